Source: an optimization exercise on an open RTL-to-GDS flow (aim: small area). Production flows keep margins and buffers that such runs may drop. Where RTL was checked, it was by simulation tests only, not by an equivalence proof against the original. Runs are listed by start time; runs that overlapped did not see each other's results, and the first one shown may already differ from the original design. The series may have gaps, and a smaller design here may also do less where the tests do not look. Only the layout flow was run in runs 3 to 5 and 21; the RTL was not checked for function there.

==> flow/design.v <==
module fir_pipeline #(
    parameter DATA_WIDTH  = 24,
    parameter TAP_NUM     = 64,
    parameter COEFF_WIDTH = 26
)(
    input  logic                          clk,
    input  logic                          rst_n,
    input  logic                          in_valid,
    input  logic signed [DATA_WIDTH-1:0]  in_data,
    output logic                          out_valid,
    output logic signed [DATA_WIDTH+15:0] out_data
);
    localparam int NR = TAP_NUM - 2;    
    localparam int AW = 27;             
    function automatic logic signed [COEFF_WIDTH-1:0] coeff(input integer k);
        case (k)
            0: coeff = 26'sd0;
            1: coeff = 26'sd137;
            2: coeff = -26'sd531;
            3: coeff = 26'sd51;
            4: coeff = 26'sd2256;
            5: coeff = -26'sd4368;
            6: coeff = 26'sd1756;
            7: coeff = 26'sd6984;
            8: coeff = -26'sd14653;
            9: coeff = 26'sd9000;
            10: coeff = 26'sd13355;
            11: coeff = -26'sd35455;
            12: coeff = 26'sd28671;
            13: coeff = 26'sd17439;
            14: coeff = -26'sd70614;
            15: coeff = 26'sd71227;
            16: coeff = 26'sd10121;
            17: coeff = -26'sd121666;
            18: coeff = 26'sd150813;
            19: coeff = -26'sd25292;
            20: coeff = -26'sd185871;
            21: coeff = 26'sd286953;
            22: coeff = -26'sd117772;
            23: coeff = -26'sd255456;
            24: coeff = 26'sd515868;
            25: coeff = -26'sd327817;
            26: coeff = -26'sd318777;
            27: coeff = 26'sd953354;
            28: coeff = -26'sd866001;
            29: coeff = -26'sd363288;
            30: coeff = 26'sd2439282;
            31: coeff = -26'sd4406275;
            32: coeff = 26'sd21990352;
            33: coeff = -26'sd4406275;
            34: coeff = 26'sd2439282;
            35: coeff = -26'sd363288;
            36: coeff = -26'sd866001;
            37: coeff = 26'sd953354;
            38: coeff = -26'sd318777;
            39: coeff = -26'sd327817;
            40: coeff = 26'sd515868;
            41: coeff = -26'sd255456;
            42: coeff = -26'sd117772;
            43: coeff = 26'sd286953;
            44: coeff = -26'sd185871;
            45: coeff = -26'sd25292;
            46: coeff = 26'sd150813;
            47: coeff = -26'sd121666;
            48: coeff = 26'sd10121;
            49: coeff = 26'sd71227;
            50: coeff = -26'sd70614;
            51: coeff = 26'sd17439;
            52: coeff = 26'sd28671;
            53: coeff = -26'sd35455;
            54: coeff = 26'sd13355;
            55: coeff = 26'sd9000;
            56: coeff = -26'sd14653;
            57: coeff = 26'sd6984;
            58: coeff = 26'sd1756;
            59: coeff = -26'sd4368;
            60: coeff = 26'sd2256;
            61: coeff = 26'sd51;
            62: coeff = -26'sd531;
            63: coeff = 26'sd137;
            default: coeff = '0;
        endcase
    endfunction
    function automatic logic signed [COEFF_WIDTH-1:0] step_coeff(input logic [5:0] v);
        integer k;
        if (v == 6'd0)       k = 63;
        else if (v == 6'd62) k = 1;
        else                 k = v + 1;
        step_coeff = coeff(k);
    endfunction
    logic [DATA_WIDTH-1:0] ring [0:NR-1];    
    logic [DATA_WIDTH-1:0] buf_q;            
    logic [5:0]  v;       
    logic [4:0]  j;       
    logic        busy;
    logic        pend;
    logic        clr;
    logic        ov;
    logic signed [AW-1:0] acc;
    always_ff @(posedge clk) begin
        ring[0] <= busy ? buf_q : (clr ? '0 : ring[NR-1]);
        for (int i = 1; i < NR; i++) ring[i] <= ring[i-1];
        if (busy)          buf_q <= ring[NR-1];
        else if (in_valid) buf_q <= in_data;
    end
    wire last_pass = (j == 5'd23);
    wire bit_in    = last_pass ? ~ring[NR-1][DATA_WIDTH-1] : ring[NR-1][j];
    wire signed [AW-1:0] coef = AW'(step_coeff(v));
    wire signed [AW-1:0] term = bit_in ? coef : AW'(0);
    wire signed [AW-1:0] half = {acc[AW-1], acc[AW-1:1]};
    wire signed [AW-1:0] base = (v == 6'd0) ? ((j == 5'd0) ? AW'(0) : half) : acc;
    wire cin = last_pass && (v == 6'd0 || v == 6'd1);
    always_ff @(posedge clk or negedge rst_n) begin
        if (!rst_n) begin
            v    <= '0;
            j    <= '0;
            busy <= 1'b0;
            pend <= 1'b0;
            clr  <= 1'b1;
            ov   <= 1'b0;
            acc  <= AW'(1) <<< 24;    
        end else begin
            ov <= in_valid;
            if (in_valid) pend <= 1'b1;
            if (!busy) begin
                v <= (v == 6'd61) ? 6'd0 : v + 6'd1;
                if (v == 6'd61) begin
                    clr <= 1'b0;
                    if (pend && !clr) begin
                        busy <= 1'b1;
                        pend <= 1'b0;
                    end
                end
            end else if (j == 5'd24) begin
                busy <= 1'b0;
                j    <= '0;
                v    <= 6'd2;
            end else begin
                v   <= (v == 6'd62) ? 6'd0 : v + 6'd1;
                acc <= base + term + AW'(cin);
                if (v == 6'd62) j <= j + 5'd1;
            end
        end
    end
    wire signed [AW-2:0] res = acc[AW-1:1] - (AW-1)'(1 << 23);
    assign out_valid = ov;
    assign out_data  = {{(DATA_WIDTH+16-(AW-1)){res[AW-2]}}, res};
endmodule
==> flow/run.sh <==
#!/bin/bash
# synth_recipe.tcl (not shown) runs the flow's synth.tcl, then flattens the netlist and writes it again
# the make line also repeats each setting of config.mk as NAME=value (left out here)
make -C /OpenROAD-flow-scripts/flow DESIGN_CONFIG=/design/flow/config.mk WORK_HOME=/design/flow/orfs CLKGATE_MAP_FILE= SYNTH_SCRIPT=/design/flow/synth_recipe.tcl finish
==> flow/config.mk <==
export PLATFORM = sky130hd
export DESIGN_NAME = fir_pipeline
export DESIGN_NICKNAME = fir_pipeline
export VERILOG_FILES = /design/flow/design.v
export SDC_FILE = /design/flow/constraint.sdc
export NUM_CORES = 8
export LEC_CHECK = 0
export CAP_MARGIN = 20
export CORE_MARGIN = 2
export CORE_UTILIZATION = 40
export SLEW_MARGIN = 20
==> flow/constraint.sdc <==
create_clock -name core_clock -period 10.0 [get_ports {clk}]
set_input_delay 2.0000 -clock core_clock [delete_from_list [all_inputs] [get_ports {clk}]]
set_output_delay 2.0000 -clock core_clock [all_outputs]
set_load 0.01 [all_outputs]
==> results.txt, run 1 <==
- Across the run, the number of max-cap violations was 0.
- The first global-routing pass estimated 98.94 mm of wire.
- Among all stages on the critical path, the largest delay is contributed by sky130_fd_sc_hd__ha_1.
- For this run, the post-layout net count is 2681.
- No sink is reached through more buffers than the 3 on the longest clock path.
- The number of hold-slack violations in the final timing report is 0.
- The cell depth of the worst flop-to-flop path is 21.
- The post-CTS resize count is 0.
- Counting distinct cell types in the post-synthesis netlist gives 81.
- During synthesis, Yosys emitted a total of 2 warnings.
- The total die area is 95560 µm².
- Dividing the final minimum period by the clock period gives 0.6632.
- The dominant cell type by area after synthesis is sky130_fd_sc_hd__dfxtp_1.
- Of the synthesized area, sequential elements account for 0.8475.
- Counting the fill cells in the layout gives 7927.
- The worst hold path passes through 0 cells.
- The combined buffer and inverter count along the critical path is 1.
- The finished cells cover 43740 µm².
- The initial utilization of the core area, before any placement, comes to 0.4051.
- The family of cells with the greatest summed delay on the critical path is compound AO/OA/AOI/OAI gates.
- The clock transition time at the flip-flop clock pins of the worst setup and hold paths is 60 ps.
- Setup repair after global routing left no endpoint under its margin.
- The achievable clock frequency is 0.1508 GHz.
- The run finished with no timing, DRC or antenna violations.
- The HPWL after detailed placement is 36.56 mm.
- The largest fanout on the critical path is 16.
- The most common cell in the synthesized netlist is sky130_fd_sc_hd__dfxtp_1.
- The area overhead of the layout relative to synthesis is 17.45%.
- The routed via count is 17330.
- The total negative slack for setup checks is 0 ps.
- The number of instances in the synthesized netlist is 2494.
- The path length in cells of the critical path is 21.
- The proportion of register bits with asynchronous set or reset after synthesis is 0.02703.
- The post-synthesis sequential element count is 1554.
- The die is 309.1 µm wide.
- Data on the critical path is required at its endpoint by 10620 ps.
- At the end of routability-driven placement, the weighted congestion stood at 0.8383.
- In this run the number of H-tree levels came out at 4.
- Row generation in the floorplan step produced 111 rows.
- The stage delay of the slowest cell on the critical path is 690 ps.
- After clock tree synthesis, the setup repair step added 0 buffers.
- The number of hold buffers added after CTS was 0.
- The pre-antenna-repair detailed-routing pass consisted of 5 iterations.
- The routed wire length is 62.45 mm.
- The routed design could run at a clock period as short as 6632 ps.
- The kind of path behind the tightest hold check is reg -> reg.
- The final cell count without fillers is 3962.
- In this run the tool buffered the top-level ports with 67 buffer cells.
- The core region is 91940 µm².
- At the later pin of the worst-skew pair, clock insertion delay measures 750 ps.
- Entering global routing, the biggest net connects 66 pins.
- The mapped netlist covers 37240 µm².
- The share of the synthesized area in the top cell type is 0.7999.
- Across every metal layer, demand over resource in global routing totals 0.1337.
- At the end of the flow the core is filled with cells to 0.4757.
- Counting every net in the synthesized netlist gives 2566.
- The element type at the critical path end is a flop.
- The average via count per standard cell is 4.374.
- The final setup skew is 33.41 ps.
- The worst pin sits at a relative slew slack of 0.2346.
- Ranked by instance count, the synthesized netlist is headed by sky130_fd_sc_hd__dfxtp_1, sky130_fd_sc_hd__nand2_1, sky130_fd_sc_hd__o21ai_0.
- The via count of the first global-routing pass is 17590.
- At the worst endpoint, the arrival time is 7250 ps.
- The signal on the critical path passes through inv_1 > ha_1 > nand3_2 > o21ai_0 > nand2_1 > ha_1 > nand2_1 > nand2_1 > a21oi_1 > o311a_1 > nor3_1 > a311oi_1 > ha_1 > o21ai_0 > nor4_1 > nor2_1 > o211ai_1 > a211oi_1 > nor2_1 > a311oi_1 > o32a_1.
- The actual transition at the worst max-transition pin is 1145 ps.
- The max-slew violation count is 0.
- The setup path with the least slack is of type reg -> reg.
- After the first detailed-routing iteration, the DRC count stood at 1144.
- The overall die height is 309.1 µm.
- The number of sinks driven by the clock tree is 1554.
- The global-route congestion overflow total is 0.
- The library cell used as clock root buffer is sky130_fd_sc_hd__clkbuf_16.
- In this run, synthesis inferred 24 flip-flops with an integrated enable.
- After synthesis, the cell types taking the most area are sky130_fd_sc_hd__dfxtp_1, sky130_fd_sc_hd__dfrtp_1, sky130_fd_sc_hd__edfxtp_1.
- The number of CTS-inserted buffers is 141.
- The most frequently used flop master after synthesis is sky130_fd_sc_hd__dfxtp_1.
- The top-level I/O count is 68.
- TritonCTS built the clock tree.
- After detailed placement, the design holds a cell count of 3708.
- A synthesized cell averages 14.93 µm².
- The placed instances occupy a cell area of 39040 µm².
- The worst setup path is launched from a flop.
- In the routed design, unresolved DRC markers number 0.
- The count of nets left with antenna violations once routing finished came out at 0.
- Of the cells placed in the final design, the portion with a size suffix greater than 1 is 0.1075.
- Setup violations remaining at the end of the flow were counted as 0.
- The post-detailed-route wirelength per cell is 15.76 µm.
- The initial antenna violation count is 1.
## flip-flops by register name, indices dropped and copies added, names as in the netlist
signal / flops
v: 6
j: 5
busy: 1
clr: 1
pend: 1
buf_q: 24
ov: 1
acc: 27
ring: 1488
## layout by cell type, fill, tap and decap left out, drive strengths merged, types with 27 or more instances in the layout
cell	synthesis	layout
nand2	175	175
ha	43	43
clkbuf	62	197
nor2	68	68
clkdlybuf4s50	0	66
nand3	52	52
o21ai	120	120
mux2	27	27
a21oi	72	72
clkinv	0	36
nand2b	30	30
dfrtp	40	40
dfxtp	1488	1488
## final cells by class
class	count	area [µm²]	share of cell area
Sequential cell	1554	31560	0.7217
Multi-Input combinational cell	813	5084	0.1162
Clock buffer	197	4001	0.09148
Tap cell	1243	1555	0.03556
Timing Repair Buffer	83	793.3	0.01814
Clock inverter	54	675.6	0.01545
Inverter	16	60.06	0.001373
Antenna cell	2	5.005	0.0001144
## metal layers
layer / up-vias / track usage / wire length (µm)
li1: 8452 / - / -
met1: 8299 / 0.1861 / 30740
met2: 428 / 0.1945 / 26610
met3: 149 / 0.03426 / 3131
met4: 0 / 0.06299 / 1969
met5: - / 0 / 0
## logic make-up after synthesis
group | Yosys count | share of synthesized area
compound gates | 321 | 0.05403
xor+xnor | 22 | 0.005174
fa+ha+maj | 45 | 0.01552
buf+inv | 127 | 0.01713
mux | 35 | 0.01243
flops | 1554 | 0.8475
simple gates | 390 | 0.04818
## per-stage QoR
stage	setup WS (ps)	hold WS, ps
after global placement	3390	310.9
final	3368	308.5
after global routing	2871	310.3
after detailed placement	3455	312.1
after CTS	3443	302.8
after floorplan	4895	309.6
## worst reg2reg max path: cells and delay by family, from the launching register on
family	cells	cell delay [ps]
flops	1	520
compound gates	9	3000
fa+ha+maj	3	1290
buf+inv	1	210
simple gates	8	1510
## worst paths after layout
kind | from | endpoint | slack, ps
setup / recovery | v[0] | acc[25] | 3370
min in group asynchronous | rst_n | acc[23] | 1330
setup reg to reg | v[0] | acc[25] | 3370
max in group asynchronous | rst_n | busy | 8110
hold reg to reg | ring[7][1] | ring[8][1] | 310
hold / removal | ring[7][1] | ring[8][1] | 310
Power of run 1 is not shown: the default activity estimate is doubtful for this run.
==> inputs of run 2 (changes only) <==
--- a/flow/config.mk
+++ b/flow/config.mk
@@ -8,4 +8,7 @@
 export CAP_MARGIN = 20
 export CORE_MARGIN = 2
 export CORE_UTILIZATION = 40
+export CTS_BUF_LIST = sky130_fd_sc_hd__clkbuf_8
+export CTS_CLUSTER_DIAMETER = 50
+export CTS_CLUSTER_SIZE = 20
 export SLEW_MARGIN = 20
==> run 2 against run 1 <==
Compared with the run above:
- clock-buffer cell count fell by 90
- largest cell class unchanged
- utilization shrank 2.9 points
- wire length fell by 2.7%
- setup slack got worse by 15 ps
- final cell count decreased by 2.4%
- non-clock buffer count stayed put
- via count fell by 2.3%
- still clean on timing, DRC and antenna
- critical endpoint unchanged
==> results.txt, run 2 <==
- The total negative slack for setup checks is 0 ps (unchanged).
- The worst-case setup slack after placement came to 3455 ps (unchanged).
- The post-detailed-route wirelength per cell is 15.72 µm (was 15.76 µm).
- The via count of the first global-routing pass was 16860 (was 17590).
- The quantity of hold-fixing buffers added after cts came to 0 (unchanged).
- The most frequently used flop master after synthesis is sky130_fd_sc_hd__dfxtp_1 (unchanged).
- The final net count is 2642 (was 2681).
- The routed wire length is 60.77 mm (was 62.45 mm).
- The actual transition at the worst max-transition pin is 1099 ps (was 1145 ps).
- The family of cells with the greatest summed delay on the critical path is compound AO/OA/AOI/OAI gates (unchanged).
- The top register by number of flip-flops is ring (unchanged).
- The register-to-register path setup slack is 3350 ps (was 3370 ps).
- The top-level I/O count is 68 (unchanged).
- The fraction of the yosys area taken by sequential cells came to 0.8475 (unchanged).
- The total die area came to 95560 µm² (unchanged).
- The number of fill cells is 8222 (was 7927).
- The clock latency on the worst-skew pair is 780 ps (was 750 ps).
- The overall die height is 309.1 µm (unchanged).
- The yosys synthesis warning count is 2 (unchanged).
- Cell types with the largest area share after synthesis: sky130_fd_sc_hd__dfxtp_1, sky130_fd_sc_hd__dfrtp_1, sky130_fd_sc_hd__edfxtp_1 (unchanged).
- Largest regs: ring x1488, acc x27, buf_q x24 (unchanged).
- The achievable clock frequency is 0.1505 GHz (was 0.1508 GHz).
- The max-slew violation count came to 0 (unchanged).
- The share of cells above drive strength 1 is 0.08362 (was 0.1075).
- The clock transition time at the flip-flop clock pins of the worst setup and hold paths is 110 ps (was 60 ps).
- The final cycle utilization of the critical path came to 0.6646 (was 0.6632).
- The remaining max-slew budget at the tightest pin is 0.2656 (was 0.2346).
- The flip-flop count of the largest register, all copies and words added is 1488 (unchanged).
- The global-route wire length before repair is 95.92 mm (was 98.94 mm).
- The number of hold-slack violations in the final timing report came to 0 (unchanged).
- The minimum clock period is 6646 ps (was 6632 ps).
- The smallest setup slack after layout is 3354 ps (was 3368 ps).
- Most frequent cells after synthesis: sky130_fd_sc_hd__dfxtp_1, sky130_fd_sc_hd__nand2_1, sky130_fd_sc_hd__o21ai_0 (unchanged).
- The most common cell after layout, fill and taps aside is sky130_fd_sc_hd__dfxtp_1 (unchanged).
- The number of sinks driven by the clock tree is 1554 (unchanged).
- The worst-case clock buffer depth is 3 (unchanged).
- The data required time at the worst endpoint came to 10650 ps (was 10620 ps).
- The total iterations of the first detailed-routing run is 5 (unchanged).
- The worst hold slack was 302.4 ps (was 308.5 ps).
- The start-to-end type of the worst setup path is reg -> reg (unchanged).
- Cell-by-cell trace of the critical path: inv_1 > ha_1 > nand3_2 > o21ai_0 > nand2_1 > ha_1 > nand2_1 > nand2_1 > a21oi_1 > o311a_1 > nor3_1 > a311oi_1 > ha_1 > o21ai_0 > nor4_1 > nor2_1 > o211ai_1 > a211oi_1 > nor2_1 > a311oi_1 > o32a_1 (unchanged).
- The number of nets produced by synthesis is 2566 (unchanged).
- The average cell area after synthesis was 14.93 µm² (unchanged).
- The dominant cell type by area after synthesis is sky130_fd_sc_hd__dfxtp_1 (unchanged).
- Commonest cells after routing, fill and taps aside: sky130_fd_sc_hd__dfxtp_1, sky130_fd_sc_hd__nand2_1, sky130_fd_sc_hd__o21ai_0 (was sky130_fd_sc_hd__dfxtp_1, sky130_fd_sc_hd__nand2_1, sky130_fd_sc_hd__clkbuf_16).
- The reported max-cap violation count is 0 (unchanged).
- The initial core utilization was 0.4051 (unchanged).
- The largest fanout on the critical path is 16 (unchanged).
- The number of core rows came to 111 (unchanged).
- Result of the run: finished clean (unchanged).
- The library cell used as clock root buffer is sky130_fd_sc_hd__clkbuf_8 (was sky130_fd_sc_hd__clkbuf_16).
- The number of CTS-inserted buffers is 102 (was 141).
- The maximum number of pins on one net before global-route repair is 66 (unchanged).
- The number of distinct library cell variants in the gate-level netlist after synthesis is 81 (unchanged).
- The number of nets still failing antenna checks after routing came to 0 (unchanged).
- The area overhead of the layout relative to synthesis is 10.19% (was 17.45%).
- The post-detailed-placement half-perimeter wirelength was 36.56 mm (unchanged).
- The placer's final routability congestion estimate is 0.8383 (unchanged).
- The routed via count is 16940 (was 17330).
- The stage delay of the slowest cell on the critical path is 690 ps (about the same).
- The proportion of register bits with asynchronous set or reset after synthesis came to 0.02703 (unchanged).
- The violation count after the first detailed-route iteration is 1141 (was 1144).
- The clock tree from TritonCTS is built (unchanged).
- The post-CTS resize count was 0 (unchanged).
- The number of setup buffers added after CTS is 0 (unchanged).
- The DRC violation count after routing is 0 (unchanged).
- The combined buffer and inverter count along the critical path was 1 (unchanged).
- The startpoint class of the critical path is a flop (unchanged).
- The element type at the critical path end is a flop (unchanged).
- The cell at the slowest stage of the critical path is sky130_fd_sc_hd__ha_1 (unchanged).
- The kind of path behind the tightest hold check was reg -> reg (unchanged).
- The H-tree depth is 3 (was 4).
- The share of the synthesized area in the top cell type is 0.7999 (unchanged).
- The number of synthesized flops with an enable pin is 24 (unchanged).
- The average via count per standard cell came to 4.381 (was 4.374).
- The global-route congestion overflow total was 0 (unchanged).
- The number of endpoints failing setup at the final stage came to 0 (unchanged).
- The final core utilization came to 0.4463 (was 0.4757).
- The area of the placeable core is 91940 µm² (unchanged).
- The number of buffer cells added on primary ports was 67 (unchanged).
- The post-synthesis cell area is 37240 µm² (unchanged).
- The final setup skew came to 37.63 ps (was 33.41 ps).
- The initial antenna violation count is 3 (was 1).
- The x dimension of the die is 309.1 µm (unchanged).
- The most numerous cell in the Yosys netlist is sky130_fd_sc_hd__dfxtp_1 (unchanged).
- The data arrival time of the critical path came to 7300 ps (was 7250 ps).
- The number of instances in the synthesized netlist is 2494 (unchanged).
- Setup repair after global routing missed its margin: false (unchanged).
- The total track usage is 0.1285 (was 0.1337).
- The post-synthesis sequential element count is 1554 (unchanged).
run 2: cell types whose count changed in the layout (fill, tap and decap cells not counted), moves of 3 or more:
cell	previous run	this run
sky130_fd_sc_hd__bufinv_16	7	1
sky130_fd_sc_hd__clkbuf_1	32	0
sky130_fd_sc_hd__clkbuf_8	22	107
sky130_fd_sc_hd__inv_12	0	8
sky130_fd_sc_hd__inv_6	2	6
sky130_fd_sc_hd__clkbuf_16	143	0
sky130_fd_sc_hd__clkinv_1	3	0
sky130_fd_sc_hd__inv_1	15	25
sky130_fd_sc_hd__clkinv_2	22	4
sky130_fd_sc_hd__inv_8	2	5
run 2: kinds of logic after synthesis:
kind of cell / synth area share
flip-flops: 0.8475
AND/OR/NAND/NOR: 0.04818
AO/OA/AOI/OAI: 0.05403
buffers and inverters: 0.01713
adder cells (fa/ha/maj): 0.01552
multiplexers: 0.01243
XOR/XNOR: 0.005174
run 2: path summary, 6_finish.rpt:
| check | to | cells past startpoint | start |
|---|---|---|---|
| worst max-delay path | acc[25] | 21 | v[0] |
| worst min-delay path | ring[9][6] | 0 | ring[8][6] |
| worst max register to register | acc[25] | 21 | v[0] |
| worst min register to register | ring[9][6] | 0 | ring[8][6] |
| max in group asynchronous | busy | 2 | rst_n |
| min in group asynchronous | acc[19] | 2 | rst_n |
run 2: metal layers:
layer  track usage  share of wire
met3       0.02864          0.044
met2        0.1881           0.42
met1        0.1848           0.50
met4       0.05046          0.030
met5             0              0
run 2: cell type report:
| class | count | area [µm²] | share of cell area |
|---|---|---|---|
| clock inverters | 46 | 498.0 | 0.01213 |
| diodes | 4 | 10.01 | 0.0002439 |
| clock buffers | 107 | 1473 | 0.03589 |
| multi-input cells | 813 | 5084 | 0.1239 |
| inverters | 16 | 60.06 | 0.001464 |
| well taps | 1243 | 1555 | 0.03790 |
| repair buffers | 83 | 793.3 | 0.01933 |
| flip-flops and latches | 1554 | 31560 | 0.7692 |
run 2: per-stage QoR:
stage | instances | area, µm²
detailed placement | 3708 | 39040
finish | 3866 | 41040
floorplan | 2494 | 37240
CTS | 3861 | 41010
global placement | 3708 | 39030
global route | 3864 | 41030
Power of run 2 is not shown: the default activity estimate is doubtful for this run.
==> inputs of run 3 (changes only) <==
--- a/flow/design.v
+++ b/flow/design.v
@@ -81,35 +81,44 @@
             default: coeff = '0;
         endcase
     endfunction
-    function automatic logic signed [COEFF_WIDTH-1:0] step_coeff(input logic [5:0] v);
-        integer k;
-        if (v == 6'd0)       k = 63;
-        else if (v == 6'd62) k = 1;
-        else                 k = v + 1;
-        step_coeff = coeff(k);
+    function automatic logic signed [COEFF_WIDTH-1:0] fold_coeff(input logic [4:0] i);
+        fold_coeff = coeff(i + 1);
+    endfunction
+    function automatic logic [AW-1:0] add3(input logic [AW-1:0] a, input logic [AW-1:0] b,
+                                           input logic ci);
+        logic c;
+        c = ci;
+        for (int i = 0; i < AW; i++) begin
+            add3[i] = a[i] ^ b[i] ^ c;
+            c = (a[i] & b[i]) | (c & (a[i] ^ b[i]));
+        end
     endfunction
     logic [DATA_WIDTH-1:0] ring [0:NR-1];    
     logic [DATA_WIDTH-1:0] buf_q;            
-    logic [5:0]  v;       
+    logic [5:0]  v;
     logic [4:0]  j;       
     logic        busy;
     logic        pend;
     logic        clr;
     logic        ov;
-    logic signed [AW-1:0] acc;
+    logic [AW-1:0] acc;
+    wire [DATA_WIDTH-1:0] head = ring[NR-1];
+    wire [DATA_WIDTH-1:0] head_rot = {head[0], head[DATA_WIDTH-1:1]};
     always_ff @(posedge clk) begin
-        ring[0] <= busy ? buf_q : (clr ? '0 : ring[NR-1]);
+        ring[0] <= busy ? buf_q : (clr ? '0 : head);
         for (int i = 1; i < NR; i++) ring[i] <= ring[i-1];
-        if (busy)          buf_q <= ring[NR-1];
+        if (busy)          buf_q <= head_rot;
         else if (in_valid) buf_q <= in_data;
     end
     wire last_pass = (j == 5'd23);
-    wire bit_in    = last_pass ? ~ring[NR-1][DATA_WIDTH-1] : ring[NR-1][j];
-    wire signed [AW-1:0] coef = AW'(step_coeff(v));
-    wire signed [AW-1:0] term = bit_in ? coef : AW'(0);
-    wire signed [AW-1:0] half = {acc[AW-1], acc[AW-1:1]};
-    wire signed [AW-1:0] base = (v == 6'd0) ? ((j == 5'd0) ? AW'(0) : half) : acc;
-    wire cin = last_pass && (v == 6'd0 || v == 6'd1);
+    wire bit_in    = head[0] ^ last_pass;
+    wire [4:0] fi  = v[4:0] ^ {5{v[5]}};
+    wire [AW-1:0] coef = AW'(fold_coeff(fi));
+    wire [AW-1:0] term = coef & {AW{bit_in}};
+    wire first = (v == 6'd0);
+    wire shift = first & (j != 5'd0);
+    wire [AW-1:0] base = ({acc[AW-1], acc[AW-1:1]} & {AW{shift}}) | (acc & {AW{~first}});
+    wire cin = last_pass & (v[5:1] == 5'd0);
     always_ff @(posedge clk or negedge rst_n) begin
         if (!rst_n) begin
             v    <= '0;
@@ -118,13 +127,13 @@
             pend <= 1'b0;
             clr  <= 1'b1;
             ov   <= 1'b0;
-            acc  <= AW'(1) <<< 24;    
+            acc  <= AW'(1) << 24;    
         end else begin
             ov <= in_valid;
             if (in_valid) pend <= 1'b1;
             if (!busy) begin
-                v <= (v == 6'd61) ? 6'd0 : v + 6'd1;
-                if (v == 6'd61) begin
+                v <= (v == 6'd62) ? 6'd0 : (v == 6'd31) ? 6'd33 : v + 6'd1;
+                if (v == 6'd62) begin
                     clr <= 1'b0;
                     if (pend && !clr) begin
                         busy <= 1'b1;
@@ -136,13 +145,13 @@
                 j    <= '0;
                 v    <= 6'd2;
             end else begin
-                v   <= (v == 6'd62) ? 6'd0 : v + 6'd1;
-                acc <= base + term + AW'(cin);
-                if (v == 6'd62) j <= j + 5'd1;
+                v   <= (v == 6'd31) ? 6'd33 : v + 6'd1;
+                acc <= add3(base, term, cin);
+                if (v == 6'd63) j <= j + 5'd1;
             end
         end
     end
-    wire signed [AW-2:0] res = acc[AW-1:1] - (AW-1)'(1 << 23);
+    wire [AW-2:0] res = acc[AW-1:1] - (AW-1)'(1 << 23);
     assign out_valid = ov;
     assign out_data  = {{(DATA_WIDTH+16-(AW-1)){res[AW-2]}}, res};
 endmodule
--- a/flow/config.mk
+++ b/flow/config.mk
@@ -5,6 +5,7 @@
 export SDC_FILE = /design/flow/constraint.sdc
 export NUM_CORES = 8
 export LEC_CHECK = 0
+export ABC_AREA = 1
 export CAP_MARGIN = 20
 export CORE_MARGIN = 2
 export CORE_UTILIZATION = 40
==> run 3 against run 2 <==
Compared with the run above:
- the layout now fails its checks (negative setup slack)
- final cell count fell by 2.9%
- worst hold slack better by 18 ps
- critical path depth up 23
- first-iteration DRC count down 34%
- wire length decreased by 15%
- design area shrank 0.33%
- global-route usage fell by 1.3 points
- sequential cell count unchanged
- sequential share of layout area grew 0.26 points
- maximum frequency decreased by 41%
==> results.txt, run 3 <==
- The fraction of the yosys area taken by sequential cells is 0.8820 (was 0.8475).
- Commonest cells after routing, fill and taps aside: sky130_fd_sc_hd__dfxtp_1, sky130_fd_sc_hd__nand2_1, sky130_fd_sc_hd__buf_4 (was sky130_fd_sc_hd__dfxtp_1, sky130_fd_sc_hd__nand2_1, sky130_fd_sc_hd__o21ai_0).
- The proportion of register bits with asynchronous set or reset after synthesis is 0.02703 (unchanged).
- The average cell area after synthesis was 15.59 µm² (was 14.93 µm²).
- The post-synthesis cell area is 35790 µm² (was 37240 µm²).
- The final net count was 2602 (was 2642).
- The number of synthesized flops with an enable pin is 24 (unchanged).
- The area overhead of the layout relative to synthesis is 14.30% (was 10.19%).
- Cell types with the largest area share after synthesis: sky130_fd_sc_hd__dfxtp_1, sky130_fd_sc_hd__dfrtp_1, sky130_fd_sc_hd__nand2_1 (was sky130_fd_sc_hd__dfxtp_1, sky130_fd_sc_hd__dfrtp_1, sky130_fd_sc_hd__edfxtp_1).
- The dominant cell type by area after synthesis is sky130_fd_sc_hd__dfxtp_1 (unchanged).
- The achievable clock frequency was 0.08866 GHz (was 0.1505 GHz).
- The maximum number of pins on one net before global-route repair is 55 (was 66).
- The number of nets still failing antenna checks after routing is 0 (unchanged).
- The reported max-cap violation count is 0 (unchanged).
- The number of endpoints failing setup at the final stage is 5 (was 0).
- The placer's final routability congestion estimate is 0.8150 (was 0.8383).
- The top register by number of flip-flops was ring (unchanged).
- The total negative slack for setup checks is -3312 ps (was 0 ps).
- The number of nets produced by synthesis is 2369 (was 2566).
- The register-to-register path setup slack was -1280 ps (was 3350 ps).
- The total iterations of the first detailed-routing run is 5 (unchanged).
- The share of cells above drive strength 1 was 0.1515 (was 0.08362).
- By instance count, the cell type seen most on the critical path is sky130_fd_sc_hd__fa_2.
- The clock latency on the worst-skew pair came to 740 ps (was 780 ps).
- The average via count per standard cell came to 4.035 (was 4.381).
- The run did not pass the layout checks because of negative setup slack.
- The number of instances in the synthesized netlist is 2295 (was 2494).
- The launching element of the worst setup path is v[5] (was v[0]).
- The data arrival time of the critical path was 11890 ps (was 7300 ps).
- The post-synthesis sequential element count is 1554 (unchanged).
- The via count of the first global-routing pass was 15580 (was 16860).
- The area of the placeable core came to 88510 µm² (was 91940 µm²).
- The cell at the slowest stage of the critical path is sky130_fd_sc_hd__dfrtp_2 (was sky130_fd_sc_hd__ha_1).
- The routed wire length is 51.93 mm (was 60.77 mm).
- The number of buffer cells added on primary ports was 67 (unchanged).
- The kind of path behind the tightest hold check was reg -> reg (unchanged).
- The most common cell after layout, fill and taps aside is sky130_fd_sc_hd__dfxtp_1 (unchanged).
- The data required time at the worst endpoint is 10610 ps (was 10650 ps).
- The initial antenna violation count is 3 (unchanged).
- The total track usage is 0.1156 (was 0.1285).
- The clock transition time at the flip-flop clock pins of the worst setup and hold paths is 110 ps (about the same).
- The total die area is 91870 µm² (was 95560 µm²).
- The final setup skew is 24.45 ps (was 37.63 ps).
- The smallest setup slack after layout is -1279 ps (was 3354 ps).
- The cell depth of the worst flop-to-flop path is 44 (was 21).
- Largest regs: ring x1488, acc x27, buf_q x24 (unchanged).
- The library cell used as clock root buffer is sky130_fd_sc_hd__clkbuf_8 (unchanged).
- The number of hold-slack violations in the final timing report came to 0 (unchanged).
- The actual transition at the worst max-transition pin was 844.0 ps (was 1099 ps).
- The DRC violation count after routing is 0 (unchanged).
- The flip-flop count of the largest register, all copies and words added is 1488 (unchanged).
- The routed via count was 15150 (was 16940).
- The minimum clock period is 11280 ps (was 6646 ps).
- The family of cells with the greatest summed delay on the critical path is adder cells (was compound AO/OA/AOI/OAI gates).
- The number of distinct library cell variants in the gate-level netlist after synthesis is 45 (was 81).
- The share of the synthesized area in the top cell type came to 0.8324 (was 0.7999).
- The start-to-end type of the worst setup path is reg -> reg (unchanged).
- The startpoint class of the critical path was a flop (unchanged).
- The H-tree depth is 3 (unchanged).
- The final cycle utilization of the critical path is 1.128 (was 0.6646).
- The post-detailed-placement half-perimeter wirelength came to 31.55 mm (was 36.56 mm).
- The number of sinks driven by the clock tree is 1554 (unchanged).
- The worst setup path endpoint is acc[26] (was acc[25]).
- The combined buffer and inverter count along the critical path is 5 (was 1).
- The max-slew violation count is 0 (unchanged).
- The path length in cells of the critical path came to 44 (was 21).
- Setup repair after global routing missed its margin: true (was false).
- Most frequent cells after synthesis: sky130_fd_sc_hd__dfxtp_1, sky130_fd_sc_hd__nand2_1, sky130_fd_sc_hd__inv_1 (was sky130_fd_sc_hd__dfxtp_1, sky130_fd_sc_hd__nand2_1, sky130_fd_sc_hd__o21ai_0).
- The top-level I/O count was 68 (unchanged).
- The number of CTS-inserted buffers is 102 (unchanged).
- The global-route wire length before repair came to 84.24 mm (was 95.92 mm).
- The most numerous cell in the Yosys netlist is sky130_fd_sc_hd__dfxtp_1 (unchanged).
- The global-route congestion overflow total is 0 (unchanged).
- The violation count after the first detailed-route iteration is 753 (was 1141).
- The reg-to-reg startpoint is v[5] (was v[0]).
- The post-detailed-route wirelength per cell is 13.83 µm (was 15.72 µm).
- The largest fanout on the critical path came to 8 (was 16).
- The number of core rows is 109 (was 111).
- The yosys synthesis warning count is 2 (unchanged).
- The worst-case clock buffer depth is 3 (unchanged).
- The overall die height is 303.1 µm (was 309.1 µm).
- The endpoint of the worst-slack reg-to-reg timing path is acc[26] (was acc[25]).
- The stage delay of the slowest cell on the critical path is 510 ps (was 690 ps).
- The most frequently used flop master after synthesis is sky130_fd_sc_hd__dfxtp_1 (unchanged).
- The x dimension of the die came to 303.1 µm (was 309.1 µm).
- The remaining max-slew budget at the tightest pin is 0.4374 (was 0.2656).
- The initial core utilization is 0.4043 (was 0.4051).
- The element type at the critical path end was a flop (unchanged).
- The clock tree from TritonCTS is built (unchanged).
- Result of the run: finished with violations (was finished clean).
[run 3: cell types whose count changed after synthesis, sizes merged, moves of 30 or more]
cell	delta
a21oi	-46
clkbuf	-41
inv	+79
nand2	+97
nand2b	-30
nor2	-41
o21ai	-51
[run 3: final cells by class]
type	count	area (µm²)
fillers	7604	47610
flip-flops and latches	1554	31570
multi-input cells	571	3649
repair buffers	202	1702
clock buffers	108	1486
well taps	1165	1458
clock inverters	56	646.9
inverters	97	389.1
diodes	2	5.005
[run 3: worst min path at each step]
stage | start | to | slack [ps] | depth (start not counted)
detailed placement | ring[0][1] | ring[1][1] | 310 | 0
CTS | ring[3][18] | ring[4][18] | 320 | 0
global route | ring[0][3] | ring[1][3] | 310 | 0
finish | ring[3][18] | ring[4][18] | 320 | 0
floorplan | ring[9][0] | ring[10][0] | 310 | 0
global placement | ring[59][1] | ring[60][1] | 310 | 0
[run 3: timing repair]
action	CTS	global route
gates resized for setup	18	12
gates cloned	1	0
pin swaps	10	5
setup endpoints to repair	5	5
buffers inserted	13	3
hold buffers	0	0
[run 3: worst register-to-register path: cells and delay by family, from the launching register on]
kind	cells	cell delay [ps]
flops	1	510
simple gates	11	910
buf+inv	5	450
xor+xnor	1	180
compound gates	1	80
fa+ha+maj	26	9110
[run 3: cell families after synthesis]
family                   synth area share
XOR/XNOR                        0.0007344
AND/OR/NAND/NOR                   0.04958
adder cells (fa/ha/maj)           0.02189
buffers and inverters             0.02413
AO/OA/AOI/OAI                     0.02168
flip-flops                         0.8820
[run 3: layer usage]
layer	share of wire	vias to the layer above	track usage	wire (µm)
li1	-	7597	-	-
met1	0.53	7180	0.1736	27450
met2	0.39	264	0.1611	20510
met3	0.047	108	0.02763	2425
met4	0.030	2	0.04293	1540
met5	0.00015	-	0	8
[run 3: through the flow]
step	util	area (µm²)	setup slack (ps)	instances	hold WS (ps)
finish	0.4621	40900	-1279	3755	320.3
global route	0.4621	40900	-1634	3755	314.6
CTS	0.4610	40800	-1289	3750	320.5
detailed placement	0.4349	38490	-1398	3572	312.1
global placement	0.4349	38490	-1427	3572	310.2
floorplan	-	35950	-965.9	2295	309.6
Power of run 3 is not shown: the default activity estimate is doubtful for this run.
==> inputs of run 4 (changes only) <==
--- a/flow/design.v
+++ b/flow/design.v
@@ -12,6 +12,8 @@
 );
     localparam int NR = TAP_NUM - 2;    
     localparam int AW = 27;             
+    localparam int LW = 13;             
+    localparam int HW = AW - LW;        
     function automatic logic signed [COEFF_WIDTH-1:0] coeff(input integer k);
         case (k)
             0: coeff = 26'sd0;
@@ -84,12 +86,22 @@
     function automatic logic signed [COEFF_WIDTH-1:0] fold_coeff(input logic [4:0] i);
         fold_coeff = coeff(i + 1);
     endfunction
-    function automatic logic [AW-1:0] add3(input logic [AW-1:0] a, input logic [AW-1:0] b,
-                                           input logic ci);
+    function automatic logic [LW:0] add_lo(input logic [LW-1:0] a, input logic [LW-1:0] b,
+                                          input logic ci);
         logic c;
         c = ci;
-        for (int i = 0; i < AW; i++) begin
-            add3[i] = a[i] ^ b[i] ^ c;
+        for (int i = 0; i < LW; i++) begin
+            add_lo[i] = a[i] ^ b[i] ^ c;
+            c = (a[i] & b[i]) | (c & (a[i] ^ b[i]));
+        end
+        add_lo[LW] = c;
+    endfunction
+    function automatic logic [HW-1:0] add_hi(input logic [HW-1:0] a, input logic [HW-1:0] b,
+                                            input logic ci);
+        logic c;
+        c = ci;
+        for (int i = 0; i < HW; i++) begin
+            add_hi[i] = a[i] ^ b[i] ^ c;
             c = (a[i] & b[i]) | (c & (a[i] ^ b[i]));
         end
     endfunction
@@ -102,23 +114,32 @@
     logic        clr;
     logic        ov;
     logic [AW-1:0] acc;
+    logic        cs;
     wire [DATA_WIDTH-1:0] head = ring[NR-1];
     wire [DATA_WIDTH-1:0] head_rot = {head[0], head[DATA_WIDTH-1:1]};
     always_ff @(posedge clk) begin
         ring[0] <= busy ? buf_q : (clr ? '0 : head);
         for (int i = 1; i < NR; i++) ring[i] <= ring[i-1];
-        if (busy)          buf_q <= head_rot;
-        else if (in_valid) buf_q <= in_data;
+        buf_q <= (head_rot & {DATA_WIDTH{busy}}) | (in_data & {DATA_WIDTH{~busy & in_valid}})
+               | (buf_q & {DATA_WIDTH{~busy & ~in_valid}});
     end
     wire last_pass = (j == 5'd23);
-    wire bit_in    = head[0] ^ last_pass;
+    wire tail      = (j == 5'd24);
+    wire bit_in    = (head[0] ^ last_pass) & ~tail;
     wire [4:0] fi  = v[4:0] ^ {5{v[5]}};
     wire [AW-1:0] coef = AW'(fold_coeff(fi));
     wire [AW-1:0] term = coef & {AW{bit_in}};
-    wire first = (v == 6'd0);
+    wire first = (v == 6'd0) & ~tail;
     wire shift = first & (j != 5'd0);
-    wire [AW-1:0] base = ({acc[AW-1], acc[AW-1:1]} & {AW{shift}}) | (acc & {AW{~first}});
+    wire keep  = ~first;
+    wire [LW-1:0] lo = acc[LW-1:0];
+    wire [HW-1:0] hi = acc[AW-1:LW];
+    wire [LW-1:0] lo_base = ({hi[0] ^ cs, lo[LW-1:1]} & {LW{shift}}) | (lo & {LW{keep}});
+    wire [HW-1:0] hi_base = ({hi[HW-1], hi[HW-1:1]} & {HW{shift}}) | (hi & {HW{keep}});
+    wire hc  = cs & (keep | (shift & hi[0]));
     wire cin = last_pass & (v[5:1] == 5'd0);
+    wire [LW:0]   lo_sum = add_lo(lo_base, term[LW-1:0], cin);
+    wire [HW-1:0] hi_sum = add_hi(hi_base, term[AW-1:LW], hc);
     always_ff @(posedge clk or negedge rst_n) begin
         if (!rst_n) begin
             v    <= '0;
@@ -128,6 +149,7 @@
             clr  <= 1'b1;
             ov   <= 1'b0;
             acc  <= AW'(1) << 24;    
+            cs   <= 1'b0;
         end else begin
             ov <= in_valid;
             if (in_valid) pend <= 1'b1;
@@ -140,14 +162,17 @@
                         pend <= 1'b0;
                     end
                 end
-            end else if (j == 5'd24) begin
-                busy <= 1'b0;
-                j    <= '0;
-                v    <= 6'd2;
             end else begin
-                v   <= (v == 6'd31) ? 6'd33 : v + 6'd1;
-                acc <= add3(base, term, cin);
-                if (v == 6'd63) j <= j + 5'd1;
+                acc <= {hi_sum, lo_sum[LW-1:0]};
+                cs  <= lo_sum[LW];
+                if (tail) begin
+                    busy <= 1'b0;
+                    j    <= '0;
+                    v    <= 6'd2;
+                end else begin
+                    v <= (v == 6'd31) ? 6'd33 : v + 6'd1;
+                    if (v == 6'd63) j <= j + 5'd1;
+                end
             end
         end
     end
==> run 4 against run 3 <==
Compared with the run above:
- clock-buffer cell count shrank 2
- synthesized cell count up 2.8%
- sequential share of layout area increased by 1.9 points
- clock skew is 13 ps higher
- worst hold slack worse by 19 ps
- setup slack better by 2200 ps
- first-iteration DRC count shrank 5.8%
- the run now finishes clean
- register-to-register slack improved by 2200 ps
- critical path depth is 13 lower
- maximum frequency is 24% higher
==> results.txt, run 4 <==
- Result of the run: finished clean (was finished with violations).
- The reg-to-reg startpoint is v[5] (unchanged).
- The family of cells with the greatest summed delay on the critical path is adder cells (unchanged).
- The library cell used as clock root buffer is sky130_fd_sc_hd__clkbuf_8 (unchanged).
- The post-synthesis cell area is 35860 µm² (was 35790 µm²).
- The worst-case clock buffer depth came to 3 (unchanged).
- The number of nets produced by synthesis came to 2432 (was 2369).
- The data required time at the worst endpoint was 10600 ps (was 10610 ps).
- The via count of the first global-routing pass came to 15750 (was 15580).
- The remaining max-slew budget at the tightest pin is 0.4494 (was 0.4374).
- Most frequent cells after synthesis: sky130_fd_sc_hd__dfxtp_1, sky130_fd_sc_hd__nand2_1, sky130_fd_sc_hd__o21ai_0 (was sky130_fd_sc_hd__dfxtp_1, sky130_fd_sc_hd__nand2_1, sky130_fd_sc_hd__inv_1).
- The number of buffer cells added on primary ports was 67 (unchanged).
- The post-detailed-placement half-perimeter wirelength is 33.06 mm (was 31.55 mm).
- The start point of the worst hold path is ring[40][23] (was ring[3][18]).
- The start-to-end type of the worst setup path is reg -> reg (unchanged).
- The total negative slack for setup checks is 0 ps (was -3312 ps).
- The cell at the slowest stage of the critical path is sky130_fd_sc_hd__dfrtp_1 (was sky130_fd_sc_hd__dfrtp_2).
- The H-tree depth is 3 (unchanged).
- The post-detailed-route wirelength per cell came to 14.84 µm (was 13.83 µm).
- The number of synthesized flops with an enable pin is 0 (was 24).
- The most numerous cell in the Yosys netlist is sky130_fd_sc_hd__dfxtp_1 (unchanged).
- The yosys synthesis warning count is 2 (unchanged).
- Commonest cells after routing, fill and taps aside: sky130_fd_sc_hd__dfxtp_1, sky130_fd_sc_hd__nand2_1, sky130_fd_sc_hd__clkbuf_8 (was sky130_fd_sc_hd__dfxtp_1, sky130_fd_sc_hd__nand2_1, sky130_fd_sc_hd__buf_4).
- The violation count after the first detailed-route iteration came to 709 (was 753).
- The stage delay of the slowest cell on the critical path is 600 ps (was 510 ps).
- The top-level I/O count is 68 (unchanged).
- The number of distinct library cell variants in the gate-level netlist after synthesis came to 46 (was 45).
- The launching element of the worst setup path was v[5] (unchanged).
- The dominant cell type by area after synthesis is sky130_fd_sc_hd__dfxtp_1 (unchanged).
- The routed wire length was 54.58 mm (was 51.93 mm).
- The post-synthesis sequential element count is 1555 (was 1554).
- The clock latency on the worst-skew pair was 760 ps (was 740 ps).
- The total iterations of the first detailed-routing run was 5 (unchanged).
- The fraction of the yosys area taken by sequential cells is 0.8741 (was 0.8820).
- The cell count of the worst hold path is 0 (unchanged).
- The number of setup buffers added after CTS came to 0 (was 13).
- The minimum clock period is 9110 ps (was 11280 ps).
- The clock transition time at the flip-flop clock pins of the worst setup and hold paths is 100 ps (was 110 ps).
- The placer's final routability congestion estimate came to 0.7842 (was 0.8150).
- The path length in cells of the critical path is 31 (was 44).
- The cell depth of the worst flop-to-flop path is 31 (was 44).
- The combined buffer and inverter count along the critical path is 5 (unchanged).
- The initial antenna violation count is 2 (was 3).
- The max-slew violation count is 0 (unchanged).
- The number of sinks driven by the clock tree came to 1555 (was 1554).
- The number of endpoints failing setup at the final stage is 0 (was 5).
- Cell types with the largest area share after synthesis: sky130_fd_sc_hd__dfxtp_1, sky130_fd_sc_hd__dfrtp_1, sky130_fd_sc_hd__nand2_1 (unchanged).
- The area of the placeable core came to 88650 µm² (was 88510 µm²).
- Largest regs: ring x1488, acc x27, buf_q x24 (unchanged).
- The final cycle utilization of the critical path was 0.9110 (was 1.128).
- The proportion of register bits with asynchronous set or reset after synthesis came to 0.02765 (was 0.02703).
- The total die area was 92060 µm² (was 91870 µm²).
- The quantity of hold-fixing buffers added after cts came to 0 (unchanged).
- The reported max-cap violation count is 0 (unchanged).
- The initial core utilization is 0.4045 (was 0.4043).
- The overall die height came to 303.4 µm (was 303.1 µm).
- The average via count per standard cell was 4.151 (was 4.035).
- The routed via count is 15270 (was 15150).
- The cell seen most often among critical-path stages is sky130_fd_sc_hd__fa_1 (was sky130_fd_sc_hd__fa_2).
- The average cell area after synthesis was 15.20 µm² (was 15.59 µm²).
- The DRC violation count after routing is 0 (unchanged).
- The achievable clock frequency is 0.1098 GHz (was 0.08866 GHz).
- The flip-flop count of the largest register, all copies and words added is 1488 (unchanged).
- The actual transition at the worst max-transition pin is 824.0 ps (was 844.0 ps).
- The top register by number of flip-flops was ring (unchanged).
- The x dimension of the die was 303.4 µm (was 303.1 µm).
- The register-to-register path setup slack is 890 ps (was -1280 ps).
- The number of core rows is 109 (unchanged).
- The smallest setup slack after layout is 890.0 ps (was -1279 ps).
- Setup repair after global routing missed its margin: false (was true).
- The share of cells above drive strength 1 is 0.07732 (was 0.1515).
- The worst min-delay path endpoint is ring[41][23] (was ring[4][18]).
- The startpoint class of the critical path is a flop (unchanged).
- The global-route congestion overflow total was 0 (unchanged).
- The maximum number of pins on one net before global-route repair is 67 (was 55).
- The final setup skew came to 37.66 ps (was 24.45 ps).
- The element type at the critical path end was a flop (unchanged).
- The total track usage is 0.1226 (was 0.1156).
- The number of CTS-inserted buffers is 100 (was 102).
- The final net count is 2531 (was 2602).
- The data arrival time of the critical path was 9710 ps (was 11890 ps).
- The global-route wire length before repair was 87.84 mm (was 84.24 mm).
- The area overhead of the layout relative to synthesis is 10.52% (was 14.30%).
- The number of nets still failing antenna checks after routing came to 0 (unchanged).
- The post-CTS resize count is 0 (was 18).
- The share of the synthesized area in the top cell type was 0.8441 (was 0.8324).
- The number of instances in the synthesized netlist is 2360 (was 2295).
- The worst-case setup slack after placement is 882.2 ps (was -1398 ps).
- The clock tree from TritonCTS is built (unchanged).
- The endpoint of the worst-slack reg-to-reg timing path is acc[12] (was acc[26]).
- The most common cell after layout, fill and taps aside is sky130_fd_sc_hd__dfxtp_1 (unchanged).
- The kind of path behind the tightest hold check is reg -> reg (unchanged).
- The largest fanout on the critical path is 13 (was 8).
- The number of hold-slack violations in the final timing report is 0 (unchanged).
- The most frequently used flop master after synthesis is sky130_fd_sc_hd__dfxtp_1 (unchanged).
run 4: cell count changes in the layout (fill, tap and decap cells not counted), moves of 24 or more:
cell / change
sky130_fd_sc_hd__buf_4: -121
sky130_fd_sc_hd__dfxtp_1: +24
sky130_fd_sc_hd__edfxtp_1: -24
sky130_fd_sc_hd__fa_1: +25
sky130_fd_sc_hd__fa_2: -25
sky130_fd_sc_hd__o211ai_1: +25
sky130_fd_sc_hd__o21ai_0: +36
run 4: how the worst max path moves through the flow:
stage                    to  slack (ps)
floorplan           acc[12]        1880
CTS                 acc[12]         850
global route        acc[12]         260
detailed placement  acc[12]         880
global placement    acc[12]         960
finish              acc[12]         890
run 4: final cells by class:
type | instances | area, µm²
Multi-Input combinational cell | 632 | 3659
Inverter | 92 | 347.8
Clock inverter | 46 | 599.3
Clock buffer | 106 | 1459
Timing Repair Buffer | 78 | 750.7
Fill cell | 7781 | 49020
Tap cell | 1165 | 1458
Sequential cell | 1555 | 31350
Antenna cell | 4 | 10.01
run 4: cells by family (layout without fill, tap and decap cells):
logic type                 Yosys count  count (layout)  synth area share
xor gates and xnor gates             3               3         0.0009423
DFF                               1555            1555            0.8741
buffers and inverters              173             322           0.02421
and+or+nand+nor                    381             381           0.04637
adders and majority gates           45              45           0.02114
AOI/OAI and AO/OA                  203             203           0.03318
other                                0               4                 0
run 4: routing by layer:
| layer | GRT usage | part of all wire | wire (µm) |
|---|---|---|---|
| met4 | 0.05124 | 0.032 | 1771 |
| met2 | 0.1714 | 0.40 | 21740 |
| met5 | 0 | 0 | 0 |
| met1 | 0.1800 | 0.52 | 28440 |
| met3 | 0.03091 | 0.048 | 2628 |
run 4: per-stage QoR:
step,hold slack (ps),instances,area (µm²),utilization
2_1_floorplan,309.6,2360,35860,-
3_3_place_gp,309.8,3522,37550,0.4236
3_5_place_dp,312.1,3522,37560,0.4237
4_1_cts,299.4,3674,39620,0.4469
5_1_grt,303.0,3676,39630,0.4470
6_report,301.2,3678,39630,0.4471
Power of run 4 is not shown: the default activity estimate is doubtful for this run.
==> inputs of run 5 (changes only) <==
==> flow/flow/run.sh (new file) <==
#!/bin/bash
# Standard ORFS layout (standard.sh) with two changes:
#  - clock tree synthesis without dummy loads, clkbuf_8 leaf clusters
#  - port buffers use buf_1
set -euo pipefail
export CTS_ARGS="-sink_clustering_enable -repair_clock_nets -dont_use_dummy_load -buf_list sky130_fd_sc_hd__clkbuf_8 -sink_clustering_size 20 -sink_clustering_max_diameter 50"
export BUFFER_PORTS_ARGS="-buffer_cell sky130_fd_sc_hd__buf_1"
bash standard.sh > standard.log 2>&1
==> flow/standard.sh (new file) <==
#!/bin/bash
# synth_recipe.tcl (not shown) runs the flow's synth.tcl, then flattens the netlist and writes it again
# the make line also repeats each setting of config.mk as NAME=value (left out here)
make -C /OpenROAD-flow-scripts/flow DESIGN_CONFIG=/design/flow/config.mk WORK_HOME=/design/flow/orfs CLKGATE_MAP_FILE= SYNTH_SCRIPT=/design/flow/synth_recipe.tcl "${@:-finish}"
removed: flow/run.sh
==> run 5 against run 4 <==
Compared with the run above:
- still clean
- largest cell class unchanged
- non-clock buffer count stayed put
- maximum frequency is 1.5% lower
- setup slack worse by 140 ps
- register-to-register slack worse by 140 ps
==> results.txt, run 5 <==
- The post-synthesis sequential element count is 1555 (unchanged).
- The number of nets still failing antenna checks after routing is 0 (unchanged).
- The start-to-end type of the worst setup path is reg -> reg (unchanged).
- The dominant cell type by area after synthesis is sky130_fd_sc_hd__dfxtp_1 (unchanged).
- The average cell area after synthesis was 15.20 µm² (unchanged).
- The global-route wire length before repair is 84.88 mm (was 87.84 mm).
- The final setup skew is 106.9 ps (was 37.66 ps).
- The number of CTS-inserted buffers is 102 (was 100).
- The maximum number of pins on one net before global-route repair came to 67 (unchanged).
- The number of hold-slack violations in the final timing report is 0 (unchanged).
- The stage delay of the slowest cell on the critical path is 590 ps (was 600 ps).
- The number of fill cells is 7946 (was 7781).
- The cell seen most often among critical-path stages is sky130_fd_sc_hd__fa_1 (unchanged).
- The yosys synthesis warning count is 2 (unchanged).
- The area fraction in compound gates after synthesis is 0.03318 (unchanged).
- The actual transition at the worst max-transition pin is 896.8 ps (was 824.0 ps).
- The via count of the first global-routing pass is 14960 (was 15750).
- The library cell used as clock root buffer was sky130_fd_sc_hd__clkbuf_8 (unchanged).
- The average via count per standard cell is 4.161 (was 4.151).
- The most frequently used flop master after synthesis was sky130_fd_sc_hd__dfxtp_1 (unchanged).
- Commonest cells after routing, fill and taps aside: sky130_fd_sc_hd__dfxtp_1, sky130_fd_sc_hd__nand2_1, sky130_fd_sc_hd__clkbuf_8 (unchanged).
- The post-CTS resize count came to 0 (unchanged).
- The number of placed cells counting well taps is 3522 (unchanged).
- The number of distinct library cell variants in the gate-level netlist after synthesis came to 46 (unchanged).
- The worst-case clock buffer depth is 3 (unchanged).
- The placer's final routability congestion estimate is 0.7857 (was 0.7842).
- The number of nets produced by synthesis is 2432 (unchanged).
- The routed wire length is 54.07 mm (was 54.58 mm).
- The met1 routing resource usage after global routing is 0.1797 (was 0.1800).
- Cell types with the largest area share after synthesis: sky130_fd_sc_hd__dfxtp_1, sky130_fd_sc_hd__dfrtp_1, sky130_fd_sc_hd__nand2_1 (unchanged).
- The most common cell after layout, fill and taps aside is sky130_fd_sc_hd__dfxtp_1 (unchanged).
- The multiplexer area fraction after synthesis came to 0 (unchanged).
- The max-slew violation count came to 0 (unchanged).
- The global routing usage on met2 is 0.1646 (was 0.1714).
- The startpoint class of the critical path is a flop (unchanged).
- The number of synthesized flops with an enable pin is 0 (unchanged).
- The post-synthesis cell area is 35860 µm² (unchanged).
- The combinational family with the most area after synthesis is simple AND/OR/NAND/NOR gates (unchanged).
- The H-tree depth is 3 (unchanged).
- The quantity of hold-fixing buffers added after cts is 0 (unchanged).
- The top-level I/O count is 68 (unchanged).
- Largest regs: ring x1488, acc x27, buf_q x24 (unchanged).
- Setup repair after global routing missed its margin: false (unchanged).
- The share of the synthesized area in the top cell type is 0.8441 (unchanged).
- The flip-flop count of the largest register, all copies and words added was 1488 (unchanged).
- The remaining max-slew budget at the tightest pin is 0.4007 (was 0.4494).
- The total iterations of the first detailed-routing run is 5 (unchanged).
- The area overhead of the layout relative to synthesis was 7.540% (was 10.52%).
- The total track usage is 0.1196 (was 0.1226).
- The most numerous cell in the Yosys netlist is sky130_fd_sc_hd__dfxtp_1 (unchanged).
- The number of buffer cells added on primary ports is 67 (unchanged).
- The final cycle utilization of the critical path was 0.9249 (was 0.9110).
- The fraction of the yosys area taken by sequential cells was 0.8741 (unchanged).
- The share of cells above drive strength 1 came to 0.06181 (was 0.07732).
- The global routing met3 resource utilization is 0.02727 (was 0.03091).
- The number of sinks driven by the clock tree is 1555 (unchanged).
- The total negative slack for setup checks was 0 ps (unchanged).
- The global-route congestion overflow total is 0 (unchanged).
- The initial core utilization is 0.4045 (unchanged).
- The routed via count is 15090 (was 15270).
- The proportion of register bits with asynchronous set or reset after synthesis is 0.02765 (unchanged).
- The post-detailed-route wirelength per cell is 14.91 µm (was 14.84 µm).
- The clock transition time at the flip-flop clock pins of the worst setup and hold paths is 110 ps (was 100 ps).
- The number of instances in the synthesized netlist came to 2360 (unchanged).
- The post-detailed-placement half-perimeter wirelength was 33.00 mm (was 33.06 mm).
- The clock latency on the worst-skew pair is 730 ps (was 760 ps).
- The simple logic cell fraction of the synthesized area was 0.04637 (unchanged).
- The x dimension of the die was 303.4 µm (unchanged).
- The DRC violation count after routing was 0 (unchanged).
- The area of the placeable core is 88650 µm² (unchanged).
- The top register by number of flip-flops was ring (unchanged).
- The most crowded layer after global routing is met1 (unchanged).
- The reported max-cap violation count came to 0 (unchanged).
- The final net count came to 2533 (was 2531).
- The data required time at the worst endpoint was 10510 ps (was 10600 ps).
- The largest fanout on the critical path is 19 (was 13).
- The element type at the critical path end is a flop (unchanged).
- The cell at the slowest stage of the critical path is sky130_fd_sc_hd__dfrtp_1 (unchanged).
- The minimum clock period is 9249 ps (was 9110 ps).
- The achievable clock frequency came to 0.1081 GHz (was 0.1098 GHz).
- The data arrival time of the critical path came to 9760 ps (was 9710 ps).
- Result of the run: finished clean (unchanged).
- The total die area came to 92060 µm² (unchanged).
- The xor-xnor portion of the synthesized cell area is 0.0009420 (unchanged).
- Most frequent cells after synthesis: sky130_fd_sc_hd__dfxtp_1, sky130_fd_sc_hd__nand2_1, sky130_fd_sc_hd__o21ai_0 (unchanged).
- The initial antenna violation count came to 2 (unchanged).
- The adder-cell share of the synthesized area is 0.02114 (unchanged).
- The final cell count without fillers is 3626 (was 3678).
- The clock tree from TritonCTS is built (unchanged).
- The number of setup buffers added after CTS is 0 (unchanged).
- The number of endpoints failing setup at the final stage was 0 (unchanged).
- The overall die height was 303.4 µm (unchanged).
- The violation count after the first detailed-route iteration is 730 (was 709).
- The kind of path behind the tightest hold check was reg -> reg (unchanged).
- The number of core rows is 109 (unchanged).
==> run 5: cell counts after synthesis <==
Identical to the previous run, type by type.
==> run 5: worst paths after layout <==
| path | startpoint | endpoint | cells past startpoint | slack [ps] |
|---|---|---|---|---|
| worst max-delay path | v[5] | acc[12] | 32 | 750 |
| max in group asynchronous | rst_n | ov | 2 | 8110 |
| worst min register to register | ring[12][0] | ring[13][0] | 0 | 230 |
| min in group asynchronous | rst_n | acc[26] | 2 | 1370 |
| worst max register to register | v[5] | acc[12] | 32 | 750 |
| worst min-delay path | ring[12][0] | ring[13][0] | 0 | 230 |
==> run 5: cell families after synthesis <==
logic type	count (synthesis)
adders and majority gates	45
buffers and inverters	173
and+or+nand+nor	381
DFF	1555
xor gates and xnor gates	3
AOI/OAI and AO/OA	203
==> run 5: layer usage <==
layer	routed length, µm	share of wire
met5	0	0
met4	1717	0.032
met3	2676	0.049
met2	21470	0.40
met1	28200	0.52
==> run 5: layout make-up <==
type | count | area (µm²) | area share
sequential | 1555 | 31350 | 0.8129
multi-input combinational | 632 | 3666 | 0.09506
tap | 1165 | 1458 | 0.03780
clock buffer | 102 | 1404 | 0.03640
inverter | 92 | 347.8 | 0.009020
timing repair buffer | 78 | 335.3 | 0.008695
antenna | 2 | 5.005 | 0.0001298
==> run 5: worst max-delay path, delay by kind of cell, from the launching register on <==
family                   cells  cell delay [ps]
AND/OR/NAND/NOR             10             1240
buffers and inverters        6             1010
adder cells (fa/ha/maj)     14             6080
flip-flops                   1              590
AO/OA/AOI/OAI                2              160
==> run 5: metrics by stage <==
stage | area (µm²) | hold WS (ps) | worst slack [ps] | util
detailed placement | 37150 | 312.1 | 782.8 | 0.4191
finish | 38560 | 231.1 | 750.8 | 0.4350
global placement | 37140 | 309.7 | 968.7 | 0.4190
floorplan | 35860 | 309.6 | 1880 | -
global route | 38560 | 228.9 | 226.5 | 0.4350
CTS | 38550 | 224.4 | 752.9 | 0.4349
Power of run 5 is not shown: the default activity estimate is doubtful for this run.
==> inputs of run 6 (changes only) <==
--- a/flow/design.v
+++ b/flow/design.v
@@ -123,23 +123,28 @@
         buf_q <= (head_rot & {DATA_WIDTH{busy}}) | (in_data & {DATA_WIDTH{~busy & in_valid}})
                | (buf_q & {DATA_WIDTH{~busy & ~in_valid}});
     end
+    localparam logic [AW-1:0] FIX = AW'(2) - (AW'(1) << 24);
     wire last_pass = (j == 5'd23);
     wire tail      = (j == 5'd24);
-    wire bit_in    = (head[0] ^ last_pass) & ~tail;
+    wire act       = busy & ~tail;
+    wire bit_in    = (head[0] ^ last_pass) & act;
     wire [4:0] fi  = v[4:0] ^ {5{v[5]}};
     wire [AW-1:0] coef = AW'(fold_coeff(fi));
-    wire [AW-1:0] term = coef & {AW{bit_in}};
-    wire first = (v == 6'd0) & ~tail;
+    wire [AW-1:0] term = (coef & {AW{bit_in}}) | (FIX & {AW{tail}});
+    wire first = (v == 6'd0) & act;
     wire shift = first & (j != 5'd0);
-    wire keep  = ~first;
+    wire keep  = ~first & ~clr;
     wire [LW-1:0] lo = acc[LW-1:0];
     wire [HW-1:0] hi = acc[AW-1:LW];
     wire [LW-1:0] lo_base = ({hi[0] ^ cs, lo[LW-1:1]} & {LW{shift}}) | (lo & {LW{keep}});
     wire [HW-1:0] hi_base = ({hi[HW-1], hi[HW-1:1]} & {HW{shift}}) | (hi & {HW{keep}});
     wire hc  = cs & (keep | (shift & hi[0]));
-    wire cin = last_pass & (v[5:1] == 5'd0);
-    wire [LW:0]   lo_sum = add_lo(lo_base, term[LW-1:0], cin);
+    wire [LW:0]   lo_sum = add_lo(lo_base, term[LW-1:0], 1'b0);
     wire [HW-1:0] hi_sum = add_hi(hi_base, term[AW-1:LW], hc);
+    always_ff @(posedge clk) begin
+        acc <= {hi_sum, lo_sum[LW-1:0]};
+        cs  <= lo_sum[LW];
+    end
     always_ff @(posedge clk or negedge rst_n) begin
         if (!rst_n) begin
             v    <= '0;
@@ -148,8 +153,6 @@
             pend <= 1'b0;
             clr  <= 1'b1;
             ov   <= 1'b0;
-            acc  <= AW'(1) << 24;    
-            cs   <= 1'b0;
         end else begin
             ov <= in_valid;
             if (in_valid) pend <= 1'b1;
@@ -162,21 +165,16 @@
                         pend <= 1'b0;
                     end
                 end
+            end else if (tail) begin
+                busy <= 1'b0;
+                j    <= '0;
+                v    <= 6'd2;
             end else begin
-                acc <= {hi_sum, lo_sum[LW-1:0]};
-                cs  <= lo_sum[LW];
-                if (tail) begin
-                    busy <= 1'b0;
-                    j    <= '0;
-                    v    <= 6'd2;
-                end else begin
-                    v <= (v == 6'd31) ? 6'd33 : v + 6'd1;
-                    if (v == 6'd63) j <= j + 5'd1;
-                end
+                v <= (v == 6'd31) ? 6'd33 : v + 6'd1;
+                if (v == 6'd63) j <= j + 5'd1;
             end
         end
     end
-    wire [AW-2:0] res = acc[AW-1:1] - (AW-1)'(1 << 23);
     assign out_valid = ov;
-    assign out_data  = {{(DATA_WIDTH+16-(AW-1)){res[AW-2]}}, res};
+    assign out_data  = {{(DATA_WIDTH+16-(AW-1)){acc[AW-1]}}, acc[AW-1:1]};
 endmodule
==> flow/flow/run.sh (replaced) <==
#!/bin/bash
# Standard ORFS layout (standard.sh) with these changes:
#  - synthesis maps with our own ABC script (flow/abc_area.script, used as
#    ORFS's area script; ABC_AREA is set in config.mk)
#  - clock tree synthesis without dummy loads, with our buffer and clustering
#  - port buffers use buf_1
set -euo pipefail
rm -rf scripts_local
cp -r "$FLOW_HOME/scripts" scripts_local
cp flow/abc_area.script scripts_local/abc_area.script
export SCRIPTS_DIR="$PWD/scripts_local"
export CTS_ARGS="-sink_clustering_enable -repair_clock_nets -dont_use_dummy_load -buf_list sky130_fd_sc_hd__clkbuf_16 -sink_clustering_size 35 -sink_clustering_max_diameter 60"
export BUFFER_PORTS_ARGS="-buffer_cell sky130_fd_sc_hd__buf_1"
bash standard.sh > standard.log 2>&1
==> flow/flow/abc_area.script (new file) <==
strash
&get -n
&deepsyn -J 300 -S 1
&put
&get -n
&dch
&nf -R 1000
&put
topo
stime -c
--- a/flow/config.mk
+++ b/flow/config.mk
@@ -9,7 +9,4 @@
 export CAP_MARGIN = 20
 export CORE_MARGIN = 2
 export CORE_UTILIZATION = 40
-export CTS_BUF_LIST = sky130_fd_sc_hd__clkbuf_8
-export CTS_CLUSTER_DIAMETER = 50
-export CTS_CLUSTER_SIZE = 20
 export SLEW_MARGIN = 20
==> run 6 against run 5 <==
Compared with the run above:
- sequential cell count unchanged
- clock-buffer cell count decreased by 31
- synthesized cell count fell by 15%
- worst hold slack better by 18 ps
- first-iteration DRC count grew 38%
- critical path type unchanged
- critical endpoint is now acc[12]
==> results.txt, run 6 <==
- The remaining max-slew budget at the tightest pin is 0.4073 (was 0.4007).
- The placer's final routability congestion estimate came to 0.8023 (was 0.7857).
- The total die area is 88350 µm² (was 92060 µm²).
- The number of nets still failing antenna checks after routing is 0 (unchanged).
- The share of cells above drive strength 1 is 0.03968 (was 0.06181).
- The overall die height is 297.2 µm (was 303.4 µm).
- The number of distinct library cell variants in the gate-level netlist after synthesis is 40 (was 46).
- The H-tree depth was 3 (unchanged).
- The cell seen most often among critical-path stages is sky130_fd_sc_hd__fa_1 (unchanged).
- The diode insertion count for antenna repair is 0 (was 2).
- The top register by number of flip-flops is ring (unchanged).
- The most frequently used flop master after synthesis is sky130_fd_sc_hd__dfxtp_1 (unchanged).
- The DRC violation count after routing came to 0 (unchanged).
- The number of CTS-inserted buffers is 71 (was 102).
- The post-detailed-route wirelength per cell was 13.68 µm (was 14.91 µm).
- The post-synthesis cell area is 34400 µm² (was 35860 µm²).
- The global-route congestion overflow total is 0 (unchanged).
- The library cell used as clock root buffer was sky130_fd_sc_hd__clkbuf_16 (was sky130_fd_sc_hd__clkbuf_8).
- Largest regs: ring x1488, acc x27, buf_q x24 (unchanged).
- The post-detailed-placement half-perimeter wirelength came to 25.40 mm (was 33.00 mm).
- The most numerous cell in the Yosys netlist was sky130_fd_sc_hd__dfxtp_1 (unchanged).
- The share of the synthesized area in the top cell type is 0.8963 (was 0.8441).
- The area overhead of the layout relative to synthesis is 9.359% (was 7.540%).
- The minimum clock period came to 9260 ps (was 9249 ps).
- The fraction of the yosys area taken by sequential cells is 0.9072 (was 0.8741).
- The clock transition time at the flip-flop clock pins of the worst setup and hold paths is 110 ps (about the same).
- The maximum number of pins on one net before global-route repair is 56 (was 67).
- The top-level I/O count came to 68 (unchanged).
- The average cell area after synthesis is 17.09 µm² (was 15.20 µm²).
- The cell at the slowest stage of the critical path was sky130_fd_sc_hd__xor2_1 (was sky130_fd_sc_hd__dfrtp_1).
- The total iterations of the first detailed-routing run is 5 (unchanged).
- Result of the run: finished clean (unchanged).
- The number of setup buffers added after CTS was 0 (unchanged).
- The number of instances in the synthesized netlist was 2013 (was 2360).
- The max-slew violation count is 0 (unchanged).
- The final setup skew is 92.76 ps (was 106.9 ps).
- The element type at the critical path end was a flop (unchanged).
- The reg-to-reg startpoint is v[0] (was v[5]).
- The initial antenna violation count is 2 (unchanged).
- The number of core rows is 107 (was 109).
- The largest fanout on the critical path is 12 (was 19).
- The routed wire length is 44.60 mm (was 54.07 mm).
- Commonest cells after routing, fill and taps aside: sky130_fd_sc_hd__dfxtp_1, sky130_fd_sc_hd__clkbuf_16, sky130_fd_sc_hd__buf_1 (was sky130_fd_sc_hd__dfxtp_1, sky130_fd_sc_hd__nand2_1, sky130_fd_sc_hd__clkbuf_8).
- The flip-flop count of the largest register, all copies and words added came to 1488 (unchanged).
- The clock tree from TritonCTS is built (unchanged).
- The post-synthesis sequential element count is 1555 (unchanged).
- The most common cell after layout, fill and taps aside is sky130_fd_sc_hd__dfxtp_1 (unchanged).
- The number of sinks driven by the clock tree is 1555 (unchanged).
- The average via count per standard cell is 4.047 (was 4.161).
- The final cycle utilization of the critical path is 0.9260 (was 0.9249).
- Most frequent cells after synthesis: sky130_fd_sc_hd__dfxtp_1, sky130_fd_sc_hd__nand2_1, sky130_fd_sc_hd__nor2_1 (was sky130_fd_sc_hd__dfxtp_1, sky130_fd_sc_hd__nand2_1, sky130_fd_sc_hd__o21ai_0).
- The data arrival time of the critical path was 9690 ps (was 9760 ps).
- The x dimension of the die is 297.2 µm (was 303.4 µm).
- The post-CTS resize count is 0 (unchanged).
- The initial core utilization came to 0.4040 (was 0.4045).
- The area of the placeable core is 85150 µm² (was 88650 µm²).
- The data required time at the worst endpoint is 10430 ps (was 10510 ps).
- The achievable clock frequency is 0.1080 GHz (was 0.1081 GHz).
- The total negative slack for setup checks is 0 ps (unchanged).
- The dominant cell type by area after synthesis is sky130_fd_sc_hd__dfxtp_1 (unchanged).
- Cell types with the largest area share after synthesis: sky130_fd_sc_hd__dfxtp_1, sky130_fd_sc_hd__fa_1, sky130_fd_sc_hd__dfrtp_1 (was sky130_fd_sc_hd__dfxtp_1, sky130_fd_sc_hd__dfrtp_1, sky130_fd_sc_hd__nand2_1).
- Setup repair after global routing missed its margin: false (unchanged).
- The worst-case clock buffer depth is 3 (unchanged).
- The number of hold-slack violations in the final timing report was 0 (unchanged).
- The launching element of the worst setup path is v[0] (was v[5]).
- The proportion of register bits with asynchronous set or reset after synthesis is 0.009646 (was 0.02765).
- The routed via count came to 13200 (was 15090).
- The total track usage is 0.1015 (was 0.1196).
- The stage delay of the slowest cell on the critical path came to 600 ps (was 590 ps).
- The startpoint class of the critical path is a flop (unchanged).
- The number of buffer cells added on primary ports is 67 (unchanged).
- The reported max-cap violation count is 0 (unchanged).
- The via count of the first global-routing pass is 13460 (was 14960).
- The quantity of hold-fixing buffers added after cts is 0 (unchanged).
- The actual transition at the worst max-transition pin is 866.7 ps (was 896.8 ps).
- The yosys synthesis warning count is 2 (unchanged).
- The violation count after the first detailed-route iteration came to 1004 (was 730).
- The final net count is 2193 (was 2533).
- The kind of path behind the tightest hold check is reg -> reg (unchanged).
- The clock latency on the worst-skew pair came to 650 ps (was 730 ps).
- The number of synthesized flops with an enable pin was 0 (unchanged).
- The global-route wire length before repair is 72.77 mm (was 84.88 mm).
- The number of endpoints failing setup at the final stage is 0 (unchanged).
- The start point of the worst hold path was ring[9][2] (was ring[12][0]).
- The number of nets produced by synthesis is 2087 (was 2432).
- The start-to-end type of the worst setup path is reg -> reg (unchanged).
run 6: changes by cell type in the layout (fill, tap and decap cells not counted), sizes merged, moves of 28 or more:
cell,change
a22o,+38
clkbuf,-32
clkinv,+43
dfxtp,+28
inv,-91
nand2,-200
nand3,-60
o21ai,-79
run 6: worst paths after layout:
path | slack [ps] | to | cells past startpoint
setup reg to reg | 740 | acc[12] | 28
hold / removal | 250 | ring[10][2] | 0
hold reg to reg | 250 | ring[10][2] | 0
setup / recovery | 740 | acc[12] | 28
max in group asynchronous | 7890 | busy | 1
min in group asynchronous | 1450 | v[4] | 1
run 6: through the flow:
| step | setup slack, ps | std cells | area (µm²) | utilization | hold slack, ps |
|---|---|---|---|---|---|
| 4_1_cts | 765.2 | 3261 | 37620 | 0.4418 | 247.1 |
| 3_5_place_dp | 895.0 | 3190 | 35840 | 0.4209 | 312.1 |
| 2_1_floorplan | 1966 | 2013 | 34400 | - | 309.6 |
| 6_report | 740.0 | 3261 | 37620 | 0.4418 | 249.1 |
| 3_3_place_gp | 990.2 | 3190 | 35840 | 0.4209 | 310.1 |
| 5_1_grt | 59.23 | 3261 | 37620 | 0.4418 | 237.0 |
run 6: worst max-delay path, delay by kind of cell, from the launching register on:
family                     cells  cell delay (ps)
adders and majority gates     12             4960
and+or+nand+nor                8             1880
buffers and inverters          5              780
xor gates and xnor gates       1              600
DFF                            1              460
AOI/OAI and AO/OA              2              380
run 6: cell families after synthesis:
kind of cell    after synthesis  synth area share
simple gates                155           0.01972
buf+inv                      84           0.01353
compound gates              158           0.03339
flops                      1555            0.9072
fa+ha+maj                    47           0.02255
xor+xnor                     14          0.003565
run 6: layout make-up:
| cell class | instances | area [µm²] |
|---|---|---|
| Clock buffer | 71 | 1777 |
| Fill cell | 7410 | 47530 |
| Inverter | 44 | 165.2 |
| Multi-Input combinational cell | 374 | 2739 |
| Sequential cell | 1555 | 31210 |
| Tap cell | 1144 | 1431 |
| Timing Repair Buffer | 73 | 296.5 |
run 6: metal layers:
| layer | track usage | part of all wire | vias up |
|---|---|---|---|
| met3 | 0.02286 | 0.048 | 105 |
| li1 | - | - | 6560 |
| met1 | 0.1500 | 0.52 | 6276 |
| met2 | 0.1421 | 0.40 | 252 |
| met5 | 0 | 0.00040 | - |
| met4 | 0.04377 | 0.030 | 4 |
Power of run 6 is not shown: the default activity estimate is doubtful for this run.
==> inputs of run 7 (changes only) <==
--- a/flow/flow/run.sh
+++ b/flow/flow/run.sh
@@ -9,6 +9,6 @@
 cp -r "$FLOW_HOME/scripts" scripts_local
 cp flow/abc_area.script scripts_local/abc_area.script
 export SCRIPTS_DIR="$PWD/scripts_local"
-export CTS_ARGS="-sink_clustering_enable -repair_clock_nets -dont_use_dummy_load -buf_list sky130_fd_sc_hd__clkbuf_16 -sink_clustering_size 35 -sink_clustering_max_diameter 60"
+export CTS_ARGS="-sink_clustering_enable -repair_clock_nets -dont_use_dummy_load -buf_list sky130_fd_sc_hd__clkbuf_8 -sink_clustering_size 20 -sink_clustering_max_diameter 50"
 export BUFFER_PORTS_ARGS="-buffer_cell sky130_fd_sc_hd__buf_1"
 bash standard.sh > standard.log 2>&1
--- a/flow/config.mk
+++ b/flow/config.mk
@@ -8,5 +8,5 @@
 export ABC_AREA = 1
 export CAP_MARGIN = 20
 export CORE_MARGIN = 2
-export CORE_UTILIZATION = 40
+export CORE_UTILIZATION = 60
 export SLEW_MARGIN = 20
==> run 7 against run 6 <==
Compared with the run above:
- register-to-register slack gained 60 ps
- sequential cell count unchanged
- wire length shrank 7.5%
- setup slack better by 64 ps
- design area fell by 2.5%
- maximum frequency increased by 0.69%
==> results.txt, run 7 <==
- The clock tree from TritonCTS was built (unchanged).
- The cell at the slowest stage of the critical path is sky130_fd_sc_hd__xor2_1 (unchanged).
- The flip-flop count of the largest register, all copies and words added is 1488 (unchanged).
- The number of nets still failing antenna checks after routing was 0 (unchanged).
- The number of nets produced by synthesis came to 2087 (unchanged).
- The quantity of hold-fixing buffers added after cts is 0 (unchanged).
- The post-CTS resize count is 0 (unchanged).
- The cell seen most often among critical-path stages is sky130_fd_sc_hd__fa_1 (unchanged).
- The combined buffer and inverter count along the critical path is 5 (unchanged).
- The data required time at the worst endpoint is 10470 ps (was 10430 ps).
- The multiplexer area fraction after synthesis is 0 (unchanged).
- The combinational family with the most area after synthesis was compound AO/OA/AOI/OAI gates (unchanged).
- Cell types with the largest area share after synthesis: sky130_fd_sc_hd__dfxtp_1, sky130_fd_sc_hd__fa_1, sky130_fd_sc_hd__dfrtp_1 (unchanged).
- The family of cells with the greatest summed delay on the critical path is adder cells (unchanged).
- The total iterations of the first detailed-routing run is 17 (was 5).
- The reported max-cap violation count is 0 (unchanged).
- The xor-xnor portion of the synthesized cell area is 0.003565 (unchanged).
- The final net count is 2217 (was 2193).
- The detailed-routing wirelength on met1 is 21.28 mm (was 23.25 mm).
- The largest fanout on the critical path came to 12 (unchanged).
- The minimum clock period came to 9196 ps (was 9260 ps).
- The highest routing layer actually used is met4 (was met5).
- The worst-case clock buffer depth is 3 (unchanged).
- The post-detailed-route wirelength per cell was 14.23 µm (was 13.68 µm).
- The total area of multi-input combinational cells is 2744 µm² (was 2739 µm²).
- The actual transition at the worst max-transition pin is 923.2 ps (was 866.7 ps).
- The worst hold slack is 262.8 ps (was 249.1 ps).
- The number of core rows was 87 (was 107).
- Largest regs: ring x1488, acc x27, buf_q x24 (unchanged).
- The startpoint class of the critical path is a flop (unchanged).
- The number of fill cells is 4008 (was 7410).
- The top-level I/O count came to 68 (unchanged).
- The library cell used as clock root buffer is sky130_fd_sc_hd__clkbuf_8 (was sky130_fd_sc_hd__clkbuf_16).
- The achievable clock frequency is 0.1087 GHz (was 0.1080 GHz).
- The number of buffer cells added on primary ports is 67 (unchanged).
- The post-synthesis cell area is 34400 µm² (unchanged).
- The simple logic cell fraction of the synthesized area is 0.01972 (unchanged).
- The data arrival time of the critical path is 9660 ps (was 9690 ps).
- The overall die height was 243.4 µm (was 297.2 µm).
- The H-tree depth is 3 (unchanged).
- The post-synthesis sequential element count was 1555 (unchanged).
- The average via count per standard cell is 4.586 (was 4.047).
- The number of sinks driven by the clock tree is 1555 (unchanged).
- The wire length on met3 is 2.137 mm (was 2.151 mm).
- The post-detailed-placement half-perimeter wirelength was 22.10 mm (was 25.40 mm).
- The maximum number of pins on one net before global-route repair is 56 (unchanged).
- The global-route congestion overflow total is 0 (unchanged).
- The violation count after the first detailed-route iteration is 1242 (was 1004).
- The DRC violation count after routing is 0 (unchanged).
- The number of endpoints failing setup at the final stage came to 0 (unchanged).
- The area of the placeable core was 56500 µm² (was 85150 µm²).
- Commonest cells after routing, fill and taps aside: sky130_fd_sc_hd__dfxtp_1, sky130_fd_sc_hd__clkbuf_8, sky130_fd_sc_hd__buf_1 (was sky130_fd_sc_hd__dfxtp_1, sky130_fd_sc_hd__clkbuf_16, sky130_fd_sc_hd__buf_1).
- The number of distinct library cell variants in the gate-level netlist after synthesis is 40 (unchanged).
- The dominant cell type by area after synthesis is sky130_fd_sc_hd__dfxtp_1 (unchanged).
- The routed wire length is 41.24 mm (was 44.60 mm).
- The number of hold-slack violations in the final timing report came to 0 (unchanged).
- The share of cells above drive strength 1 came to 0.05044 (was 0.03968).
- The element type at the critical path end is a flop (unchanged).
- The number of setup buffers added after CTS is 0 (unchanged).
- The initial core utilization was 0.6088 (was 0.4040).
- The clock transition time at the flip-flop clock pins of the worst setup and hold paths came to 100 ps (was 110 ps).
- The area overhead of the layout relative to synthesis is 6.624% (was 9.359%).
- The final cycle utilization of the critical path is 0.9196 (was 0.9260).
- The top register by number of flip-flops is ring (unchanged).
- The final setup skew was 81.20 ps (was 92.76 ps).
- The global-route wire length before repair is 68.57 mm (was 72.77 mm).
- The yosys synthesis warning count is 2 (unchanged).
- The kind of path behind the tightest hold check is reg -> reg (unchanged).
- The stage delay of the slowest cell on the critical path is 580 ps (was 600 ps).
- The area fraction in compound gates after synthesis is 0.03339 (unchanged).
- The max-slew violation count is 0 (unchanged).
- Setup repair after global routing missed its margin: false (unchanged).
- The remaining max-slew budget at the tightest pin is 0.3831 (was 0.4073).
- The initial antenna violation count was 1 (was 2).
- The proportion of register bits with asynchronous set or reset after synthesis was 0.009646 (unchanged).
- The total track usage came to 0.1435 (was 0.1015).
- The fraction of the yosys area taken by sequential cells came to 0.9072 (unchanged).
- The number of synthesized flops with an enable pin is 0 (unchanged).
- The routed via count is 13290 (was 13200).
- The total negative slack for setup checks is 0 ps (unchanged).
- The adder-cell share of the synthesized area came to 0.02255 (unchanged).
- Result of the run: finished clean (unchanged).
- The share of the synthesized area in the top cell type was 0.8963 (unchanged).
- Most frequent cells after synthesis: sky130_fd_sc_hd__dfxtp_1, sky130_fd_sc_hd__nand2_1, sky130_fd_sc_hd__nor2_1 (unchanged).
- The start-to-end type of the worst setup path is reg -> reg (unchanged).
- The number of CTS-inserted buffers is 96 (was 71).
- The most common cell after layout, fill and taps aside is sky130_fd_sc_hd__dfxtp_1 (unchanged).
- The total die area is 59260 µm² (was 88350 µm²).
- The placer's final routability congestion estimate is 1.047 (was 0.8023).
- The routed length on met2 is 15.99 mm (was 17.84 mm).
- The via count of the first global-routing pass is 13300 (was 13460).
- The number of instances in the synthesized netlist is 2013 (unchanged).
- The x dimension of the die is 243.4 µm (was 297.2 µm).
- The most numerous cell in the Yosys netlist was sky130_fd_sc_hd__dfxtp_1 (unchanged).
- The storage element area came to 31210 µm² (unchanged).
- The average cell area after synthesis is 17.09 µm² (unchanged).
- The clock latency on the worst-skew pair was 660 ps (was 650 ps).
- The most frequently used flop master after synthesis is sky130_fd_sc_hd__dfxtp_1 (unchanged).
## run 7: cell counts after synthesis
Identical to the previous run, type by type.
## run 7: area by class of cell
type	count	share of cell area
repair buffers	72	0.007881
diodes	1	0.00006823
flip-flops and latches	1555	0.8509
well taps	756	0.02579
clock buffers	96	0.03603
multi-input cells	374	0.07482
inverters	44	0.004503
## run 7: stage by stage
stage          worst slack, ps  utilization  instance area (µm²)  std cells
6_report                 803.6       0.6492                36680       2898
3_5_place_dp             980.5       0.6257                35350       2801
4_1_cts                  882.1       0.6491                36670       2897
2_1_floorplan             1966            -                34400       2013
3_3_place_gp              1348       0.6257                35350       2801
5_1_grt                  257.3       0.6492                36680       2898
## run 7: routing by layer
metal	GRT usage	vias up
li1	-	6592
met3	0.03723	173
met2	0.1953	380
met5	0	-
met4	0.06333	0
met1	0.2163	6146
## run 7: worst paths after layout
path / startpoint / end / slack (ps) / cells after the start
min reg2reg: ring[30][4] / ring[31][4] / 260 / 0
max: v[0] / acc[12] / 800 / 28
min in group asynchronous: rst_n / v[4] / 1400 / 1
max reg2reg: v[0] / acc[12] / 800 / 28
min: ring[30][4] / ring[31][4] / 260 / 0
max in group asynchronous: rst_n / busy / 8040 / 1
## run 7: logic make-up after synthesis
group / Yosys count
buffers and inverters: 84
adder cells (fa/ha/maj): 47
flip-flops: 1555
AO/OA/AOI/OAI: 158
XOR/XNOR: 14
AND/OR/NAND/NOR: 155
Power of run 7 is not shown: the default activity estimate is doubtful for this run.
==> inputs of run 8 (changes only) <==
--- a/flow/flow/run.sh
+++ b/flow/flow/run.sh
@@ -9,6 +9,6 @@
 cp -r "$FLOW_HOME/scripts" scripts_local
 cp flow/abc_area.script scripts_local/abc_area.script
 export SCRIPTS_DIR="$PWD/scripts_local"
-export CTS_ARGS="-sink_clustering_enable -repair_clock_nets -dont_use_dummy_load -buf_list sky130_fd_sc_hd__clkbuf_8 -sink_clustering_size 20 -sink_clustering_max_diameter 50"
+export CTS_ARGS="-sink_clustering_enable -repair_clock_nets -dont_use_dummy_load -buf_list sky130_fd_sc_hd__clkbuf_8 -sink_clustering_size 26 -sink_clustering_max_diameter 35"
 export BUFFER_PORTS_ARGS="-buffer_cell sky130_fd_sc_hd__buf_1"
 bash standard.sh > standard.log 2>&1
==> run 8 against run 7 <==
Compared with the run above:
- critical path type unchanged
- clock skew decreased by 14 ps
- wire length up 1.2%
- utilization is 1.1 points higher
- first-iteration DRC count fell by 7.4%
- via count up 1.9%
- global-route usage rose by 0.49 points
- final cell count up 1.5%
- die area did not move
- critical path depth did not move
- design area increased by 1.6%
- sequential share of layout area down 1.4 points
- highest routed layer unchanged
- register-to-register slack better by 110 ps
==> results.txt, run 8 <==
- Result of the run: finished clean (unchanged).
- The actual transition at the worst max-transition pin was 896.2 ps (was 923.2 ps).
- The number of core rows came to 87 (unchanged).
- The data arrival time of the critical path was 9660 ps (about the same).
- The data required time at the worst endpoint is 10570 ps (was 10470 ps).
- The xor-xnor portion of the synthesized cell area is 0.003565 (unchanged).
- The post-detailed-placement half-perimeter wirelength is 22.10 mm (unchanged).
- The combinational family with the most area after synthesis is compound AO/OA/AOI/OAI gates (unchanged).
- The number of nets still failing antenna checks after routing is 0 (unchanged).
- The startpoint class of the critical path is a flop (unchanged).
- The detailed-routing wirelength on met1 is 21.06 mm (was 21.28 mm).
- The element type at the critical path end is a flop (unchanged).
- The via count of the first global-routing pass is 13680 (was 13300).
- The largest fanout on the critical path is 12 (unchanged).
- The number of endpoints failing setup at the final stage is 0 (unchanged).
- The reported max-cap violation count is 0 (unchanged).
- The minimum clock period is 9091 ps (was 9196 ps).
- The area fraction in compound gates after synthesis was 0.03339 (unchanged).
- The multiplexer area fraction after synthesis came to 0 (unchanged).
- Commonest cells after routing, fill and taps aside: sky130_fd_sc_hd__dfxtp_1, sky130_fd_sc_hd__clkbuf_8, sky130_fd_sc_hd__buf_1 (unchanged).
- The final cycle utilization of the critical path is 0.9091 (was 0.9196).
- The diode insertion count for antenna repair was 0 (was 1).
- The cell count of the worst hold path is 0 (unchanged).
- The top register by number of flip-flops is ring (unchanged).
- The most common cell after layout, fill and taps aside is sky130_fd_sc_hd__dfxtp_1 (unchanged).
- The share of cells above drive strength 1 came to 0.06957 (was 0.05044).
- The most frequently used flop master after synthesis is sky130_fd_sc_hd__dfxtp_1 (unchanged).
- The number of sinks driven by the clock tree came to 1555 (unchanged).
- The adder-cell share of the synthesized area is 0.02255 (unchanged).
- The number of distinct library cell variants in the gate-level netlist after synthesis came to 40 (unchanged).
- Largest regs: ring x1488, acc x27, buf_q x24 (unchanged).
- The initial antenna violation count was 0 (was 1).
- The total track usage was 0.1484 (was 0.1435).
- The violation count after the first detailed-route iteration is 1150 (was 1242).
- The clock transition time at the flip-flop clock pins of the worst setup and hold paths was 90 ps (was 100 ps).
- The flip-flop count of the largest register, all copies and words added came to 1488 (unchanged).
- The post-synthesis sequential element count is 1555 (unchanged).
- The number of synthesized flops with an enable pin is 0 (unchanged).
- The launching element of the worst setup path is v[0] (unchanged).
- The post-detailed-route wirelength per cell came to 14.19 µm (was 14.23 µm).
- Most frequent cells after synthesis: sky130_fd_sc_hd__dfxtp_1, sky130_fd_sc_hd__nand2_1, sky130_fd_sc_hd__nor2_1 (unchanged).
- The clock latency on the worst-skew pair is 760 ps (was 660 ps).
- The number of fill cells came to 3941 (was 4008).
- The number of setup buffers added after CTS is 0 (unchanged).
- The global-route congestion overflow total is 0 (unchanged).
- The stage delay of the slowest cell on the critical path is 570 ps (was 580 ps).
- The overall die height is 243.4 µm (unchanged).
- The top-level I/O count is 68 (unchanged).
- The simple logic cell fraction of the synthesized area is 0.01972 (unchanged).
- The most numerous cell in the Yosys netlist is sky130_fd_sc_hd__dfxtp_1 (unchanged).
- The start point of the worst hold path is ring[25][6] (was ring[30][4]).
- The H-tree depth is 4 (was 3).
- The total iterations of the first detailed-routing run came to 22 (was 17).
- The library cell used as clock root buffer is sky130_fd_sc_hd__clkbuf_8 (unchanged).
- The remaining max-slew budget at the tightest pin is 0.4011 (was 0.3831).
- The highest routing layer actually used is met4 (unchanged).
- The routed wire length is 41.72 mm (was 41.24 mm).
- The routed length on met2 is 16.45 mm (was 15.99 mm).
- The number of hold-slack violations in the final timing report is 0 (unchanged).
- The total die area was 59260 µm² (unchanged).
- The proportion of register bits with asynchronous set or reset after synthesis came to 0.009646 (unchanged).
- The cell depth of the worst flop-to-flop path is 28 (unchanged).
- The fraction of the yosys area taken by sequential cells is 0.9072 (unchanged).
- The total negative slack for setup checks came to 0 ps (unchanged).
- The initial core utilization is 0.6088 (unchanged).
- The worst min-delay path endpoint is ring[26][6] (was ring[31][4]).
- The average cell area after synthesis was 17.09 µm² (unchanged).
- The register-to-register path setup slack is 910 ps (was 800 ps).
- The max-slew violation count is 0 (unchanged).
- The maximum number of pins on one net before global-route repair is 56 (unchanged).
- The final setup skew came to 67.47 ps (was 81.20 ps).
- The quantity of hold-fixing buffers added after cts is 0 (unchanged).
- The kind of path behind the tightest hold check is reg -> reg (unchanged).
- The final net count is 2261 (was 2217).
- The post-synthesis cell area came to 34400 µm² (unchanged).
- The wire length on met3 is 2.579 mm (was 2.137 mm).
- The routed via count is 13550 (was 13290).
- The placer's final routability congestion estimate is 1.047 (unchanged).
- The DRC violation count after routing is 0 (unchanged).
- The dominant cell type by area after synthesis was sky130_fd_sc_hd__dfxtp_1 (unchanged).
- The x dimension of the die was 243.4 µm (unchanged).
- The post-CTS resize count is 0 (unchanged).
- The achievable clock frequency came to 0.1100 GHz (was 0.1087 GHz).
- The start-to-end type of the worst setup path is reg -> reg (unchanged).
- Setup repair after global routing missed its margin: false (unchanged).
- The endpoint of the worst-slack reg-to-reg timing path is acc[12] (unchanged).
- The number of buffer cells added on primary ports is 67 (unchanged).
- The cell at the slowest stage of the critical path is sky130_fd_sc_hd__xor2_1 (unchanged).
- The reg-to-reg startpoint was v[0] (unchanged).
- The number of instances in the synthesized netlist was 2013 (unchanged).
- The area overhead of the layout relative to synthesis was 8.377% (was 6.624%).
- The number of CTS-inserted buffers is 140 (was 96).
- The area of the placeable core is 56500 µm² (unchanged).
- The worst-case clock buffer depth is 3 (unchanged).
- The cell seen most often among critical-path stages is sky130_fd_sc_hd__fa_1 (unchanged).
- The share of the synthesized area in the top cell type came to 0.8963 (unchanged).
- The clock tree from TritonCTS is built (unchanged).
- Cell types with the largest area share after synthesis: sky130_fd_sc_hd__dfxtp_1, sky130_fd_sc_hd__fa_1, sky130_fd_sc_hd__dfrtp_1 (unchanged).
- The number of nets produced by synthesis is 2087 (unchanged).
- The global-route wire length before repair is 69.81 mm (was 68.57 mm).
- The average via count per standard cell is 4.607 (was 4.586).
- The yosys synthesis warning count was 2 (unchanged).
-- run 8: logic make-up (layout without fill, tap and decap cells) --
kind of cell | Yosys count | in the layout
fa+ha+maj | 47 | 47
xor+xnor | 14 | 14
buf+inv | 84 | 256
flops | 1555 | 1555
simple gates | 155 | 155
compound gates | 158 | 158
-- run 8: layout make-up --
type / count / area (µm²) / share of cell area
timing repair buffer: 72 / 289.0 / 0.007753
inverter: 44 / 165.2 / 0.004430
sequential: 1555 / 31210 / 0.8371
clock buffer: 140 / 1927 / 0.05169
tap: 756 / 945.9 / 0.02537
multi-input combinational: 374 / 2744 / 0.07361
-- run 8: metrics by stage --
step           utilization  worst slack [ps]  cells  area [µm²]  hold slack, ps
2_1_floorplan            -              1966   2013       34400           309.6
3_3_place_gp        0.6257              1348   2801       35350           309.6
3_5_place_dp        0.6257             980.5   2801       35350           312.1
4_1_cts             0.6598             959.8   2941       37280           252.5
5_1_grt             0.6598             323.2   2941       37280           263.3
6_report            0.6598             908.9   2941       37280           260.8
-- run 8: worst max-delay path by stage --
stage,to,slack [ps],depth (start not counted)
6_report,acc[12],910,28
2_1_floorplan,acc[12],1970,28
3_3_place_gp,acc[12],1350,28
4_1_cts,acc[12],960,28
5_1_grt,acc[12],320,28
3_5_place_dp,acc[12],980,28
-- run 8: per-layer routing --
layer | GRT usage | up-vias
met5 | 0 | -
met4 | 0.08499 | 0
met3 | 0.04494 | 166
met2 | 0.1971 | 398
met1 | 0.2155 | 6298
li1 | - | 6688
-- run 8: critical path, delay by kind of cell (launching register included) --
kind / cells / cell delay [ps]
adders and majority gates: 12 / 4990
and+or+nand+nor: 8 / 1870
buffers and inverters: 5 / 740
xor gates and xnor gates: 1 / 570
DFF: 1 / 410
AOI/OAI and AO/OA: 2 / 350
Power of run 8 is not shown: the default activity estimate is doubtful for this run.
==> inputs of run 9 (changes only) <==
--- a/flow/flow/run.sh
+++ b/flow/flow/run.sh
@@ -9,6 +9,6 @@
 cp -r "$FLOW_HOME/scripts" scripts_local
 cp flow/abc_area.script scripts_local/abc_area.script
 export SCRIPTS_DIR="$PWD/scripts_local"
-export CTS_ARGS="-sink_clustering_enable -repair_clock_nets -dont_use_dummy_load -buf_list sky130_fd_sc_hd__clkbuf_8 -sink_clustering_size 26 -sink_clustering_max_diameter 35"
+export CTS_ARGS="-sink_clustering_enable -repair_clock_nets -dont_use_dummy_load -buf_list sky130_fd_sc_hd__clkbuf_4 -sink_clustering_size 12 -sink_clustering_max_diameter 30"
 export BUFFER_PORTS_ARGS="-buffer_cell sky130_fd_sc_hd__buf_1"
 bash standard.sh > standard.log 2>&1
--- a/flow/config.mk
+++ b/flow/config.mk
@@ -8,5 +8,5 @@
 export ABC_AREA = 1
 export CAP_MARGIN = 20
 export CORE_MARGIN = 2
-export CORE_UTILIZATION = 60
+export CORE_UTILIZATION = 40
 export SLEW_MARGIN = 20
==> run 9 against run 8 <==
Compared with the run above:
- non-clock buffer count increased by 1
- critical path type unchanged
- die area rose by 49%
- still clean
- first-iteration DRC count fell by 17%
- setup slack worse by 96 ps
- utilization shrank 22 points
- worst hold slack improved by 4.9 ps
- sequential cell count is the same
- final cell count increased by 15%
- maximum frequency is 1.0% lower
- critical endpoint unchanged
- via count up 2.6%
- clock-buffer cell count increased by 53
- clock skew increased by 51 ps
==> results.txt, run 9 <==
- The H-tree depth is 4 (unchanged).
- The initial antenna violation count is 3 (was 0).
- Result of the run: finished clean (unchanged).
- The actual transition at the worst max-transition pin is 865.5 ps (was 896.2 ps).
- The data arrival time of the critical path is 9980 ps (was 9660 ps).
- The number of setup buffers added after CTS is 0 (unchanged).
- The post-detailed-route wirelength per cell is 13.53 µm (was 14.19 µm).
- The overall die height was 297.2 µm (was 243.4 µm).
- The number of nets still failing antenna checks after routing is 0 (unchanged).
- The largest fanout on the critical path is 12 (unchanged).
- The average via count per standard cell is 4.108 (was 4.607).
- The number of buffer cells added on primary ports is 67 (unchanged).
- The post-synthesis cell area was 34400 µm² (unchanged).
- The top register by number of flip-flops is ring (unchanged).
- The proportion of register bits with asynchronous set or reset after synthesis is 0.009646 (unchanged).
- The number of nets produced by synthesis is 2087 (unchanged).
- The top-level I/O count was 68 (unchanged).
- The violation count after the first detailed-route iteration is 950 (was 1150).
- The area overhead of the layout relative to synthesis is 8.428% (was 8.377%).
- The maximum number of pins on one net before global-route repair was 56 (unchanged).
- The number of core rows is 107 (was 87).
- The minimum clock period is 9187 ps (was 9091 ps).
- The number of hold-slack violations in the final timing report is 0 (unchanged).
- The number of sinks driven by the clock tree came to 1555 (unchanged).
- The most common cell after layout, fill and taps aside was sky130_fd_sc_hd__dfxtp_1 (unchanged).
- The stage delay of the slowest cell on the critical path is 600 ps (was 570 ps).
- The number of instances in the synthesized netlist came to 2013 (unchanged).
- The clock tree from TritonCTS is built (unchanged).
- The post-CTS resize count came to 0 (unchanged).
- The number of distinct library cell variants in the gate-level netlist after synthesis is 40 (unchanged).
- The share of cells above drive strength 1 came to 0.09201 (was 0.06957).
- The clock latency on the worst-skew pair is 1010 ps (was 760 ps).
- The max-slew violation count came to 0 (unchanged).
- The via count of the first global-routing pass came to 14670 (was 13680).
- The routed wire length is 45.82 mm (was 41.72 mm).
- The most frequently used flop master after synthesis is sky130_fd_sc_hd__dfxtp_1 (unchanged).
- The data required time at the worst endpoint was 10800 ps (was 10570 ps).
- The quantity of hold-fixing buffers added after cts was 0 (unchanged).
- The dominant cell type by area after synthesis is sky130_fd_sc_hd__dfxtp_1 (unchanged).
- The final setup skew is 118.2 ps (was 67.47 ps).
- The number of CTS-inserted buffers is 193 (was 140).
- Setup repair after global routing missed its margin: false (unchanged).
- The achievable clock frequency came to 0.1088 GHz (was 0.1100 GHz).
- The reported max-cap violation count is 0 (unchanged).
- The cell at the slowest stage of the critical path is sky130_fd_sc_hd__xor2_1 (unchanged).
- The kind of path behind the tightest hold check is reg -> reg (unchanged).
- The DRC violation count after routing is 0 (unchanged).
- The global-route congestion overflow total was 0 (unchanged).
- The total track usage is 0.1070 (was 0.1484).
- The x dimension of the die was 297.2 µm (was 243.4 µm).
- The cell seen most often among critical-path stages is sky130_fd_sc_hd__fa_1 (unchanged).
- The post-detailed-placement half-perimeter wirelength is 25.40 mm (was 22.10 mm).
- The flip-flop count of the largest register, all copies and words added is 1488 (unchanged).
- The number of endpoints failing setup at the final stage is 0 (unchanged).
- The start-to-end type of the worst setup path is reg -> reg (unchanged).
- The global-route wire length before repair is 75.96 mm (was 69.81 mm).
- The final cycle utilization of the critical path is 0.9187 (was 0.9091).
- The startpoint class of the critical path was a flop (unchanged).
- The library cell used as clock root buffer is sky130_fd_sc_hd__clkbuf_4 (was sky130_fd_sc_hd__clkbuf_8).
- The worst-case clock buffer depth was 3 (unchanged).
- The yosys synthesis warning count is 2 (unchanged).
- The average cell area after synthesis is 17.09 µm² (unchanged).
- Most frequent cells after synthesis: sky130_fd_sc_hd__dfxtp_1, sky130_fd_sc_hd__nand2_1, sky130_fd_sc_hd__nor2_1 (unchanged).
- The total negative slack for setup checks is 0 ps (unchanged).
- Cell types with the largest area share after synthesis: sky130_fd_sc_hd__dfxtp_1, sky130_fd_sc_hd__fa_1, sky130_fd_sc_hd__dfrtp_1 (unchanged).
- The total iterations of the first detailed-routing run was 5 (was 22).
- Commonest cells after routing, fill and taps aside: sky130_fd_sc_hd__dfxtp_1, sky130_fd_sc_hd__clkbuf_4, sky130_fd_sc_hd__buf_1 (was sky130_fd_sc_hd__dfxtp_1, sky130_fd_sc_hd__clkbuf_8, sky130_fd_sc_hd__buf_1).
- The placer's final routability congestion estimate is 0.8023 (was 1.047).
- The clock transition time at the flip-flop clock pins of the worst setup and hold paths is 100 ps (was 90 ps).
- The post-synthesis sequential element count came to 1555 (unchanged).
- The most numerous cell in the Yosys netlist was sky130_fd_sc_hd__dfxtp_1 (unchanged).
- The initial core utilization is 0.4040 (was 0.6088).
- The fraction of the yosys area taken by sequential cells is 0.9072 (unchanged).
- The final net count came to 2315 (was 2261).
- The remaining max-slew budget at the tightest pin came to 0.4081 (was 0.4011).
- The total die area is 88350 µm² (was 59260 µm²).
- The share of the synthesized area in the top cell type is 0.8963 (unchanged).
- The area of the placeable core is 85150 µm² (was 56500 µm²).
- The routed via count is 13910 (was 13550).
- Largest regs: ring x1488, acc x27, buf_q x24 (unchanged).
- The number of synthesized flops with an enable pin is 0 (unchanged).
- The element type at the critical path end is a flop (unchanged).
-- run 9: cell counts after synthesis --
No cell type changed its count.
-- run 9: worst max-delay path: cells and delay by family (launching register included) --
| family | cells | cell delay, ps |
|---|---|---|
| xor gates and xnor gates | 1 | 600 |
| and+or+nand+nor | 8 | 1840 |
| AOI/OAI and AO/OA | 2 | 390 |
| buffers and inverters | 5 | 750 |
| adders and majority gates | 12 | 4980 |
| DFF | 1 | 440 |
-- run 9: per-stage QoR --
stage               cell area, µm²  hold WS, ps  instances    util  worst slack [ps]
finish                       37300        265.8       3386  0.4380             812.6
global route                 37290        267.3       3384  0.4380             81.49
CTS                          37290        256.2       3383  0.4379             808.2
detailed placement           35840        312.1       3190  0.4209             895.0
global placement             35840        310.1       3190  0.4209             990.2
floorplan                    34400        309.6       2013       -              1966
-- run 9: cells by family after synthesis --
group	count (synthesis)	share of synthesized area
xor gates and xnor gates	14	0.003565
adders and majority gates	47	0.02255
and+or+nand+nor	155	0.01972
buffers and inverters	84	0.01353
AOI/OAI and AO/OA	158	0.03339
DFF	1555	0.9072
-- run 9: final cells by class --
type / instances / area, µm²
Multi-Input combinational cell: 374 / 2739
Timing Repair Buffer: 73 / 296.5
Clock buffer: 193 / 1449
Inverter: 44 / 165.2
Antenna cell: 3 / 7.507
Tap cell: 1144 / 1431
Sequential cell: 1555 / 31210
Fill cell: 7508 / 47850
-- run 9: worst paths after layout --
path,start,endpoint,slack (ps),cells past startpoint
hold / removal,ring[22][0],ring[23][0],270,0
setup / recovery,v[1],acc[12],810,28
max in group asynchronous,rst_n,busy,8270,1
setup reg to reg,v[1],acc[12],810,28
hold reg to reg,ring[22][0],ring[23][0],270,0
min in group asynchronous,rst_n,v[5],1090,1
-- run 9: routing by layer --
layer  global-route usage  share of wire  up-vias
met3              0.03710          0.057      154
li1                     -              -     6854
met5                    0        0.00039        -
met1               0.1483           0.50     6533
met2               0.1448           0.40      363
met4              0.06025          0.037        4
Power of run 9 is not shown: the default activity estimate is doubtful for this run.
==> inputs of run 10 (changes only) <==
--- a/flow/flow/run.sh
+++ b/flow/flow/run.sh
@@ -9,6 +9,6 @@
 cp -r "$FLOW_HOME/scripts" scripts_local
 cp flow/abc_area.script scripts_local/abc_area.script
 export SCRIPTS_DIR="$PWD/scripts_local"
-export CTS_ARGS="-sink_clustering_enable -repair_clock_nets -dont_use_dummy_load -buf_list sky130_fd_sc_hd__clkbuf_4 -sink_clustering_size 12 -sink_clustering_max_diameter 30"
+export CTS_ARGS="-sink_clustering_enable -repair_clock_nets -dont_use_dummy_load -buf_list sky130_fd_sc_hd__clkbuf_8 -sink_clustering_size 20 -sink_clustering_max_diameter 50"
 export BUFFER_PORTS_ARGS="-buffer_cell sky130_fd_sc_hd__buf_1"
 bash standard.sh > standard.log 2>&1
==> run 10 against run 9 <==
Compared with the run above:
- first-iteration DRC count is 6.7% higher
- setup slack worse by 81 ps
- via count fell by 4.3%
- synthesized cell count stayed put
- final cell count shrank 2.7%
- wire length is 2.1% lower
- still clean
- sequential share of layout area rose by 0.11 points
- critical path depth is the same
- die area is the same
- critical path type unchanged
- global-route usage shrank 0.47 points
- utilization fell by 0.059 points
==> results.txt, run 10 <==
- Result of the run: finished clean (unchanged).
- The share of the synthesized area in the top cell type is 0.8963 (unchanged).
- The yosys synthesis warning count is 2 (unchanged).
- The initial antenna violation count is 3 (unchanged).
- The number of nets still failing antenna checks after routing was 0 (unchanged).
- The proportion of register bits with asynchronous set or reset after synthesis is 0.009646 (unchanged).
- The average via count per standard cell is 4.040 (was 4.108).
- The number of hold-slack violations in the final timing report is 0 (unchanged).
- The stage delay of the slowest cell on the critical path is 600 ps (about the same).
- The instance area at placement is 35840 µm² (unchanged).
- The routed via count is 13310 (was 13910).
- The cell at the slowest stage of the critical path was sky130_fd_sc_hd__xor2_1 (unchanged).
- The number of synthesized flops with an enable pin came to 0 (unchanged).
- The element type at the critical path end is a flop (unchanged).
- The post-detailed-route wirelength per cell is 13.62 µm (was 13.53 µm).
- The total negative slack for setup checks was 0 ps (unchanged).
- The violation count after the first detailed-route iteration is 1014 (was 950).
- The final cell count without fillers is 3293 (was 3386).
- The number of nets produced by synthesis came to 2087 (unchanged).
- The quantity of hold-fixing buffers added after cts is 0 (unchanged).
- The total track usage is 0.1023 (was 0.1070).
- The total die area is 88350 µm² (unchanged).
- The number of distinct library cell variants in the gate-level netlist after synthesis is 40 (unchanged).
- The cell seen most often among critical-path stages was sky130_fd_sc_hd__fa_1 (unchanged).
- The data required time at the worst endpoint is 10500 ps (was 10800 ps).
- The start-to-end type of the worst setup path is reg -> reg (unchanged).
- The kind of path behind the tightest hold check is reg -> reg (unchanged).
- The fraction of the yosys area taken by sequential cells was 0.9072 (unchanged).
- The post-detailed-placement half-perimeter wirelength was 25.40 mm (unchanged).
- The reported max-cap violation count came to 0 (unchanged).
- The most frequently used flop master after synthesis is sky130_fd_sc_hd__dfxtp_1 (unchanged).
- The final instance area was 37250 µm² (was 37300 µm²).
- The total iterations of the first detailed-routing run was 5 (unchanged).
- The achievable clock frequency is 0.1079 GHz (was 0.1088 GHz).
- The top-level I/O count came to 68 (unchanged).
- The share of cells above drive strength 1 is 0.05354 (was 0.09201).
- The worst hold slack is 271.5 ps (was 265.8 ps).
- Most frequent cells after synthesis: sky130_fd_sc_hd__dfxtp_1, sky130_fd_sc_hd__nand2_1, sky130_fd_sc_hd__nor2_1 (unchanged).
- The placer's final routability congestion estimate is 0.8023 (unchanged).
- The post-CTS resize count was 0 (unchanged).
- The most numerous cell in the Yosys netlist is sky130_fd_sc_hd__dfxtp_1 (unchanged).
- The final setup skew is 83.84 ps (was 118.2 ps).
- The number of buffer cells added on primary ports came to 67 (unchanged).
- The routed wire length came to 44.85 mm (was 45.82 mm).
- Commonest cells after routing, fill and taps aside: sky130_fd_sc_hd__dfxtp_1, sky130_fd_sc_hd__clkbuf_8, sky130_fd_sc_hd__buf_1 (was sky130_fd_sc_hd__dfxtp_1, sky130_fd_sc_hd__clkbuf_4, sky130_fd_sc_hd__buf_1).
- Largest regs: ring x1488, acc x27, buf_q x24 (unchanged).
- The DRC violation count after routing is 0 (unchanged).
- The library cell used as clock root buffer is sky130_fd_sc_hd__clkbuf_8 (was sky130_fd_sc_hd__clkbuf_4).
- The number of endpoints failing setup at the final stage is 0 (unchanged).
- The number of instances in the synthesized netlist was 2013 (unchanged).
- The global-route wire length before repair came to 73.44 mm (was 75.96 mm).
- The clock latency on the worst-skew pair is 700 ps (was 1010 ps).
- The via count of the first global-routing pass is 13730 (was 14670).
- The post-synthesis sequential element count was 1555 (unchanged).
- The final net count is 2224 (was 2315).
- The data arrival time of the critical path is 9770 ps (was 9980 ps).
- The max-slew violation count is 0 (unchanged).
- The clock transition time at the flip-flop clock pins of the worst setup and hold paths is 100 ps (about the same).
- The final cycle utilization of the critical path is 0.9268 (was 0.9187).
- The number of CTS-inserted buffers is 102 (was 193).
- The minimum clock period is 9268 ps (was 9187 ps).
- The maximum number of pins on one net before global-route repair was 56 (unchanged).
- The actual transition at the worst max-transition pin is 866.6 ps (was 865.5 ps).
- The remaining max-slew budget at the tightest pin came to 0.4073 (was 0.4081).
- The dominant cell type by area after synthesis is sky130_fd_sc_hd__dfxtp_1 (unchanged).
- The flip-flop count of the largest register, all copies and words added is 1488 (unchanged).
- The largest fanout on the critical path is 12 (unchanged).
- The area overhead of the layout relative to synthesis is 8.283% (was 8.428%).
- The clock tree from TritonCTS is built (unchanged).
- The number of placed cells counting well taps is 3190 (unchanged).
- The overall die height is 297.2 µm (unchanged).
- The most common cell after layout, fill and taps aside is sky130_fd_sc_hd__dfxtp_1 (unchanged).
- The average cell area after synthesis was 17.09 µm² (unchanged).
- The number of setup buffers added after CTS was 0 (unchanged).
- The global-route congestion overflow total was 0 (unchanged).
- The top register by number of flip-flops is ring (unchanged).
- The post-synthesis cell area is 34400 µm² (unchanged).
- The startpoint class of the critical path is a flop (unchanged).
- The x dimension of the die is 297.2 µm (unchanged).
- The number of sinks driven by the clock tree is 1555 (unchanged).
- The worst-case clock buffer depth came to 3 (unchanged).
- The initial core utilization was 0.4040 (unchanged).
- Cell types with the largest area share after synthesis: sky130_fd_sc_hd__dfxtp_1, sky130_fd_sc_hd__fa_1, sky130_fd_sc_hd__dfrtp_1 (unchanged).
- The area of the placeable core is 85150 µm² (unchanged).
- The H-tree depth is 3 (was 4).
- Setup repair after global routing missed its margin: false (unchanged).
- The number of core rows is 107 (unchanged).
## run 10: changes by cell type in the layout (fill, tap and decap cells not counted), sizes merged
cell / change
clkbuf: -91
diode: -2
## run 10: layout make-up
type / instances / area [µm²]
fillers: 7457 / 47900
flip-flops and latches: 1555 / 31210
multi-input cells: 374 / 2739
well taps: 1144 / 1431
clock buffers: 102 / 1404
repair buffers: 73 / 296.5
inverters: 44 / 165.2
diodes: 1 / 2.502
## run 10: kinds of logic after synthesis
logic type,share of synthesized area
simple gates,0.01972
buf+inv,0.01353
xor+xnor,0.003565
fa+ha+maj,0.02255
compound gates,0.03339
flops,0.9072
## run 10: layer usage
metal	routed length, µm	up-vias	GRT usage	share of wire
li1	-	6607	-	-
met1	23240	6306	0.1495	0.52
met2	18030	272	0.1417	0.40
met3	2187	116	0.02534	0.049
met4	1379	4	0.04810	0.031
met5	18	-	0	0.00040
## run 10: worst max-delay path, delay by kind of cell (launching register included)
| family | cells | cell delay, ps |
|---|---|---|
| adders and majority gates | 12 | 4980 |
| AOI/OAI and AO/OA | 2 | 380 |
| DFF | 1 | 450 |
| xor gates and xnor gates | 1 | 600 |
| buffers and inverters | 5 | 780 |
| and+or+nand+nor | 8 | 1880 |
## run 10: worst paths after layout
kind | end | slack, ps | cells after the start | from
setup reg to reg | acc[12] | 730 | 28 | v[0]
hold reg to reg | ring[36][4] | 270 | 0 | ring[35][4]
setup / recovery | acc[12] | 730 | 28 | v[0]
min in group asynchronous | v[4] | 1380 | 1 | rst_n
max in group asynchronous | v[3] | 7990 | 1 | rst_n
hold / removal | ring[36][4] | 270 | 0 | ring[35][4]
## run 10: metrics by stage
| step | worst slack (ps) | util |
|---|---|---|
| finish | 731.7 | 0.4374 |
| detailed placement | 895.0 | 0.4209 |
| global placement | 990.2 | 0.4209 |
| global route | 95.04 | 0.4374 |
| CTS | 763.5 | 0.4374 |
| floorplan | 1966 | - |
Power of run 10 is not shown: the default activity estimate is doubtful for this run.
==> inputs of run 11 (changes only) <==
--- a/flow/flow/run.sh
+++ b/flow/flow/run.sh
@@ -9,6 +9,6 @@
 cp -r "$FLOW_HOME/scripts" scripts_local
 cp flow/abc_area.script scripts_local/abc_area.script
 export SCRIPTS_DIR="$PWD/scripts_local"
-export CTS_ARGS="-sink_clustering_enable -repair_clock_nets -dont_use_dummy_load -buf_list sky130_fd_sc_hd__clkbuf_8 -sink_clustering_size 20 -sink_clustering_max_diameter 50"
+export CTS_ARGS="-sink_clustering_enable -repair_clock_nets -dont_use_dummy_load -buf_list sky130_fd_sc_hd__clkbuf_8 -sink_clustering_size 20 -sink_clustering_max_diameter 80"
 export BUFFER_PORTS_ARGS="-buffer_cell sky130_fd_sc_hd__buf_1"
 bash standard.sh > standard.log 2>&1
--- a/flow/config.mk
+++ b/flow/config.mk
@@ -8,5 +8,5 @@
 export ABC_AREA = 1
 export CAP_MARGIN = 20
 export CORE_MARGIN = 2
-export CORE_UTILIZATION = 40
+export CORE_UTILIZATION = 50
 export SLEW_MARGIN = 20
==> run 11 against run 10 <==
Compared with the run above:
- still clean on timing, DRC and antenna
- synthesized cell count unchanged
- global-route usage increased by 2.4 points
- clock-buffer cell count decreased by 13
- via count decreased by 1.4%
- sequential cell count unchanged
- critical path depth unchanged
- worst hold slack got worse by 13 ps
- critical endpoint unchanged
- highest routed layer is now met4
==> results.txt, run 11 <==
- The post-detailed-route wirelength per cell is 14.23 µm (was 13.62 µm).
- The number of distinct library cell variants in the gate-level netlist after synthesis is 40 (unchanged).
- The kind of path behind the tightest hold check is reg -> reg (unchanged).
- The clock latency on the worst-skew pair is 690 ps (was 700 ps).
- The number of sinks driven by the clock tree came to 1555 (unchanged).
- The remaining max-slew budget at the tightest pin is 0.4679 (was 0.4073).
- Result of the run: finished clean (unchanged).
- The global-route wire length before repair was 71.58 mm (was 73.44 mm).
- The total negative slack for setup checks was 0 ps (unchanged).
- The global-route congestion overflow total is 0 (unchanged).
- The minimum clock period was 9142 ps (was 9268 ps).
- The initial core utilization is 0.5033 (was 0.4040).
- The final cycle utilization of the critical path is 0.9142 (was 0.9268).
- Cell types with the largest area share after synthesis: sky130_fd_sc_hd__dfxtp_1, sky130_fd_sc_hd__fa_1, sky130_fd_sc_hd__dfrtp_1 (unchanged).
- The routed length on met2 came to 17.56 mm (was 18.03 mm).
- The highest routing layer actually used is met4 (was met5).
- The most common cell after layout, fill and taps aside is sky130_fd_sc_hd__dfxtp_1 (unchanged).
- The post-synthesis cell area came to 34400 µm² (unchanged).
- The post-detailed-placement half-perimeter wirelength is 24.17 mm (was 25.40 mm).
- Largest regs: ring x1488, acc x27, buf_q x24 (unchanged).
- The area of the placeable core is 68350 µm² (was 85150 µm²).
- The number of setup buffers added after CTS came to 0 (unchanged).
- The violation count after the first detailed-route iteration is 546 (was 1014).
- The average via count per standard cell is 4.349 (was 4.040).
- The detailed-routing wirelength on met1 is 21.90 mm (was 23.24 mm).
- The data required time at the worst endpoint came to 10510 ps (was 10500 ps).
- The number of endpoints failing setup at the final stage is 0 (unchanged).
- The element type at the critical path end was a flop (unchanged).
- The worst-case clock buffer depth was 3 (unchanged).
- The number of synthesized flops with an enable pin is 0 (unchanged).
- The dominant cell type by area after synthesis is sky130_fd_sc_hd__dfxtp_1 (unchanged).
- The clock tree from TritonCTS was built (unchanged).
- The most numerous cell in the Yosys netlist is sky130_fd_sc_hd__dfxtp_1 (unchanged).
- The flip-flop count of the largest register, all copies and words added was 1488 (unchanged).
- The cell at the slowest stage of the critical path is sky130_fd_sc_hd__xor2_1 (unchanged).
- The number of buffer cells added on primary ports is 67 (unchanged).
- The start-to-end type of the worst setup path is reg -> reg (unchanged).
- Most frequent cells after synthesis: sky130_fd_sc_hd__dfxtp_1, sky130_fd_sc_hd__nand2_1, sky130_fd_sc_hd__nor2_1 (unchanged).
- The proportion of register bits with asynchronous set or reset after synthesis came to 0.009646 (unchanged).
- The DRC violation count after routing came to 0 (unchanged).
- The maximum number of pins on one net before global-route repair was 55 (was 56).
- The number of core rows is 96 (was 107).
- The library cell used as clock root buffer is sky130_fd_sc_hd__clkbuf_8 (unchanged).
- The number of instances in the synthesized netlist is 2013 (unchanged).
- The share of cells above drive strength 1 is 0.04778 (was 0.05354).
- The achievable clock frequency is 0.1094 GHz (was 0.1079 GHz).
- The x dimension of the die is 266.3 µm (was 297.2 µm).
- The top-level I/O count is 68 (unchanged).
- The total track usage came to 0.1264 (was 0.1023).
- The most frequently used flop master after synthesis is sky130_fd_sc_hd__dfxtp_1 (unchanged).
- The number of placed cells counting well taps came to 2928 (was 3190).
- The overall die height came to 266.3 µm (was 297.2 µm).
- The wire length on met3 is 1.983 mm (was 2.187 mm).
- The initial antenna violation count was 1 (was 3).
- The post-synthesis sequential element count is 1555 (unchanged).
- The share of the synthesized area in the top cell type is 0.8963 (unchanged).
- The top register by number of flip-flops was ring (unchanged).
- The startpoint class of the critical path was a flop (unchanged).
- The routed via count is 13130 (was 13310).
- The H-tree depth is 3 (unchanged).
- The actual transition at the worst max-transition pin came to 778.0 ps (was 866.6 ps).
- The routed wire length is 42.94 mm (was 44.85 mm).
- The placer's final routability congestion estimate came to 0.7829 (was 0.8023).
- The via count of the first global-routing pass was 13510 (was 13730).
- The total iterations of the first detailed-routing run is 5 (unchanged).
- The quantity of hold-fixing buffers added after cts came to 0 (unchanged).
- The number of hold-slack violations in the final timing report came to 0 (unchanged).
- The number of nets produced by synthesis is 2087 (unchanged).
- The reported max-cap violation count came to 0 (unchanged).
- The average cell area after synthesis is 17.09 µm² (unchanged).
- The clock transition time at the flip-flop clock pins of the worst setup and hold paths was 110 ps (was 100 ps).
- The final core utilization is 0.5375 (was 0.4374).
- The max-slew violation count is 0 (unchanged).
- The stage delay of the slowest cell on the critical path is 650 ps (was 600 ps).
- The yosys synthesis warning count is 2 (unchanged).
- Commonest cells after routing, fill and taps aside: sky130_fd_sc_hd__dfxtp_1, sky130_fd_sc_hd__clkbuf_8, sky130_fd_sc_hd__buf_1 (unchanged).
- The largest fanout on the critical path is 12 (unchanged).
- The number of CTS-inserted buffers is 89 (was 102).
- The data arrival time of the critical path is 9650 ps (was 9770 ps).
- Setup repair after global routing missed its margin: false (unchanged).
- The fraction of the yosys area taken by sequential cells came to 0.9072 (unchanged).
- The final net count is 2211 (was 2224).
- The final setup skew is 81.31 ps (was 83.84 ps).
- The final cell count without fillers came to 3018 (was 3293).
- The post-CTS resize count is 0 (unchanged).
- The worst hold slack was 258.5 ps (was 271.5 ps).
- The area overhead of the layout relative to synthesis is 6.810% (was 8.283%).
- The number of nets still failing antenna checks after routing came to 0 (unchanged).
- The total die area is 70910 µm² (was 88350 µm²).
- The cell seen most often among critical-path stages is sky130_fd_sc_hd__fa_1 (unchanged).
-- run 11: layout make-up --
class                           instances  area (µm²)
Multi-Input combinational cell        374        2739
Timing Repair Buffer                   73       296.5
Antenna cell                            1       2.502
Clock buffer                           89        1225
Tap cell                              882        1104
Inverter                               44       165.2
Sequential cell                      1555       31210
Fill cell                            5377       31610
-- run 11: per-layer routing --
layer  global-route usage  vias to the layer above
li1                     -                     6587
met1               0.1834                     6187
met2               0.1819                      246
met3              0.02939                      105
met4              0.05390                        0
met5                    0                        -
-- run 11: logic make-up after synthesis --
family	synth area share
AO/OA/AOI/OAI	0.03339
buffers and inverters	0.01353
adder cells (fa/ha/maj)	0.02255
flip-flops	0.9072
AND/OR/NAND/NOR	0.01972
XOR/XNOR	0.003565
-- run 11: final timing paths --
kind	slack (ps)	cells after the start	to	from
max in group asynchronous	7990	1	busy	rst_n
max reg2reg	860	28	acc[12]	v[0]
min reg2reg	260	0	ring[48][18]	ring[47][18]
min in group asynchronous	1410	1	ov	rst_n
max	860	28	acc[12]	v[0]
min	260	0	ring[48][18]	ring[47][18]
-- run 11: stage by stage --
| step | cell area, µm² | setup slack (ps) |
|---|---|---|
| after floorplan | 34400 | 1966 |
| after global placement | 35510 | 942.2 |
| after detailed placement | 35510 | 827.6 |
| final | 36740 | 858.1 |
| after global routing | 36740 | 212.3 |
| after CTS | 36740 | 784.1 |
-- run 11: worst max-delay path: cells and delay by family (launching register included) --
kind,cells,cell delay [ps]
buf+inv,5,770
flops,1,450
xor+xnor,1,650
compound gates,2,350
fa+ha+maj,12,4990
simple gates,8,1780
Power of run 11 is not shown: the default activity estimate is doubtful for this run.
==> inputs of run 12 (changes only) <==
--- a/flow/flow/run.sh
+++ b/flow/flow/run.sh
@@ -9,6 +9,6 @@
 cp -r "$FLOW_HOME/scripts" scripts_local
 cp flow/abc_area.script scripts_local/abc_area.script
 export SCRIPTS_DIR="$PWD/scripts_local"
-export CTS_ARGS="-sink_clustering_enable -repair_clock_nets -dont_use_dummy_load -buf_list sky130_fd_sc_hd__clkbuf_8 -sink_clustering_size 20 -sink_clustering_max_diameter 80"
+export CTS_ARGS="-sink_clustering_enable -repair_clock_nets -dont_use_dummy_load -buf_list sky130_fd_sc_hd__clkbuf_8 -sink_clustering_size 22 -sink_clustering_max_diameter 80"
 export BUFFER_PORTS_ARGS="-buffer_cell sky130_fd_sc_hd__buf_1"
 bash standard.sh > standard.log 2>&1
==> run 12 against run 11 <==
Compared with the run above:
- first-iteration DRC count increased by 1.5%
- sequential share of layout area increased by 0.22 points
- utilization decreased by 0.14 points
- largest cell class unchanged
- synthesized cell count unchanged
- via count about the same
- register-to-register slack got worse by 50 ps
- final cell count decreased by 0.20%
- worst hold slack improved by 13 ps
- critical endpoint unchanged
==> results.txt, run 12 <==
- The reported max-cap violation count is 0 (unchanged).
- The dominant cell type by area after synthesis is sky130_fd_sc_hd__dfxtp_1 (unchanged).
- The endpoint of the worst-slack reg-to-reg timing path is acc[12] (unchanged).
- The cell at the slowest stage of the critical path is sky130_fd_sc_hd__xor2_1 (unchanged).
- The number of buffer cells added on primary ports came to 67 (unchanged).
- The smallest setup slack after layout is 813.0 ps (was 858.1 ps).
- The number of nets still failing antenna checks after routing is 0 (unchanged).
- The DRC violation count after routing is 0 (unchanged).
- The most common cell after layout, fill and taps aside is sky130_fd_sc_hd__dfxtp_1 (unchanged).
- The fraction of the yosys area taken by sequential cells is 0.9072 (unchanged).
- The area overhead of the layout relative to synthesis is 6.537% (was 6.810%).
- The post-detailed-placement half-perimeter wirelength is 24.17 mm (unchanged).
- The start-to-end type of the worst setup path was reg -> reg (unchanged).
- Result of the run: finished clean (unchanged).
- The total iterations of the first detailed-routing run is 5 (unchanged).
- Setup repair after global routing missed its margin: false (unchanged).
- The total track usage was 0.1258 (was 0.1264).
- The post-detailed-route wirelength per cell came to 14.35 µm (was 14.23 µm).
- The routed wire length is 43.21 mm (was 42.94 mm).
- The reg-to-reg startpoint is v[0] (unchanged).
- The achievable clock frequency was 0.1089 GHz (was 0.1094 GHz).
- The number of distinct library cell variants in the gate-level netlist after synthesis was 40 (unchanged).
- Largest regs: ring x1488, acc x27, buf_q x24 (unchanged).
- The number of nets produced by synthesis came to 2087 (unchanged).
- The actual transition at the worst max-transition pin is 780.6 ps (was 778.0 ps).
- The average via count per standard cell is 4.356 (was 4.349).
- The final net count is 2204 (was 2211).
- The clock transition time at the flip-flop clock pins of the worst setup and hold paths is 120 ps (was 110 ps).
- The remaining max-slew budget at the tightest pin is 0.4662 (was 0.4679).
- The top register by number of flip-flops is ring (unchanged).
- The global-route congestion overflow total is 0 (unchanged).
- The average cell area after synthesis is 17.09 µm² (unchanged).
- The global-route wire length before repair is 71.26 mm (was 71.58 mm).
- The stage delay of the slowest cell on the critical path is 650 ps (about the same).
- The largest fanout on the critical path is 12 (unchanged).
- The placer's final routability congestion estimate is 0.7829 (unchanged).
- The cell count of the worst hold path is 0 (unchanged).
- The kind of path behind the tightest hold check is reg -> reg (unchanged).
- The max-slew violation count is 0 (unchanged).
- The H-tree depth was 3 (unchanged).
- The overall die height is 266.3 µm (unchanged).
- The instance area at placement was 35510 µm² (unchanged).
- The worst min-delay path endpoint is ring[25][17] (was ring[48][18]).
- The number of CTS-inserted buffers is 82 (was 89).
- The data required time at the worst endpoint came to 10510 ps (about the same).
- The top-level I/O count was 68 (unchanged).
- The share of cells above drive strength 1 is 0.04464 (was 0.04778).
- The initial core utilization came to 0.5033 (unchanged).
- The register-to-register path setup slack is 810 ps (was 860 ps).
- Commonest cells after routing, fill and taps aside: sky130_fd_sc_hd__dfxtp_1, sky130_fd_sc_hd__clkbuf_8, sky130_fd_sc_hd__buf_1 (unchanged).
- The post-synthesis sequential element count is 1555 (unchanged).
- The element type at the critical path end was a flop (unchanged).
- The number of sinks driven by the clock tree came to 1555 (unchanged).
- The clock tree from TritonCTS was built (unchanged).
- The final cell count without fillers is 3012 (was 3018).
- The data arrival time of the critical path is 9690 ps (was 9650 ps).
- The number of hold-slack violations in the final timing report is 0 (unchanged).
- The final setup skew was 61.60 ps (was 81.31 ps).
- The total negative slack for setup checks came to 0 ps (unchanged).
- The cell depth of the worst flop-to-flop path is 28 (unchanged).
- The number of setup buffers added after CTS is 0 (unchanged).
- The number of instances in the synthesized netlist was 2013 (unchanged).
- The flip-flop count of the largest register, all copies and words added is 1488 (unchanged).
- The post-synthesis cell area is 34400 µm² (unchanged).
- The start point of the worst hold path is ring[24][17] (was ring[47][18]).
- The minimum clock period was 9187 ps (was 9142 ps).
- The x dimension of the die came to 266.3 µm (unchanged).
- The routed via count is 13120 (was 13130).
- The most frequently used flop master after synthesis is sky130_fd_sc_hd__dfxtp_1 (unchanged).
- The number of placed cells counting well taps is 2928 (unchanged).
- The final instance area came to 36650 µm² (was 36740 µm²).
- The most numerous cell in the Yosys netlist was sky130_fd_sc_hd__dfxtp_1 (unchanged).
- The violation count after the first detailed-route iteration was 554 (was 546).
- The number of synthesized flops with an enable pin is 0 (unchanged).
- The worst-case clock buffer depth was 3 (unchanged).
- The quantity of hold-fixing buffers added after cts was 0 (unchanged).
- The maximum number of pins on one net before global-route repair is 55 (unchanged).
- The worst-case setup slack after placement came to 827.6 ps (unchanged).
- The initial antenna violation count is 1 (unchanged).
- The number of core rows is 96 (unchanged).
- The startpoint class of the critical path is a flop (unchanged).
- The yosys synthesis warning count is 2 (unchanged).
- The post-CTS resize count is 0 (unchanged).
- The area of the placeable core is 68350 µm² (unchanged).
- The proportion of register bits with asynchronous set or reset after synthesis is 0.009646 (unchanged).
- The final cycle utilization of the critical path was 0.9187 (was 0.9142).
- The number of endpoints failing setup at the final stage is 0 (unchanged).
- Cell types with the largest area share after synthesis: sky130_fd_sc_hd__dfxtp_1, sky130_fd_sc_hd__fa_1, sky130_fd_sc_hd__dfrtp_1 (unchanged).
- The library cell used as clock root buffer is sky130_fd_sc_hd__clkbuf_8 (unchanged).
- The clock latency on the worst-skew pair is 700 ps (was 690 ps).
- Most frequent cells after synthesis: sky130_fd_sc_hd__dfxtp_1, sky130_fd_sc_hd__nand2_1, sky130_fd_sc_hd__nor2_1 (unchanged).
- The share of the synthesized area in the top cell type is 0.8963 (unchanged).
- The total die area was 70910 µm² (unchanged).
- The via count of the first global-routing pass came to 13350 (was 13510).
- The cell seen most often among critical-path stages is sky130_fd_sc_hd__fa_1 (unchanged).
## run 12: changes by cell type in the layout (fill, tap and decap cells not counted), sizes merged
cell / change
diode: +1
clkbuf: -7
## run 12: metal layers
metal / GRT usage / vias to the layer above / wire, µm
li1: - / 6566 / -
met5: 0 / - / 0
met2: 0.1788 / 221 / 17350
met3: 0.02837 / 115 / 1848
met1: 0.1848 / 6219 / 22350
met4: 0.05466 / 0 / 1659
## run 12: metrics by stage
step,hold WS (ps),util
6_report,271.3,0.5362
5_1_grt,268.5,0.5362
4_1_cts,264.6,0.5361
3_5_place_dp,312.1,0.5196
3_3_place_gp,311.2,0.5196
2_1_floorplan,309.6,-
## run 12: cell type report
class	count	area, µm²
fillers	5401	31700
clock buffers	82	1129
inverters	44	165.2
diodes	2	5.005
flip-flops and latches	1555	31210
well taps	882	1104
multi-input cells	374	2739
repair buffers	73	296.5
## run 12: worst max-delay path, delay by kind of cell, from the launching register on
kind / cells / cell delay (ps)
AOI/OAI and AO/OA: 2 / 370
xor gates and xnor gates: 1 / 650
adders and majority gates: 12 / 5000
buffers and inverters: 5 / 770
DFF: 1 / 450
and+or+nand+nor: 8 / 1770
## run 12: how the worst max path moves through the flow
| stage | cells past startpoint | startpoint | slack, ps | end |
|---|---|---|---|---|
| 6_report | 28 | v[0] | 810 | acc[12] |
| 3_3_place_gp | 28 | v[0] | 940 | acc[12] |
| 5_1_grt | 28 | v[0] | 190 | acc[12] |
| 2_1_floorplan | 28 | v[0] | 1970 | acc[12] |
| 3_5_place_dp | 28 | v[0] | 830 | acc[12] |
| 4_1_cts | 28 | v[0] | 770 | acc[12] |
## run 12: cells by family after synthesis
group           after synthesis  share of synthesized area
xor+xnor                     14                   0.003565
buf+inv                      84                    0.01353
simple gates                155                    0.01972
compound gates              158                    0.03339
flops                      1555                     0.9072
fa+ha+maj                    47                    0.02255
Power of run 12 is not shown: the default activity estimate is doubtful for this run.
==> inputs of run 13 (changes only) <==
--- a/flow/flow/run.sh
+++ b/flow/flow/run.sh
@@ -9,6 +9,6 @@
 cp -r "$FLOW_HOME/scripts" scripts_local
 cp flow/abc_area.script scripts_local/abc_area.script
 export SCRIPTS_DIR="$PWD/scripts_local"
-export CTS_ARGS="-sink_clustering_enable -repair_clock_nets -dont_use_dummy_load -buf_list sky130_fd_sc_hd__clkbuf_8 -sink_clustering_size 22 -sink_clustering_max_diameter 80"
+export CTS_ARGS="-sink_clustering_enable -repair_clock_nets -dont_use_dummy_load -buf_list sky130_fd_sc_hd__clkbuf_8 -sink_clustering_size 22 -sink_clustering_max_diameter 60"
 export BUFFER_PORTS_ARGS="-buffer_cell sky130_fd_sc_hd__buf_1"
 bash standard.sh > standard.log 2>&1
--- a/flow/config.mk
+++ b/flow/config.mk
@@ -8,5 +8,5 @@
 export ABC_AREA = 1
 export CAP_MARGIN = 20
 export CORE_MARGIN = 2
-export CORE_UTILIZATION = 50
+export CORE_UTILIZATION = 55
 export SLEW_MARGIN = 20
==> run 13 against run 12 <==
Compared with the run above:
- die area down 9.0%
- global-route usage grew 2.2 points
- maximum frequency up 1.6%
- utilization grew 5.7 points
- via count grew 0.43%
- still clean
- synthesized cell count is the same
- non-clock buffer count increased by 8
- design area hardly changed
==> results.txt, run 13 <==
- The via count of the first global-routing pass came to 13280 (was 13350).
- The most numerous cell in the Yosys netlist is sky130_fd_sc_hd__dfxtp_1 (unchanged).
- The data arrival time of the critical path is 9540 ps (was 9690 ps).
- The initial antenna violation count is 2 (was 1).
- The number of nets produced by synthesis is 2087 (unchanged).
- The average via count per standard cell is 4.427 (was 4.356).
- The most frequently used flop master after synthesis was sky130_fd_sc_hd__dfxtp_1 (unchanged).
- The x dimension of the die is 254.1 µm (was 266.3 µm).
- The final setup skew came to 85.82 ps (was 61.60 ps).
- The dominant cell type by area after synthesis is sky130_fd_sc_hd__dfxtp_1 (unchanged).
- The achievable clock frequency is 0.1106 GHz (was 0.1089 GHz).
- The final net count came to 2213 (was 2204).
- Cell types with the largest area share after synthesis: sky130_fd_sc_hd__dfxtp_1, sky130_fd_sc_hd__fa_1, sky130_fd_sc_hd__dfrtp_1 (unchanged).
- The overall die height was 254.1 µm (was 266.3 µm).
- The clock tree from TritonCTS is built (unchanged).
- The flip-flop count of the largest register, all copies and words added was 1488 (unchanged).
- The element type at the critical path end is a flop (unchanged).
- The number of buffer cells added on primary ports is 67 (unchanged).
- The area of the placeable core is 61830 µm² (was 68350 µm²).
- The cell seen most often among critical-path stages is sky130_fd_sc_hd__fa_1 (unchanged).
- The routed wire length is 46.16 mm (was 43.21 mm).
- The library cell used as clock root buffer is sky130_fd_sc_hd__clkbuf_8 (unchanged).
- The max-slew violation count is 0 (unchanged).
- The largest fanout on the critical path is 10 (was 12).
- The remaining max-slew budget at the tightest pin is 0.4266 (was 0.4662).
- The stage delay of the slowest cell on the critical path is 650 ps (about the same).
- The data required time at the worst endpoint was 10500 ps (was 10510 ps).
- The number of CTS-inserted buffers is 83 (was 82).
- The post-synthesis cell area is 34400 µm² (unchanged).
- The total area of multi-input combinational cells was 2739 µm² (unchanged).
- The number of fill cells is 4650 (was 5401).
- The global-route wire length before repair was 73.26 mm (was 71.26 mm).
- The reported max-cap violation count is 0 (unchanged).
- Setup repair after global routing missed its margin: false (unchanged).
- The number of synthesized flops with an enable pin is 0 (unchanged).
- The share of the synthesized area in the top cell type came to 0.8963 (unchanged).
- The clock latency on the worst-skew pair came to 700 ps (about the same).
- The number of endpoints failing setup at the final stage is 0 (unchanged).
- The post-detailed-placement half-perimeter wirelength is 27.05 mm (was 24.17 mm).
- The post-detailed-route wirelength per cell is 15.51 µm (was 14.35 µm).
- The actual transition at the worst max-transition pin is 838.4 ps (was 780.6 ps).
- The top register by number of flip-flops is ring (unchanged).
- The maximum number of pins on one net before global-route repair is 55 (unchanged).
- The violation count after the first detailed-route iteration is 573 (was 554).
- The initial core utilization is 0.5564 (was 0.5033).
- The total track usage was 0.1475 (was 0.1258).
- The number of hold-slack violations in the final timing report is 0 (unchanged).
- The kind of path behind the tightest hold check is reg -> reg (unchanged).
- The post-synthesis sequential element count is 1555 (unchanged).
- The routed via count is 13180 (was 13120).
- The number of distinct library cell variants in the gate-level netlist after synthesis is 40 (unchanged).
- The number of placed cells counting well taps is 2891 (was 2928).
- The worst-case clock buffer depth is 3 (unchanged).
- The quantity of hold-fixing buffers added after cts is 0 (unchanged).
- The number of nets still failing antenna checks after routing is 0 (unchanged).
- The DRC violation count after routing was 0 (unchanged).
- The clock transition time at the flip-flop clock pins of the worst setup and hold paths is 110 ps (was 120 ps).
- The top-level I/O count came to 68 (unchanged).
- The global-route congestion overflow total is 0 (unchanged).
- The most common cell after layout, fill and taps aside is sky130_fd_sc_hd__dfxtp_1 (unchanged).
- Commonest cells after routing, fill and taps aside: sky130_fd_sc_hd__dfxtp_1, sky130_fd_sc_hd__clkbuf_8, sky130_fd_sc_hd__buf_1 (unchanged).
- The cell depth of the worst flop-to-flop path came to 29 (was 28).
- The total die area came to 64560 µm² (was 70910 µm²).
- The proportion of register bits with asynchronous set or reset after synthesis is 0.009646 (unchanged).
- The H-tree depth is 3 (unchanged).
- The placer's final routability congestion estimate came to 0.7950 (was 0.7829).
- The cell at the slowest stage of the critical path is sky130_fd_sc_hd__xor2_1 (unchanged).
- The total iterations of the first detailed-routing run came to 7 (was 5).
- The cell count of the worst hold path is 0 (unchanged).
- The average cell area after synthesis is 17.09 µm² (unchanged).
- Result of the run: finished clean (unchanged).
- The storage element area is 31210 µm² (unchanged).
- Largest regs: ring x1488, acc x27, buf_q x24 (unchanged).
- The share of cells above drive strength 1 is 0.04867 (was 0.04464).
- The number of setup buffers added after CTS came to 0 (unchanged).
- The fraction of the yosys area taken by sequential cells is 0.9072 (unchanged).
- The start-to-end type of the worst setup path was reg -> reg (unchanged).
- The startpoint class of the critical path is a flop (unchanged).
- The number of instances in the synthesized netlist is 2013 (unchanged).
- The final cell count without fillers is 2977 (was 3012).
- The number of sinks driven by the clock tree came to 1555 (unchanged).
- The post-CTS resize count is 0 (unchanged).
- The number of core rows is 91 (was 96).
- The area overhead of the layout relative to synthesis came to 6.595% (was 6.537%).
- The minimum clock period is 9039 ps (was 9187 ps).
- The final cycle utilization of the critical path is 0.9039 (was 0.9187).
- The yosys synthesis warning count is 2 (unchanged).
- The total negative slack for setup checks is 0 ps (unchanged).
- Most frequent cells after synthesis: sky130_fd_sc_hd__dfxtp_1, sky130_fd_sc_hd__nand2_1, sky130_fd_sc_hd__nor2_1 (unchanged).
## run 13: routing by layer
| metal | track usage | up-vias | wire length [µm] |
|---|---|---|---|
| met4 | 0.06050 | 0 | 1538 |
| li1 | - | 6601 | - |
| met3 | 0.02940 | 98 | 1545 |
| met1 | 0.2146 | 6310 | 23850 |
| met2 | 0.2167 | 169 | 19230 |
| met5 | 0 | - | 0 |
## run 13: critical path: cells and delay by family, from the launching register on
family | cells | cell delay (ps)
AO/OA/AOI/OAI | 2 | 370
XOR/XNOR | 1 | 650
adder cells (fa/ha/maj) | 12 | 5020
buffers and inverters | 6 | 1010
flip-flops | 1 | 460
AND/OR/NAND/NOR | 8 | 1340
## run 13: kinds of logic after synthesis
group                    count (synthesis)  share of synthesized area
buffers and inverters                   84                    0.01353
AND/OR/NAND/NOR                        155                    0.01972
AO/OA/AOI/OAI                          158                    0.03339
adder cells (fa/ha/maj)                 47                    0.02255
flip-flops                            1555                     0.9072
XOR/XNOR                                14                   0.003565
## run 13: per-stage QoR
stage            util  setup WS [ps]  instance area (µm²)  hold slack, ps
2_1_floorplan       -           1966                34400           309.6
3_3_place_gp   0.5744           1237                35520           309.6
3_5_place_dp   0.5744          963.0                35520           312.1
4_1_cts        0.5929          847.9                36660           254.4
5_1_grt        0.5930          291.5                36660           242.7
6_report       0.5930          961.0                36670           255.7
## run 13: final cells by class
class                      instances  area share
sequential                      1555      0.8511
multi-input combinational        374     0.07470
clock buffer                      83     0.03116
tap                              837     0.02856
timing repair buffer              81    0.009726
inverter                          44    0.004504
antenna                            3   0.0002048
## run 13: path summary, 6_finish.rpt
path | from | end | slack [ps]
setup / recovery | v[0] | acc[12] | 960
hold reg to reg | ring[25][19] | ring[26][19] | 260
setup reg to reg | v[0] | acc[12] | 960
min in group asynchronous | rst_n | ov | 1350
max in group asynchronous | rst_n | busy | 8030
hold / removal | ring[25][19] | ring[26][19] | 260
Power of run 13 is not shown: the default activity estimate is doubtful for this run.
==> inputs of run 14 (changes only) <==
--- a/flow/flow/run.sh
+++ b/flow/flow/run.sh
@@ -9,6 +9,7 @@
 cp -r "$FLOW_HOME/scripts" scripts_local
 cp flow/abc_area.script scripts_local/abc_area.script
 export SCRIPTS_DIR="$PWD/scripts_local"
-export CTS_ARGS="-sink_clustering_enable -repair_clock_nets -dont_use_dummy_load -buf_list sky130_fd_sc_hd__clkbuf_8 -sink_clustering_size 22 -sink_clustering_max_diameter 60"
+export CTS_ARGS="-sink_clustering_enable -repair_clock_nets -dont_use_dummy_load -buf_list sky130_fd_sc_hd__clkbuf_8 -sink_clustering_size 22 -sink_clustering_max_diameter 80"
 export BUFFER_PORTS_ARGS="-buffer_cell sky130_fd_sc_hd__buf_1"
+export DONT_USE_CELLS="sky130_fd_sc_hd__ha_1 sky130_fd_sc_hd__ha_2 sky130_fd_sc_hd__ha_4"
 bash standard.sh > standard.log 2>&1
--- a/flow/config.mk
+++ b/flow/config.mk
@@ -8,5 +8,5 @@
 export ABC_AREA = 1
 export CAP_MARGIN = 20
 export CORE_MARGIN = 2
-export CORE_UTILIZATION = 55
+export CORE_UTILIZATION = 50
 export SLEW_MARGIN = 20
==> run 14 against run 13 <==
Compared with the run above:
- die area up 9.8%
- sequential share of layout area hardly changed
- wire length down 6.4%
- global-route usage shrank 2.2 points
- area after synthesis did not move
==> results.txt, run 14 <==
- Result of the run: finished clean (unchanged).
- The initial antenna violation count is 1 (was 2).
- The startpoint class of the critical path is a flop (unchanged).
- The final net count came to 2204 (was 2213).
- The post-CTS resize count came to 0 (unchanged).
- The overall die height is 266.3 µm (was 254.1 µm).
- Most frequent cells after synthesis: sky130_fd_sc_hd__dfxtp_1, sky130_fd_sc_hd__nand2_1, sky130_fd_sc_hd__nor2_1 (unchanged).
- Largest regs: ring x1488, acc x27, buf_q x24 (unchanged).
- The number of setup buffers added after CTS came to 0 (unchanged).
- The number of endpoints failing setup at the final stage is 0 (unchanged).
- The share of cells above drive strength 1 came to 0.04464 (was 0.04867).
- The cell at the slowest stage of the critical path is sky130_fd_sc_hd__xor2_1 (unchanged).
- The violation count after the first detailed-route iteration is 554 (was 573).
- The quantity of hold-fixing buffers added after cts came to 0 (unchanged).
- The number of sinks driven by the clock tree was 1555 (unchanged).
- The dominant cell type by area after synthesis is sky130_fd_sc_hd__dfxtp_1 (unchanged).
- The post-synthesis sequential element count is 1555 (unchanged).
- The total die area was 70910 µm² (was 64560 µm²).
- The actual transition at the worst max-transition pin was 780.6 ps (was 838.4 ps).
- The combined buffer and inverter count along the critical path is 5 (was 6).
- The minimum clock period is 9187 ps (was 9039 ps).
- The number of core rows was 96 (was 91).
- Cell types with the largest area share after synthesis: sky130_fd_sc_hd__dfxtp_1, sky130_fd_sc_hd__fa_1, sky130_fd_sc_hd__dfrtp_1 (unchanged).
- The post-synthesis cell area is 34400 µm² (unchanged).
- The clock transition time at the flip-flop clock pins of the worst setup and hold paths came to 120 ps (was 110 ps).
- Setup repair after global routing missed its margin: false (unchanged).
- The stage delay of the slowest cell on the critical path is 650 ps (about the same).
- The top-level I/O count came to 68 (unchanged).
- The worst-case clock buffer depth is 3 (unchanged).
- The max-slew violation count came to 0 (unchanged).
- The initial core utilization is 0.5033 (was 0.5564).
- The average cell area after synthesis is 17.09 µm² (unchanged).
- The clock tree from TritonCTS is built (unchanged).
- The number of synthesized flops with an enable pin is 0 (unchanged).
- The library cell used as clock root buffer is sky130_fd_sc_hd__clkbuf_8 (unchanged).
- The number of CTS-inserted buffers is 82 (was 83).
- The post-detailed-route wirelength per cell is 14.35 µm (was 15.51 µm).
- The flip-flop count of the largest register, all copies and words added is 1488 (unchanged).
- The most common cell after layout, fill and taps aside is sky130_fd_sc_hd__dfxtp_1 (unchanged).
- The kind of path behind the tightest hold check was reg -> reg (unchanged).
- The smallest setup slack after layout is 813.0 ps (was 961.0 ps).
- The number of nets produced by synthesis is 2087 (unchanged).
- The proportion of register bits with asynchronous set or reset after synthesis is 0.009646 (unchanged).
- The cell seen most often among critical-path stages was sky130_fd_sc_hd__fa_1 (unchanged).
- The worst hold slack came to 271.3 ps (was 255.7 ps).
- The yosys synthesis warning count is 2 (unchanged).
- The H-tree depth is 3 (unchanged).
- The number of fill cells is 5401 (was 4650).
- The largest fanout on the critical path is 12 (was 10).
- The fraction of the yosys area taken by sequential cells is 0.9072 (unchanged).
- The family of cells with the greatest summed delay on the critical path is adder cells (unchanged).
- The worst-case setup slack after placement is 827.6 ps (was 963.0 ps).
- The area of the placeable core is 68350 µm² (was 61830 µm²).
- The clock latency on the worst-skew pair is 700 ps (about the same).
- The data required time at the worst endpoint is 10510 ps (was 10500 ps).
- The achievable clock frequency came to 0.1089 GHz (was 0.1106 GHz).
- The data arrival time of the critical path is 9690 ps (was 9540 ps).
- The final core utilization came to 0.5362 (was 0.5930).
- The final cycle utilization of the critical path is 0.9187 (was 0.9039).
- The DRC violation count after routing is 0 (unchanged).
- The global-route congestion overflow total is 0 (unchanged).
- The most numerous cell in the Yosys netlist was sky130_fd_sc_hd__dfxtp_1 (unchanged).
- The number of nets still failing antenna checks after routing was 0 (unchanged).
- The number of buffer cells added on primary ports is 67 (unchanged).
- The most frequently used flop master after synthesis is sky130_fd_sc_hd__dfxtp_1 (unchanged).
- The final setup skew is 61.60 ps (was 85.82 ps).
- The element type at the critical path end is a flop (unchanged).
- The reported max-cap violation count was 0 (unchanged).
- The start-to-end type of the worst setup path is reg -> reg (unchanged).
- The share of the synthesized area in the top cell type is 0.8963 (unchanged).
- The global-route wire length before repair is 71.26 mm (was 73.26 mm).
- The remaining max-slew budget at the tightest pin is 0.4662 (was 0.4266).
- The number of distinct library cell variants in the gate-level netlist after synthesis is 40 (unchanged).
- The total track usage came to 0.1258 (was 0.1475).
- The routed wire length is 43.21 mm (was 46.16 mm).
- The post-detailed-placement half-perimeter wirelength is 24.17 mm (was 27.05 mm).
- The x dimension of the die is 266.3 µm (was 254.1 µm).
- The number of hold-slack violations in the final timing report is 0 (unchanged).
- The via count of the first global-routing pass is 13350 (was 13280).
- The total negative slack for setup checks is 0 ps (unchanged).
- The routed via count is 13120 (was 13180).
- The area overhead of the layout relative to synthesis is 6.537% (was 6.595%).
- The number of instances in the synthesized netlist is 2013 (unchanged).
- Commonest cells after routing, fill and taps aside: sky130_fd_sc_hd__dfxtp_1, sky130_fd_sc_hd__clkbuf_8, sky130_fd_sc_hd__buf_1 (unchanged).
- The maximum number of pins on one net before global-route repair is 55 (unchanged).
- The placer's final routability congestion estimate came to 0.7829 (was 0.7950).
- The average via count per standard cell is 4.356 (was 4.427).
- The total iterations of the first detailed-routing run was 5 (was 7).
- The top register by number of flip-flops is ring (unchanged).
## run 14: cell counts after synthesis
No cell type changed its count.
## run 14: path summary, 6_finish.rpt
| check | from | endpoint | slack, ps | cells after the start |
|---|---|---|---|---|
| setup / recovery | v[0] | acc[12] | 810 | 28 |
| hold / removal | ring[24][17] | ring[25][17] | 270 | 0 |
| setup reg to reg | v[0] | acc[12] | 810 | 28 |
| hold reg to reg | ring[24][17] | ring[25][17] | 270 | 0 |
| max in group asynchronous | rst_n | busy | 8060 | 1 |
| min in group asynchronous | rst_n | ov | 1390 | 1 |
## run 14: cells by family after synthesis
logic type	synth area share
adder cells (fa/ha/maj)	0.02255
AND/OR/NAND/NOR	0.01972
AO/OA/AOI/OAI	0.03339
buffers and inverters	0.01353
flip-flops	0.9072
XOR/XNOR	0.003565
## run 14: metal layers
| metal | up-vias | GRT usage | routed length [µm] |
|---|---|---|---|
| li1 | 6566 | - | - |
| met1 | 6219 | 0.1848 | 22350 |
| met2 | 221 | 0.1788 | 17350 |
| met3 | 115 | 0.02837 | 1848 |
| met4 | 0 | 0.05466 | 1659 |
| met5 | - | 0 | 0 |
## run 14: area by class of cell
| type | instances | area [µm²] | share of cell area |
|---|---|---|---|
| inverter | 44 | 165.2 | 0.004507 |
| antenna | 2 | 5.005 | 0.0001366 |
| clock buffer | 82 | 1129 | 0.03080 |
| timing repair buffer | 73 | 296.5 | 0.008092 |
| tap | 882 | 1104 | 0.03011 |
| sequential | 1555 | 31210 | 0.8516 |
| multi-input combinational | 374 | 2739 | 0.07474 |
## run 14: metrics by stage
step	std cells	area [µm²]
after floorplan	2013	34400
after global placement	2928	35510
after detailed placement	2928	35510
after CTS	3010	36640
after global routing	3012	36650
final	3012	36650
Power of run 14 is not shown: the default activity estimate is doubtful for this run.
==> inputs of run 15 (changes only) <==
==> flow/run.sh (new file) <==
#!/bin/bash
# synth_recipe.tcl (not shown) runs the flow's synth.tcl, then flattens the netlist and writes it again
# the make line also repeats each setting of config.mk as NAME=value (left out here)
make -C /OpenROAD-flow-scripts/flow DESIGN_CONFIG=/design/flow/config.mk WORK_HOME=/design/flow/orfs CLKGATE_MAP_FILE= SYNTH_SCRIPT=/design/flow/synth_recipe.tcl finish
--- a/flow/config.mk
+++ b/flow/config.mk
@@ -9,4 +9,7 @@
 export CAP_MARGIN = 20
 export CORE_MARGIN = 2
 export CORE_UTILIZATION = 50
+export CTS_BUF_LIST = sky130_fd_sc_hd__clkbuf_8
+export CTS_CLUSTER_DIAMETER = 80
+export CTS_CLUSTER_SIZE = 20
 export SLEW_MARGIN = 20
removed: flow/flow/run.sh
removed: flow/flow/abc_area.script
removed: flow/standard.sh
==> run 15 against run 14 <==
Compared with the run above:
- still clean
- wire length grew 20%
- global-route usage grew 2.0 points
- synthesized cell count grew 12%
- maximum frequency grew 13%
- critical path depth grew 1
- worst hold slack gained 45 ps
- utilization grew 0.94 points
- area after synthesis grew 2.3%
- die area grew 2.2%
- sequential share of layout area shrank 3.2 points
- via count grew 8.7%
- final cell count grew 9.7%
- critical endpoint unchanged
==> results.txt, run 15 <==
- The cell at the slowest stage of the critical path is sky130_fd_sc_hd__fa_1 (was sky130_fd_sc_hd__xor2_1).
- The H-tree depth is 3 (unchanged).
- The routed via count is 14260 (was 13120).
- The final net count is 2419 (was 2204).
- The via count of the first global-routing pass came to 14480 (was 13350).
- The average cell area after synthesis came to 15.63 µm² (was 17.09 µm²).
- The routed wire length is 52.00 mm (was 43.21 mm).
- The post-detailed-placement half-perimeter wirelength is 31.94 mm (was 24.17 mm).
- The reported max-cap violation count is 0 (unchanged).
- The dominant cell type by area after synthesis is sky130_fd_sc_hd__dfxtp_1 (unchanged).
- The most common cell after layout, fill and taps aside was sky130_fd_sc_hd__dfxtp_1 (unchanged).
- The element type at the critical path end is a flop (unchanged).
- The remaining max-slew budget at the tightest pin came to 0.3747 (was 0.4662).
- The final cell count without fillers came to 3303 (was 3012).
- The share of cells above drive strength 1 is 0.05678 (was 0.04464).
- The yosys synthesis warning count is 2 (unchanged).
- The library cell used as clock root buffer is sky130_fd_sc_hd__clkbuf_8 (unchanged).
- The number of distinct library cell variants in the gate-level netlist after synthesis is 44 (was 40).
- The minimum clock period came to 8129 ps (was 9187 ps).
- The violation count after the first detailed-route iteration was 594 (was 554).
- The number of nets still failing antenna checks after routing is 0 (unchanged).
- The number of instances in the synthesized netlist is 2251 (was 2013).
- The flip-flop count of the largest register, all copies and words added is 1488 (unchanged).
- The global-route congestion overflow total is 0 (unchanged).
- The quantity of hold-fixing buffers added after cts is 0 (unchanged).
- The max-slew violation count is 0 (unchanged).
- The kind of path behind the tightest hold check is reg -> reg (unchanged).
- The number of setup buffers added after CTS was 0 (unchanged).
- The final cycle utilization of the critical path came to 0.8129 (was 0.9187).
- The area overhead of the layout relative to synthesis was 8.242% (was 6.537%).
- The average via count per standard cell is 4.318 (was 4.356).
- The overall die height is 269.2 µm (was 266.3 µm).
- The share of the synthesized area in the top cell type came to 0.8764 (was 0.8963).
- The most numerous cell in the Yosys netlist is sky130_fd_sc_hd__dfxtp_1 (unchanged).
- The global-route wire length before repair is 82.53 mm (was 71.26 mm).
- The total iterations of the first detailed-routing run is 6 (was 5).
- The cell seen most often among critical-path stages is sky130_fd_sc_hd__fa_1 (unchanged).
- The DRC violation count after routing is 0 (unchanged).
- The total track usage is 0.1459 (was 0.1258).
- The placer's final routability congestion estimate was 0.7772 (was 0.7829).
- The post-detailed-route wirelength per cell was 15.74 µm (was 14.35 µm).
- Setup repair after global routing missed its margin: false (unchanged).
- The clock tree from TritonCTS is built (unchanged).
- The combined buffer and inverter count along the critical path is 7 (was 5).
- The number of fill cells is 5695 (was 5401).
- The post-synthesis sequential element count is 1555 (unchanged).
- The worst-case clock buffer depth is 3 (unchanged).
- The fraction of the yosys area taken by sequential cells was 0.8871 (was 0.9072).
- The initial core utilization is 0.5041 (was 0.5033).
- The total die area was 72490 µm² (was 70910 µm²).
- The number of sinks driven by the clock tree is 1555 (unchanged).
- The data required time at the worst endpoint is 10650 ps (was 10510 ps).
- The actual transition at the worst max-transition pin is 935.0 ps (was 780.6 ps).
- The top register by number of flip-flops is ring (unchanged).
- The clock latency on the worst-skew pair was 710 ps (was 700 ps).
- The total negative slack for setup checks is 0 ps (unchanged).
- The number of placed cells counting well taps is 3192 (was 2928).
- Commonest cells after routing, fill and taps aside: sky130_fd_sc_hd__dfxtp_1, sky130_fd_sc_hd__nand2_1, sky130_fd_sc_hd__inv_1 (was sky130_fd_sc_hd__dfxtp_1, sky130_fd_sc_hd__clkbuf_8, sky130_fd_sc_hd__buf_1).
- The achievable clock frequency is 0.1230 GHz (was 0.1089 GHz).
- The data arrival time of the critical path is 8770 ps (was 9690 ps).
- The stage delay of the slowest cell on the critical path is 530 ps (was 650 ps).
- The post-CTS resize count is 0 (unchanged).
- Result of the run: finished clean (unchanged).
- The clock transition time at the flip-flop clock pins of the worst setup and hold paths is 120 ps (about the same).
- The number of core rows was 97 (was 96).
- The number of synthesized flops with an enable pin is 0 (unchanged).
- The most frequently used flop master after synthesis is sky130_fd_sc_hd__dfxtp_1 (unchanged).
- The x dimension of the die is 269.2 µm (was 266.3 µm).
- The area of the placeable core came to 69790 µm² (was 68350 µm²).
- The proportion of register bits with asynchronous set or reset after synthesis came to 0.009646 (unchanged).
- The number of CTS-inserted buffers was 90 (was 82).
- The final setup skew is 20.35 ps (was 61.60 ps).
- The top-level I/O count is 68 (unchanged).
- The initial antenna violation count is 3 (was 1).
- The startpoint class of the critical path is a flop (unchanged).
- The final core utilization was 0.5456 (was 0.5362).
- The worst hold slack is 316.1 ps (was 271.3 ps).
- The number of nets produced by synthesis is 2325 (was 2087).
- The start-to-end type of the worst setup path is reg -> reg (unchanged).
- The number of buffer cells added on primary ports is 67 (unchanged).
- Largest regs: ring x1488, acc x27, buf_q x24 (unchanged).
- The post-synthesis cell area came to 35180 µm² (was 34400 µm²).
- The family of cells with the greatest summed delay on the critical path is adder cells (unchanged).
- The maximum number of pins on one net before global-route repair came to 40 (was 55).
- Most frequent cells after synthesis: sky130_fd_sc_hd__dfxtp_1, sky130_fd_sc_hd__nand2_1, sky130_fd_sc_hd__inv_1 (was sky130_fd_sc_hd__dfxtp_1, sky130_fd_sc_hd__nand2_1, sky130_fd_sc_hd__nor2_1).
- The number of endpoints failing setup at the final stage was 0 (unchanged).
- The largest fanout on the critical path came to 37 (was 12).
- Cell types with the largest area share after synthesis: sky130_fd_sc_hd__dfxtp_1, sky130_fd_sc_hd__nand2_1, sky130_fd_sc_hd__fa_1 (was sky130_fd_sc_hd__dfxtp_1, sky130_fd_sc_hd__fa_1, sky130_fd_sc_hd__dfrtp_1).
- The number of hold-slack violations in the final timing report came to 0 (unchanged).
==> run 15: cell types whose count changed in the layout (fill, tap and decap cells not counted), moves of 13 or more <==
cell                              change
sky130_fd_sc_hd__nand2_1            +136
sky130_fd_sc_hd__inv_1              +118
sky130_fd_sc_hd__buf_1               -67
sky130_fd_sc_hd__clkdlybuf4s50_1     +67
sky130_fd_sc_hd__nand3_1             +51
sky130_fd_sc_hd__clkinv_1            -43
sky130_fd_sc_hd__a22o_1              -38
sky130_fd_sc_hd__nor2_1              -29
sky130_fd_sc_hd__o21ai_0             +26
sky130_fd_sc_hd__o22ai_1             +23
sky130_fd_sc_hd__a222oi_1            -15
sky130_fd_sc_hd__o211ai_1            +13
==> run 15: area by class of cell <==
class	count	area, µm²	share of cell area
multi-input cells	504	3054	0.08021
inverters	122	460.4	0.01209
well taps	940	1176	0.03089
flip-flops and latches	1555	31210	0.8196
diodes	3	7.507	0.0001972
clock buffers	93	1280	0.03362
clock inverters	14	162.7	0.004272
repair buffers	72	728.2	0.01913
==> run 15: final timing paths <==
| path | startpoint | endpoint | slack (ps) | cells after the start |
|---|---|---|---|---|
| setup / recovery | v[5] | acc[12] | 1870 | 29 |
| hold / removal | ring[41][20] | ring[42][20] | 320 | 0 |
| setup reg to reg | v[5] | acc[12] | 1870 | 29 |
| hold reg to reg | ring[41][20] | ring[42][20] | 320 | 0 |
| max in group asynchronous | rst_n | j[0] | 7620 | 1 |
| min in group asynchronous | rst_n | ov | 1780 | 1 |
==> run 15: worst reg2reg max path, delay by kind of cell (launching register included) <==
family	cells	cell delay [ps]
simple gates	8	1410
fa+ha+maj	13	5170
buf+inv	7	880
flops	1	490
compound gates	1	140
==> run 15: through the flow <==
stage               setup WS [ps]  cell area (µm²)
floorplan                    2781            35180
global placement             1836            36600
detailed placement           1846            36600
CTS                          1837            38040
global route                 1422            38070
finish                       1871            38080
==> run 15: cell families (layout without fill, tap and decap cells) <==
family / Yosys count / count (layout) / synth area share
flip-flops: 1555 / 1555 / 0.8871
adder cells (fa/ha/maj): 47 / 47 / 0.02205
AND/OR/NAND/NOR: 305 / 305 / 0.03827
AO/OA/AOI/OAI: 150 / 150 / 0.02593
other: 0 / 3 / 0
buffers and inverters: 192 / 301 / 0.02611
XOR/XNOR: 2 / 2 / 0.0004981
==> run 15: routing by layer <==
layer / global-route usage / vias to the layer above / wire [µm]
met5: 0 / - / 14
met4: 0.05440 / 4 / 1422
met3: 0.02805 / 100 / 1909
met2: 0.2131 / 204 / 21760
met1: 0.2159 / 6832 / 26890
li1: - / 7123 / -
Power of run 15 is not shown: the default activity estimate is doubtful for this run.
==> inputs of run 16 (changes only) <==
==> flow/flow/run.sh (new file) <==
#!/bin/bash
# Standard ORFS layout (standard.sh) with these changes:
#  - synthesis maps with our own ABC script (flow/abc_area.script, used as
#    ORFS's area script; ABC_AREA is set in config.mk)
#  - extra don't-use cells: sky130_fd_sc_hd__ha_1 sky130_fd_sc_hd__ha_2 sky130_fd_sc_hd__ha_4 sky130_fd_sc_hd__o21ai_0 sky130_fd_sc_hd__a21boi_0 sky130_fd_sc_hd__and2_0 sky130_fd_sc_hd__o311ai_0 sky130_fd_sc_hd__or2_0
#  - clock tree synthesis without dummy loads, with our buffer and clustering
#  - port buffers use buf_1
# Each tool's output is in orfs/logs; make's output is in standard.log.
set -euo pipefail
rm -rf scripts_local
cp -r "$FLOW_HOME/scripts" scripts_local
cp flow/abc_area.script scripts_local/abc_area.script
cat > config_local.mk <<EOC
include $PWD/config.mk
export SCRIPTS_DIR = $PWD/scripts_local
export CTS_ARGS = -sink_clustering_enable -repair_clock_nets -dont_use_dummy_load -buf_list sky130_fd_sc_hd__clkbuf_8 -sink_clustering_size 22 -sink_clustering_max_diameter 80
export BUFFER_PORTS_ARGS = -buffer_cell sky130_fd_sc_hd__buf_1
export DONT_USE_CELLS += sky130_fd_sc_hd__ha_1 sky130_fd_sc_hd__ha_2 sky130_fd_sc_hd__ha_4 sky130_fd_sc_hd__o21ai_0 sky130_fd_sc_hd__a21boi_0 sky130_fd_sc_hd__and2_0 sky130_fd_sc_hd__o311ai_0 sky130_fd_sc_hd__or2_0
EOC
sed "s#DESIGN_CONFIG=[^ ]*#DESIGN_CONFIG=$PWD/config_local.mk#" standard.sh > standard_local.sh
bash standard_local.sh > standard.log 2>&1
==> flow/flow/abc_area.script (new file) <==
strash
&get -n
&deepsyn -J 300 -S 1
&put
&get -n
&dch
&nf -R 1000
&put
topo
stime -c
==> flow/standard.sh (new file) <==
#!/bin/bash
# synth_recipe.tcl (not shown) runs the flow's synth.tcl, then flattens the netlist and writes it again
# the make line also repeats each setting of config.mk as NAME=value (left out here)
make -C /OpenROAD-flow-scripts/flow DESIGN_CONFIG=/design/flow/config.mk WORK_HOME=/design/flow/orfs CLKGATE_MAP_FILE= SYNTH_SCRIPT=/design/flow/synth_recipe.tcl "${@:-finish}"
--- a/flow/config.mk
+++ b/flow/config.mk
@@ -9,7 +9,4 @@
 export CAP_MARGIN = 20
 export CORE_MARGIN = 2
 export CORE_UTILIZATION = 50
-export CTS_BUF_LIST = sky130_fd_sc_hd__clkbuf_8
-export CTS_CLUSTER_DIAMETER = 80
-export CTS_CLUSTER_SIZE = 20
 export SLEW_MARGIN = 20
removed: flow/run.sh
==> run 16 against run 15 <==
Compared with the run above:
- still clean on timing, DRC and antenna
- utilization is 0.68 points lower
- critical path depth decreased by 5
- non-clock buffer count rose by 1
- synthesized cell count decreased by 13%
- global-route usage shrank 2.7 points
==> results.txt, run 16 <==
- The quantity of hold-fixing buffers added after cts is 0 (unchanged).
- The maximum number of pins on one net before global-route repair is 59 (was 40).
- The final setup skew came to 81.29 ps (was 20.35 ps).
- The register-to-register path setup slack is 800 ps (was 1870 ps).
- The violation count after the first detailed-route iteration is 774 (was 594).
- The reg-to-reg startpoint is v[0] (was v[5]).
- The reported max-cap violation count is 0 (unchanged).
- The most common cell after layout, fill and taps aside is sky130_fd_sc_hd__dfxtp_1 (unchanged).
- The post-detailed-route wirelength per cell is 13.80 µm (was 15.74 µm).
- The element type at the critical path end is a flop (unchanged).
- The share of cells above drive strength 1 is 0.04581 (was 0.05678).
- The initial antenna violation count is 3 (unchanged).
- The instance area at placement is 35100 µm² (was 36600 µm²).
- The H-tree depth is 3 (unchanged).
- The final net count is 2128 (was 2419).
- The final instance area is 36250 µm² (was 38080 µm²).
- The number of sinks driven by the clock tree is 1555 (unchanged).
- The achievable clock frequency came to 0.1087 GHz (was 0.1230 GHz).
- Cell types with the largest area share after synthesis: sky130_fd_sc_hd__dfxtp_1, sky130_fd_sc_hd__fa_1, sky130_fd_sc_hd__dfrtp_1 (was sky130_fd_sc_hd__dfxtp_1, sky130_fd_sc_hd__nand2_1, sky130_fd_sc_hd__fa_1).
- The worst min-delay path endpoint is ring[29][3] (was ring[42][20]).
- The final core utilization is 0.5388 (was 0.5456).
- The dominant cell type by area after synthesis was sky130_fd_sc_hd__dfxtp_1 (unchanged).
- The area of the placeable core came to 67280 µm² (was 69790 µm²).
- The post-synthesis sequential element count was 1555 (unchanged).
- The data arrival time of the critical path is 9690 ps (was 8770 ps).
- Setup repair after global routing missed its margin: false (unchanged).
- The clock transition time at the flip-flop clock pins of the worst setup and hold paths is 110 ps (was 120 ps).
- The start point of the worst hold path is ring[28][3] (was ring[41][20]).
- The most numerous cell in the Yosys netlist is sky130_fd_sc_hd__dfxtp_1 (unchanged).
- The number of core rows was 95 (was 97).
- The overall die height came to 264.8 µm (was 269.2 µm).
- The data required time at the worst endpoint came to 10490 ps (was 10650 ps).
- The worst-case clock buffer depth is 3 (unchanged).
- The share of the synthesized area in the top cell type is 0.9068 (was 0.8764).
- The proportion of register bits with asynchronous set or reset after synthesis was 0.009646 (unchanged).
- The largest fanout on the critical path was 12 (was 37).
- The number of CTS-inserted buffers was 82 (was 90).
- The average cell area after synthesis was 17.35 µm² (was 15.63 µm²).
- The start-to-end type of the worst setup path was reg -> reg (unchanged).
- The actual transition at the worst max-transition pin was 1046 ps (was 935.0 ps).
- The via count of the first global-routing pass is 12700 (was 14480).
- The cell depth of the worst flop-to-flop path is 24 (was 29).
- The final cycle utilization of the critical path was 0.9198 (was 0.8129).
- The number of setup buffers added after CTS is 0 (unchanged).
- The top register by number of flip-flops is ring (unchanged).
- The x dimension of the die is 264.8 µm (was 269.2 µm).
- The number of nets produced by synthesis is 2011 (was 2325).
- The startpoint class of the critical path is a flop (unchanged).
- The total track usage was 0.1190 (was 0.1459).
- The number of distinct library cell variants in the gate-level netlist after synthesis is 40 (was 44).
- The area overhead of the layout relative to synthesis is 6.613% (was 8.242%).
- Commonest cells after routing, fill and taps aside: sky130_fd_sc_hd__dfxtp_1, sky130_fd_sc_hd__clkbuf_8, sky130_fd_sc_hd__buf_1 (was sky130_fd_sc_hd__dfxtp_1, sky130_fd_sc_hd__nand2_1, sky130_fd_sc_hd__inv_1).
- The DRC violation count after routing came to 0 (unchanged).
- The placer's final routability congestion estimate is 0.8683 (was 0.7772).
- The post-CTS resize count is 0 (unchanged).
- The clock latency on the worst-skew pair is 690 ps (was 710 ps).
- The post-synthesis cell area is 34000 µm² (was 35180 µm²).
- The yosys synthesis warning count is 2 (unchanged).
- The number of hold-slack violations in the final timing report is 0 (unchanged).
- The number of nets still failing antenna checks after routing came to 0 (unchanged).
- The average via count per standard cell is 4.274 (was 4.318).
- The top-level I/O count is 68 (unchanged).
- The global-route congestion overflow total was 0 (unchanged).
- The number of buffer cells added on primary ports is 67 (unchanged).
- The initial core utilization is 0.5053 (was 0.5041).
- The number of instances in the synthesized netlist is 1959 (was 2251).
- The fraction of the yosys area taken by sequential cells is 0.9179 (was 0.8871).
- The clock tree from TritonCTS is built (unchanged).
- The global-route wire length before repair is 67.20 mm (was 82.53 mm).
- The most frequently used flop master after synthesis was sky130_fd_sc_hd__dfxtp_1 (unchanged).
- The number of endpoints failing setup at the final stage came to 0 (unchanged).
- The total negative slack for setup checks came to 0 ps (unchanged).
- The minimum clock period is 9198 ps (was 8129 ps).
- The cell count of the worst hold path was 0 (unchanged).
- The library cell used as clock root buffer is sky130_fd_sc_hd__clkbuf_8 (unchanged).
- The total die area was 70100 µm² (was 72490 µm²).
- Largest regs: ring x1488, acc x27, buf_q x24 (unchanged).
- The worst-case setup slack after placement is 975.8 ps (was 1846 ps).
- The remaining max-slew budget at the tightest pin was 0.2975 (was 0.3747).
- The kind of path behind the tightest hold check is reg -> reg (unchanged).
- The total iterations of the first detailed-routing run is 5 (was 6).
- The post-detailed-placement half-perimeter wirelength is 22.84 mm (was 31.94 mm).
- The number of synthesized flops with an enable pin is 0 (unchanged).
- The routed wire length is 40.73 mm (was 52.00 mm).
- Result of the run: finished clean (unchanged).
- The flip-flop count of the largest register, all copies and words added is 1488 (unchanged).
- The endpoint of the worst-slack reg-to-reg timing path is acc[12] (unchanged).
- The max-slew violation count came to 0 (unchanged).
- The smallest setup slack after layout was 802.4 ps (was 1871 ps).
- The routed via count is 12620 (was 14260).
- Most frequent cells after synthesis: sky130_fd_sc_hd__dfxtp_1, sky130_fd_sc_hd__nand2_1, sky130_fd_sc_hd__buf_4 (was sky130_fd_sc_hd__dfxtp_1, sky130_fd_sc_hd__nand2_1, sky130_fd_sc_hd__inv_1).
-- run 16: changes by cell type after synthesis, moves of 12 or more --
cell,delta
sky130_fd_sc_hd__o22ai_1,-25
sky130_fd_sc_hd__a222oi_1,+18
sky130_fd_sc_hd__nor2_1,+12
sky130_fd_sc_hd__inv_1,-115
sky130_fd_sc_hd__a22o_1,+36
sky130_fd_sc_hd__nand2_1,-143
sky130_fd_sc_hd__clkinv_1,+34
sky130_fd_sc_hd__nand3_1,-50
sky130_fd_sc_hd__o21ai_0,-48
sky130_fd_sc_hd__clkbuf_1,-15
sky130_fd_sc_hd__o21ai_1,+19
sky130_fd_sc_hd__o211ai_1,-14
sky130_fd_sc_hd__ha_1,-22
-- run 16: worst max-delay path: stages (launching register included) --
cell	delay, ps
sky130_fd_sc_hd__dfrtp_1	510
sky130_fd_sc_hd__xnor2_1	890
sky130_fd_sc_hd__nand3_1	350
sky130_fd_sc_hd__nand2_1	230
sky130_fd_sc_hd__nor2b_1	730
sky130_fd_sc_hd__a21oi_1	190
sky130_fd_sc_hd__nor2b_1	210
sky130_fd_sc_hd__o41ai_1	380
sky130_fd_sc_hd__a31oi_1	170
sky130_fd_sc_hd__nand2b_1	180
sky130_fd_sc_hd__fa_1	190
sky130_fd_sc_hd__clkinv_1	90
sky130_fd_sc_hd__fa_1	470
sky130_fd_sc_hd__fa_1	460
sky130_fd_sc_hd__fa_1	470
sky130_fd_sc_hd__fa_1	470
sky130_fd_sc_hd__fa_1	460
sky130_fd_sc_hd__fa_1	460
sky130_fd_sc_hd__fa_1	470
sky130_fd_sc_hd__fa_1	460
sky130_fd_sc_hd__fa_1	430
sky130_fd_sc_hd__clkinv_1	70
sky130_fd_sc_hd__fa_1	170
sky130_fd_sc_hd__clkinv_1	80
sky130_fd_sc_hd__fa_1	480
-- run 16: cell families (layout without fill, tap and decap cells) --
family / count (synthesis) / count (layout) / share of synthesized area
AOI/OAI and AO/OA: 153 / 153 / 0.03239
DFF: 1555 / 1555 / 0.9179
and+or+nand+nor: 134 / 134 / 0.01792
buffers and inverters: 75 / 190 / 0.01270
xor gates and xnor gates: 17 / 17 / 0.004379
adders and majority gates: 25 / 25 / 0.01472
other: 0 / 5 / 0
-- run 16: per-layer routing --
| layer | GRT usage | share of wire | vias up |
|---|---|---|---|
| met3 | 0.02954 | 0.053 | 77 |
| li1 | - | - | 6386 |
| met4 | 0.04642 | 0.025 | 4 |
| met1 | 0.1774 | 0.52 | 5912 |
| met2 | 0.1667 | 0.40 | 237 |
| met5 | 0 | 0.00056 | - |
-- run 16: stage by stage --
| step | std cells | hold WS, ps |
|---|---|---|
| after CTS | 2947 | 241.4 |
| after detailed placement | 2865 | 312.1 |
| final | 2952 | 243.8 |
| after global placement | 2865 | 310.2 |
| after floorplan | 1959 | 309.6 |
| after global routing | 2952 | 240.8 |
-- run 16: final cells by class --
type	count	area [µm²]
Tap cell	873	1092
Antenna cell	5	12.51
Timing Repair Buffer	73	296.5
Fill cell	5363	31030
Inverter	35	131.4
Multi-Input combinational cell	329	2377
Clock buffer	82	1129
Sequential cell	1555	31210
-- run 16: worst max path at each step --
stage / start / end / slack, ps / depth (start not counted)
floorplan: v[0] / acc[25] / 1550 / 23
finish: v[0] / acc[12] / 800 / 24
CTS: v[0] / acc[12] / 920 / 24
global route: v[0] / acc[12] / 390 / 24
global placement: v[0] / acc[12] / 920 / 24
detailed placement: v[0] / acc[12] / 980 / 24
Power of run 16 is not shown: the default activity estimate is doubtful for this run.
==> inputs of run 17 (changes only) <==
==> flow/flow/run.sh (replaced) <==
#!/bin/bash
# Standard ORFS layout (standard.sh) with these changes:
#  - synthesis maps with our own ABC script (flow/abc_area.script, used as
#    ORFS's area script; ABC_AREA is set in config.mk)
#  - extra don't-use cells: sky130_fd_sc_hd__ha_1 sky130_fd_sc_hd__ha_2 sky130_fd_sc_hd__ha_4
#  - clock tree synthesis without dummy loads, with our buffer and clustering
#  - port buffers use buf_1
# Each tool's output is in orfs/logs; make's output is in standard.log.
set -euo pipefail
rm -rf scripts_local
cp -r "$FLOW_HOME/scripts" scripts_local
cp flow/abc_area.script scripts_local/abc_area.script
cat > config_local.mk <<EOC
include $PWD/config.mk
export SCRIPTS_DIR = $PWD/scripts_local
export CTS_ARGS = -sink_clustering_enable -repair_clock_nets -dont_use_dummy_load -buf_list sky130_fd_sc_hd__clkbuf_8 -sink_clustering_size 22 -sink_clustering_max_diameter 80
export BUFFER_PORTS_ARGS = -buffer_cell sky130_fd_sc_hd__buf_1
export DONT_USE_CELLS += sky130_fd_sc_hd__ha_1 sky130_fd_sc_hd__ha_2 sky130_fd_sc_hd__ha_4
EOC
sed "s#DESIGN_CONFIG=[^ ]*#DESIGN_CONFIG=$PWD/config_local.mk#" standard.sh > standard_local.sh
bash standard_local.sh > standard.log 2>&1
--- a/flow/config.mk
+++ b/flow/config.mk
@@ -7,6 +7,7 @@
 export LEC_CHECK = 0
 export ABC_AREA = 1
 export CAP_MARGIN = 20
+export CELL_PAD_IN_SITES_GLOBAL_PLACEMENT = 1
 export CORE_MARGIN = 2
 export CORE_UTILIZATION = 50
 export SLEW_MARGIN = 20
==> run 17 against run 16 <==
Compared with the run above:
- highest routed layer unchanged
- sequential cell count unchanged
- critical path depth unchanged
- critical endpoint unchanged
- utilization hardly changed
==> results.txt, run 17 <==
- The smallest setup slack after layout is 1033 ps (was 802.4 ps).
- The post-synthesis cell area is 34000 µm² (unchanged).
- Largest regs: ring x1488, acc x27, buf_q x24 (unchanged).
- The violation count after the first detailed-route iteration is 859 (was 774).
- The final setup skew came to 54.23 ps (was 81.29 ps).
- The initial core utilization was 0.5053 (unchanged).
- The dominant cell type by area after synthesis is sky130_fd_sc_hd__dfxtp_1 (unchanged).
- The largest fanout on the critical path is 12 (unchanged).
- The number of fill cells was 5447 (was 5363).
- The worst-case setup slack after placement came to 1231 ps (was 975.8 ps).
- The x dimension of the die is 264.8 µm (unchanged).
- The most numerous cell in the Yosys netlist is sky130_fd_sc_hd__dfxtp_1 (unchanged).
- The actual transition at the worst max-transition pin was 921.4 ps (was 1046 ps).
- The reg-to-reg startpoint is v[0] (unchanged).
- The number of distinct library cell variants in the gate-level netlist after synthesis came to 40 (unchanged).
- The share of the synthesized area in the top cell type is 0.9068 (unchanged).
- The worst-case clock buffer depth was 3 (unchanged).
- The minimum clock period is 8967 ps (was 9198 ps).
- The data arrival time of the critical path came to 9530 ps (was 9690 ps).
- The startpoint class of the critical path is a flop (unchanged).
- The final net count is 2127 (was 2128).
- The top-level I/O count came to 68 (unchanged).
- The most frequently used flop master after synthesis is sky130_fd_sc_hd__dfxtp_1 (unchanged).
- The DRC violation count after routing came to 0 (unchanged).
- The library cell used as clock root buffer is sky130_fd_sc_hd__clkbuf_8 (unchanged).
- The instance area at placement was 35100 µm² (unchanged).
- The start-to-end type of the worst setup path was reg -> reg (unchanged).
- The total iterations of the first detailed-routing run came to 8 (was 5).
- The kind of path behind the tightest hold check is reg -> reg (unchanged).
- The data required time at the worst endpoint is 10560 ps (was 10490 ps).
- The area overhead of the layout relative to synthesis was 6.551% (was 6.613%).
- The xor-xnor portion of the synthesized cell area is 0.004380 (unchanged).
- The average via count per standard cell is 4.337 (was 4.274).
- The number of instances in the synthesized netlist is 1959 (unchanged).
- The start point of the worst hold path is ring[53][12] (was ring[28][3]).
- The post-detailed-placement half-perimeter wirelength is 20.69 mm (was 22.84 mm).
- The number of buffer cells added on primary ports is 67 (unchanged).
- The global-route wire length before repair came to 65.33 mm (was 67.20 mm).
- The simple logic cell fraction of the synthesized area came to 0.01792 (unchanged).
- The launching element of the worst setup path is v[0] (unchanged).
- The share of cells above drive strength 1 was 0.04534 (was 0.04581).
- The maximum number of pins on one net before global-route repair is 60 (was 59).
- The remaining max-slew budget at the tightest pin is 0.3813 (was 0.2975).
- Cell types with the largest area share after synthesis: sky130_fd_sc_hd__dfxtp_1, sky130_fd_sc_hd__fa_1, sky130_fd_sc_hd__dfrtp_1 (unchanged).
- The average cell area after synthesis is 17.35 µm² (unchanged).
- The element type at the critical path end is a flop (unchanged).
- The number of sinks driven by the clock tree was 1555 (unchanged).
- The placer's final routability congestion estimate came to 0.9392 (was 0.8683).
- The final cycle utilization of the critical path is 0.8967 (was 0.9198).
- The most common cell after layout, fill and taps aside is sky130_fd_sc_hd__dfxtp_1 (unchanged).
- The yosys synthesis warning count was 2 (unchanged).
- The H-tree depth is 3 (unchanged).
- The area of the placeable core is 67280 µm² (unchanged).
- The fraction of the yosys area taken by sequential cells is 0.9179 (unchanged).
- The number of endpoints failing setup at the final stage came to 0 (unchanged).
- The proportion of register bits with asynchronous set or reset after synthesis is 0.009646 (unchanged).
- The initial antenna violation count is 3 (unchanged).
- The post-detailed-route wirelength per cell is 13.36 µm (was 13.80 µm).
- The clock latency on the worst-skew pair was 690 ps (about the same).
- Commonest cells after routing, fill and taps aside: sky130_fd_sc_hd__dfxtp_1, sky130_fd_sc_hd__clkbuf_8, sky130_fd_sc_hd__buf_1 (unchanged).
- The number of core rows is 95 (unchanged).
- The overall die height is 264.8 µm (unchanged).
- Most frequent cells after synthesis: sky130_fd_sc_hd__dfxtp_1, sky130_fd_sc_hd__nand2_1, sky130_fd_sc_hd__buf_4 (unchanged).
- The number of setup buffers added after CTS is 0 (unchanged).
- The clock tree from TritonCTS is built (unchanged).
- The total die area is 70100 µm² (unchanged).
- The post-synthesis sequential element count is 1555 (unchanged).
- The number of nets still failing antenna checks after routing is 0 (unchanged).
- The total negative slack for setup checks came to 0 ps (unchanged).
- The number of synthesized flops with an enable pin is 0 (unchanged).
- The adder-cell share of the synthesized area is 0.01472 (unchanged).
- The reported max-cap violation count is 0 (unchanged).
- The max-slew violation count came to 0 (unchanged).
- Setup repair after global routing missed its margin: false (unchanged).
- The achievable clock frequency is 0.1115 GHz (was 0.1087 GHz).
- The flip-flop count of the largest register, all copies and words added was 1488 (unchanged).
- The top register by number of flip-flops is ring (unchanged).
- The via count of the first global-routing pass is 12470 (was 12700).
- The area fraction in compound gates after synthesis is 0.03239 (unchanged).
- The post-CTS resize count was 0 (unchanged).
- The total track usage came to 0.1152 (was 0.1190).
- The clock transition time at the flip-flop clock pins of the worst setup and hold paths is 120 ps (was 110 ps).
- Result of the run: finished clean (unchanged).
- The routed via count is 12790 (was 12620).
- The number of CTS-inserted buffers is 81 (was 82).
- The combinational family with the most area after synthesis is compound AO/OA/AOI/OAI gates (unchanged).
- The multiplexer area fraction after synthesis came to 0 (unchanged).
- The number of nets produced by synthesis is 2011 (unchanged).
- The final instance area was 36220 µm² (was 36250 µm²).
- The number of hold-slack violations in the final timing report came to 0 (unchanged).
- The global-route congestion overflow total is 0 (unchanged).
- The quantity of hold-fixing buffers added after cts is 0 (unchanged).
- The routed wire length is 39.40 mm (was 40.73 mm).
run 17: changes by cell type after synthesis:
cell / previous run / this run
sky130_fd_sc_hd__or2_1: 3 / 0
sky130_fd_sc_hd__or2_0: 0 / 3
sky130_fd_sc_hd__o21ai_0: 0 / 25
sky130_fd_sc_hd__o21ai_1: 25 / 0
sky130_fd_sc_hd__and2_1: 7 / 0
sky130_fd_sc_hd__and2_0: 0 / 7
run 17: worst max-delay path: stages (launching register included):
cell and delay, ps:
sky130_fd_sc_hd__dfrtp_1 530, sky130_fd_sc_hd__xnor2_1 800, sky130_fd_sc_hd__nand3_1 330, sky130_fd_sc_hd__nand2_1 240, sky130_fd_sc_hd__nor2b_1 650, sky130_fd_sc_hd__a21oi_1 160
sky130_fd_sc_hd__nor2b_1 200, sky130_fd_sc_hd__o41ai_1 380, sky130_fd_sc_hd__a31oi_1 140, sky130_fd_sc_hd__nand2b_1 170, sky130_fd_sc_hd__fa_1 190, sky130_fd_sc_hd__clkinv_1 90
sky130_fd_sc_hd__fa_1 450, sky130_fd_sc_hd__fa_1 470, sky130_fd_sc_hd__fa_1 470, sky130_fd_sc_hd__fa_1 480, sky130_fd_sc_hd__fa_1 470, sky130_fd_sc_hd__fa_1 470
sky130_fd_sc_hd__fa_1 460, sky130_fd_sc_hd__fa_1 460, sky130_fd_sc_hd__fa_1 430, sky130_fd_sc_hd__clkinv_1 70, sky130_fd_sc_hd__fa_1 170, sky130_fd_sc_hd__clkinv_1 80
sky130_fd_sc_hd__fa_1 520
run 17: worst paths after layout:
check	endpoint	cells past startpoint	slack (ps)
min in group asynchronous	v[5]	1	1440
max	acc[12]	24	1030
min reg2reg	ring[54][12]	0	310
max in group asynchronous	busy	1	7930
max reg2reg	acc[12]	24	1030
min	ring[54][12]	0	310
run 17: layout make-up:
type                            count  area, µm²  area share
Inverter                           35      131.4    0.003627
Antenna cell                        2      5.005   0.0001382
Tap cell                          873       1092     0.03015
Clock buffer                       81       1115     0.03078
Sequential cell                  1555      31210      0.8615
Multi-Input combinational cell    329       2377     0.06563
Timing Repair Buffer               73      296.5    0.008186
run 17: through the flow:
stage          cells  hold WS, ps    util
2_1_floorplan   1959        309.6       -
3_3_place_gp    2865        309.7  0.5218
3_5_place_dp    2865        312.1  0.5218
4_1_cts         2946        298.6  0.5384
5_1_grt         2948        297.9  0.5384
6_report        2948        308.0  0.5384
run 17: logic make-up after synthesis:
kind of cell	count (synthesis)
AOI/OAI and AO/OA	153
and+or+nand+nor	134
DFF	1555
xor gates and xnor gates	17
adders and majority gates	25
buffers and inverters	75
run 17: metal layers:
layer | GRT usage | share of wire
met3 | 0.03065 | 0.057
met1 | 0.1750 | 0.53
met2 | 0.1544 | 0.38
met4 | 0.04902 | 0.031
met5 | 0 | 0.00020
Power of run 17 is not shown: the default activity estimate is doubtful for this run.
==> inputs of run 18 (changes only) <==
==> flow/flow/run.sh (replaced) <==
#!/bin/bash
# Standard ORFS layout (standard.sh) with these changes:
#  - synthesis maps with our own ABC script (flow/abc_area.script, used as
#    ORFS's area script; ABC_AREA is set in config.mk)
#  - extra don't-use cells: sky130_fd_sc_hd__ha_1 sky130_fd_sc_hd__ha_2 sky130_fd_sc_hd__ha_4 sky130_fd_sc_hd__o21ai_0 sky130_fd_sc_hd__a21boi_0 sky130_fd_sc_hd__and2_0 sky130_fd_sc_hd__o311ai_0 sky130_fd_sc_hd__or2_0
#  - clock tree synthesis without dummy loads, with our buffer and clustering
#  - port buffers use buf_1
# Each tool's output is in orfs/logs; make's output is in standard.log.
set -euo pipefail
rm -rf scripts_local
cp -r "$FLOW_HOME/scripts" scripts_local
cp flow/abc_area.script scripts_local/abc_area.script
cat > config_local.mk <<EOC
include $PWD/config.mk
export SCRIPTS_DIR = $PWD/scripts_local
export CTS_ARGS = -sink_clustering_enable -repair_clock_nets -dont_use_dummy_load -buf_list sky130_fd_sc_hd__clkbuf_8 -sink_clustering_size 22 -sink_clustering_max_diameter 80
export BUFFER_PORTS_ARGS = -buffer_cell sky130_fd_sc_hd__buf_1
export DONT_USE_CELLS += sky130_fd_sc_hd__ha_1 sky130_fd_sc_hd__ha_2 sky130_fd_sc_hd__ha_4 sky130_fd_sc_hd__o21ai_0 sky130_fd_sc_hd__a21boi_0 sky130_fd_sc_hd__and2_0 sky130_fd_sc_hd__o311ai_0 sky130_fd_sc_hd__or2_0
EOC
sed "s#DESIGN_CONFIG=[^ ]*#DESIGN_CONFIG=$PWD/config_local.mk#" standard.sh > standard_local.sh
bash standard_local.sh > standard.log 2>&1
==> flow/flow/abc_area.script (replaced) <==
strash
&get -n
&deepsyn -J 1000 -S 1
&put
&get -n
&dch
&nf -R 1000
&put
topo
stime -c
--- a/flow/config.mk
+++ b/flow/config.mk
@@ -7,7 +7,6 @@
 export LEC_CHECK = 0
 export ABC_AREA = 1
 export CAP_MARGIN = 20
-export CELL_PAD_IN_SITES_GLOBAL_PLACEMENT = 1
 export CORE_MARGIN = 2
 export CORE_UTILIZATION = 50
 export SLEW_MARGIN = 20
==> run 18 against run 17 <==
Compared with the run above:
- still clean on timing, DRC and antenna
- setup slack got worse by 230 ps
- clock skew increased by 27 ps
- worst hold slack lost 64 ps
- sequential share of layout area decreased by 0.051 points
- register-to-register slack lost 230 ps
- clock-buffer cell count increased by 1
- non-clock buffer count unchanged
- sequential cell count stayed put
- via count is 1.3% lower
- global-route usage is 0.37 points higher
- synthesized cell count stayed put
- die area stayed put
==> results.txt, run 18 <==
- Result of the run: finished clean (unchanged).
- The clock tree from TritonCTS is built (unchanged).
- The share of cells above drive strength 1 is 0.04581 (was 0.04534).
- The start-to-end type of the worst setup path is reg -> reg (unchanged).
- The post-detailed-route wirelength per cell is 13.80 µm (was 13.36 µm).
- The quantity of hold-fixing buffers added after cts is 0 (unchanged).
- The global-route congestion overflow total is 0 (unchanged).
- The number of hold-slack violations in the final timing report is 0 (unchanged).
- The total negative slack for setup checks is 0 ps (unchanged).
- The average cell area after synthesis came to 17.35 µm² (unchanged).
- The proportion of register bits with asynchronous set or reset after synthesis is 0.009646 (unchanged).
- The total iterations of the first detailed-routing run is 5 (was 8).
- The cell count of the worst hold path was 0 (unchanged).
- The number of setup buffers added after CTS is 0 (unchanged).
- The reg-to-reg startpoint is v[0] (unchanged).
- The DRC violation count after routing is 0 (unchanged).
- The remaining max-slew budget at the tightest pin is 0.2975 (was 0.3813).
- The endpoint of the worst-slack reg-to-reg timing path is acc[12] (unchanged).
- The total track usage is 0.1190 (was 0.1152).
- The combined buffer and inverter count along the critical path is 3 (unchanged).
- The clock latency on the worst-skew pair is 690 ps (about the same).
- Cell types with the largest area share after synthesis: sky130_fd_sc_hd__dfxtp_1, sky130_fd_sc_hd__fa_1, sky130_fd_sc_hd__dfrtp_1 (unchanged).
- Setup repair after global routing missed its margin: false (unchanged).
- The most common cell after layout, fill and taps aside is sky130_fd_sc_hd__dfxtp_1 (unchanged).
- The post-detailed-placement half-perimeter wirelength came to 22.84 mm (was 20.69 mm).
- The number of nets produced by synthesis is 2011 (unchanged).
- The achievable clock frequency is 0.1087 GHz (was 0.1115 GHz).
- The number of core rows was 95 (unchanged).
- The final cycle utilization of the critical path is 0.9198 (was 0.8967).
- The via count of the first global-routing pass is 12700 (was 12470).
- The number of fill cells is 5363 (was 5447).
- The max-slew violation count came to 0 (unchanged).
- The initial antenna violation count is 3 (unchanged).
- The routed via count is 12620 (was 12790).
- The final setup skew is 81.29 ps (was 54.23 ps).
- The yosys synthesis warning count is 2 (unchanged).
- The final cell count without fillers is 2952 (was 2948).
- The minimum clock period is 9198 ps (was 8967 ps).
- The number of buffer cells added on primary ports was 67 (unchanged).
- The routed wire length is 40.73 mm (was 39.40 mm).
- The final net count is 2128 (was 2127).
- The flip-flop count of the largest register, all copies and words added is 1488 (unchanged).
- The largest fanout on the critical path came to 12 (unchanged).
- The kind of path behind the tightest hold check was reg -> reg (unchanged).
- The number of endpoints failing setup at the final stage is 0 (unchanged).
- The actual transition at the worst max-transition pin is 1046 ps (was 921.4 ps).
- The overall die height is 264.8 µm (unchanged).
- The clock transition time at the flip-flop clock pins of the worst setup and hold paths is 110 ps (was 120 ps).
- The number of nets still failing antenna checks after routing is 0 (unchanged).
- The data arrival time of the critical path was 9690 ps (was 9530 ps).
- The fraction of the yosys area taken by sequential cells came to 0.9179 (unchanged).
- The number of placed cells counting well taps was 2865 (unchanged).
- The reported max-cap violation count is 0 (unchanged).
- The post-synthesis cell area came to 34000 µm² (unchanged).
- The register-to-register path setup slack is 800 ps (was 1030 ps).
- The number of CTS-inserted buffers is 82 (was 81).
- The post-synthesis sequential element count was 1555 (unchanged).
- The average via count per standard cell is 4.274 (was 4.337).
- The global-route wire length before repair is 67.20 mm (was 65.33 mm).
- The initial core utilization is 0.5053 (unchanged).
- The H-tree depth came to 3 (unchanged).
- The dominant cell type by area after synthesis is sky130_fd_sc_hd__dfxtp_1 (unchanged).
- The family of cells with the greatest summed delay on the critical path is adder cells (unchanged).
- The violation count after the first detailed-route iteration is 774 (was 859).
- The stage delay of the slowest cell on the critical path is 890 ps (was 800 ps).
- The share of the synthesized area in the top cell type is 0.9068 (unchanged).
- The area of the placeable core is 67280 µm² (unchanged).
- The number of synthesized flops with an enable pin is 0 (unchanged).
- The worst min-delay path endpoint is ring[29][3] (was ring[54][12]).
- The maximum number of pins on one net before global-route repair was 59 (was 60).
- The cell at the slowest stage of the critical path is sky130_fd_sc_hd__xnor2_1 (unchanged).
- Cell-by-cell trace of the critical path: xnor2_1 > nand3_1 > nand2_1 > nor2b_1 > a21oi_1 > nor2b_1 > o41ai_1 > a31oi_1 > nand2b_1 > fa_1 > clkinv_1 > fa_1 > fa_1 > fa_1 > fa_1 > fa_1 > fa_1 > fa_1 > fa_1 > fa_1 > clkinv_1 > fa_1 > clkinv_1 > fa_1 (unchanged).
- The number of instances in the synthesized netlist came to 1959 (unchanged).
- The number of sinks driven by the clock tree is 1555 (unchanged).
- The library cell used as clock root buffer was sky130_fd_sc_hd__clkbuf_8 (unchanged).
- Largest regs: ring x1488, acc x27, buf_q x24 (unchanged).
- The post-CTS resize count is 0 (unchanged).
- The most frequently used flop master after synthesis is sky130_fd_sc_hd__dfxtp_1 (unchanged).
- The placer's final routability congestion estimate came to 0.8683 (was 0.9392).
- Most frequent cells after synthesis: sky130_fd_sc_hd__dfxtp_1, sky130_fd_sc_hd__nand2_1, sky130_fd_sc_hd__buf_4 (unchanged).
- The worst-case clock buffer depth is 3 (unchanged).
- The data required time at the worst endpoint is 10490 ps (was 10560 ps).
- The top-level I/O count came to 68 (unchanged).
- The start point of the worst hold path is ring[28][3] (was ring[53][12]).
- The cell seen most often among critical-path stages is sky130_fd_sc_hd__fa_1 (unchanged).
- The most numerous cell in the Yosys netlist is sky130_fd_sc_hd__dfxtp_1 (unchanged).
- Commonest cells after routing, fill and taps aside: sky130_fd_sc_hd__dfxtp_1, sky130_fd_sc_hd__clkbuf_8, sky130_fd_sc_hd__buf_1 (unchanged).
- The cell depth of the worst flop-to-flop path is 24 (unchanged).
- The number of distinct library cell variants in the gate-level netlist after synthesis came to 40 (unchanged).
- The x dimension of the die is 264.8 µm (unchanged).
- The total die area is 70100 µm² (unchanged).
- The area overhead of the layout relative to synthesis came to 6.613% (was 6.551%).
- The element type at the critical path end is a flop (unchanged).
- The startpoint class of the critical path is a flop (unchanged).
- The top register by number of flip-flops is ring (unchanged).
## run 18: cell count changes after synthesis
cell	change
sky130_fd_sc_hd__or2_0	-3
sky130_fd_sc_hd__and2_1	+7
sky130_fd_sc_hd__or2_1	+3
sky130_fd_sc_hd__o21ai_1	+25
sky130_fd_sc_hd__o21ai_0	-25
sky130_fd_sc_hd__and2_0	-7
## run 18: how the worst max path moves through the flow
stage               start       to  cells after the start
global route         v[0]  acc[12]                     24
CTS                  v[0]  acc[12]                     24
detailed placement   v[0]  acc[12]                     24
floorplan            v[0]  acc[25]                     23
finish               v[0]  acc[12]                     24
global placement     v[0]  acc[12]                     24
## run 18: area by class of cell
cell class / count / area (µm²) / share of cell area
sequential: 1555 / 31210 / 0.8610
antenna: 5 / 12.51 / 0.0003452
timing repair buffer: 73 / 296.5 / 0.008181
tap: 873 / 1092 / 0.03014
inverter: 35 / 131.4 / 0.003625
multi-input combinational: 329 / 2377 / 0.06559
clock buffer: 82 / 1129 / 0.03114
## run 18: metrics by stage
stage,utilization,worst slack [ps],cell area [µm²],hold slack [ps]
after floorplan,-,1551,34000,309.6
after global placement,0.5218,918.1,35100,310.2
after detailed placement,0.5218,975.8,35100,312.1
after CTS,0.5386,921.8,36230,241.4
after global routing,0.5388,390.5,36250,240.8
final,0.5388,802.4,36250,243.8
## run 18: cells by family (layout without fill, tap and decap cells)
family,after synthesis,after routing,share of synthesized area
adders and majority gates,25,25,0.01472
xor gates and xnor gates,17,17,0.004379
other,0,5,0
DFF,1555,1555,0.9179
buffers and inverters,75,190,0.01270
and+or+nand+nor,134,134,0.01792
AOI/OAI and AO/OA,153,153,0.03239
## run 18: per-layer routing
| metal | routed length [µm] | vias to the layer above | GRT usage | share of wire |
|---|---|---|---|---|
| met1 | 21200 | 5912 | 0.1774 | 0.52 |
| li1 | - | 6386 | - | - |
| met5 | 23 | - | 0 | 0.00056 |
| met2 | 16330 | 237 | 0.1667 | 0.40 |
| met3 | 2178 | 77 | 0.02954 | 0.053 |
| met4 | 1005 | 4 | 0.04642 | 0.025 |
Power of run 18 is not shown: the default activity estimate is doubtful for this run.
==> inputs of run 19 (changes only) <==
--- a/flow/flow/run.sh
+++ b/flow/flow/run.sh
@@ -13,7 +13,7 @@
 cat > config_local.mk <<EOC
 include $PWD/config.mk
 export SCRIPTS_DIR = $PWD/scripts_local
-export CTS_ARGS = -sink_clustering_enable -repair_clock_nets -dont_use_dummy_load -buf_list sky130_fd_sc_hd__clkbuf_8 -sink_clustering_size 22 -sink_clustering_max_diameter 80
+export CTS_ARGS = -sink_clustering_enable -repair_clock_nets -dont_use_dummy_load -buf_list sky130_fd_sc_hd__clkbuf_8 -sink_clustering_size 21 -sink_clustering_max_diameter 100
 export BUFFER_PORTS_ARGS = -buffer_cell sky130_fd_sc_hd__buf_1
 export DONT_USE_CELLS += sky130_fd_sc_hd__ha_1 sky130_fd_sc_hd__ha_2 sky130_fd_sc_hd__ha_4 sky130_fd_sc_hd__o21ai_0 sky130_fd_sc_hd__a21boi_0 sky130_fd_sc_hd__and2_0 sky130_fd_sc_hd__o311ai_0 sky130_fd_sc_hd__or2_0
 EOC
==> flow/flow/abc_area.script (replaced) <==
strash
&get -n
&deepsyn -J 300 -S 1
&put
&get -n
&dch
&nf -R 1000
&put
topo
stime -c
==> run 19 against run 18 <==
Compared with the run above:
- sequential cell count is the same
- die area unchanged
- register-to-register slack better by 60 ps
- sequential share of layout area hardly changed
- critical path depth stayed put
- design area barely moved
- final cell count down 0.10%
- clock-buffer cell count grew 2
==> results.txt, run 19 <==
- Result of the run: finished clean (unchanged).
- The area fraction in compound gates after synthesis is 0.03239 (unchanged).
- The routed wire length is 40.92 mm (was 40.73 mm).
- The clock tree from TritonCTS is built (unchanged).
- The start-to-end type of the worst setup path is reg -> reg (unchanged).
- The flip-flop count of the largest register, all copies and words added came to 1488 (unchanged).
- The initial antenna violation count came to 2 (was 3).
- The number of core rows is 95 (unchanged).
- The post-synthesis sequential element count is 1555 (unchanged).
- Largest regs: ring x1488, acc x27, buf_q x24 (unchanged).
- The total negative slack for setup checks is 0 ps (unchanged).
- The number of sinks driven by the clock tree is 1555 (unchanged).
- The global-route wire length before repair is 67.45 mm (was 67.20 mm).
- The max-slew violation count is 0 (unchanged).
- The area overhead of the layout relative to synthesis is 6.658% (was 6.613%).
- The via count of the first global-routing pass is 12700 (about the same).
- The number of endpoints failing setup at the final stage is 0 (unchanged).
- The clock transition time at the flip-flop clock pins of the worst setup and hold paths is 110 ps (about the same).
- The reported max-cap violation count came to 0 (unchanged).
- The placer's final routability congestion estimate was 0.8683 (unchanged).
- The post-detailed-placement half-perimeter wirelength is 22.84 mm (unchanged).
- The library cell used as clock root buffer is sky130_fd_sc_hd__clkbuf_8 (unchanged).
- The element type at the critical path end is a flop (unchanged).
- The top-level I/O count is 68 (unchanged).
- The number of nets produced by synthesis is 2011 (unchanged).
- The area of the placeable core is 67280 µm² (unchanged).
- The DRC violation count after routing is 0 (unchanged).
- The average cell area after synthesis is 17.35 µm² (unchanged).
- The number of synthesized flops with an enable pin is 0 (unchanged).
- The endpoint of the worst-slack reg-to-reg timing path is acc[12] (unchanged).
- The initial core utilization is 0.5053 (unchanged).
- The kind of path behind the tightest hold check is reg -> reg (unchanged).
- The clock latency on the worst-skew pair is 690 ps (about the same).
- The xor-xnor portion of the synthesized cell area came to 0.004380 (unchanged).
- The number of setup buffers added after CTS came to 0 (unchanged).
- The post-detailed-route wirelength per cell is 13.88 µm (was 13.80 µm).
- The combinational family with the most area after synthesis is compound AO/OA/AOI/OAI gates (unchanged).
- The proportion of register bits with asynchronous set or reset after synthesis was 0.009646 (unchanged).
- The achievable clock frequency is 0.1095 GHz (was 0.1087 GHz).
- The H-tree depth is 3 (unchanged).
- The remaining max-slew budget at the tightest pin is 0.2992 (was 0.2975).
- The total iterations of the first detailed-routing run came to 5 (unchanged).
- The diode insertion count for antenna repair is 0 (was 5).
- The top register by number of flip-flops is ring (unchanged).
- The worst-case clock buffer depth came to 3 (unchanged).
- The register-to-register path setup slack is 860 ps (was 800 ps).
- The fraction of the yosys area taken by sequential cells is 0.9179 (unchanged).
- Most frequent cells after synthesis: sky130_fd_sc_hd__dfxtp_1, sky130_fd_sc_hd__nand2_1, sky130_fd_sc_hd__buf_4 (unchanged).
- The simple logic cell fraction of the synthesized area was 0.01792 (unchanged).
- The number of nets still failing antenna checks after routing was 0 (unchanged).
- The reg-to-reg startpoint is v[0] (unchanged).
- The routed via count is 12680 (was 12620).
- The data required time at the worst endpoint came to 10520 ps (was 10490 ps).
- The x dimension of the die is 264.8 µm (unchanged).
- The final cycle utilization of the critical path was 0.9136 (was 0.9198).
- The number of CTS-inserted buffers came to 84 (was 82).
- The most numerous cell in the Yosys netlist is sky130_fd_sc_hd__dfxtp_1 (unchanged).
- The post-CTS resize count is 0 (unchanged).
- The violation count after the first detailed-route iteration is 787 (was 774).
- The total die area is 70100 µm² (unchanged).
- Setup repair after global routing missed its margin: false (unchanged).
- The share of cells above drive strength 1 is 0.04672 (was 0.04581).
- The most frequently used flop master after synthesis was sky130_fd_sc_hd__dfxtp_1 (unchanged).
- The launching element of the worst setup path is v[0] (unchanged).
- The number of instances in the synthesized netlist is 1959 (unchanged).
- The share of the synthesized area in the top cell type is 0.9068 (unchanged).
- The startpoint class of the critical path was a flop (unchanged).
- The global-route congestion overflow total was 0 (unchanged).
- The post-synthesis cell area is 34000 µm² (unchanged).
- The multiplexer area fraction after synthesis is 0 (unchanged).
- The final net count is 2130 (was 2128).
- The yosys synthesis warning count is 2 (unchanged).
- The cell depth of the worst flop-to-flop path came to 24 (unchanged).
- The worst setup path endpoint is acc[12] (unchanged).
- The average via count per standard cell was 4.300 (was 4.274).
- The number of buffer cells added on primary ports came to 67 (unchanged).
- The final setup skew was 64.31 ps (was 81.29 ps).
- The total track usage is 0.1197 (was 0.1190).
- Commonest cells after routing, fill and taps aside: sky130_fd_sc_hd__dfxtp_1, sky130_fd_sc_hd__clkbuf_8, sky130_fd_sc_hd__buf_1 (unchanged).
- The maximum number of pins on one net before global-route repair was 59 (unchanged).
- The largest fanout on the critical path came to 12 (unchanged).
- The most common cell after layout, fill and taps aside is sky130_fd_sc_hd__dfxtp_1 (unchanged).
- The overall die height is 264.8 µm (unchanged).
- The number of distinct library cell variants in the gate-level netlist after synthesis is 40 (unchanged).
- The adder-cell share of the synthesized area is 0.01472 (unchanged).
- The quantity of hold-fixing buffers added after cts came to 0 (unchanged).
- Cell types with the largest area share after synthesis: sky130_fd_sc_hd__dfxtp_1, sky130_fd_sc_hd__fa_1, sky130_fd_sc_hd__dfrtp_1 (unchanged).
- The data arrival time of the critical path is 9650 ps (was 9690 ps).
- The actual transition at the worst max-transition pin is 1044 ps (was 1046 ps).
- The number of hold-slack violations in the final timing report is 0 (unchanged).
- The minimum clock period is 9136 ps (was 9198 ps).
- The dominant cell type by area after synthesis was sky130_fd_sc_hd__dfxtp_1 (unchanged).
==> run 19: changes by cell type in the layout (fill, tap and decap cells not counted) <==
cell / previous run / this run
sky130_fd_sc_hd__clkbuf_8: 82 / 84
sky130_fd_sc_hd__diode_2: 5 / 0
==> run 19: cell families (layout without fill, tap and decap cells) <==
kind of cell,after synthesis,in the layout
buffers and inverters,75,192
AND/OR/NAND/NOR,134,134
XOR/XNOR,17,17
adder cells (fa/ha/maj),25,25
flip-flops,1555,1555
AO/OA/AOI/OAI,153,153
==> run 19: critical path, stage by stage (launching register included) <==
cell                       delay, ps
sky130_fd_sc_hd__dfrtp_1         500
sky130_fd_sc_hd__xnor2_1         880
sky130_fd_sc_hd__nand3_1         350
sky130_fd_sc_hd__nand2_1         230
sky130_fd_sc_hd__nor2b_1         730
sky130_fd_sc_hd__a21oi_1         180
sky130_fd_sc_hd__nor2b_1         210
sky130_fd_sc_hd__o41ai_1         360
sky130_fd_sc_hd__a31oi_1         160
sky130_fd_sc_hd__nand2b_1        180
sky130_fd_sc_hd__fa_1            190
sky130_fd_sc_hd__clkinv_1         90
sky130_fd_sc_hd__fa_1            460
sky130_fd_sc_hd__fa_1            460
sky130_fd_sc_hd__fa_1            470
sky130_fd_sc_hd__fa_1            470
sky130_fd_sc_hd__fa_1            460
sky130_fd_sc_hd__fa_1            460
sky130_fd_sc_hd__fa_1            470
sky130_fd_sc_hd__fa_1            460
sky130_fd_sc_hd__fa_1            430
sky130_fd_sc_hd__clkinv_1         70
sky130_fd_sc_hd__fa_1            170
sky130_fd_sc_hd__clkinv_1         80
sky130_fd_sc_hd__fa_1            480
==> run 19: how the worst min path moves through the flow <==
stage,startpoint,to,slack (ps),cells after the start
final,ring[56][13],ring[57][13],280,0
after global routing,ring[56][13],ring[57][13],310,0
after CTS,ring[56][13],ring[57][13],290,0
after detailed placement,ring[11][22],ring[12][22],310,0
after global placement,ring[17][14],ring[18][14],310,0
after floorplan,ring[9][0],ring[10][0],310,0
==> run 19: through the flow <==
stage	setup WS, ps	instance area, µm²	instances	hold WS (ps)	utilization
CTS	943.2	36260	2949	286.3	0.5390
global route	418.9	36260	2949	306.7	0.5390
finish	863.7	36260	2949	283.8	0.5390
floorplan	1551	34000	1959	309.6	-
global placement	918.1	35100	2865	310.2	0.5218
detailed placement	975.8	35100	2865	312.1	0.5218
==> run 19: layer usage <==
metal,share of wire,global-route usage,vias to the layer above
li1,-,-,6397
met1,0.52,0.1787,5969
met2,0.40,0.1661,221
met3,0.053,0.02991,90
met4,0.027,0.04902,4
met5,0.00051,0,-
==> run 19: final cells by class <==
class	count	area, µm²
Timing Repair Buffer	73	296.5
Inverter	35	131.4
Fill cell	5370	31020
Sequential cell	1555	31210
Tap cell	873	1092
Clock buffer	84	1156
Multi-Input combinational cell	329	2377
Power of run 19 is not shown: the default activity estimate is doubtful for this run.
==> inputs of run 20 (changes only) <==
==> flow/flow/run.sh (replaced) <==
#!/bin/bash
# The standard ORFS layout (standard.sh, same synthesis script and
# steps), with these changes:
#  - ABC maps the logic with flow/abc_area.script (ORFS's area script slot;
#    ABC_AREA is set in config.mk): deep AIG synthesis, then area mapping.
#  - half adder cells are not used (they are left as gates for ABC).
#  - clock tree synthesis: clkbuf_8 clusters of at most 22 sinks, 80 um
#    diameter, no dummy loads.
#  - port buffers are buf_1 (every port still gets its own buffer).
# Every tool writes its full log to orfs/logs/...; make's output goes to
# standard.log in this folder.
set -euo pipefail
rm -rf scripts_local
cp -r "$FLOW_HOME/scripts" scripts_local
cp flow/abc_area.script scripts_local/abc_area.script
cat > config_local.mk <<EOC
include $PWD/config.mk
export SCRIPTS_DIR = $PWD/scripts_local
export CTS_ARGS = -sink_clustering_enable -repair_clock_nets -dont_use_dummy_load -buf_list sky130_fd_sc_hd__clkbuf_8 -sink_clustering_size 22 -sink_clustering_max_diameter 80
export BUFFER_PORTS_ARGS = -buffer_cell sky130_fd_sc_hd__buf_1
export DONT_USE_CELLS += sky130_fd_sc_hd__ha_1 sky130_fd_sc_hd__ha_2 sky130_fd_sc_hd__ha_4
EOC
sed "s#DESIGN_CONFIG=[^ ]*#DESIGN_CONFIG=$PWD/config_local.mk#" standard.sh > standard_local.sh
bash standard_local.sh > standard.log 2>&1
--- a/flow/config.mk
+++ b/flow/config.mk
@@ -7,6 +7,7 @@
 export LEC_CHECK = 0
 export ABC_AREA = 1
 export CAP_MARGIN = 20
+export CELL_PAD_IN_SITES_GLOBAL_PLACEMENT = 1
 export CORE_MARGIN = 2
 export CORE_UTILIZATION = 50
 export SLEW_MARGIN = 20
==> run 20 against run 19 <==
Compared with the run above:
- still clean
- non-clock buffer count is the same
- global-route usage down 0.44 points
- sequential share of layout area grew 0.086 points
- register-to-register slack better by 170 ps
==> results.txt, run 20 <==
- The minimum clock period is 8967 ps (was 9136 ps).
- The total area of multi-input combinational cells was 2377 µm² (unchanged).
- The via count of the first global-routing pass is 12470 (was 12700).
- The top-level I/O count was 68 (unchanged).
- The library cell used as clock root buffer is sky130_fd_sc_hd__clkbuf_8 (unchanged).
- The number of hold-slack violations in the final timing report came to 0 (unchanged).
- The reg-to-reg startpoint is v[0] (unchanged).
- The top register by number of flip-flops is ring (unchanged).
- The startpoint class of the critical path is a flop (unchanged).
- The proportion of register bits with asynchronous set or reset after synthesis was 0.009646 (unchanged).
- The placer's final routability congestion estimate came to 0.9392 (was 0.8683).
- The routed wire length is 39.40 mm (was 40.92 mm).
- The launching element of the worst setup path is v[0] (unchanged).
- The fraction of the yosys area taken by sequential cells is 0.9179 (unchanged).
- The worst hold slack came to 308.0 ps (was 283.8 ps).
- The worst-case clock buffer depth came to 3 (unchanged).
- Largest regs: ring x1488, acc x27, buf_q x24 (unchanged).
- The most numerous cell in the Yosys netlist is sky130_fd_sc_hd__dfxtp_1 (unchanged).
- The final net count is 2127 (was 2130).
- The number of setup buffers added after CTS is 0 (unchanged).
- Most frequent cells after synthesis: sky130_fd_sc_hd__dfxtp_1, sky130_fd_sc_hd__nand2_1, sky130_fd_sc_hd__buf_4 (unchanged).
- The violation count after the first detailed-route iteration is 859 (was 787).
- The final setup skew was 54.23 ps (was 64.31 ps).
- The number of synthesized flops with an enable pin is 0 (unchanged).
- The remaining max-slew budget at the tightest pin came to 0.3813 (was 0.2992).
- The post-CTS resize count is 0 (unchanged).
- The most frequently used flop master after synthesis is sky130_fd_sc_hd__dfxtp_1 (unchanged).
- The total track usage is 0.1152 (was 0.1197).
- The flip-flop count of the largest register, all copies and words added came to 1488 (unchanged).
- The number of endpoints failing setup at the final stage is 0 (unchanged).
- The number of distinct library cell variants in the gate-level netlist after synthesis is 40 (unchanged).
- The kind of path behind the tightest hold check is reg -> reg (unchanged).
- The total negative slack for setup checks is 0 ps (unchanged).
- The storage element area is 31210 µm² (unchanged).
- The share of the synthesized area in the top cell type is 0.9068 (unchanged).
- The number of fill cells is 5447 (was 5370).
- The clock tree from TritonCTS is built (unchanged).
- The global-route congestion overflow total was 0 (unchanged).
- The DRC violation count after routing was 0 (unchanged).
- Cell types with the largest area share after synthesis: sky130_fd_sc_hd__dfxtp_1, sky130_fd_sc_hd__fa_1, sky130_fd_sc_hd__dfrtp_1 (unchanged).
- The post-detailed-route wirelength per cell came to 13.36 µm (was 13.88 µm).
- The share of cells above drive strength 1 came to 0.04534 (was 0.04672).
- Commonest cells after routing, fill and taps aside: sky130_fd_sc_hd__dfxtp_1, sky130_fd_sc_hd__clkbuf_8, sky130_fd_sc_hd__buf_1 (unchanged).
- The H-tree depth was 3 (unchanged).
- The routed via count was 12790 (was 12680).
- The dominant cell type by area after synthesis is sky130_fd_sc_hd__dfxtp_1 (unchanged).
- The number of buffer cells added on primary ports is 67 (unchanged).
- The start point of the worst hold path is ring[53][12] (was ring[56][13]).
- The area overhead of the layout relative to synthesis is 6.551% (was 6.658%).
- The final core utilization was 0.5384 (was 0.5390).
- The number of CTS-inserted buffers was 81 (was 84).
- The global-route wire length before repair is 65.33 mm (was 67.45 mm).
- Result of the run: finished clean (unchanged).
- The total die area is 70100 µm² (unchanged).
- The data arrival time of the critical path came to 9530 ps (was 9650 ps).
- The start-to-end type of the worst setup path is reg -> reg (unchanged).
- The data required time at the worst endpoint came to 10560 ps (was 10520 ps).
- The number of instances in the synthesized netlist is 1959 (unchanged).
- The most common cell after layout, fill and taps aside is sky130_fd_sc_hd__dfxtp_1 (unchanged).
- The actual transition at the worst max-transition pin is 921.4 ps (was 1044 ps).
- The largest fanout on the critical path is 12 (unchanged).
- The yosys synthesis warning count came to 2 (unchanged).
- The quantity of hold-fixing buffers added after cts is 0 (unchanged).
- The post-detailed-placement half-perimeter wirelength is 20.69 mm (was 22.84 mm).
- The area of the placeable core is 67280 µm² (unchanged).
- The post-synthesis cell area is 34000 µm² (unchanged).
- The achievable clock frequency is 0.1115 GHz (was 0.1095 GHz).
- The maximum number of pins on one net before global-route repair is 60 (was 59).
- The final cycle utilization of the critical path is 0.8967 (was 0.9136).
- The number of core rows was 95 (unchanged).
- The number of nets produced by synthesis is 2011 (unchanged).
- Setup repair after global routing missed its margin: false (unchanged).
- The post-synthesis sequential element count is 1555 (unchanged).
- The clock latency on the worst-skew pair is 690 ps (about the same).
- The total iterations of the first detailed-routing run is 8 (was 5).
- The reported max-cap violation count came to 0 (unchanged).
- The initial antenna violation count came to 3 (was 2).
- The average cell area after synthesis is 17.35 µm² (unchanged).
- The element type at the critical path end is a flop (unchanged).
- The number of nets still failing antenna checks after routing was 0 (unchanged).
- The x dimension of the die is 264.8 µm (unchanged).
- The clock transition time at the flip-flop clock pins of the worst setup and hold paths is 120 ps (was 110 ps).
- The average via count per standard cell is 4.337 (was 4.300).
- The max-slew violation count is 0 (unchanged).
- The number of sinks driven by the clock tree is 1555 (unchanged).
- The initial core utilization is 0.5053 (unchanged).
- The overall die height came to 264.8 µm (unchanged).
-- run 20: cell type report --
| class | instances | share of cell area |
|---|---|---|
| inverter | 35 | 0.003627 |
| sequential | 1555 | 0.8615 |
| antenna | 2 | 0.0001382 |
| timing repair buffer | 73 | 0.008186 |
| clock buffer | 81 | 0.03078 |
| tap | 873 | 0.03015 |
| multi-input combinational | 329 | 0.06563 |
-- run 20: critical path: stages (launching register included) --
cell and delay, ps:
sky130_fd_sc_hd__dfrtp_1 530, sky130_fd_sc_hd__xnor2_1 800, sky130_fd_sc_hd__nand3_1 330, sky130_fd_sc_hd__nand2_1 240
sky130_fd_sc_hd__nor2b_1 650, sky130_fd_sc_hd__a21oi_1 160, sky130_fd_sc_hd__nor2b_1 200, sky130_fd_sc_hd__o41ai_1 380
sky130_fd_sc_hd__a31oi_1 140, sky130_fd_sc_hd__nand2b_1 170, sky130_fd_sc_hd__fa_1 190, sky130_fd_sc_hd__clkinv_1 90
sky130_fd_sc_hd__fa_1 450, sky130_fd_sc_hd__fa_1 470, sky130_fd_sc_hd__fa_1 470, sky130_fd_sc_hd__fa_1 480
sky130_fd_sc_hd__fa_1 470, sky130_fd_sc_hd__fa_1 470, sky130_fd_sc_hd__fa_1 460, sky130_fd_sc_hd__fa_1 460
sky130_fd_sc_hd__fa_1 430, sky130_fd_sc_hd__clkinv_1 70, sky130_fd_sc_hd__fa_1 170, sky130_fd_sc_hd__clkinv_1 80
sky130_fd_sc_hd__fa_1 520
-- run 20: worst paths after layout --
path                                      to  slack, ps  cells after the start
worst max-delay path                 acc[12]       1030                     24
worst min-delay path            ring[54][12]        310                      0
worst max register to register       acc[12]       1030                     24
worst min register to register  ring[54][12]        310                      0
max in group asynchronous               busy       7930                      1
min in group asynchronous               v[5]       1440                      1
-- run 20: cells by family (layout without fill, tap and decap cells) --
| logic type | Yosys count | in the layout | share of synthesized area |
|---|---|---|---|
| flip-flops | 1555 | 1555 | 0.9179 |
| XOR/XNOR | 17 | 17 | 0.004379 |
| AO/OA/AOI/OAI | 153 | 153 | 0.03239 |
| adder cells (fa/ha/maj) | 25 | 25 | 0.01472 |
| buffers and inverters | 75 | 189 | 0.01270 |
| AND/OR/NAND/NOR | 134 | 134 | 0.01792 |
| other | 0 | 2 | 0 |
-- run 20: per-layer routing --
metal | track usage | routed length, µm
met4 | 0.04902 | 1213
met1 | 0.1750 | 20850
met3 | 0.03065 | 2240
met2 | 0.1544 | 15090
met5 | 0 | 8
-- run 20: metrics by stage --
stage	cell area, µm²	setup slack [ps]	instances
floorplan	34000	1562	1959
global placement	35100	1382	2865
detailed placement	35100	1231	2865
CTS	36220	1144	2946
global route	36220	476.7	2948
finish	36220	1033	2948
Power of run 20 is not shown: the default activity estimate is doubtful for this run.
==> inputs of run 21 (changes only) <==
--- a/flow/design.v
+++ b/flow/design.v
@@ -113,8 +113,9 @@
     logic        pend;
     logic        clr;
     logic        ov;
-    logic [AW-1:0] acc;
+    logic [AW-1:0] acc_n;    
     logic        cs;
+    wire  [AW-1:0] acc = ~acc_n;
     wire [DATA_WIDTH-1:0] head = ring[NR-1];
     wire [DATA_WIDTH-1:0] head_rot = {head[0], head[DATA_WIDTH-1:1]};
     always_ff @(posedge clk) begin
@@ -142,7 +143,7 @@
     wire [LW:0]   lo_sum = add_lo(lo_base, term[LW-1:0], 1'b0);
     wire [HW-1:0] hi_sum = add_hi(hi_base, term[AW-1:LW], hc);
     always_ff @(posedge clk) begin
-        acc <= {hi_sum, lo_sum[LW-1:0]};
+        acc_n <= ~{hi_sum, lo_sum[LW-1:0]};
         cs  <= lo_sum[LW];
     end
     always_ff @(posedge clk or negedge rst_n) begin
==> run 21 against run 20 <==
Compared with the run above:
- still clean on timing, DRC and antenna
- utilization rose by 0.23 points
- via count rose by 1.4%
- design area rose by 0.25%
- die area fell by 0.27%
- highest routed layer is now met4
==> results.txt, run 21 <==
- The post-synthesis cell area is 33900 µm² (was 34000 µm²).
- The number of synthesized flops with an enable pin is 0 (unchanged).
- The number of CTS-inserted buffers is 81 (unchanged).
- The number of core rows came to 95 (unchanged).
- The data required time at the worst endpoint is 10580 ps (was 10560 ps).
- The final net count is 2170 (was 2127).
- The total iterations of the first detailed-routing run is 12 (was 8).
- The minimum clock period is 9283 ps (was 8967 ps).
- Commonest cells after routing, fill and taps aside: sky130_fd_sc_hd__dfxtp_1, sky130_fd_sc_hd__clkbuf_8, sky130_fd_sc_hd__buf_1 (unchanged).
- The total track usage came to 0.1177 (was 0.1152).
- The actual transition at the worst max-transition pin was 922.0 ps (was 921.4 ps).
- Largest regs: ring x1488, acc_n x27, buf_q x24 (was ring x1488, acc x27, buf_q x24).
- The kind of path behind the tightest hold check is reg -> reg (unchanged).
- The number of nets produced by synthesis is 2028 (was 2011).
- The final cycle utilization of the critical path is 0.9283 (was 0.8967).
- The combined buffer and inverter count along the critical path is 1 (was 3).
- The proportion of register bits with asynchronous set or reset after synthesis is 0.009646 (unchanged).
- The start-to-end type of the worst setup path is reg -> reg (unchanged).
- The number of nets still failing antenna checks after routing came to 0 (unchanged).
- The number of sinks driven by the clock tree is 1555 (unchanged).
- Setup repair after global routing missed its margin: false (unchanged).
- The clock transition time at the flip-flop clock pins of the worst setup and hold paths was 120 ps (about the same).
- The number of fill cells was 5388 (was 5447).
- The number of endpoints failing setup at the final stage is 0 (unchanged).
- The post-detailed-route wirelength per cell is 13.27 µm (was 13.36 µm).
- The routed wire length is 39.69 mm (was 39.40 mm).
- The initial antenna violation count is 1 (was 3).
- The average cell area after synthesis was 17.16 µm² (was 17.35 µm²).
- The number of setup buffers added after CTS is 0 (unchanged).
- The reported max-cap violation count is 0 (unchanged).
- The number of distinct library cell variants in the gate-level netlist after synthesis is 39 (was 40).
- The most numerous cell in the Yosys netlist is sky130_fd_sc_hd__dfxtp_1 (unchanged).
- The worst hold slack is 270.2 ps (was 308.0 ps).
- The routed via count came to 12970 (was 12790).
- The placer's final routability congestion estimate is 1.008 (was 0.9392).
- The clock latency on the worst-skew pair is 690 ps (about the same).
- The endpoint of the worst-slack reg-to-reg timing path is acc_n[26] (was acc[12]).
- Most frequent cells after synthesis: sky130_fd_sc_hd__dfxtp_1, sky130_fd_sc_hd__clkinv_1, sky130_fd_sc_hd__nand2_1 (was sky130_fd_sc_hd__dfxtp_1, sky130_fd_sc_hd__nand2_1, sky130_fd_sc_hd__buf_4).
- The cell count of the worst hold path came to 0 (unchanged).
- The worst min-delay path endpoint is ring[38][18] (was ring[54][12]).
- The stage delay of the slowest cell on the critical path is 690 ps (was 800 ps).
- The total die area is 69910 µm² (was 70100 µm²).
- The top-level I/O count was 68 (unchanged).
- The fraction of the yosys area taken by sequential cells is 0.9204 (was 0.9179).
- The global-route wire length before repair is 66.96 mm (was 65.33 mm).
- The remaining max-slew budget at the tightest pin is 0.3833 (was 0.3813).
- The register-to-register path setup slack is 720 ps (was 1030 ps).
- The data arrival time of the critical path was 9860 ps (was 9530 ps).
- The family of cells with the greatest summed delay on the critical path is adder cells (unchanged).
- The area of the placeable core is 67160 µm² (was 67280 µm²).
- The largest fanout on the critical path came to 14 (was 12).
- The total negative slack for setup checks was 0 ps (unchanged).
- The number of hold-slack violations in the final timing report is 0 (unchanged).
- The H-tree depth is 3 (unchanged).
- The quantity of hold-fixing buffers added after cts came to 0 (unchanged).
- Result of the run: finished clean (unchanged).
- The global-route congestion overflow total is 0 (unchanged).
- The achievable clock frequency came to 0.1077 GHz (was 0.1115 GHz).
- The overall die height is 264.4 µm (was 264.8 µm).
- The via count of the first global-routing pass is 12920 (was 12470).
- The number of instances in the synthesized netlist is 1976 (was 1959).
- The area overhead of the layout relative to synthesis is 7.108% (was 6.551%).
- The post-synthesis sequential element count came to 1555 (unchanged).
- The clock tree from TritonCTS was built (unchanged).
- The maximum number of pins on one net before global-route repair came to 56 (was 60).
- The x dimension of the die was 264.4 µm (was 264.8 µm).
- The startpoint class of the critical path is a flop (unchanged).
- The share of the synthesized area in the top cell type is 0.9093 (was 0.9068).
- The final setup skew is 83.26 ps (was 54.23 ps).
- Cell-by-cell trace of the critical path: xor2_1 > nand2_1 > nor2_1 > nand3_1 > nand2_1 > a221oi_1 > a21oi_1 > nor2_1 > fa_1 > fa_1 > fa_1 > fa_1 > fa_1 > fa_1 > fa_1 > fa_1 > fa_1 > fa_1 > fa_1 > fa_1 > clkinv_1 > fa_1 > xor2_1 > xnor2_1 (was xnor2_1 > nand3_1 > nand2_1 > nor2b_1 > a21oi_1 > nor2b_1 > o41ai_1 > a31oi_1 > nand2b_1 > fa_1 > clkinv_1 > fa_1 > fa_1 > fa_1 > fa_1 > fa_1 > fa_1 > fa_1 > fa_1 > fa_1 > clkinv_1 > fa_1 > clkinv_1 > fa_1).
- The violation count after the first detailed-route iteration was 734 (was 859).
- The average via count per standard cell is 4.336 (was 4.337).
- The worst-case clock buffer depth is 3 (unchanged).
- The element type at the critical path end is a flop (unchanged).
- Cell types with the largest area share after synthesis: sky130_fd_sc_hd__dfxtp_1, sky130_fd_sc_hd__fa_1, sky130_fd_sc_hd__dfrtp_1 (unchanged).
- The cell at the slowest stage of the critical path is sky130_fd_sc_hd__dfrtp_1 (was sky130_fd_sc_hd__xnor2_1).
- The top register by number of flip-flops is ring (unchanged).
- The max-slew violation count is 0 (unchanged).
- The start point of the worst hold path is ring[37][18] (was ring[53][12]).
- The initial core utilization is 0.5048 (was 0.5053).
- The post-detailed-placement half-perimeter wirelength is 21.23 mm (was 20.69 mm).
- The cell depth of the worst flop-to-flop path came to 24 (unchanged).
- The post-CTS resize count came to 0 (unchanged).
- The cell seen most often among critical-path stages was sky130_fd_sc_hd__fa_1 (unchanged).
- The flip-flop count of the largest register, all copies and words added is 1488 (unchanged).
- The reg-to-reg startpoint is v[5] (was v[0]).
- The library cell used as clock root buffer is sky130_fd_sc_hd__clkbuf_8 (unchanged).
- The yosys synthesis warning count came to 2 (unchanged).
- The DRC violation count after routing was 0 (unchanged).
- The number of buffer cells added on primary ports is 67 (unchanged).
- The most common cell after layout, fill and taps aside is sky130_fd_sc_hd__dfxtp_1 (unchanged).
- The dominant cell type by area after synthesis is sky130_fd_sc_hd__dfxtp_1 (unchanged).
- The most frequently used flop master after synthesis is sky130_fd_sc_hd__dfxtp_1 (unchanged).
- The share of cells above drive strength 1 was 0.04348 (was 0.04534).
[run 21: cell types whose count changed after synthesis, sizes merged, moves of 4 or more]
cell,before,now
a22o,36,24
o22ai,0,24
o21ai,25,20
buf,40,14
nand2,48,64
o211ai,5,1
clkinv,35,66
a22oi,20,16
a222oi,18,12
[run 21: final cells by class]
type	instances	area, µm²	area share
sequential	1555	31210	0.8594
multi-input combinational	341	2352	0.06478
clock buffer	81	1115	0.03070
tap	873	1092	0.03008
timing repair buffer	73	296.5	0.008166
inverter	66	247.7	0.006822
antenna	1	2.502	0.00006891
[run 21: through the flow]
stage	area, µm²	setup WS (ps)	instances	util
finish	36310	717.0	2990	0.5407
CTS	36310	885.2	2989	0.5407
detailed placement	35200	900.9	2908	0.5241
global route	36310	189.3	2990	0.5407
global placement	35200	1026	2908	0.5241
floorplan	33900	1652	1976	-
[run 21: cell families (layout without fill, tap and decap cells)]
kind of cell    after synthesis  after routing  synth area share
xor+xnor                     18             18          0.004650
fa+ha+maj                    25             25           0.01476
buf+inv                      80            220           0.01041
compound gates              155            155           0.03152
simple gates                143            143           0.01823
flops                      1555           1555            0.9204
other cells                   0              1                 0
[run 21: how the worst max path moves through the flow]
stage | start | depth (start not counted) | endpoint | slack [ps]
floorplan | v[5] | 24 | acc_n[26] | 1650
global placement | v[5] | 27 | acc_n[12] | 1030
detailed placement | v[5] | 24 | acc_n[26] | 900
CTS | v[5] | 24 | acc_n[26] | 890
global route | v[5] | 24 | acc_n[26] | 190
finish | v[5] | 24 | acc_n[26] | 720
[run 21: layer usage]
| layer | track usage | up-vias | wire length, µm |
|---|---|---|---|
| li1 | - | 6481 | - |
| met1 | 0.1781 | 6037 | 21120 |
| met2 | 0.1598 | 303 | 14840 |
| met3 | 0.03400 | 144 | 2331 |
| met4 | 0.04284 | 0 | 1404 |
| met5 | 0 | - | 0 |
[run 21: worst reg2reg max path, delay by kind of cell (launching register included)]
kind,cells,cell delay [ps]
adders and majority gates,13,5680
and+or+nand+nor,5,1650
xor gates and xnor gates,3,880
DFF,1,690
AOI/OAI and AO/OA,2,300
buffers and inverters,1,70
Power of run 21 is not shown: the default activity estimate is doubtful for this run.
==> inputs of run 22 (changes only) <==
--- a/flow/design.v
+++ b/flow/design.v
@@ -113,9 +113,8 @@
     logic        pend;
     logic        clr;
     logic        ov;
-    logic [AW-1:0] acc_n;    
+    logic [AW-1:0] acc;
     logic        cs;
-    wire  [AW-1:0] acc = ~acc_n;
     wire [DATA_WIDTH-1:0] head = ring[NR-1];
     wire [DATA_WIDTH-1:0] head_rot = {head[0], head[DATA_WIDTH-1:1]};
     always_ff @(posedge clk) begin
@@ -143,7 +142,7 @@
     wire [LW:0]   lo_sum = add_lo(lo_base, term[LW-1:0], 1'b0);
     wire [HW-1:0] hi_sum = add_hi(hi_base, term[AW-1:LW], hc);
     always_ff @(posedge clk) begin
-        acc_n <= ~{hi_sum, lo_sum[LW-1:0]};
+        acc <= {hi_sum, lo_sum[LW-1:0]};
         cs  <= lo_sum[LW];
     end
     always_ff @(posedge clk or negedge rst_n) begin
--- a/flow/flow/run.sh
+++ b/flow/flow/run.sh
@@ -16,7 +16,7 @@
 cat > config_local.mk <<EOC
 include $PWD/config.mk
 export SCRIPTS_DIR = $PWD/scripts_local
-export CTS_ARGS = -sink_clustering_enable -repair_clock_nets -dont_use_dummy_load -buf_list sky130_fd_sc_hd__clkbuf_8 -sink_clustering_size 22 -sink_clustering_max_diameter 80
+export CTS_ARGS = -sink_clustering_enable -repair_clock_nets -dont_use_dummy_load -buf_list sky130_fd_sc_hd__clkbuf_8 -sink_clustering_size 22 -sink_clustering_max_diameter 80 -root_buf sky130_fd_sc_hd__clkbuf_16 -tree_buf sky130_fd_sc_hd__clkbuf_16
 export BUFFER_PORTS_ARGS = -buffer_cell sky130_fd_sc_hd__buf_1
 export DONT_USE_CELLS += sky130_fd_sc_hd__ha_1 sky130_fd_sc_hd__ha_2 sky130_fd_sc_hd__ha_4
 EOC
==> run 22 against run 21 <==
Compared with the run above:
- first-iteration DRC count grew 18%
- clock-buffer cell count did not move
- largest cell class unchanged
- critical path depth unchanged
- setup slack gained 290 ps
- via count decreased by 1.2%
- worst hold slack improved by 46 ps
- sequential cell count unchanged
- global-route usage down 0.25 points
- design area is essentially flat
- area after synthesis grew 0.28%
- clock skew fell by 38 ps
- sequential share of layout area barely moved
==> results.txt, run 22 <==
- Result of the run: finished clean (unchanged).
- The yosys synthesis warning count is 2 (unchanged).
- The dominant cell type by area after synthesis was sky130_fd_sc_hd__dfxtp_1 (unchanged).
- Cell-by-cell trace of the critical path: xnor2_1 > nand3_1 > nand2_1 > nor2b_1 > a21oi_1 > nor2b_1 > o41ai_1 > a31oi_1 > nand2b_1 > fa_1 > clkinv_1 > fa_1 > fa_1 > fa_1 > fa_1 > fa_1 > fa_1 > fa_1 > fa_1 > fa_1 > clkinv_1 > fa_1 > clkinv_1 > fa_1 (was xor2_1 > nand2_1 > nor2_1 > nand3_1 > nand2_1 > a221oi_1 > a21oi_1 > nor2_1 > fa_1 > fa_1 > fa_1 > fa_1 > fa_1 > fa_1 > fa_1 > fa_1 > fa_1 > fa_1 > fa_1 > fa_1 > clkinv_1 > fa_1 > xor2_1 > xnor2_1).
- The post-detailed-route wirelength per cell is 13.34 µm (was 13.27 µm).
- The largest fanout on the critical path is 12 (was 14).
- The final cycle utilization of the critical path is 0.8992 (was 0.9283).
- The total iterations of the first detailed-routing run is 8 (was 12).
- The top register by number of flip-flops is ring (unchanged).
- The diode insertion count for antenna repair is 0 (was 1).
- Commonest cells after routing, fill and taps aside: sky130_fd_sc_hd__dfxtp_1, sky130_fd_sc_hd__clkbuf_8, sky130_fd_sc_hd__buf_1 (unchanged).
- The number of endpoints failing setup at the final stage is 0 (unchanged).
- The number of instances in the synthesized netlist is 1959 (was 1976).
- The reg-to-reg startpoint is v[0] (was v[5]).
- The clock tree from TritonCTS is built (unchanged).
- The instance area at placement is 35100 µm² (was 35200 µm²).
- The share of cells above drive strength 1 is 0.04534 (was 0.04348).
- The max-slew violation count is 0 (unchanged).
- The number of buffer cells added on primary ports is 67 (unchanged).
- The share of the synthesized area in the top cell type is 0.9068 (was 0.9093).
- The number of hold-slack violations in the final timing report was 0 (unchanged).
- The element type at the critical path end was a flop (unchanged).
- The final setup skew is 45.74 ps (was 83.26 ps).
- Largest regs: ring x1488, acc x27, buf_q x24 (was ring x1488, acc_n x27, buf_q x24).
- The minimum clock period is 8992 ps (was 9283 ps).
- The detailed-routing wirelength on met1 is 20.76 mm (was 21.12 mm).
- The H-tree depth was 3 (unchanged).
- The total track usage is 0.1153 (was 0.1177).
- The total negative slack for setup checks is 0 ps (unchanged).
- Most frequent cells after synthesis: sky130_fd_sc_hd__dfxtp_1, sky130_fd_sc_hd__nand2_1, sky130_fd_sc_hd__buf_4 (was sky130_fd_sc_hd__dfxtp_1, sky130_fd_sc_hd__clkinv_1, sky130_fd_sc_hd__nand2_1).
- The cell at the slowest stage of the critical path is sky130_fd_sc_hd__xnor2_1 (was sky130_fd_sc_hd__dfrtp_1).
- The number of fill cells came to 5428 (was 5388).
- The cell seen most often among critical-path stages is sky130_fd_sc_hd__fa_1 (unchanged).
- The global-route wire length before repair is 65.35 mm (was 66.96 mm).
- The cell depth of the worst flop-to-flop path was 24 (unchanged).
- Setup repair after global routing missed its margin: false (unchanged).
- The register-to-register path setup slack is 1010 ps (was 720 ps).
- The most frequently used flop master after synthesis is sky130_fd_sc_hd__dfxtp_1 (unchanged).
- The data required time at the worst endpoint came to 10420 ps (was 10580 ps).
- The startpoint class of the critical path is a flop (unchanged).
- The routed wire length was 39.31 mm (was 39.69 mm).
- The x dimension of the die is 264.8 µm (was 264.4 µm).
- The placer's final routability congestion estimate was 0.9392 (was 1.008).
- The endpoint of the worst-slack reg-to-reg timing path is acc[12] (was acc_n[26]).
- The worst min-delay path endpoint is ring[37][8] (was ring[38][18]).
- The number of nets still failing antenna checks after routing came to 0 (unchanged).
- The highest routing layer actually used was met5 (was met4).
- The initial antenna violation count is 2 (was 1).
- The clock transition time at the flip-flop clock pins of the worst setup and hold paths is 120 ps (about the same).
- The average cell area after synthesis is 17.35 µm² (was 17.16 µm²).
- The global-route congestion overflow total is 0 (unchanged).
- The post-synthesis cell area is 34000 µm² (was 33900 µm²).
- The start-to-end type of the worst setup path is reg -> reg (unchanged).
- The most common cell after layout, fill and taps aside is sky130_fd_sc_hd__dfxtp_1 (unchanged).
- The maximum number of pins on one net before global-route repair came to 60 (was 56).
- The actual transition at the worst max-transition pin is 929.5 ps (was 922.0 ps).
- The achievable clock frequency is 0.1112 GHz (was 0.1077 GHz).
- The area of the placeable core is 67280 µm² (was 67160 µm²).
- The fraction of the yosys area taken by sequential cells was 0.9179 (was 0.9204).
- The worst hold slack is 316.3 ps (was 270.2 ps).
- Cell types with the largest area share after synthesis: sky130_fd_sc_hd__dfxtp_1, sky130_fd_sc_hd__fa_1, sky130_fd_sc_hd__dfrtp_1 (unchanged).
- The post-synthesis sequential element count came to 1555 (unchanged).
- The via count of the first global-routing pass came to 12470 (was 12920).
- The number of nets produced by synthesis is 2011 (was 2028).
- The violation count after the first detailed-route iteration is 864 (was 734).
- The final net count was 2127 (was 2170).
- The number of synthesized flops with an enable pin is 0 (unchanged).
- The average via count per standard cell came to 4.346 (was 4.336).
- The start point of the worst hold path is ring[36][8] (was ring[37][18]).
- The proportion of register bits with asynchronous set or reset after synthesis is 0.009646 (unchanged).
- The number of core rows was 95 (unchanged).
- The top-level I/O count is 68 (unchanged).
- The total die area is 70100 µm² (was 69910 µm²).
- The most numerous cell in the Yosys netlist is sky130_fd_sc_hd__dfxtp_1 (unchanged).
- The flip-flop count of the largest register, all copies and words added is 1488 (unchanged).
- The post-detailed-placement half-perimeter wirelength is 20.69 mm (was 21.23 mm).
- The final instance area is 36320 µm² (was 36310 µm²).
- The number of distinct library cell variants in the gate-level netlist after synthesis is 40 (was 39).
- The quantity of hold-fixing buffers added after cts is 0 (unchanged).
- The number of setup buffers added after CTS is 0 (unchanged).
- The data arrival time of the critical path was 9420 ps (was 9860 ps).
- The cell count of the worst hold path is 0 (unchanged).
- The area overhead of the layout relative to synthesis is 6.834% (was 7.108%).
- The initial core utilization is 0.5053 (was 0.5048).
- The wire length on met3 is 2.182 mm (was 2.331 mm).
- The worst-case clock buffer depth came to 3 (unchanged).
- The number of sinks driven by the clock tree was 1555 (unchanged).
- The number of CTS-inserted buffers is 81 (unchanged).
- The routed via count is 12800 (was 12970).
- The clock latency on the worst-skew pair is 580 ps (was 690 ps).
- The stage delay of the slowest cell on the critical path is 790 ps (was 690 ps).
- The library cell used as clock root buffer is sky130_fd_sc_hd__clkbuf_16 (was sky130_fd_sc_hd__clkbuf_8).
- The final core utilization is 0.5399 (was 0.5407).
- The routed length on met2 is 15.02 mm (was 14.84 mm).
- The reported max-cap violation count is 0 (unchanged).
- The overall die height is 264.8 µm (was 264.4 µm).
- The DRC violation count after routing came to 0 (unchanged).
- The kind of path behind the tightest hold check is reg -> reg (unchanged).
- The post-CTS resize count is 0 (unchanged).
- The remaining max-slew budget at the tightest pin is 0.3803 (was 0.3833).
-- run 22: cell types whose count changed in the layout (fill, tap and decap cells not counted), sizes merged, moves of 3 or more --
cell,change
o21ai,+5
nand2,-16
clkinv,-31
a31oi,-3
a22oi,+4
and2,+3
o22ai,-24
nor3,-3
a222oi,+6
a22o,+12
o211ai,+4
-- run 22: critical path: cells and delay by family (launching register included) --
kind | cells | cell delay (ps)
and+or+nand+nor | 5 | 1590
adders and majority gates | 12 | 4970
DFF | 1 | 530
buffers and inverters | 3 | 240
AOI/OAI and AO/OA | 3 | 720
xor gates and xnor gates | 1 | 790
-- run 22: cell families (layout without fill, tap and decap cells) --
| family | after synthesis | count (layout) | share of synthesized area |
|---|---|---|---|
| adders and majority gates | 25 | 25 | 0.01472 |
| and+or+nand+nor | 134 | 134 | 0.01792 |
| xor gates and xnor gates | 17 | 17 | 0.004379 |
| buffers and inverters | 75 | 189 | 0.01270 |
| DFF | 1555 | 1555 | 0.9179 |
| AOI/OAI and AO/OA | 153 | 153 | 0.03239 |
-- run 22: how the worst max path moves through the flow --
stage | slack (ps) | startpoint | endpoint
after floorplan | 1560 | v[0] | acc[25]
after detailed placement | 1230 | v[5] | acc[25]
final | 1010 | v[0] | acc[12]
after global placement | 1380 | v[5] | acc[12]
after global routing | 460 | v[5] | acc[26]
after CTS | 1140 | v[5] | acc[12]
-- run 22: routing by layer --
metal | global-route usage | up-vias
li1 | - | 6401
met1 | 0.1748 | 5981
met2 | 0.1548 | 290
met3 | 0.02963 | 130
met4 | 0.05039 | 2
met5 | 0 | -
-- run 22: area by class of cell --
type	count	area [µm²]	area share
tap	873	1092	0.03007
inverter	35	131.4	0.003617
timing repair buffer	73	296.5	0.008164
sequential	1555	31210	0.8592
multi-input combinational	329	2377	0.06545
clock buffer	81	1216	0.03348
-- run 22: metrics by stage --
stage,worst slack [ps],std cells
3_5_place_dp,1231,2865
5_1_grt,458.2,2946
3_3_place_gp,1382,2865
4_1_cts,1144,2946
2_1_floorplan,1562,1959
6_report,1008,2946
Power of run 22 is not shown: the default activity estimate is doubtful for this run.
==> inputs of run 23 (changes only) <==
--- a/flow/flow/run.sh
+++ b/flow/flow/run.sh
@@ -16,7 +16,7 @@
 cat > config_local.mk <<EOC
 include $PWD/config.mk
 export SCRIPTS_DIR = $PWD/scripts_local
-export CTS_ARGS = -sink_clustering_enable -repair_clock_nets -dont_use_dummy_load -buf_list sky130_fd_sc_hd__clkbuf_8 -sink_clustering_size 22 -sink_clustering_max_diameter 80 -root_buf sky130_fd_sc_hd__clkbuf_16 -tree_buf sky130_fd_sc_hd__clkbuf_16
+export CTS_ARGS = -sink_clustering_enable -repair_clock_nets -dont_use_dummy_load -buf_list sky130_fd_sc_hd__clkbuf_8 -sink_clustering_size 22 -sink_clustering_max_diameter 80
 export BUFFER_PORTS_ARGS = -buffer_cell sky130_fd_sc_hd__buf_1
 export DONT_USE_CELLS += sky130_fd_sc_hd__ha_1 sky130_fd_sc_hd__ha_2 sky130_fd_sc_hd__ha_4
 EOC
--- a/flow/config.mk
+++ b/flow/config.mk
@@ -6,8 +6,8 @@
 export NUM_CORES = 8
 export LEC_CHECK = 0
 export ABC_AREA = 1
-export CAP_MARGIN = 20
+export CAP_MARGIN = 0
 export CELL_PAD_IN_SITES_GLOBAL_PLACEMENT = 1
 export CORE_MARGIN = 2
 export CORE_UTILIZATION = 50
-export SLEW_MARGIN = 20
+export SLEW_MARGIN = 0
==> run 23 against run 22 <==
Compared with the run above:
- via count decreased by 0.14%
- final cell count about the same
- critical endpoint unchanged
- utilization decreased by 0.14 points
- synthesized cell count unchanged
- still clean on timing, DRC and antenna
- area after synthesis unchanged
==> results.txt, run 23 <==
- Commonest cells after routing, fill and taps aside: sky130_fd_sc_hd__dfxtp_1, sky130_fd_sc_hd__clkbuf_8, sky130_fd_sc_hd__buf_1 (unchanged).
- The multiplexer area fraction after synthesis came to 0 (unchanged).
- The average via count per standard cell was 4.337 (was 4.346).
- The post-detailed-route wirelength per cell came to 13.36 µm (was 13.34 µm).
- The yosys synthesis warning count is 2 (unchanged).
- Most frequent cells after synthesis: sky130_fd_sc_hd__dfxtp_1, sky130_fd_sc_hd__nand2_1, sky130_fd_sc_hd__buf_4 (unchanged).
- The total die area is 70100 µm² (unchanged).
- The worst hold slack is 308.0 ps (was 316.3 ps).
- The share of the synthesized area in the top cell type is 0.9068 (unchanged).
- The largest fanout on the critical path is 12 (unchanged).
- The number of setup buffers added after CTS was 0 (unchanged).
- The average cell area after synthesis is 17.35 µm² (unchanged).
- The stage delay of the slowest cell on the critical path is 800 ps (was 790 ps).
- The area of the placeable core was 67280 µm² (unchanged).
- The cell seen most often among critical-path stages is sky130_fd_sc_hd__fa_1 (unchanged).
- Largest regs: ring x1488, acc x27, buf_q x24 (unchanged).
- The total negative slack for setup checks was 0 ps (unchanged).
- The number of hold-slack violations in the final timing report is 0 (unchanged).
- The adder-cell share of the synthesized area was 0.01472 (unchanged).
- The most numerous cell in the Yosys netlist is sky130_fd_sc_hd__dfxtp_1 (unchanged).
- The kind of path behind the tightest hold check is reg -> reg (unchanged).
- The startpoint class of the critical path is a flop (unchanged).
- The most frequently used flop master after synthesis is sky130_fd_sc_hd__dfxtp_1 (unchanged).
- The top-level I/O count is 68 (unchanged).
- The number of instances in the synthesized netlist was 1959 (unchanged).
- The max-slew violation count is 0 (unchanged).
- The routed length on met2 came to 15.09 mm (was 15.02 mm).
- The total track usage is 0.1152 (was 0.1153).
- The post-CTS resize count is 0 (unchanged).
- The post-detailed-placement half-perimeter wirelength came to 20.69 mm (unchanged).
- The share of cells above drive strength 1 is 0.04534 (unchanged).
- The flip-flop count of the largest register, all copies and words added is 1488 (unchanged).
- The highest routing layer actually used is met5 (unchanged).
- The violation count after the first detailed-route iteration was 859 (was 864).
- The data arrival time of the critical path is 9530 ps (was 9420 ps).
- The number of buffer cells added on primary ports is 67 (unchanged).
- The quantity of hold-fixing buffers added after cts is 0 (unchanged).
- The global-route congestion overflow total was 0 (unchanged).
- The overall die height is 264.8 µm (unchanged).
- The dominant cell type by area after synthesis is sky130_fd_sc_hd__dfxtp_1 (unchanged).
- The number of fill cells is 5447 (was 5428).
- The number of CTS-inserted buffers is 81 (unchanged).
- The actual transition at the worst max-transition pin came to 921.4 ps (was 929.5 ps).
- The number of nets produced by synthesis is 2011 (unchanged).
- The number of sinks driven by the clock tree is 1555 (unchanged).
- The minimum clock period was 8967 ps (was 8992 ps).
- The area overhead of the layout relative to synthesis is 6.551% (was 6.834%).
- The area fraction in compound gates after synthesis was 0.03239 (unchanged).
- The clock transition time at the flip-flop clock pins of the worst setup and hold paths is 120 ps (about the same).
- The reported max-cap violation count is 0 (unchanged).
- The global-route wire length before repair was 65.33 mm (was 65.35 mm).
- The final setup skew was 54.23 ps (was 45.74 ps).
- The final net count was 2127 (unchanged).
- The worst-case clock buffer depth is 3 (unchanged).
- The total iterations of the first detailed-routing run is 8 (unchanged).
- The post-synthesis cell area was 34000 µm² (unchanged).
- The number of core rows came to 95 (unchanged).
- The number of nets still failing antenna checks after routing came to 0 (unchanged).
- The clock tree from TritonCTS was built (unchanged).
- The cell at the slowest stage of the critical path was sky130_fd_sc_hd__xnor2_1 (unchanged).
- The start-to-end type of the worst setup path is reg -> reg (unchanged).
- The initial antenna violation count was 3 (was 2).
- The x dimension of the die is 264.8 µm (unchanged).
- The top register by number of flip-flops is ring (unchanged).
- The maximum number of pins on one net before global-route repair was 60 (unchanged).
- The final cell count without fillers is 2948 (was 2946).
- Cell types with the largest area share after synthesis: sky130_fd_sc_hd__dfxtp_1, sky130_fd_sc_hd__fa_1, sky130_fd_sc_hd__dfrtp_1 (unchanged).
- Cell-by-cell trace of the critical path: xnor2_1 > nand3_1 > nand2_1 > nor2b_1 > a21oi_1 > nor2b_1 > o41ai_1 > a31oi_1 > nand2b_1 > fa_1 > clkinv_1 > fa_1 > fa_1 > fa_1 > fa_1 > fa_1 > fa_1 > fa_1 > fa_1 > fa_1 > clkinv_1 > fa_1 > clkinv_1 > fa_1 (unchanged).
- The via count of the first global-routing pass came to 12470 (about the same).
- The DRC violation count after routing is 0 (unchanged).
- The final cycle utilization of the critical path came to 0.8967 (was 0.8992).
- Setup repair after global routing missed its margin: false (unchanged).
- The simple logic cell fraction of the synthesized area is 0.01792 (unchanged).
- The element type at the critical path end is a flop (unchanged).
- The routed via count is 12790 (was 12800).
- The number of synthesized flops with an enable pin was 0 (unchanged).
- The combinational family with the most area after synthesis is compound AO/OA/AOI/OAI gates (unchanged).
- The library cell used as clock root buffer was sky130_fd_sc_hd__clkbuf_8 (was sky130_fd_sc_hd__clkbuf_16).
- The number of distinct library cell variants in the gate-level netlist after synthesis was 40 (unchanged).
- The wire length on met3 was 2.240 mm (was 2.182 mm).
- The xor-xnor portion of the synthesized cell area is 0.004380 (unchanged).
- The H-tree depth came to 3 (unchanged).
- The detailed-routing wirelength on met1 was 20.85 mm (was 20.76 mm).
- The fraction of the yosys area taken by sequential cells was 0.9179 (unchanged).
- The number of placed cells counting well taps is 2865 (unchanged).
- The routed wire length is 39.40 mm (was 39.31 mm).
- The proportion of register bits with asynchronous set or reset after synthesis was 0.009646 (unchanged).
- The post-synthesis sequential element count was 1555 (unchanged).
- Result of the run: finished clean (unchanged).
- The clock latency on the worst-skew pair is 690 ps (was 580 ps).
- The achievable clock frequency is 0.1115 GHz (was 0.1112 GHz).
- The remaining max-slew budget at the tightest pin is 0.3813 (was 0.3803).
- The placer's final routability congestion estimate is 0.9392 (unchanged).
- The most common cell after layout, fill and taps aside is sky130_fd_sc_hd__dfxtp_1 (unchanged).
- The data required time at the worst endpoint is 10560 ps (was 10420 ps).
- The initial core utilization was 0.5053 (unchanged).
- The number of endpoints failing setup at the final stage is 0 (unchanged).
==> run 23: cell count changes in the layout (fill, tap and decap cells not counted), sizes merged <==
cell / before / now
diode: 0 / 2
==> run 23: final cells by class <==
cell class,count,area [µm²],area share
clock buffers,81,1115,0.03078
well taps,873,1092,0.03015
multi-input cells,329,2377,0.06563
inverters,35,131.4,0.003627
flip-flops and latches,1555,31210,0.8615
repair buffers,73,296.5,0.008186
diodes,2,5.005,0.0001382
==> run 23: stage by stage <==
stage	setup slack, ps	cell area, µm²	utilization
final	1033	36220	0.5384
after global routing	476.7	36220	0.5384
after CTS	1144	36220	0.5384
after detailed placement	1231	35100	0.5218
after global placement	1382	35100	0.5218
after floorplan	1562	34000	-
==> run 23: final timing paths <==
kind                              startpoint           end  slack, ps  cells after the start
worst max register to register          v[0]       acc[12]       1030                     24
worst min register to register  ring[53][12]  ring[54][12]        310                      0
worst max-delay path                    v[0]       acc[12]       1030                     24
max in group asynchronous              rst_n          busy       7930                      1
worst min-delay path            ring[53][12]  ring[54][12]        310                      0
min in group asynchronous              rst_n          v[5]       1440                      1
==> run 23: logic make-up (layout without fill, tap and decap cells) <==
logic type | count (synthesis) | count (layout)
and+or+nand+nor | 134 | 134
DFF | 1555 | 1555
other | 0 | 2
adders and majority gates | 25 | 25
AOI/OAI and AO/OA | 153 | 153
xor gates and xnor gates | 17 | 17
buffers and inverters | 75 | 189
==> run 23: critical path: cells and delay by family, from the launching register on <==
family	cells	cell delay (ps)
xor gates and xnor gates	1	800
AOI/OAI and AO/OA	3	680
DFF	1	530
adders and majority gates	12	5040
and+or+nand+nor	5	1590
buffers and inverters	3	240
==> run 23: routing by layer <==
metal / track usage / up-vias
li1: - / 6401
met1: 0.1750 / 5982
met2: 0.1544 / 276
met3: 0.03065 / 125
met4: 0.04902 / 2
met5: 0 / -
Power of run 23 is not shown: the default activity estimate is doubtful for this run.

afterwards: timing with drivers on the ports:
In the flow no input, the clock included, has a driving cell. The finished layouts below were timed again as built, in two steps.
Step 1: set_driving_cell puts a clkbuf_16 on clk and a buf_2 on each other input, an assumption about the parent block.
Step 2 times the ports against the registers' clock, not the clock port: input delays grow and output delays shrink by t, the midpoint of the rising clock arrivals with the driver on.
Three values: ideal, step 1, step 2; two values: the first two.
run | shift t [ns] | slack for setup (ns) | worst setup path at the end
run 1 | 0.795 | 3.368 / 3.368 / 3.368 | register to register
run 2 | 0.814 | 3.354 / 3.354 / 3.354 | register to register
run 3 | 0.782 | -1.279 / -1.279 / -1.279 | register to register
run 4 | 0.800 | 0.890 / 0.890 / 0.890 | register to register
run 5 | 0.731 | 0.751 / 0.751 / 0.751 | register to register
run 6 | 0.660 | 0.740 / 0.740 / 0.740 | register to register
run 7 | 0.700 | 0.804 / 0.804 / 0.804 | register to register
run 8 | 0.777 | 0.909 / 0.909 / 0.909 | register to register
run 9 | 1.018 | 0.813 / 0.813 / 0.813 | register to register
run 10 | 0.735 | 0.732 / 0.732 / 0.732 | register to register
run 11 | 0.700 | 0.858 / 0.858 / 0.858 | register to register
run 12 | 0.701 | 0.813 / 0.813 / 0.813 | register to register
run 13 | 0.705 | 0.961 / 0.961 / 0.961 | register to register
run 14 | 0.701 | 0.813 / 0.813 / 0.813 | register to register
run 15 | 0.760 | 1.871 / 1.871 / 1.871 | register to register
run 16 | 0.701 | 0.802 / 0.802 / 0.802 | register to register
run 17 | 0.704 | 1.033 / 1.033 / 1.033 | register to register
run 18 | 0.701 | 0.802 / 0.802 / 0.802 | register to register
run 19 | 0.716 | 0.864 / 0.864 / 0.864 | register to register
run 20 | 0.704 | 1.033 / 1.033 / 1.033 | register to register
run 21 | 0.697 | 0.717 / 0.717 / 0.717 | register to register
run 22 | 0.635 | 1.008 / 1.008 / 1.008 | register to register
run 23 | 0.704 | 1.033 / 1.033 / 1.033 | register to register
